This design comes from an exercise in tuning for a short achievable clock period and few clock cycles on the open sky130 flow, not from production work.
Where RTL was checked, it was by simulation tests only, not by an equivalence proof against the original.
Order is by start time. A run may have started before the one above it ended, and the first run may already hold edits.
Not every run is shown, and edits may drop behaviour that the tests do not exercise.
Only the layout flow was run in runs 2, 6 to 11 and 15; the RTL was not checked for function there.

**run.sh**
```bash
#!/bin/bash
# synth_recipe.tcl (not shown) runs the flow's synth.tcl, then flattens the netlist and writes it again
# the make line also repeats each setting of config.mk as NAME=value (left out here)
make -C /OpenROAD-flow-scripts/flow DESIGN_CONFIG=/design/flow/config.mk WORK_HOME=/design/flow/orfs CLKGATE_MAP_FILE= SYNTH_SCRIPT=/design/flow/synth_recipe.tcl finish
```
**constraint.sdc**
```tcl
create_clock -name core_clock -period 5.0 [get_ports {clk}]
set_input_delay 1.0000 -clock core_clock [delete_from_list [all_inputs] [get_ports {clk}]]
set_output_delay 1.0000 -clock core_clock [all_outputs]
set_load 0.01 [all_outputs]
```
**config.mk**
```make
export PLATFORM = sky130hd
export DESIGN_NAME = processor
export DESIGN_NICKNAME = processor
export VERILOG_FILES = /design/flow/design.v
export SDC_FILE = /design/flow/constraint.sdc
export NUM_CORES = 4
export LEC_CHECK = 0
export CAP_MARGIN = 20
export CORE_MARGIN = 2
export CORE_UTILIZATION = 40
export PLACE_DENSITY = 0.6
export SLEW_MARGIN = 20
```
**design.v**
```verilog
module ALU (
  input wire [17:0] operand1,
  input wire [17:0] operand2,
  input wire [1:0] alu_select,
  input wire reset,
  input wire enable,
  input wire clk,
  output reg [17:0] result
);
  always @(posedge clk or posedge reset) begin
    if (reset) begin
      result <= 18'b0;
    end else if (enable) begin
      case (alu_select)
        2'b00: result <= operand1 + operand2;  
        2'b01: result <= operand1 & operand2;  
        2'b10: result <= ~(operand1 & operand2);  
        2'b11: result <= ~(operand1 | operand2);  
        default: result <= 18'b0;  
      endcase
    end
  end
endmodule
module RegisterFile(
  input [3:0] read_addr1,
  input [3:0] read_addr2,
  input [3:0] write_addr,
  input [17:0] write_data,
  input [17:0] write_data_in,
  input write_enable,
  input clk,
  output reg [17:0] data_out1,
  output reg [17:0] data_out2
);
  reg [17:0] registers [0:15];
  always @(posedge clk) begin
    if (write_enable) begin
      registers[write_addr] <= write_data;
    end
    data_out1 <= registers[read_addr1];
    data_out2 <= registers[read_addr2];
  end
endmodule
module Comparator_2sComplement (
  input signed [17:0] input1,
  input signed [17:0] input2,
  output reg zf,
  output reg cf
);
  always @* begin
    if (input1 == input2) begin
      cf = 0;
      zf = 1;
    end else if (input1 > input2) begin
      cf = 0;
      zf = 0;
    end else begin
      cf = 1;
      zf = 0;
    end
  end
endmodule
module PC_Counter (
  input signed [10:0] jumpAddress,
  input nextInstr,
  input jump,
  input cmpJump,
  input clk,
  input reset,
  input enable,
  output reg [10:0] pc
);
  always @(posedge clk or posedge reset) begin
    if (reset) begin
      pc <= 11'b0;
    end else if (enable) begin
      if (nextInstr) begin
        pc <= pc + 1;
      end else if (jump | cmpJump) begin
        pc <= pc + jumpAddress;
      end
    end
  end
endmodule
module processor (
  input  wire        clk,
  input  wire        reset,
  output wire [10:0] imem_addr,
  input  wire [17:0] imem_data,
  output wire [9:0]  dmem_addr,
  output wire        dmem_we,
  output wire [17:0] dmem_wdata,
  input  wire [17:0] dmem_rdata,
  output wire        halted
);
  localparam S_FETCH  = 3'd0;
  localparam S_DECODE = 3'd1;
  localparam S_EXEC   = 3'd2;
  localparam S_WB     = 3'd3;
  localparam S_HALT   = 3'd4;
  localparam OP_HALT = 4'b0000;
  localparam OP_ADD  = 4'b0001;
  localparam OP_AND  = 4'b0010;
  localparam OP_NAND = 4'b0011;
  localparam OP_NOR  = 4'b0100;
  localparam OP_ADDI = 4'b0101;
  localparam OP_ANDI = 4'b0110;
  localparam OP_JUMP = 4'b0111;
  localparam OP_LD   = 4'b1000;
  localparam OP_ST   = 4'b1001;
  localparam OP_CMP  = 4'b1010;
  localparam OP_JE   = 4'b1011;
  localparam OP_JA   = 4'b1100;
  localparam OP_JB   = 4'b1101;
  localparam OP_JAE  = 4'b1110;
  localparam OP_JBE  = 4'b1111;
  reg  [2:0]  state;
  reg  [17:0] ir;
  reg         zf_q, cf_q;
  wire [10:0] pc;
  wire [17:0] instr  = (state == S_DECODE) ? imem_data : ir;
  wire [3:0]  opcode = instr[17:14];
  wire [3:0]  op_ir  = ir[17:14];
  wire [17:0] rdata1, rdata2;
  wire        rd_from_hi = (opcode == OP_CMP) || (opcode == OP_ST);
  wire [3:0]  raddr1 = rd_from_hi ? instr[13:10] : instr[9:6];
  wire [3:0]  raddr2 = (opcode == OP_CMP) ? instr[9:6] : instr[5:2];
  wire        is_alu = (op_ir == OP_ADD) || (op_ir == OP_AND) || (op_ir == OP_NAND) ||
                       (op_ir == OP_NOR) || (op_ir == OP_ADDI) || (op_ir == OP_ANDI);
  wire        is_jcc = (op_ir == OP_JE) || (op_ir == OP_JA) || (op_ir == OP_JB) ||
                       (op_ir == OP_JAE) || (op_ir == OP_JBE);
  wire [17:0] alu_result;
  wire        rf_we    = (state == S_WB);
  wire [17:0] rf_wdata = (op_ir == OP_LD) ? dmem_rdata : alu_result;
  RegisterFile u_rf (
    .read_addr1   (raddr1),
    .read_addr2   (raddr2),
    .write_addr   (ir[13:10]),
    .write_data   (rf_wdata),
    .write_data_in(18'b0),
    .write_enable (rf_we),
    .clk          (clk),
    .data_out1    (rdata1),
    .data_out2    (rdata2)
  );
  reg  [1:0]  alu_sel;
  always @* begin
    case (op_ir)
      OP_ADD, OP_ADDI: alu_sel = 2'b00;
      OP_AND, OP_ANDI: alu_sel = 2'b01;
      OP_NAND:         alu_sel = 2'b10;
      default:         alu_sel = 2'b11;
    endcase
  end
  wire        use_imm = (op_ir == OP_ADDI) || (op_ir == OP_ANDI);
  wire [17:0] imm     = {{12{ir[5]}}, ir[5:0]};
  ALU u_alu (
    .operand1  (rdata1),
    .operand2  (use_imm ? imm : rdata2),
    .alu_select(alu_sel),
    .reset     (reset),
    .enable    ((state == S_EXEC) && is_alu),
    .clk       (clk),
    .result    (alu_result)
  );
  wire zf_c, cf_c;
  Comparator_2sComplement u_cmp (
    .input1(rdata1),
    .input2(rdata2),
    .zf    (zf_c),
    .cf    (cf_c)
  );
  reg taken;
  always @* begin
    case (op_ir)
      OP_JE:   taken = zf_q;
      OP_JA:   taken = !zf_q && !cf_q;
      OP_JB:   taken = cf_q;
      OP_JAE:  taken = !cf_q;
      OP_JBE:  taken = cf_q || zf_q;
      default: taken = 1'b0;
    endcase
  end
  wire in_exec   = (state == S_EXEC);
  wire pc_next   = (state == S_WB) ||
                   (in_exec && ((op_ir == OP_ST) || (op_ir == OP_CMP) || (is_jcc && !taken)));
  wire pc_jump   = in_exec && (op_ir == OP_JUMP);
  wire pc_cjump  = in_exec && is_jcc && taken;
  PC_Counter u_pc (
    .jumpAddress(ir[13:3]),
    .nextInstr  (pc_next),
    .jump       (pc_jump),
    .cmpJump    (pc_cjump),
    .clk        (clk),
    .reset      (reset),
    .enable     (pc_next || pc_jump || pc_cjump),
    .pc         (pc)
  );
  always @(posedge clk or posedge reset) begin
    if (reset) begin
      state <= S_FETCH;
      zf_q  <= 1'b0;
      cf_q  <= 1'b0;
    end else begin
      case (state)
        S_FETCH:  state <= S_DECODE;
        S_DECODE: state <= S_EXEC;
        S_EXEC: begin
          if (op_ir == OP_HALT)
            state <= S_HALT;
          else if (is_alu || (op_ir == OP_LD))
            state <= S_WB;
          else
            state <= S_FETCH;
          if (op_ir == OP_CMP) begin
            zf_q <= zf_c;
            cf_q <= cf_c;
          end
        end
        S_WB:     state <= S_FETCH;
        default:  state <= S_HALT;
      endcase
    end
  end
  always @(posedge clk or posedge reset) begin
    if (reset)
      ir <= 18'd0;
    else if (state == S_DECODE)
      ir <= imem_data;
  end
  assign imem_addr  = pc;
  assign dmem_addr  = ir[9:0];
  assign dmem_we    = in_exec && (op_ir == OP_ST);
  assign dmem_wdata = rdata1;
  assign halted     = (state == S_HALT);
endmodule
```
==> results of run 1 <==
==> sequential cells by signal, summed over array words and instances, names as in the netlist <==
| register | count |
|---|---|
| zf_q | 1 |
| ir | 18 |
| u_rf.data_out1 | 18 |
| u_alu.result | 18 |
| u_rf.data_out2 | 18 |
| u_pc.pc | 11 |
| cf_q | 1 |
| state | 3 |
| u_rf.registers | 288 |
==> cell usage in the layout, fill, tap and decap left out, types with 5 or more instances in the layout <==
master / netlist / layout
inv_1: 73 / 72
o21ai_0: 48 / 47
dfrtp_1: 52 / 52
nor2b_1: 16 / 16
clkinv_1: 1 / 6
dfxtp_1: 36 / 36
xnor2_1: 14 / 14
nor3_1: 13 / 8
nand2b_1: 9 / 9
nand3_1: 7 / 7
clkdlybuf4s50_1: 0 / 78
nand4_1: 7 / 7
ha_1: 64 / 64
a31oi_1: 6 / 6
nor3_2: 0 / 5
a211oi_1: 6 / 6
clkbuf_1: 16 / 14
clkinv_2: 0 / 8
edfxtp_1: 288 / 288
xor2_1: 7 / 7
buf_12: 0 / 5
nor2_1: 48 / 36
a21o_1: 10 / 10
mux2_2: 39 / 38
clkbuf_16: 0 / 43
mux2i_1: 356 / 356
buf_4: 22 / 43
a22o_1: 11 / 11
nor2_2: 0 / 12
a222oi_1: 7 / 7
mux4_2: 57 / 57
a21oi_1: 59 / 56
nand2_1: 45 / 45
mux4_1: 15 / 15
==> worst max-delay path, stage by stage (launching register included) <==
cell and delay (ns):
dfrtp_1 0.60, clkinv_1 0.16, nand3_1 0.11, buf_4 0.28
mux2i_1 0.15, inv_1 0.07, ha_1 0.18, inv_1 0.09
fa_1 0.44, nor2b_1 0.13, o21ai_0 0.11, a21boi_0 0.36
o31ai_1 0.20, a221oi_1 0.51, nand2_1 0.19, mux2i_1 0.18
nor2_1 0.06
==> layout make-up <==
cell class	count	area (µm²)
Sequential cell	376	10700
Fill cell	4380	27000
Tap cell	672	841
Multi-Input combinational cell	904	8840
Inverter	74	278
Clock inverter	20	190
Clock buffer	58	1140
Timing Repair Buffer	126	1200
==> through the flow <==
step,utilization,setup WS [ns]
finish,0.462,1.07
global route,0.462,0.728
CTS,0.462,1.08
detailed placement,0.435,0.926
global placement,0.435,0.997
floorplan,-,1.41
==> routing by layer <==
metal | wire (µm) | vias to the layer above | global-route usage
met3 | 2920 | 79 | 0.0279
li1 | - | 5693 | -
met1 | 24800 | 6524 | 0.295
met5 | 0 | - | 0
met2 | 26100 | 405 | 0.343
met4 | 1500 | 0 | 0.0676
==> final timing paths <==
kind | from | endpoint | slack [ns] | cells past startpoint
worst max-delay path | ir[17]$_DFF_PP0_ | u_alu.result[16]$_DFFE_PP0P_ | 1.07 | 16
max in group asynchronous | reset | u_alu.result[3]$_DFFE_PP0P_ | 3.40 | 3
worst min register to register | u_pc.pc[10]$_DFFE_PP0P_ | u_pc.pc[10]$_DFFE_PP0P_ | 0.47 | 1
worst max register to register | ir[17]$_DFF_PP0_ | u_alu.result[16]$_DFFE_PP0P_ | 1.07 | 16
min in group asynchronous | reset | u_alu.result[14]$_DFFE_PP0P_ | 0.75 | 2
worst min-delay path | u_pc.pc[10]$_DFFE_PP0P_ | u_pc.pc[10]$_DFFE_PP0P_ | 0.47 | 1
==> logic make-up after synthesis <==
| family | synth area share |
|---|---|
| mux | 0.281 |
| flops | 0.525 |
| compound gates | 0.0575 |
| buf+inv | 0.0454 |
| simple gates | 0.0400 |
| fa+ha+maj | 0.0414 |
| xor+xnor | 0.00906 |
==> flow_summary.json, run 1 <==
{
  "yosysMostFrequentCell": "mux2i_1",
  "maxSlewHeadroom": 0.280,
  "dr.first_iter.drc_count": 1048,
  "grt_max_degree": 73,
  "avgSynthCellArea_um2": 14.0,
  "antenna_found_initial": 1,
  "required_ns": 5.45,
  "setup_viol": 0,
  "diodes": 0,
  "wirelength_mm": 55.4,
  "crit_type": "reg -> reg",
  "synth_area_leader_cell": "edfxtp_1",
  "num_vias": 12700,
  "ys_ff_latch": 376,
  "synth_cell_types": 70,
  "layout_min_cycle_time_ns": 3.94,
  "post_cts_resize_count": 0,
  "placed_area_um2": 21800,
  "io_pins": 79,
  "drv_cap": 0,
  "first_pass_iters": 5,
  "clock_latency_ns": 0.59,
  "post_drt_wl_per_cell_um": 24.8,
  "grt_pass1_vias": 12800,
  "period_share": 0.787,
  "endpoint_kind": "flip-flop",
  "area_growth_pct": 14.1,
  "postCtsHoldBufs": 0,
  "synth_common_cells": "mux2i_1, edfxtp_1, inv_1, ha_1, a21oi_1",
  "synth.area.top_cells": "edfxtp_1, mux2i_1, dfrtp_1, mux4_2, ha_1",
  "worst_pin_slew_ns": 1.07,
  "hpwl_mm": 35.9,
  "die-area_um2": 52600,
  "max_clock_freq_mhz": 254,
  "cts.path.max_buffers": 3,
  "clkSinkCount": 376,
  "status": "finished clean",
  "core_um2": 50200,
  "synth_fp_nets": 1550,
  "final.setup.tns_ns": 0,
  "post_cts_buffers": 0,
  "cts_tree": "built",
  "slew_violations": 0,
  "htreeDepth": 2,
  "yosys_warnings": 5,
  "fin_hold_ws_ns": 0.474,
  "hold_class": "reg -> reg",
  "final.setup_skew_ns": 0.0276,
  "drive_gt1_frac": 0.151,
  "gp_congestion": 0.853,
  "rsz0062_at_grt": "false",
  "path_clk_slew_ns": 0.06,
  "synth_edf_count": 288,
  "grt-ovfl-total": 0,
  "fin_nets": 1629,
  "grt_pass1_wl_mm": 82.9,
  "synth_cells": 1446,
  "io_buffers": 78,
  "cts_root_buf": "clkbuf_16",
  "cts_buffers": 43,
  "grt_usage": 0.211,
  "critPathArrivalTime_ns": 4.38,
  "vias_per_cell": 5.70,
  "drc": 0,
  "timing_hold_violations_final": 0,
  "die_y_um": 229,
  "instances_no_fill": 2230,
  "fin_area_um2": 23200,
  "ant_nets": 0,
  "synthArstFlopShare": 0.138,
  "netlist_area_um2": 20300,
  "critPathLaunchType": "flip-flop",
  "yosysSeqAreaShare": 0.525,
  "initial_core_util": 0.405,
  "die_w_um": 229,
  "dp_cells": 2152,
  "yosys.area.top_type_share": 0.426,
  "ys.flop_type": "edfxtp_1",
  "crit_fanout": 19,
  "num_rows": 82
}
Testbench counts, summed over its fixed seeds: cycles 94,750.
Power of run 1 is not shown: the default activity estimate is doubtful for this run.
==> inputs of run 2 (changes only) <==
==> design.v (replaced) <==
module processor (
  input  wire        clk,
  input  wire        reset,
  output wire [10:0] imem_addr,
  input  wire [17:0] imem_data,
  output wire [9:0]  dmem_addr,
  output wire        dmem_we,
  output wire [17:0] dmem_wdata,
  input  wire [17:0] dmem_rdata,
  output wire        halted
);
  localparam OP_HALT = 4'b0000;
  localparam OP_ADD  = 4'b0001;
  localparam OP_AND  = 4'b0010;
  localparam OP_NAND = 4'b0011;
  localparam OP_NOR  = 4'b0100;
  localparam OP_ADDI = 4'b0101;
  localparam OP_ANDI = 4'b0110;
  localparam OP_JUMP = 4'b0111;
  localparam OP_LD   = 4'b1000;
  localparam OP_ST   = 4'b1001;
  localparam OP_CMP  = 4'b1010;
  localparam OP_JE   = 4'b1011;
  localparam OP_JA   = 4'b1100;
  localparam OP_JB   = 4'b1101;
  localparam OP_JAE  = 4'b1110;
  localparam OP_JBE  = 4'b1111;
  reg  [10:0] pc_f;           
  reg  [10:0] pc_d;           
  reg         v_d;            
  reg         halt_q;
  reg         e_alu;          
  reg         e_ld;           
  reg         e_cmp;          
  reg  [1:0]  e_sel;          
  reg  [3:0]  e_rd;
  reg  [17:0] x1, x2, x3;     
  reg         w_ld;           
  reg  [3:0]  w_rd;
  reg         zf_q, cf_q;
  reg  [9:0]  daddr_q;
  reg         dwe_q;
  reg  [17:0] dwdata_q;
  reg  [17:0] rf [0:15];
  reg  [17:0] alu;
  always @* begin
    case (e_sel)
      2'b00: alu = x2 + x3;
      2'b01: alu = x2 & x3;
      2'b10: alu = ~(x2 & x3);
      default: alu = ~(x2 | x3);
    endcase
  end
  wire        c_zf = (x1 == x2);
  wire        c_cf = ($signed(x1) < $signed(x2));
  wire        zf = e_cmp ? c_zf : zf_q;
  wire        cf = e_cmp ? c_cf : cf_q;
  wire [17:0] ir  = imem_data;
  wire [3:0]  op  = ir[17:14];
  wire [3:0]  f1  = ir[13:10];
  wire [3:0]  f2  = ir[9:6];
  wire [3:0]  f3  = ir[5:2];
  wire        vd  = v_d & ~halt_q;
  wire is_rr   = (op == OP_ADD) | (op == OP_AND) | (op == OP_NAND) | (op == OP_NOR);
  wire is_ri   = (op == OP_ADDI) | (op == OP_ANDI);
  wire is_alu  = is_rr | is_ri;
  wire is_ld   = (op == OP_LD);
  wire is_st   = (op == OP_ST);
  wire is_cmp  = (op == OP_CMP);
  wire is_jmp  = (op == OP_JUMP);
  wire is_halt = (op == OP_HALT);
  wire use1 = is_st | is_cmp;
  wire use2 = is_alu | is_cmp;
  wire use3 = is_rr;
  wire stall = e_ld & ((use1 & (f1 == e_rd)) | (use2 & (f2 == e_rd)) | (use3 & (f3 == e_rd)));
  wire go    = vd & ~stall;
  reg cond;
  always @* begin
    case (op)
      OP_JUMP: cond = 1'b1;
      OP_JE:   cond = zf;
      OP_JA:   cond = ~zf & ~cf;
      OP_JB:   cond = cf;
      OP_JAE:  cond = ~cf;
      OP_JBE:  cond = cf | zf;
      default: cond = 1'b0;
    endcase
  end
  wire [10:0] off    = ir[13:3];
  wire [10:0] target = pc_d + off;
  wire        taken  = go & cond & (off != 11'd1);
  function [17:0] rd_fwd(input [3:0] a);
    if (e_alu & (e_rd == a))      rd_fwd = alu;
    else if (w_ld & (w_rd == a))  rd_fwd = dmem_rdata;
    else                          rd_fwd = rf[a];
  endfunction
  wire [17:0] p1 = rd_fwd(f1);
  wire [17:0] p2 = rd_fwd(f2);
  wire [17:0] p3 = is_ri ? {{12{ir[5]}}, ir[5:0]} : rd_fwd(f3);
  reg [1:0] sel_d;
  always @* begin
    case (op)
      OP_ADD, OP_ADDI: sel_d = 2'b00;
      OP_AND, OP_ANDI: sel_d = 2'b01;
      OP_NAND:         sel_d = 2'b10;
      default:         sel_d = 2'b11;
    endcase
  end
  always @(posedge clk or posedge reset) begin
    if (reset) begin
      pc_f    <= 11'd0;
      pc_d    <= 11'd0;
      v_d     <= 1'b0;
      halt_q  <= 1'b0;
      e_alu   <= 1'b0;
      e_ld    <= 1'b0;
      e_cmp   <= 1'b0;
      w_ld    <= 1'b0;
      zf_q    <= 1'b0;
      cf_q    <= 1'b0;
      dwe_q   <= 1'b0;
    end else begin
      pc_d <= pc_f;
      if (vd & stall) begin
        pc_f <= pc_d;             
        v_d  <= 1'b0;
      end else if (taken) begin
        pc_f <= target;
        v_d  <= 1'b0;
      end else begin
        pc_f <= pc_f + 11'd1;
        v_d  <= 1'b1;
      end
      if (go & is_halt) halt_q <= 1'b1;
      e_alu <= go & is_alu;
      e_ld  <= go & is_ld;
      e_cmp <= go & is_cmp;
      w_ld  <= e_ld;
      if (e_cmp) begin
        zf_q <= c_zf;
        cf_q <= c_cf;
      end
      dwe_q <= go & is_st;
    end
  end
  always @(posedge clk) begin
    e_sel    <= sel_d;
    e_rd     <= f1;
    x1       <= p1;
    x2       <= p2;
    x3       <= p3;
    w_rd     <= e_rd;
    daddr_q  <= ir[9:0];
    dwdata_q <= p1;
  end
  integer k;
  always @(posedge clk) begin
    for (k = 0; k < 16; k = k + 1) begin
      if (e_alu & (e_rd == k))
        rf[k] <= alu;
      else if (w_ld & (w_rd == k))
        rf[k] <= dmem_rdata;
    end
  end
  assign imem_addr  = pc_f;
  assign dmem_addr  = daddr_q;
  assign dmem_we    = dwe_q;
  assign dmem_wdata = dwdata_q;
  assign halted     = halt_q;
endmodule
==> run 2 against run 1 <==
Die area up 20%. Final area increased by 23%. Non-clock buffer count up 107. Register-to-register slack got worse by 0.37 ns. Via count is 99% higher. Core utilization increased by 1.0 points. Fmax decreased by 8.5%. First-iteration DRC count rose to 5.1 times the previous value. Highest routed layer is now met5.
==> flow_summary.json, run 2 <==
{
  "met2_usage": 0.570,
  "largest_reg_flops": 288,
  "area_growth_pct": 16.2,
  "ys.flop_type": "edfxtp_1",
  "cp-startpoint": "x2[0]$_DFF_P_",
  "grt_use_met1": 0.524,
  "post-route-util": 0.472,
  "cts_root_buf": "clkbuf_16",
  "post-place-ws_ns": 0.692,
  "synth_common_cells": "nand2_1, o21ai_0, edfxtp_1, a22oi_1, clkbuf_1",
  "multi_input_comb_area_um2": 12800,
  "first_pass_iters": 14,
  "dr.first_iter.drc_count": 5317,
  "fillCellCount": 5644,
  "endpoint_kind": "flip-flop",
  "required_ns": 5.36,
  "clkSinkCount": 393,
  "hold_class": "reg -> reg",
  "synthArstFlopShare": 0.0789,
  "r2r-start": "x2[0]$_DFF_P_",
  "post_drt_wl_per_cell_um": 37.6,
  "post_cts_resize_count": 0,
  "vias_per_cell": 7.26,
  "die_y_um": 252,
  "ys_ff_latch": 393,
  "crit_fanout": 19,
  "drc": 0,
  "timing_hold_violations_final": 0,
  "critPathLaunchType": "flip-flop",
  "cts_tree": "built",
  "htreeDepth": 2,
  "fin_hold_ws_ns": 0.411,
  "synth_fp_nets": 2736,
  "io_buffers": 78,
  "cts_buffers": 47,
  "hpwl_mm": 84.2,
  "postCtsHoldBufs": 0,
  "ant_nets": 0,
  "io_pins": 79,
  "seq_area_um2": 10900,
  "grt_pass1_wl_mm": 181,
  "grt_pass1_vias": 23700,
  "grt_usage": 0.405,
  "path_clk_slew_ns": 0.06,
  "grt-ovfl-total": 0,
  "synth.area.top_cells": "edfxtp_1, a22oi_1, dfxtp_1, o21ai_0, nand2_1",
  "final.setup.tns_ns": 0,
  "min_from": "e_ld$_DFF_PP0_",
  "yosysMostFrequentCell": "nand2_1",
  "avgSynthCellArea_um2": 9.33,
  "core_um2": 60500,
  "max_clock_freq_mhz": 232,
  "initial_core_util": 0.406,
  "synth_edf_count": 288,
  "clock_latency_ns": 0.63,
  "yosys_warnings": 2,
  "antenna_found_initial": 5,
  "rsz0062_at_grt": "false",
  "die-area_um2": 63400,
  "yosys.area.top_type_share": 0.352,
  "slew_violations": 0,
  "drv_cap": 0,
  "num_rows": 90,
  "fin_nets": 2761,
  "synth_cell_types": 92,
  "setup_viol": 0,
  "synth_cells": 2631,
  "final.setup_skew_ns": 0.0299,
  "post_cts_buffers": 0,
  "gr-usage-met3": 0.152,
  "fin_ws_ns": 0.697,
  "status": "finished clean",
  "worst_pin_slew_ns": 1.20,
  "layout_min_cycle_time_ns": 4.30,
  "gp_congestion": 1.00,
  "crit_type": "reg -> reg",
  "final_common_cell": "nand2_1",
  "netlist_area_um2": 24500,
  "layout_common_cells": "nand2_1, edfxtp_1, o21ai_0",
  "maxSlewHeadroom": 0.200,
  "critPathArrivalTime_ns": 4.66,
  "regMostFlops": "rf",
  "die_w_um": 252,
  "wirelength_mm": 131,
  "num_vias": 25300,
  "drive_gt1_frac": 0.142,
  "synth_area_leader_cell": "edfxtp_1",
  "busiest_layer": "met2",
  "period_share": 0.861,
  "grt_max_degree": 55,
  "cts.path.max_buffers": 3,
  "yosysSeqAreaShare": 0.444
}
run 2: cell type report:
cell class / instances / share of cell area
Inverter: 67 / 0.00881
Multi-Input combinational cell: 1914 / 0.449
Sequential cell: 393 / 0.382
Clock inverter: 24 / 0.00816
Timing Repair Buffer: 233 / 0.0703
Clock buffer: 64 / 0.0471
Tap cell: 782 / 0.0343
Antenna cell: 2 / 0.000175
run 2: worst paths after layout:
kind                                   endpoint  slack [ns]  cells past startpoint
setup / recovery           rf[12][16]$_DFFE_PP_        0.70                     10
hold / removal                   w_ld$_DFF_PP0_        0.41                      0
setup reg to reg           rf[12][16]$_DFFE_PP_        0.70                     10
hold reg to reg                  w_ld$_DFF_PP0_        0.41                      0
max in group asynchronous     pc_f[8]$_DFF_PP0_        3.92                      3
min in group asynchronous     pc_f[6]$_DFF_PP0_        0.78                      3
run 2: logic make-up after synthesis:
group | synth area share
simple gates | 0.139
xor+xnor | 0.0175
fa+ha+maj | 0.0348
buf+inv | 0.0505
mux | 0.0479
compound gates | 0.266
flops | 0.444
run 2: metal layers:
layer | up-vias | routed length, µm
met5 | - | 103
met4 | 6 | 10200
met3 | 656 | 20100
met2 | 2409 | 52300
met1 | 12000 | 48100
li1 | 10200 | -
run 2: metrics by stage:
step | cell area, µm² | cells
2_1_floorplan | 24500 | 2631
3_3_place_gp | 26900 | 3388
3_5_place_dp | 26900 | 3388
4_1_cts | 28500 | 3476
5_1_grt | 28500 | 3477
6_report | 28500 | 3479
run 2: worst max-delay path, cell delays in order (launching register included):
cell	delay, ns
dfxtp_1	0.44
ha_1	0.32
fa_1	0.46
a211oi_1	0.42
o211ai_1	0.19
a41o_1	0.38
a211o_1	0.35
a211oi_1	0.44
o21ai_1	0.10
o21a_1	0.51
mux2_2	0.43
Power of run 2 is not shown: the default activity estimate is doubtful for this run.
==> inputs of run 3 (changes only) <==
==> design.v (replaced) <==
module processor (
  input  wire        clk,
  input  wire        reset,
  output wire [10:0] imem_addr,
  input  wire [17:0] imem_data,
  output wire [9:0]  dmem_addr,
  output wire        dmem_we,
  output wire [17:0] dmem_wdata,
  input  wire [17:0] dmem_rdata,
  output wire        halted
);
  localparam OP_HALT = 4'b0000;
  localparam OP_ADD  = 4'b0001;
  localparam OP_AND  = 4'b0010;
  localparam OP_NAND = 4'b0011;
  localparam OP_NOR  = 4'b0100;
  localparam OP_ADDI = 4'b0101;
  localparam OP_ANDI = 4'b0110;
  localparam OP_JUMP = 4'b0111;
  localparam OP_LD   = 4'b1000;
  localparam OP_ST   = 4'b1001;
  localparam OP_CMP  = 4'b1010;
  localparam OP_JE   = 4'b1011;
  localparam OP_JA   = 4'b1100;
  localparam OP_JB   = 4'b1101;
  localparam OP_JAE  = 4'b1110;
  localparam OP_JBE  = 4'b1111;
  reg  [10:0] pc_f;           
  reg  [10:0] pc_d;           
  reg         v_d;            
  reg         p_d;            
  reg         halt_q;
  reg         e_rep;          
  reg  [10:0] pc_e;
  reg         e_alu;          
  reg         e_add;          
  reg         e_ld;           
  reg         e_cmp;          
  reg  [1:0]  e_sel;          
  reg  [3:0]  e_rd;
  reg  [17:0] x1, x2, x3;     
  reg         w_we;           
  reg         w_ld;           
  reg  [3:0]  w_rd;
  reg  [17:0] r_q;            
  reg         lt_q, gt_q;
  reg  [9:0]  daddr_q;
  reg         dwe_q;
  reg  [17:0] dwdata_q;
  reg  [17:0] rf [0:15];
  wire [17:0] sum;
  pp_add #(18) u_add (.a(x2), .b(x3), .s(sum));
  reg  [17:0] lres;
  always @* begin
    case (e_sel)
      2'b01:   lres = x2 & x3;
      2'b10:   lres = ~(x2 & x3);
      default: lres = ~(x2 | x3);
    endcase
  end
  wire [17:0] alu;
  lmux #(18) u_alu (.s(e_add), .a(lres), .b(sum), .y(alu));
  wire        c_lt, c_eq, c_gt;
  cmp_s18 u_cmp (.a(x1), .b(x2), .lt(c_lt), .eq(c_eq), .gt(c_gt));
  wire [17:0] w_val = w_ld ? dmem_rdata : r_q;
  wire [17:0] ir  = imem_data;
  wire [3:0]  op  = ir[17:14];
  wire [3:0]  f1  = ir[13:10];
  wire [3:0]  f2  = ir[9:6];
  wire [3:0]  f3  = ir[5:2];
  wire        vd  = v_d & ~halt_q;
  wire is_rr   = (op == OP_ADD) | (op == OP_AND) | (op == OP_NAND) | (op == OP_NOR);
  wire is_ri   = (op == OP_ADDI) | (op == OP_ANDI);
  wire is_alu  = is_rr | is_ri;
  wire is_add  = (op == OP_ADD) | (op == OP_ADDI);
  wire is_ld   = (op == OP_LD);
  wire is_st   = (op == OP_ST);
  wire is_cmp  = (op == OP_CMP);
  wire is_halt = (op == OP_HALT);
  wire is_jmp  = (op == OP_JUMP);
  wire use1 = is_st | is_cmp;
  wire use2 = is_alu | is_cmp;
  wire use3 = is_rr;
  wire stall = e_ld & ((use1 & (f1 == e_rd)) | (use2 & (f2 == e_rd)) | (use3 & (f3 == e_rd)));
  wire go    = vd & ~stall & ~e_rep;
  wire [10:0] off    = ir[13:3];
  wire        far    = (off != 11'd1);
  wire        tk_lt  = far & (is_jmp | (op == OP_JB)  | (op == OP_JBE));
  wire        tk_eq  = far & (is_jmp | (op == OP_JE)  | (op == OP_JAE) | (op == OP_JBE));
  wire        tk_gt  = far & (is_jmp | (op == OP_JA)  | (op == OP_JAE));
  wire [10:0] target;
  pp_add #(11) u_tgt (.a(pc_d), .b(off), .s(target));
  wire [10:0] pc_f_inc, pc_d_inc;
  pp_inc #(11) u_incf (.a(pc_f), .s(pc_f_inc));
  pp_inc #(11) u_incd (.a(pc_d), .s(pc_d_inc));
  reg         bt_v [0:1];
  reg  [10:0] bt_pc [0:1];
  reg  [10:0] bt_tg [0:1];
  reg         bt_rep;
  reg         bt_wr;          
  reg  [10:0] bt_wpc, bt_wtg;
  wire        bt_h0  = bt_v[0] & (bt_pc[0] == pc_f);
  wire        bt_h1  = bt_v[1] & (bt_pc[1] == pc_f);
  wire        bt_hit = bt_h0 | bt_h1;
  wire [10:0] bt_nx  = bt_h0 ? bt_tg[0] : bt_tg[1];
  wire [10:0] pc_seq = bt_hit ? bt_nx : pc_f_inc;
  wire        rdy  = ~e_rep & vd;
  wire [3:0]  tk   = {tk_lt, tk_eq, tk_gt, (lt_q ? tk_lt : (gt_q ? tk_gt : tk_eq))};
  wire [3:0]  s_t  = {4{rdy & ~p_d}} & tk;      
  wire [3:0]  s_r  = {4{rdy & p_d}} & ~tk;      
  wire [3:0]  s_s  = {4{~e_rep}} & ~(s_t | s_r);
  wire        sel_t, sel_r, sel_s;
  br_sel u_bs (.use_c(e_cmp), .lt(c_lt), .eq(c_eq), .gt(c_gt),
               .s_t(s_t), .s_r(s_r), .s_s(s_s),
               .sel_t(sel_t), .sel_r(sel_r), .sel_s(sel_s));
  wire [10:0] pc_nx;
  pc_ao u_pc (.sel_t(sel_t), .sel_r(sel_r), .sel_s(sel_s), .sel_e(e_rep),
              .target(target), .pc_r(pc_d_inc), .pc_s(pc_seq), .pc_e(pc_e), .y(pc_nx));
  wire [17:0] imm = {{12{ir[5]}}, ir[5:0]};
  wire        e1 = e_alu & (e_rd == f1);
  wire        e2 = e_alu & (e_rd == f2);
  wire        e3 = e_alu & (e_rd == f3) & ~is_ri;
  wire [17:0] o1 = e1 ? lres : (w_we & (w_rd == f1)) ? w_val : rf[f1];
  wire [17:0] o2 = e2 ? lres : (w_we & (w_rd == f2)) ? w_val : rf[f2];
  wire [17:0] o3 = e3 ? lres : is_ri ? imm : (w_we & (w_rd == f3)) ? w_val : rf[f3];
  wire [17:0] p1, p2, p3;
  lmux #(18) u_p1 (.s(e1 & e_add), .a(o1), .b(sum), .y(p1));
  lmux #(18) u_p2 (.s(e2 & e_add), .a(o2), .b(sum), .y(p2));
  lmux #(18) u_p3 (.s(e3 & e_add), .a(o3), .b(sum), .y(p3));
  reg [1:0] sel_d;
  always @* begin
    case (op)
      OP_AND, OP_ANDI: sel_d = 2'b01;
      OP_NAND:         sel_d = 2'b10;
      default:         sel_d = 2'b11;
    endcase
  end
  always @(posedge clk or posedge reset) begin
    if (reset) begin
      pc_f    <= 11'd0;
      pc_d    <= 11'd0;
      v_d     <= 1'b0;
      p_d     <= 1'b0;
      bt_v[0] <= 1'b0;
      bt_v[1] <= 1'b0;
      bt_rep  <= 1'b0;
      bt_wr   <= 1'b0;
      halt_q  <= 1'b0;
      e_rep   <= 1'b0;
      e_alu   <= 1'b0;
      e_ld    <= 1'b0;
      e_cmp   <= 1'b0;
      w_we    <= 1'b0;
      w_ld    <= 1'b0;
      lt_q    <= 1'b0;
      gt_q    <= 1'b1;
      dwe_q   <= 1'b0;
    end else begin
      pc_f  <= pc_nx;
      v_d   <= sel_s;
      p_d   <= sel_s & bt_hit;
      bt_wr <= sel_t;
      pc_d  <= pc_f;
      if (bt_wr) begin
        bt_v[bt_rep] <= 1'b1;
        bt_rep       <= ~bt_rep;
      end
      if (go & is_halt) halt_q <= 1'b1;
      e_rep <= vd & stall & ~e_rep;
      e_alu <= go & is_alu;
      e_ld  <= go & is_ld;
      e_cmp <= go & is_cmp;
      w_we  <= e_alu | e_ld;
      w_ld  <= e_ld;
      if (e_cmp) begin
        lt_q <= c_lt;
        gt_q <= c_gt;
      end
      dwe_q <= go & is_st;
    end
  end
  always @(posedge clk) begin
    pc_e     <= pc_d;
    e_add    <= is_add;
    e_sel    <= sel_d;
    e_rd     <= f1;
    x1       <= p1;
    x2       <= p2;
    x3       <= p3;
    w_rd     <= e_rd;
    r_q      <= alu;
    daddr_q  <= ir[9:0];
    dwdata_q <= p1;
    bt_wpc   <= pc_d;
    bt_wtg   <= target;
  end
  always @(posedge clk) begin
    if (bt_wr) begin
      bt_pc[bt_rep] <= bt_wpc;
      bt_tg[bt_rep] <= bt_wtg;
    end
  end
  always @(posedge clk) begin
    if (w_we)
      rf[w_rd] <= w_val;
  end
  assign imem_addr  = pc_f;
  assign dmem_addr  = daddr_q;
  assign dmem_we    = dwe_q;
  assign dmem_wdata = dwdata_q;
  assign halted     = halt_q;
endmodule
module lmux #(parameter W = 18) (
  input  wire         s,
  input  wire [W-1:0] a,
  input  wire [W-1:0] b,
  output wire [W-1:0] y
);
  assign y = s ? b : a;
endmodule
module cmp_s18 (
  input  wire [17:0] a,
  input  wire [17:0] b,
  output wire        lt,
  output wire        eq,
  output wire        gt
);
  wire [17:0] ua = {~a[17], a[16:0]};
  wire [17:0] ub = {~b[17], b[16:0]};
  wire [17:0] e0 = ~(ua ^ ub);
  wire [17:0] l0 = ~ua & ub;
  wire [5:0]  e1, l1;
  wire [1:0]  e2, l2;
  genvar k;
  generate
    for (k = 0; k < 6; k = k + 1) begin : g1
      assign e1[k] = &e0[3*k +: 3];
      assign l1[k] = l0[3*k+2] | (e0[3*k+2] & l0[3*k+1]) | (e0[3*k+2] & e0[3*k+1] & l0[3*k]);
    end
    for (k = 0; k < 2; k = k + 1) begin : g2
      assign e2[k] = &e1[3*k +: 3];
      assign l2[k] = l1[3*k+2] | (e1[3*k+2] & l1[3*k+1]) | (e1[3*k+2] & e1[3*k+1] & l1[3*k]);
    end
  endgenerate
  assign eq = e2[1] & e2[0];
  assign lt = l2[1] | (e2[1] & l2[0]);
  assign gt = ~lt & ~eq;
endmodule
module br_sel (
  input  wire       use_c,
  input  wire       lt,
  input  wire       eq,
  input  wire       gt,
  input  wire [3:0] s_t,
  input  wire [3:0] s_r,
  input  wire [3:0] s_s,
  output wire       sel_t,
  output wire       sel_r,
  output wire       sel_s
);
  wire [3:0] m = use_c ? {lt, eq, gt, 1'b0} : 4'b0001;
  assign sel_t = |(m & s_t);
  assign sel_r = |(m & s_r);
  assign sel_s = |(m & s_s);
endmodule
module pc_ao (
  input  wire        sel_t,
  input  wire        sel_r,
  input  wire        sel_s,
  input  wire        sel_e,
  input  wire [10:0] target,
  input  wire [10:0] pc_r,
  input  wire [10:0] pc_s,
  input  wire [10:0] pc_e,
  output wire [10:0] y
);
  assign y = ({11{sel_t}} & target) | ({11{sel_r}} & pc_r) |
             ({11{sel_s}} & pc_s) | ({11{sel_e}} & pc_e);
endmodule
module pp_add #(parameter W = 18) (
  input  wire [W-1:0] a,
  input  wire [W-1:0] b,
  output wire [W-1:0] s
);
  assign s = a + b;
endmodule
module pp_inc #(parameter W = 11) (
  input  wire [W-1:0] a,
  output wire [W-1:0] s
);
  genvar j;
  generate
    for (j = 0; j < W; j = j + 1) begin : bt
      if (j == 0) begin : b0
        assign s[j] = ~a[j];
      end else begin : bn
        assign s[j] = a[j] ^ (&a[j-1:0]);
      end
    end
  endgenerate
endmodule
==> flow/run.sh (new file) <==
#!/bin/bash
set -euo pipefail
export BUFFER_PORTS_ARGS="-buffer_cell sky130_fd_sc_hd__buf_4"
bash standard.sh > standard.log 2>&1
==> standard.sh (new file) <==
#!/bin/bash
# synth_recipe.tcl (not shown) runs the flow's synth.tcl, then flattens the netlist and writes it again
# the make line also repeats each setting of config.mk as NAME=value (left out here)
make -C /OpenROAD-flow-scripts/flow DESIGN_CONFIG=/design/flow/config.mk WORK_HOME=/design/flow/orfs CLKGATE_MAP_FILE= SYNTH_SCRIPT=/design/flow/synth_recipe.tcl "${@:-finish}"
--- a/config.mk
+++ b/config.mk
@@ -10,3 +10,5 @@
 export CORE_UTILIZATION = 40
 export PLACE_DENSITY = 0.6
+export SETUP_SLACK_MARGIN = 3.0
 export SLEW_MARGIN = 20
+export SYNTH_HIERARCHICAL = 1
removed: run.sh
==> run 3 against run 2 <==
Synthesized area increased by 8.1%. Die area increased by 8.0%. Wire length decreased by 31%. Global-route usage decreased by 14 points. Final area increased by 22%. Worst hold slack improved by 0.013 ns. Critical path type unchanged.
==> flow_summary.json, run 3 <==
{
  "post_drt_wl_per_cell_um": 29.8,
  "synth_xor_xnor_area_share": 0.0287,
  "gp_congestion": 0.907,
  "grt_pass1_wl_mm": 131,
  "grt_usage": 0.263,
  "ant_nets": 0,
  "max_clock_freq_mhz": 346,
  "grt_max_degree": 42,
  "yosys.area.top_type_share": 0.376,
  "r2r-start": "dwdata_q[13]$_DFF_P_",
  "slowest_delay_ns": 0.60,
  "synth_top_family_by_area": "multiplexers",
  "layout_min_cycle_time_ns": 2.89,
  "yosysMostFrequentCell": "edfxtp_1",
  "rsz0062_at_grt": "true",
  "wirelength_mm": 90.9,
  "io_buffers": 78,
  "critical_path.cell_chain": "inv_4 > ha_4 > nand4_1 > or4_4 > nor3_4 > nor4_2 > buf_4 > a222oi_1 > buf_4 > a21oi_4 > a22oi_2 > nand2_1",
  "required_ns": 5.50,
  "largest_reg_flops": 288,
  "timing_hold_violations_final": 0,
  "synth_cells": 1911,
  "avgSynthCellArea_um2": 13.9,
  "synth_compound_area_frac": 0.0954,
  "fillCellCount": 5251,
  "clkSinkCount": 485,
  "diodes": 0,
  "crit_type": "reg -> reg",
  "die-area_um2": 68400,
  "cts_tree": "built",
  "ff2ff_setup_slack_ns": 2.11,
  "regMostFlops": "rf",
  "io_pins": 79,
  "synth_area_leader_cell": "edfxtp_1",
  "final.setup_skew_ns": 0.0327,
  "cp_common_cell": "buf_4",
  "yosysSeqAreaShare": 0.498,
  "worst_pin_slew_ns": 0.838,
  "endpoint_kind": "flip-flop",
  "cts.path.max_buffers": 3,
  "die_w_um": 262,
  "multi_input_comb_area_um2": 14300,
  "slew_violations": 0,
  "cp_slowest_cell": "or4_4",
  "synthMuxAreaShare": 0.250,
  "ys.flop_type": "edfxtp_1",
  "path_clk_slew_ns": 0.06,
  "synth.area.top_cells": "edfxtp_1, mux4_2, dfxtp_1, mux2i_1, dfrtp_1",
  "fin_nets": 2237,
  "hold_depth": 0,
  "setup_viol": 0,
  "final.setup.tns_ns": 0,
  "initial_core_util": 0.404,
  "critPathArrivalTime_ns": 3.39,
  "maxSlewHeadroom": 0.441,
  "core_um2": 65700,
  "num_vias": 19200,
  "critPathLaunchType": "flip-flop",
  "first_pass_iters": 7,
  "yosys.area_share.simple": 0.0575,
  "ys_ff_latch": 485,
  "grt_pass1_vias": 19300,
  "htreeDepth": 2,
  "cts_root_buf": "clkbuf_16",
  "status": "finished clean",
  "crit_buf_inv": 3,
  "hold_path_end": "bt_tg[1][3]$_DFFE_PP_",
  "synthAdderAreaFrac": 0.0278,
  "hpwl_mm": 54.0,
  "yosys_warnings": 8,
  "r2r_end": "pc_f[7]$_DFF_PP0_",
  "drive_gt1_frac": 0.480,
  "final_common_cell": "edfxtp_1",
  "crit_family": "simple AND/OR/NAND/NOR gates",
  "min_from": "bt_wtg[3]$_DFF_P_",
  "antenna_found_initial": 3,
  "synth_cell_types": 80,
  "die_y_um": 262,
  "grt-ovfl-total": 0,
  "clock_latency_ns": 0.63,
  "drc": 0,
  "seq_area_um2": 13300,
  "num_rows": 94,
  "drv_cap": 0,
  "dr.first_iter.drc_count": 2546,
  "synth_common_cells": "edfxtp_1, mux4_2, mux2i_1, dfxtp_1, nand2_1",
  "synthArstFlopShare": 0.0784,
  "crit_fanout": 6,
  "reg.largest.list": "rf x288, bt_pc x22, bt_tg x22",
  "layout_common_cells": "edfxtp_1, mux4_2, buf_4",
  "worst_r2r_path_depth": 12,
  "hold_class": "reg -> reg",
  "area_growth_pct": 30.9,
  "netlist_area_um2": 26500,
  "vias_per_cell": 6.31,
  "synth_fp_nets": 2006,
  "postCtsHoldBufs": 0,
  "cts_buffers": 52,
  "synth_edf_count": 332,
  "period_share": 0.577
}
## run 3: what timing repair did
item                                    CTS  global route
gates resized for setup                 455           111
pin swaps                               124            73
gates cloned                             32             2
setup buffers                           105            34
endpoints found under the setup margin  330           182
## run 3: how the worst max path moves through the flow
stage	from	end	slack, ns	cells past startpoint
CTS	dwdata_q[14]$_DFF_P_	pc_f[6]$_DFF_PP0_	2.11	12
finish	dwdata_q[13]$_DFF_P_	pc_f[7]$_DFF_PP0_	2.11	12
global route	dwdata_q[13]$_DFF_P_	pc_f[4]$_DFF_PP0_	2.06	12
floorplan	imem_data[8]	pc_f[0]$_DFF_PP0_	2.07	13
detailed placement	imem_data[10]	dwdata_q[10]$_DFF_P_	1.21	7
global placement	imem_data[10]	dwdata_q[10]$_DFF_P_	1.24	7
## run 3: layout make-up
cell class	count	area share
clock inverters	33	0.00980
clock buffers	65	0.0404
repair buffers	307	0.114
multi-input cells	1215	0.412
flip-flops and latches	485	0.384
inverters	81	0.00883
well taps	864	0.0311
## run 3: per-stage QoR
stage / setup WS, ns / hold WS [ns] / instance area [µm²] / utilization / instances
after floorplan: 2.07 / 0.396 / 27400 / - / 1911
after detailed placement: 1.21 / 0.413 / 28500 / 0.433 / 2779
after global placement: 1.24 / 0.406 / 28500 / 0.433 / 2779
after global routing: 2.06 / 0.438 / 34700 / 0.528 / 3050
after CTS: 2.11 / 0.427 / 33800 / 0.515 / 3014
final: 2.11 / 0.424 / 34700 / 0.528 / 3050
## run 3: logic make-up after synthesis
family                   Yosys count
AO/OA/AOI/OAI                    359
multiplexers                     410
flip-flops                       485
AND/OR/NAND/NOR                  300
adder cells (fa/ha/maj)           58
XOR/XNOR                          87
buffers and inverters            212
## run 3: modules after synthesis (local to each module, per instance), excerpt
module | cell area (µm²) | cells
processor | 23000 | 1489
br_sel | 56.3 | 9
pc_ao | 244 | 37
cmp_s18 | 475 | 65
## run 3: per-layer routing
metal | vias up | global-route usage | wire length (µm)
met5 | - | 0 | 33
met4 | 6 | 0.102 | 3510
met3 | 206 | 0.0577 | 8910
met2 | 1064 | 0.415 | 42500
met1 | 9887 | 0.356 | 35900
li1 | 8076 | - | -
Testbench counts for the RTL of run 3, summed over its fixed seeds: cycles 28,464.
Power of run 3 is not shown: the default activity estimate is doubtful for this run.
==> inputs of run 4 (changes only) <==
--- a/design.v
+++ b/design.v
@@ -50,5 +50,5 @@
   reg  [17:0] rf [0:15];
   wire [17:0] sum;
-  pp_add #(18) u_add (.a(x2), .b(x3), .s(sum));
+  add18 u_add (.a(x2), .b(x3), .s(sum));
   reg  [17:0] lres;
   always @* begin
@@ -61,6 +61,5 @@
   wire [17:0] alu;
   lmux #(18) u_alu (.s(e_add), .a(lres), .b(sum), .y(alu));
-  wire        c_lt, c_eq, c_gt;
-  cmp_s18 u_cmp (.a(x1), .b(x2), .lt(c_lt), .eq(c_eq), .gt(c_gt));
+  wire        c_lt, c_gt;
   wire [17:0] w_val = w_ld ? dmem_rdata : r_q;
   wire [17:0] ir  = imem_data;
@@ -90,5 +89,5 @@
   wire        tk_gt  = far & (is_jmp | (op == OP_JA)  | (op == OP_JAE));
   wire [10:0] target;
-  pp_add #(11) u_tgt (.a(pc_d), .b(off), .s(target));
+  add11 u_tgt (.a(pc_d), .b(off), .s(target));
   wire [10:0] pc_f_inc, pc_d_inc;
   pp_inc #(11) u_incf (.a(pc_f), .s(pc_f_inc));
@@ -107,11 +106,11 @@
   wire        rdy  = ~e_rep & vd;
   wire [3:0]  tk   = {tk_lt, tk_eq, tk_gt, (lt_q ? tk_lt : (gt_q ? tk_gt : tk_eq))};
-  wire [3:0]  s_t  = {4{rdy & ~p_d}} & tk;      
-  wire [3:0]  s_r  = {4{rdy & p_d}} & ~tk;      
-  wire [3:0]  s_s  = {4{~e_rep}} & ~(s_t | s_r);
+  wire [2:0]  tkx  = e_cmp ? tk[3:1] : {3{tk[0]}};
+  wire [2:0]  s_t  = {3{rdy & ~p_d}} & tkx;      
+  wire [2:0]  s_r  = {3{rdy & p_d}} & ~tkx;      
+  wire [2:0]  s_s  = {3{~e_rep}} & ~({3{rdy}} & (tkx ^ {3{p_d}}));
   wire        sel_t, sel_r, sel_s;
-  br_sel u_bs (.use_c(e_cmp), .lt(c_lt), .eq(c_eq), .gt(c_gt),
-               .s_t(s_t), .s_r(s_r), .s_s(s_s),
-               .sel_t(sel_t), .sel_r(sel_r), .sel_s(sel_s));
+  br_sel u_bs (.a(x1), .b(x2), .tn(~s_t), .rn(~s_r), .sn(~s_s),
+               .c_lt(c_lt), .c_gt(c_gt), .sel_t(sel_t), .sel_r(sel_r), .sel_s(sel_s));
   wire [10:0] pc_nx;
   pc_ao u_pc (.sel_t(sel_t), .sel_r(sel_r), .sel_s(sel_s), .sel_e(e_rep),
@@ -219,48 +218,165 @@
   assign y = s ? b : a;
 endmodule
-module cmp_s18 (
-  input  wire [17:0] a,
-  input  wire [17:0] b,
-  output wire        lt,
-  output wire        eq,
-  output wire        gt
-);
-  wire [17:0] ua = {~a[17], a[16:0]};
-  wire [17:0] ub = {~b[17], b[16:0]};
-  wire [17:0] e0 = ~(ua ^ ub);
-  wire [17:0] l0 = ~ua & ub;
-  wire [5:0]  e1, l1;
-  wire [1:0]  e2, l2;
-  genvar k;
+module pp_inc #(parameter W = 11) (
+  input  wire [W-1:0] a,
+  output wire [W-1:0] s
+);
+  genvar j;
   generate
-    for (k = 0; k < 6; k = k + 1) begin : g1
-      assign e1[k] = &e0[3*k +: 3];
-      assign l1[k] = l0[3*k+2] | (e0[3*k+2] & l0[3*k+1]) | (e0[3*k+2] & e0[3*k+1] & l0[3*k]);
-    end
-    for (k = 0; k < 2; k = k + 1) begin : g2
-      assign e2[k] = &e1[3*k +: 3];
-      assign l2[k] = l1[3*k+2] | (e1[3*k+2] & l1[3*k+1]) | (e1[3*k+2] & e1[3*k+1] & l1[3*k]);
+    for (j = 0; j < W; j = j + 1) begin : bt
+      if (j == 0) begin : b0
+        assign s[j] = ~a[j];
+      end else begin : bn
+        assign s[j] = a[j] ^ (&a[j-1:0]);
+      end
     end
   endgenerate
-  assign eq = e2[1] & e2[0];
-  assign lt = l2[1] | (e2[1] & l2[0]);
-  assign gt = ~lt & ~eq;
 endmodule
 module br_sel (
-  input  wire       use_c,
-  input  wire       lt,
-  input  wire       eq,
-  input  wire       gt,
-  input  wire [3:0] s_t,
-  input  wire [3:0] s_r,
-  input  wire [3:0] s_s,
-  output wire       sel_t,
-  output wire       sel_r,
-  output wire       sel_s
-);
-  wire [3:0] m = use_c ? {lt, eq, gt, 1'b0} : 4'b0001;
-  assign sel_t = |(m & s_t);
-  assign sel_r = |(m & s_r);
-  assign sel_s = |(m & s_s);
+  input  wire [17:0] a,
+  input  wire [17:0] b,
+  input  wire [2:0]  tn,
+  input  wire [2:0]  rn,
+  input  wire [2:0]  sn,
+  output wire        c_lt,
+  output wire        c_gt,
+  output wire        sel_t,
+  output wire        sel_r,
+  output wire        sel_s
+);
+  wire n1, n2, n3, n4, n5, n6, n7, n8, n9, n10, n11, n12;
+  wire n13, n14, n15, n16, n17, n18, n19, n20, n21, n22, n23, n24;
+  wire n25, n26, n27, n28, n29, n30, n31, n32, n33, n34, n35, n36;
+  wire n37, n38, n39, n40, n41, n42, n43, n44, n45, n46, n47, n48;
+  wire n49, n50, n51, n52, n53, n54, n55, n56, n57, n58, n59, n60;
+  wire n61, n62, n63, n64, n65, n66, n67, n68, n69, n70, n71, n72;
+  wire n73, n74, n75, n76, n77, n78, n79, n80, n81, n82, n83, n84;
+  wire n85, n86, n87, n88, n89, n90, n91, n92, n93, n94, n95, n96;
+  wire n97, n98, n99, n100, n101, n102, n103, n104, n105, n106, n107, n108;
+  wire n109, n110, n111, n112, n113, n114, n115, n116, n117, n118, n119;
+  g_nor2b u1 (.a(a[0]), .bn(b[0]), .y(n1));
+  g_nor2b u2 (.a(b[0]), .bn(a[0]), .y(n2));
+  g_xnor2 u3 (.a(a[0]), .b(b[0]), .y(n3));
+  g_nor2b u4 (.a(a[1]), .bn(b[1]), .y(n4));
+  g_nor2b u5 (.a(b[1]), .bn(a[1]), .y(n5));
+  g_xnor2 u6 (.a(a[1]), .b(b[1]), .y(n6));
+  g_nor2b u7 (.a(a[2]), .bn(b[2]), .y(n7));
+  g_nor2b u8 (.a(b[2]), .bn(a[2]), .y(n8));
+  g_xnor2 u9 (.a(a[2]), .b(b[2]), .y(n9));
+  g_nor2b u10 (.a(a[3]), .bn(b[3]), .y(n10));
+  g_nor2b u11 (.a(b[3]), .bn(a[3]), .y(n11));
+  g_xnor2 u12 (.a(a[3]), .b(b[3]), .y(n12));
+  g_nor2b u13 (.a(a[4]), .bn(b[4]), .y(n13));
+  g_nor2b u14 (.a(b[4]), .bn(a[4]), .y(n14));
+  g_xnor2 u15 (.a(a[4]), .b(b[4]), .y(n15));
+  g_nor2b u16 (.a(a[5]), .bn(b[5]), .y(n16));
+  g_nor2b u17 (.a(b[5]), .bn(a[5]), .y(n17));
+  g_xnor2 u18 (.a(a[5]), .b(b[5]), .y(n18));
+  g_nor2b u19 (.a(a[6]), .bn(b[6]), .y(n19));
+  g_nor2b u20 (.a(b[6]), .bn(a[6]), .y(n20));
+  g_xnor2 u21 (.a(a[6]), .b(b[6]), .y(n21));
+  g_nor2b u22 (.a(a[7]), .bn(b[7]), .y(n22));
+  g_nor2b u23 (.a(b[7]), .bn(a[7]), .y(n23));
+  g_xnor2 u24 (.a(a[7]), .b(b[7]), .y(n24));
+  g_nor2b u25 (.a(a[8]), .bn(b[8]), .y(n25));
+  g_nor2b u26 (.a(b[8]), .bn(a[8]), .y(n26));
+  g_xnor2 u27 (.a(a[8]), .b(b[8]), .y(n27));
+  g_nor2b u28 (.a(a[9]), .bn(b[9]), .y(n28));
+  g_nor2b u29 (.a(b[9]), .bn(a[9]), .y(n29));
+  g_xnor2 u30 (.a(a[9]), .b(b[9]), .y(n30));
+  g_nor2b u31 (.a(a[10]), .bn(b[10]), .y(n31));
+  g_nor2b u32 (.a(b[10]), .bn(a[10]), .y(n32));
+  g_xnor2 u33 (.a(a[10]), .b(b[10]), .y(n33));
+  g_nor2b u34 (.a(a[11]), .bn(b[11]), .y(n34));
+  g_nor2b u35 (.a(b[11]), .bn(a[11]), .y(n35));
+  g_xnor2 u36 (.a(a[11]), .b(b[11]), .y(n36));
+  g_nor2b u37 (.a(a[12]), .bn(b[12]), .y(n37));
+  g_nor2b u38 (.a(b[12]), .bn(a[12]), .y(n38));
+  g_xnor2 u39 (.a(a[12]), .b(b[12]), .y(n39));
+  g_nor2b u40 (.a(a[13]), .bn(b[13]), .y(n40));
+  g_nor2b u41 (.a(b[13]), .bn(a[13]), .y(n41));
+  g_xnor2 u42 (.a(a[13]), .b(b[13]), .y(n42));
+  g_nor2b u43 (.a(a[14]), .bn(b[14]), .y(n43));
+  g_nor2b u44 (.a(b[14]), .bn(a[14]), .y(n44));
+  g_xnor2 u45 (.a(a[14]), .b(b[14]), .y(n45));
+  g_nor2b u46 (.a(a[15]), .bn(b[15]), .y(n46));
+  g_nor2b u47 (.a(b[15]), .bn(a[15]), .y(n47));
+  g_xnor2 u48 (.a(a[15]), .b(b[15]), .y(n48));
+  g_nor2b u49 (.a(a[16]), .bn(b[16]), .y(n49));
+  g_nor2b u50 (.a(b[16]), .bn(a[16]), .y(n50));
+  g_xnor2 u51 (.a(a[16]), .b(b[16]), .y(n51));
+  g_nor2b u52 (.a(b[17]), .bn(a[17]), .y(n52));
+  g_nor2b u53 (.a(a[17]), .bn(b[17]), .y(n53));
+  g_xnor2 u54 (.a(a[17]), .b(b[17]), .y(n54));
+  g_a21oi u55 (.a1(n6), .a2(n1), .b1(n4), .y(n55));
+  g_a21oi u56 (.a1(n6), .a2(n2), .b1(n5), .y(n56));
+  g_nand2 u57 (.a(n6), .b(n3), .y(n57));
+  g_a21oi u58 (.a1(n12), .a2(n7), .b1(n10), .y(n58));
+  g_a21oi u59 (.a1(n12), .a2(n8), .b1(n11), .y(n59));
+  g_nand2 u60 (.a(n12), .b(n9), .y(n60));
+  g_a21oi u61 (.a1(n18), .a2(n13), .b1(n16), .y(n61));
+  g_a21oi u62 (.a1(n18), .a2(n14), .b1(n17), .y(n62));
+  g_nand2 u63 (.a(n18), .b(n15), .y(n63));
+  g_a21oi u64 (.a1(n24), .a2(n19), .b1(n22), .y(n64));
+  g_a21oi u65 (.a1(n24), .a2(n20), .b1(n23), .y(n65));
+  g_nand2 u66 (.a(n24), .b(n21), .y(n66));
+  g_a21oi u67 (.a1(n30), .a2(n25), .b1(n28), .y(n67));
+  g_a21oi u68 (.a1(n30), .a2(n26), .b1(n29), .y(n68));
+  g_nand2 u69 (.a(n30), .b(n27), .y(n69));
+  g_a21oi u70 (.a1(n36), .a2(n31), .b1(n34), .y(n70));
+  g_a21oi u71 (.a1(n36), .a2(n32), .b1(n35), .y(n71));
+  g_nand2 u72 (.a(n36), .b(n33), .y(n72));
+  g_a21oi u73 (.a1(n42), .a2(n37), .b1(n40), .y(n73));
+  g_a21oi u74 (.a1(n42), .a2(n38), .b1(n41), .y(n74));
+  g_nand2 u75 (.a(n42), .b(n39), .y(n75));
+  g_a21oi u76 (.a1(n48), .a2(n43), .b1(n46), .y(n76));
+  g_a21oi u77 (.a1(n48), .a2(n44), .b1(n47), .y(n77));
+  g_nand2 u78 (.a(n48), .b(n45), .y(n78));
+  g_a21oi u79 (.a1(n54), .a2(n49), .b1(n52), .y(n79));
+  g_a21oi u80 (.a1(n54), .a2(n50), .b1(n53), .y(n80));
+  g_nand2 u81 (.a(n54), .b(n51), .y(n81));
+  g_o21ai u82 (.a1(n60), .a2(n55), .b1(n58), .y(n82));
+  g_o21ai u83 (.a1(n60), .a2(n56), .b1(n59), .y(n83));
+  g_nor2 u84 (.a(n60), .b(n57), .y(n84));
+  g_o21ai u85 (.a1(n66), .a2(n61), .b1(n64), .y(n85));
+  g_o21ai u86 (.a1(n66), .a2(n62), .b1(n65), .y(n86));
+  g_nor2 u87 (.a(n66), .b(n63), .y(n87));
+  g_o21ai u88 (.a1(n72), .a2(n67), .b1(n70), .y(n88));
+  g_o21ai u89 (.a1(n72), .a2(n68), .b1(n71), .y(n89));
+  g_nor2 u90 (.a(n72), .b(n69), .y(n90));
+  g_o21ai u91 (.a1(n78), .a2(n73), .b1(n76), .y(n91));
+  g_o21ai u92 (.a1(n78), .a2(n74), .b1(n77), .y(n92));
+  g_nor2 u93 (.a(n78), .b(n75), .y(n93));
+  g_inv u94 (.a(n79), .y(n94));
+  g_inv u95 (.a(n81), .y(n95));
+  g_inv u96 (.a(n80), .y(n96));
+  g_a21oi u97 (.a1(n87), .a2(n82), .b1(n85), .y(n97));
+  g_a21oi u98 (.a1(n87), .a2(n83), .b1(n86), .y(n98));
+  g_nand2 u99 (.a(n87), .b(n84), .y(n99));
+  g_a21oi u100 (.a1(n93), .a2(n88), .b1(n91), .y(n100));
+  g_a21oi u101 (.a1(n93), .a2(n89), .b1(n92), .y(n101));
+  g_nand2 u102 (.a(n93), .b(n90), .y(n102));
+  g_inv u103 (.a(n94), .y(n103));
+  g_inv u104 (.a(n95), .y(n104));
+  g_inv u105 (.a(n96), .y(n105));
+  g_o21ai u106 (.a1(n102), .a2(n97), .b1(n100), .y(n106));
+  g_o21ai u107 (.a1(n102), .a2(n98), .b1(n101), .y(n107));
+  g_nor2 u108 (.a(n102), .b(n99), .y(n108));
+  g_inv u109 (.a(n103), .y(n109));
+  g_inv u110 (.a(n104), .y(n110));
+  g_inv u111 (.a(n105), .y(n111));
+  g_a21oi u112 (.a1(n110), .a2(n106), .b1(n109), .y(n112));
+  g_a21oi u113 (.a1(n110), .a2(n107), .b1(n111), .y(n113));
+  g_nand2 u114 (.a(n110), .b(n108), .y(n114));
+  g_o222ai u115 (.a1(n112), .a2(tn[2]), .b1(n114), .b2(tn[1]), .c1(n113), .c2(tn[0]), .y(n115));
+  g_o222ai u116 (.a1(n112), .a2(rn[2]), .b1(n114), .b2(rn[1]), .c1(n113), .c2(rn[0]), .y(n116));
+  g_o222ai u117 (.a1(n112), .a2(sn[2]), .b1(n114), .b2(sn[1]), .c1(n113), .c2(sn[0]), .y(n117));
+  g_inv u118 (.a(n112), .y(n118));
+  g_inv u119 (.a(n113), .y(n119));
+  assign c_lt  = n118;
+  assign c_gt  = n119;
+  assign sel_t = n115;
+  assign sel_r = n116;
+  assign sel_s = n117;
 endmodule
 module pc_ao (
@@ -275,27 +391,456 @@
   output wire [10:0] y
 );
-  assign y = ({11{sel_t}} & target) | ({11{sel_r}} & pc_r) |
-             ({11{sel_s}} & pc_s) | ({11{sel_e}} & pc_e);
+  wire n1, n2, n3, n4, n5, n6, n7, n8, n9, n10, n11, n12;
+  wire n13, n14, n15, n16, n17, n18, n19, n20, n21, n22, n23, n24;
+  wire n25, n26, n27, n28, n29, n30, n31, n32, n33;
+  g_a22oi u1 (.a1(target[0]), .a2(sel_t), .b1(pc_r[0]), .b2(sel_r), .y(n1));
+  g_a22oi u2 (.a1(pc_s[0]), .a2(sel_s), .b1(pc_e[0]), .b2(sel_e), .y(n2));
+  g_nand2 u3 (.a(n1), .b(n2), .y(n3));
+  g_a22oi u4 (.a1(target[1]), .a2(sel_t), .b1(pc_r[1]), .b2(sel_r), .y(n4));
+  g_a22oi u5 (.a1(pc_s[1]), .a2(sel_s), .b1(pc_e[1]), .b2(sel_e), .y(n5));
+  g_nand2 u6 (.a(n4), .b(n5), .y(n6));
+  g_a22oi u7 (.a1(target[2]), .a2(sel_t), .b1(pc_r[2]), .b2(sel_r), .y(n7));
+  g_a22oi u8 (.a1(pc_s[2]), .a2(sel_s), .b1(pc_e[2]), .b2(sel_e), .y(n8));
+  g_nand2 u9 (.a(n7), .b(n8), .y(n9));
+  g_a22oi u10 (.a1(target[3]), .a2(sel_t), .b1(pc_r[3]), .b2(sel_r), .y(n10));
+  g_a22oi u11 (.a1(pc_s[3]), .a2(sel_s), .b1(pc_e[3]), .b2(sel_e), .y(n11));
+  g_nand2 u12 (.a(n10), .b(n11), .y(n12));
+  g_a22oi u13 (.a1(target[4]), .a2(sel_t), .b1(pc_r[4]), .b2(sel_r), .y(n13));
+  g_a22oi u14 (.a1(pc_s[4]), .a2(sel_s), .b1(pc_e[4]), .b2(sel_e), .y(n14));
+  g_nand2 u15 (.a(n13), .b(n14), .y(n15));
+  g_a22oi u16 (.a1(target[5]), .a2(sel_t), .b1(pc_r[5]), .b2(sel_r), .y(n16));
+  g_a22oi u17 (.a1(pc_s[5]), .a2(sel_s), .b1(pc_e[5]), .b2(sel_e), .y(n17));
+  g_nand2 u18 (.a(n16), .b(n17), .y(n18));
+  g_a22oi u19 (.a1(target[6]), .a2(sel_t), .b1(pc_r[6]), .b2(sel_r), .y(n19));
+  g_a22oi u20 (.a1(pc_s[6]), .a2(sel_s), .b1(pc_e[6]), .b2(sel_e), .y(n20));
+  g_nand2 u21 (.a(n19), .b(n20), .y(n21));
+  g_a22oi u22 (.a1(target[7]), .a2(sel_t), .b1(pc_r[7]), .b2(sel_r), .y(n22));
+  g_a22oi u23 (.a1(pc_s[7]), .a2(sel_s), .b1(pc_e[7]), .b2(sel_e), .y(n23));
+  g_nand2 u24 (.a(n22), .b(n23), .y(n24));
+  g_a22oi u25 (.a1(target[8]), .a2(sel_t), .b1(pc_r[8]), .b2(sel_r), .y(n25));
+  g_a22oi u26 (.a1(pc_s[8]), .a2(sel_s), .b1(pc_e[8]), .b2(sel_e), .y(n26));
+  g_nand2 u27 (.a(n25), .b(n26), .y(n27));
+  g_a22oi u28 (.a1(target[9]), .a2(sel_t), .b1(pc_r[9]), .b2(sel_r), .y(n28));
+  g_a22oi u29 (.a1(pc_s[9]), .a2(sel_s), .b1(pc_e[9]), .b2(sel_e), .y(n29));
+  g_nand2 u30 (.a(n28), .b(n29), .y(n30));
+  g_a22oi u31 (.a1(target[10]), .a2(sel_t), .b1(pc_r[10]), .b2(sel_r), .y(n31));
+  g_a22oi u32 (.a1(pc_s[10]), .a2(sel_s), .b1(pc_e[10]), .b2(sel_e), .y(n32));
+  g_nand2 u33 (.a(n31), .b(n32), .y(n33));
+  assign y[0] = n3;
+  assign y[1] = n6;
+  assign y[2] = n9;
+  assign y[3] = n12;
+  assign y[4] = n15;
+  assign y[5] = n18;
+  assign y[6] = n21;
+  assign y[7] = n24;
+  assign y[8] = n27;
+  assign y[9] = n30;
+  assign y[10] = n33;
 endmodule
-module pp_add #(parameter W = 18) (
-  input  wire [W-1:0] a,
-  input  wire [W-1:0] b,
-  output wire [W-1:0] s
+module add18 (
+  input  wire [17:0] a,
+  input  wire [17:0] b,
+  output wire [17:0] s
 );
-  assign s = a + b;
+  wire n1, n2, n3, n4, n5, n6, n7, n8, n9, n10, n11, n12;
+  wire n13, n14, n15, n16, n17, n18, n19, n20, n21, n22, n23, n24;
+  wire n25, n26, n27, n28, n29, n30, n31, n32, n33, n34, n35, n36;
+  wire n37, n38, n39, n40, n41, n42, n43, n44, n45, n46, n47, n48;
+  wire n49, n50, n51, n52, n53, n54, n55, n56, n57, n58, n59, n60;
+  wire n61, n62, n63, n64, n65, n66, n67, n68, n69, n70, n71, n72;
+  wire n73, n74, n75, n76, n77, n78, n79, n80, n81, n82, n83, n84;
+  wire n85, n86, n87, n88, n89, n90, n91, n92, n93, n94, n95, n96;
+  wire n97, n98, n99, n100, n101, n102, n103, n104, n105, n106, n107, n108;
+  wire n109, n110, n111, n112, n113, n114, n115, n116, n117, n118, n119, n120;
+  wire n121, n122, n123, n124, n125, n126, n127, n128, n129, n130, n131, n132;
+  wire n133, n134, n135, n136, n137, n138, n139, n140, n141, n142, n143, n144;
+  wire n145, n146, n147, n148, n149, n150, n151, n152, n153, n154, n155, n156;
+  wire n157, n158, n159, n160, n161, n162, n163, n164, n165, n166, n167, n168;
+  wire n169, n170, n171, n172, n173, n174, n175, n176, n177, n178, n179, n180;
+  wire n181, n182, n183, n184, n185, n186, n187, n188, n189, n190, n191, n192;
+  wire n193, n194, n195, n196, n197, n198, n199, n200, n201, n202, n203;
+  g_xor2 u1 (.a(a[0]), .b(b[0]), .y(n1));
+  g_xor2 u2 (.a(a[1]), .b(b[1]), .y(n2));
+  g_xor2 u3 (.a(a[2]), .b(b[2]), .y(n3));
+  g_xor2 u4 (.a(a[3]), .b(b[3]), .y(n4));
+  g_xor2 u5 (.a(a[4]), .b(b[4]), .y(n5));
+  g_xor2 u6 (.a(a[5]), .b(b[5]), .y(n6));
+  g_xor2 u7 (.a(a[6]), .b(b[6]), .y(n7));
+  g_xor2 u8 (.a(a[7]), .b(b[7]), .y(n8));
+  g_xor2 u9 (.a(a[8]), .b(b[8]), .y(n9));
+  g_xor2 u10 (.a(a[9]), .b(b[9]), .y(n10));
+  g_xor2 u11 (.a(a[10]), .b(b[10]), .y(n11));
+  g_xor2 u12 (.a(a[11]), .b(b[11]), .y(n12));
+  g_xor2 u13 (.a(a[12]), .b(b[12]), .y(n13));
+  g_xor2 u14 (.a(a[13]), .b(b[13]), .y(n14));
+  g_xor2 u15 (.a(a[14]), .b(b[14]), .y(n15));
+  g_xor2 u16 (.a(a[15]), .b(b[15]), .y(n16));
+  g_xor2 u17 (.a(a[16]), .b(b[16]), .y(n17));
+  g_xor2 u18 (.a(a[17]), .b(b[17]), .y(n18));
+  g_nand2 u19 (.a(a[0]), .b(b[0]), .y(n19));
+  g_nand2 u20 (.a(a[1]), .b(b[1]), .y(n20));
+  g_nand2 u21 (.a(a[2]), .b(b[2]), .y(n21));
+  g_nand2 u22 (.a(a[3]), .b(b[3]), .y(n22));
+  g_nand2 u23 (.a(a[4]), .b(b[4]), .y(n23));
+  g_nand2 u24 (.a(a[5]), .b(b[5]), .y(n24));
+  g_nand2 u25 (.a(a[6]), .b(b[6]), .y(n25));
+  g_nand2 u26 (.a(a[7]), .b(b[7]), .y(n26));
+  g_nand2 u27 (.a(a[8]), .b(b[8]), .y(n27));
+  g_nand2 u28 (.a(a[9]), .b(b[9]), .y(n28));
+  g_nand2 u29 (.a(a[10]), .b(b[10]), .y(n29));
+  g_nand2 u30 (.a(a[11]), .b(b[11]), .y(n30));
+  g_nand2 u31 (.a(a[12]), .b(b[12]), .y(n31));
+  g_nand2 u32 (.a(a[13]), .b(b[13]), .y(n32));
+  g_nand2 u33 (.a(a[14]), .b(b[14]), .y(n33));
+  g_nand2 u34 (.a(a[15]), .b(b[15]), .y(n34));
+  g_nand2 u35 (.a(a[16]), .b(b[16]), .y(n35));
+  g_nand2 u36 (.a(a[17]), .b(b[17]), .y(n36));
+  g_nor2 u37 (.a(a[0]), .b(b[0]), .y(n37));
+  g_nor2 u38 (.a(a[1]), .b(b[1]), .y(n38));
+  g_nor2 u39 (.a(a[2]), .b(b[2]), .y(n39));
+  g_nor2 u40 (.a(a[3]), .b(b[3]), .y(n40));
+  g_nor2 u41 (.a(a[4]), .b(b[4]), .y(n41));
+  g_nor2 u42 (.a(a[5]), .b(b[5]), .y(n42));
+  g_nor2 u43 (.a(a[6]), .b(b[6]), .y(n43));
+  g_nor2 u44 (.a(a[7]), .b(b[7]), .y(n44));
+  g_nor2 u45 (.a(a[8]), .b(b[8]), .y(n45));
+  g_nor2 u46 (.a(a[9]), .b(b[9]), .y(n46));
+  g_nor2 u47 (.a(a[10]), .b(b[10]), .y(n47));
+  g_nor2 u48 (.a(a[11]), .b(b[11]), .y(n48));
+  g_nor2 u49 (.a(a[12]), .b(b[12]), .y(n49));
+  g_nor2 u50 (.a(a[13]), .b(b[13]), .y(n50));
+  g_nor2 u51 (.a(a[14]), .b(b[14]), .y(n51));
+  g_nor2 u52 (.a(a[15]), .b(b[15]), .y(n52));
+  g_nor2 u53 (.a(a[16]), .b(b[16]), .y(n53));
+  g_nor2 u54 (.a(a[17]), .b(b[17]), .y(n54));
+  g_inv u55 (.a(n19), .y(n55));
+  g_o21ai u56 (.a1(n38), .a2(n19), .b1(n20), .y(n56));
+  g_o21ai u57 (.a1(n39), .a2(n20), .b1(n21), .y(n57));
+  g_nor2 u58 (.a(n39), .b(n38), .y(n58));
+  g_o21ai u59 (.a1(n40), .a2(n21), .b1(n22), .y(n59));
+  g_nor2 u60 (.a(n40), .b(n39), .y(n60));
+  g_o21ai u61 (.a1(n41), .a2(n22), .b1(n23), .y(n61));
+  g_nor2 u62 (.a(n41), .b(n40), .y(n62));
+  g_o21ai u63 (.a1(n42), .a2(n23), .b1(n24), .y(n63));
+  g_nor2 u64 (.a(n42), .b(n41), .y(n64));
+  g_o21ai u65 (.a1(n43), .a2(n24), .b1(n25), .y(n65));
+  g_nor2 u66 (.a(n43), .b(n42), .y(n66));
+  g_o21ai u67 (.a1(n44), .a2(n25), .b1(n26), .y(n67));
+  g_nor2 u68 (.a(n44), .b(n43), .y(n68));
+  g_o21ai u69 (.a1(n45), .a2(n26), .b1(n27), .y(n69));
+  g_nor2 u70 (.a(n45), .b(n44), .y(n70));
+  g_o21ai u71 (.a1(n46), .a2(n27), .b1(n28), .y(n71));
+  g_nor2 u72 (.a(n46), .b(n45), .y(n72));
+  g_o21ai u73 (.a1(n47), .a2(n28), .b1(n29), .y(n73));
+  g_nor2 u74 (.a(n47), .b(n46), .y(n74));
+  g_o21ai u75 (.a1(n48), .a2(n29), .b1(n30), .y(n75));
+  g_nor2 u76 (.a(n48), .b(n47), .y(n76));
+  g_o21ai u77 (.a1(n49), .a2(n30), .b1(n31), .y(n77));
+  g_nor2 u78 (.a(n49), .b(n48), .y(n78));
+  g_o21ai u79 (.a1(n50), .a2(n31), .b1(n32), .y(n79));
+  g_nor2 u80 (.a(n50), .b(n49), .y(n80));
+  g_o21ai u81 (.a1(n51), .a2(n32), .b1(n33), .y(n81));
+  g_nor2 u82 (.a(n51), .b(n50), .y(n82));
+  g_o21ai u83 (.a1(n52), .a2(n33), .b1(n34), .y(n83));
+  g_nor2 u84 (.a(n52), .b(n51), .y(n84));
+  g_o21ai u85 (.a1(n53), .a2(n34), .b1(n35), .y(n85));
+  g_nor2 u86 (.a(n53), .b(n52), .y(n86));
+  g_o21ai u87 (.a1(n54), .a2(n35), .b1(n36), .y(n87));
+  g_nor2 u88 (.a(n54), .b(n53), .y(n88));
+  g_inv u89 (.a(n55), .y(n89));
+  g_inv u90 (.a(n56), .y(n90));
+  g_a21oi u91 (.a1(n58), .a2(n55), .b1(n57), .y(n91));
+  g_a21oi u92 (.a1(n60), .a2(n56), .b1(n59), .y(n92));
+  g_a21oi u93 (.a1(n62), .a2(n57), .b1(n61), .y(n93));
+  g_nand2 u94 (.a(n62), .b(n58), .y(n94));
+  g_a21oi u95 (.a1(n64), .a2(n59), .b1(n63), .y(n95));
+  g_nand2 u96 (.a(n64), .b(n60), .y(n96));
+  g_a21oi u97 (.a1(n66), .a2(n61), .b1(n65), .y(n97));
+  g_nand2 u98 (.a(n66), .b(n62), .y(n98));
+  g_a21oi u99 (.a1(n68), .a2(n63), .b1(n67), .y(n99));
+  g_nand2 u100 (.a(n68), .b(n64), .y(n100));
+  g_a21oi u101 (.a1(n70), .a2(n65), .b1(n69), .y(n101));
+  g_nand2 u102 (.a(n70), .b(n66), .y(n102));
+  g_a21oi u103 (.a1(n72), .a2(n67), .b1(n71), .y(n103));
+  g_nand2 u104 (.a(n72), .b(n68), .y(n104));
+  g_a21oi u105 (.a1(n74), .a2(n69), .b1(n73), .y(n105));
+  g_nand2 u106 (.a(n74), .b(n70), .y(n106));
+  g_a21oi u107 (.a1(n76), .a2(n71), .b1(n75), .y(n107));
+  g_nand2 u108 (.a(n76), .b(n72), .y(n108));
+  g_a21oi u109 (.a1(n78), .a2(n73), .b1(n77), .y(n109));
+  g_nand2 u110 (.a(n78), .b(n74), .y(n110));
+  g_a21oi u111 (.a1(n80), .a2(n75), .b1(n79), .y(n111));
+  g_nand2 u112 (.a(n80), .b(n76), .y(n112));
+  g_a21oi u113 (.a1(n82), .a2(n77), .b1(n81), .y(n113));
+  g_nand2 u114 (.a(n82), .b(n78), .y(n114));
+  g_a21oi u115 (.a1(n84), .a2(n79), .b1(n83), .y(n115));
+  g_nand2 u116 (.a(n84), .b(n80), .y(n116));
+  g_a21oi u117 (.a1(n86), .a2(n81), .b1(n85), .y(n117));
+  g_nand2 u118 (.a(n86), .b(n82), .y(n118));
+  g_a21oi u119 (.a1(n88), .a2(n83), .b1(n87), .y(n119));
+  g_nand2 u120 (.a(n88), .b(n84), .y(n120));
+  g_inv u121 (.a(n89), .y(n121));
+  g_inv u122 (.a(n90), .y(n122));
+  g_inv u123 (.a(n91), .y(n123));
+  g_inv u124 (.a(n92), .y(n124));
+  g_o21ai u125 (.a1(n94), .a2(n89), .b1(n93), .y(n125));
+  g_o21ai u126 (.a1(n96), .a2(n90), .b1(n95), .y(n126));
+  g_o21ai u127 (.a1(n98), .a2(n91), .b1(n97), .y(n127));
+  g_o21ai u128 (.a1(n100), .a2(n92), .b1(n99), .y(n128));
+  g_o21ai u129 (.a1(n102), .a2(n93), .b1(n101), .y(n129));
+  g_nor2 u130 (.a(n102), .b(n94), .y(n130));
+  g_o21ai u131 (.a1(n104), .a2(n95), .b1(n103), .y(n131));
+  g_nor2 u132 (.a(n104), .b(n96), .y(n132));
+  g_o21ai u133 (.a1(n106), .a2(n97), .b1(n105), .y(n133));
+  g_nor2 u134 (.a(n106), .b(n98), .y(n134));
+  g_o21ai u135 (.a1(n108), .a2(n99), .b1(n107), .y(n135));
+  g_nor2 u136 (.a(n108), .b(n100), .y(n136));
+  g_o21ai u137 (.a1(n110), .a2(n101), .b1(n109), .y(n137));
+  g_nor2 u138 (.a(n110), .b(n102), .y(n138));
+  g_o21ai u139 (.a1(n112), .a2(n103), .b1(n111), .y(n139));
+  g_nor2 u140 (.a(n112), .b(n104), .y(n140));
+  g_o21ai u141 (.a1(n114), .a2(n105), .b1(n113), .y(n141));
+  g_nor2 u142 (.a(n114), .b(n106), .y(n142));
+  g_o21ai u143 (.a1(n116), .a2(n107), .b1(n115), .y(n143));
+  g_nor2 u144 (.a(n116), .b(n108), .y(n144));
+  g_o21ai u145 (.a1(n118), .a2(n109), .b1(n117), .y(n145));
+  g_nor2 u146 (.a(n118), .b(n110), .y(n146));
+  g_o21ai u147 (.a1(n120), .a2(n111), .b1(n119), .y(n147));
+  g_nor2 u148 (.a(n120), .b(n112), .y(n148));
+  g_inv u149 (.a(n121), .y(n149));
+  g_inv u150 (.a(n122), .y(n150));
+  g_inv u151 (.a(n123), .y(n151));
+  g_inv u152 (.a(n124), .y(n152));
+  g_inv u153 (.a(n125), .y(n153));
+  g_inv u154 (.a(n126), .y(n154));
+  g_inv u155 (.a(n127), .y(n155));
+  g_inv u156 (.a(n128), .y(n156));
+  g_a21oi u157 (.a1(n130), .a2(n121), .b1(n129), .y(n157));
+  g_a21oi u158 (.a1(n132), .a2(n122), .b1(n131), .y(n158));
+  g_a21oi u159 (.a1(n134), .a2(n123), .b1(n133), .y(n159));
+  g_a21oi u160 (.a1(n136), .a2(n124), .b1(n135), .y(n160));
+  g_a21oi u161 (.a1(n138), .a2(n125), .b1(n137), .y(n161));
+  g_a21oi u162 (.a1(n140), .a2(n126), .b1(n139), .y(n162));
+  g_a21oi u163 (.a1(n142), .a2(n127), .b1(n141), .y(n163));
+  g_a21oi u164 (.a1(n144), .a2(n128), .b1(n143), .y(n164));
+  g_a21oi u165 (.a1(n146), .a2(n129), .b1(n145), .y(n165));
+  g_nand2 u166 (.a(n146), .b(n130), .y(n166));
+  g_a21oi u167 (.a1(n148), .a2(n131), .b1(n147), .y(n167));
+  g_nand2 u168 (.a(n148), .b(n132), .y(n168));
+  g_inv u169 (.a(n149), .y(n169));
+  g_inv u170 (.a(n150), .y(n170));
+  g_inv u171 (.a(n151), .y(n171));
+  g_inv u172 (.a(n152), .y(n172));
+  g_inv u173 (.a(n153), .y(n173));
+  g_inv u174 (.a(n154), .y(n174));
+  g_inv u175 (.a(n155), .y(n175));
+  g_inv u176 (.a(n156), .y(n176));
+  g_inv u177 (.a(n157), .y(n177));
+  g_inv u178 (.a(n158), .y(n178));
+  g_inv u179 (.a(n159), .y(n179));
+  g_inv u180 (.a(n160), .y(n180));
+  g_inv u181 (.a(n161), .y(n181));
+  g_inv u182 (.a(n162), .y(n182));
+  g_inv u183 (.a(n163), .y(n183));
+  g_inv u184 (.a(n164), .y(n184));
+  g_o21ai u185 (.a1(n166), .a2(n149), .b1(n165), .y(n185));
+  g_o21ai u186 (.a1(n168), .a2(n150), .b1(n167), .y(n186));
+  g_xor2 u187 (.a(n2), .b(n169), .y(n187));
+  g_xor2 u188 (.a(n3), .b(n170), .y(n188));
+  g_xor2 u189 (.a(n4), .b(n171), .y(n189));
+  g_xor2 u190 (.a(n5), .b(n172), .y(n190));
+  g_xor2 u191 (.a(n6), .b(n173), .y(n191));
+  g_xor2 u192 (.a(n7), .b(n174), .y(n192));
+  g_xor2 u193 (.a(n8), .b(n175), .y(n193));
+  g_xor2 u194 (.a(n9), .b(n176), .y(n194));
+  g_xor2 u195 (.a(n10), .b(n177), .y(n195));
+  g_xor2 u196 (.a(n11), .b(n178), .y(n196));
+  g_xor2 u197 (.a(n12), .b(n179), .y(n197));
+  g_xor2 u198 (.a(n13), .b(n180), .y(n198));
+  g_xor2 u199 (.a(n14), .b(n181), .y(n199));
+  g_xor2 u200 (.a(n15), .b(n182), .y(n200));
+  g_xor2 u201 (.a(n16), .b(n183), .y(n201));
+  g_xor2 u202 (.a(n17), .b(n184), .y(n202));
+  g_xor2 u203 (.a(n18), .b(n185), .y(n203));
+  assign s[0] = n1;
+  assign s[1] = n187;
+  assign s[2] = n188;
+  assign s[3] = n189;
+  assign s[4] = n190;
+  assign s[5] = n191;
+  assign s[6] = n192;
+  assign s[7] = n193;
+  assign s[8] = n194;
+  assign s[9] = n195;
+  assign s[10] = n196;
+  assign s[11] = n197;
+  assign s[12] = n198;
+  assign s[13] = n199;
+  assign s[14] = n200;
+  assign s[15] = n201;
+  assign s[16] = n202;
+  assign s[17] = n203;
 endmodule
-module pp_inc #(parameter W = 11) (
-  input  wire [W-1:0] a,
-  output wire [W-1:0] s
+module add11 (
+  input  wire [10:0] a,
+  input  wire [10:0] b,
+  output wire [10:0] s
 );
-  genvar j;
-  generate
-    for (j = 0; j < W; j = j + 1) begin : bt
-      if (j == 0) begin : b0
-        assign s[j] = ~a[j];
-      end else begin : bn
-        assign s[j] = a[j] ^ (&a[j-1:0]);
-      end
-    end
-  endgenerate
+  wire n1, n2, n3, n4, n5, n6, n7, n8, n9, n10, n11, n12;
+  wire n13, n14, n15, n16, n17, n18, n19, n20, n21, n22, n23, n24;
+  wire n25, n26, n27, n28, n29, n30, n31, n32, n33, n34, n35, n36;
+  wire n37, n38, n39, n40, n41, n42, n43, n44, n45, n46, n47, n48;
+  wire n49, n50, n51, n52, n53, n54, n55, n56, n57, n58, n59, n60;
+  wire n61, n62, n63, n64, n65, n66, n67, n68, n69, n70, n71, n72;
+  wire n73, n74, n75, n76, n77, n78, n79, n80, n81, n82, n83, n84;
+  wire n85, n86, n87, n88, n89, n90, n91, n92, n93, n94, n95, n96;
+  wire n97, n98, n99, n100, n101, n102, n103, n104, n105, n106;
+  g_xor2 u1 (.a(a[0]), .b(b[0]), .y(n1));
+  g_xor2 u2 (.a(a[1]), .b(b[1]), .y(n2));
+  g_xor2 u3 (.a(a[2]), .b(b[2]), .y(n3));
+  g_xor2 u4 (.a(a[3]), .b(b[3]), .y(n4));
+  g_xor2 u5 (.a(a[4]), .b(b[4]), .y(n5));
+  g_xor2 u6 (.a(a[5]), .b(b[5]), .y(n6));
+  g_xor2 u7 (.a(a[6]), .b(b[6]), .y(n7));
+  g_xor2 u8 (.a(a[7]), .b(b[7]), .y(n8));
+  g_xor2 u9 (.a(a[8]), .b(b[8]), .y(n9));
+  g_xor2 u10 (.a(a[9]), .b(b[9]), .y(n10));
+  g_xor2 u11 (.a(a[10]), .b(b[10]), .y(n11));
+  g_nand2 u12 (.a(a[0]), .b(b[0]), .y(n12));
+  g_nand2 u13 (.a(a[1]), .b(b[1]), .y(n13));
+  g_nand2 u14 (.a(a[2]), .b(b[2]), .y(n14));
+  g_nand2 u15 (.a(a[3]), .b(b[3]), .y(n15));
+  g_nand2 u16 (.a(a[4]), .b(b[4]), .y(n16));
+  g_nand2 u17 (.a(a[5]), .b(b[5]), .y(n17));
+  g_nand2 u18 (.a(a[6]), .b(b[6]), .y(n18));
+  g_nand2 u19 (.a(a[7]), .b(b[7]), .y(n19));
+  g_nand2 u20 (.a(a[8]), .b(b[8]), .y(n20));
+  g_nand2 u21 (.a(a[9]), .b(b[9]), .y(n21));
+  g_nand2 u22 (.a(a[10]), .b(b[10]), .y(n22));
+  g_nor2 u23 (.a(a[0]), .b(b[0]), .y(n23));
+  g_nor2 u24 (.a(a[1]), .b(b[1]), .y(n24));
+  g_nor2 u25 (.a(a[2]), .b(b[2]), .y(n25));
+  g_nor2 u26 (.a(a[3]), .b(b[3]), .y(n26));
+  g_nor2 u27 (.a(a[4]), .b(b[4]), .y(n27));
+  g_nor2 u28 (.a(a[5]), .b(b[5]), .y(n28));
+  g_nor2 u29 (.a(a[6]), .b(b[6]), .y(n29));
+  g_nor2 u30 (.a(a[7]), .b(b[7]), .y(n30));
+  g_nor2 u31 (.a(a[8]), .b(b[8]), .y(n31));
+  g_nor2 u32 (.a(a[9]), .b(b[9]), .y(n32));
+  g_nor2 u33 (.a(a[10]), .b(b[10]), .y(n33));
+  g_inv u34 (.a(n12), .y(n34));
+  g_o21ai u35 (.a1(n24), .a2(n12), .b1(n13), .y(n35));
+  g_o21ai u36 (.a1(n25), .a2(n13), .b1(n14), .y(n36));
+  g_nor2 u37 (.a(n25), .b(n24), .y(n37));
+  g_o21ai u38 (.a1(n26), .a2(n14), .b1(n15), .y(n38));
+  g_nor2 u39 (.a(n26), .b(n25), .y(n39));
+  g_o21ai u40 (.a1(n27), .a2(n15), .b1(n16), .y(n40));
+  g_nor2 u41 (.a(n27), .b(n26), .y(n41));
+  g_o21ai u42 (.a1(n28), .a2(n16), .b1(n17), .y(n42));
+  g_nor2 u43 (.a(n28), .b(n27), .y(n43));
+  g_o21ai u44 (.a1(n29), .a2(n17), .b1(n18), .y(n44));
+  g_nor2 u45 (.a(n29), .b(n28), .y(n45));
+  g_o21ai u46 (.a1(n30), .a2(n18), .b1(n19), .y(n46));
+  g_nor2 u47 (.a(n30), .b(n29), .y(n47));
+  g_o21ai u48 (.a1(n31), .a2(n19), .b1(n20), .y(n48));
+  g_nor2 u49 (.a(n31), .b(n30), .y(n49));
+  g_o21ai u50 (.a1(n32), .a2(n20), .b1(n21), .y(n50));
+  g_nor2 u51 (.a(n32), .b(n31), .y(n51));
+  g_o21ai u52 (.a1(n33), .a2(n21), .b1(n22), .y(n52));
+  g_nor2 u53 (.a(n33), .b(n32), .y(n53));
+  g_inv u54 (.a(n34), .y(n54));
+  g_inv u55 (.a(n35), .y(n55));
+  g_a21oi u56 (.a1(n37), .a2(n34), .b1(n36), .y(n56));
+  g_a21oi u57 (.a1(n39), .a2(n35), .b1(n38), .y(n57));
+  g_a21oi u58 (.a1(n41), .a2(n36), .b1(n40), .y(n58));
+  g_nand2 u59 (.a(n41), .b(n37), .y(n59));
+  g_a21oi u60 (.a1(n43), .a2(n38), .b1(n42), .y(n60));
+  g_nand2 u61 (.a(n43), .b(n39), .y(n61));
+  g_a21oi u62 (.a1(n45), .a2(n40), .b1(n44), .y(n62));
+  g_nand2 u63 (.a(n45), .b(n41), .y(n63));
+  g_a21oi u64 (.a1(n47), .a2(n42), .b1(n46), .y(n64));
+  g_nand2 u65 (.a(n47), .b(n43), .y(n65));
+  g_a21oi u66 (.a1(n49), .a2(n44), .b1(n48), .y(n66));
+  g_nand2 u67 (.a(n49), .b(n45), .y(n67));
+  g_a21oi u68 (.a1(n51), .a2(n46), .b1(n50), .y(n68));
+  g_nand2 u69 (.a(n51), .b(n47), .y(n69));
+  g_a21oi u70 (.a1(n53), .a2(n48), .b1(n52), .y(n70));
+  g_nand2 u71 (.a(n53), .b(n49), .y(n71));
+  g_inv u72 (.a(n54), .y(n72));
+  g_inv u73 (.a(n55), .y(n73));
+  g_inv u74 (.a(n56), .y(n74));
+  g_inv u75 (.a(n57), .y(n75));
+  g_o21ai u76 (.a1(n59), .a2(n54), .b1(n58), .y(n76));
+  g_o21ai u77 (.a1(n61), .a2(n55), .b1(n60), .y(n77));
+  g_o21ai u78 (.a1(n63), .a2(n56), .b1(n62), .y(n78));
+  g_o21ai u79 (.a1(n65), .a2(n57), .b1(n64), .y(n79));
+  g_o21ai u80 (.a1(n67), .a2(n58), .b1(n66), .y(n80));
+  g_nor2 u81 (.a(n67), .b(n59), .y(n81));
+  g_o21ai u82 (.a1(n69), .a2(n60), .b1(n68), .y(n82));
+  g_nor2 u83 (.a(n69), .b(n61), .y(n83));
+  g_o21ai u84 (.a1(n71), .a2(n62), .b1(n70), .y(n84));
+  g_nor2 u85 (.a(n71), .b(n63), .y(n85));
+  g_inv u86 (.a(n72), .y(n86));
+  g_inv u87 (.a(n73), .y(n87));
+  g_inv u88 (.a(n74), .y(n88));
+  g_inv u89 (.a(n75), .y(n89));
+  g_inv u90 (.a(n76), .y(n90));
+  g_inv u91 (.a(n77), .y(n91));
+  g_inv u92 (.a(n78), .y(n92));
+  g_inv u93 (.a(n79), .y(n93));
+  g_a21oi u94 (.a1(n81), .a2(n72), .b1(n80), .y(n94));
+  g_a21oi u95 (.a1(n83), .a2(n73), .b1(n82), .y(n95));
+  g_a21oi u96 (.a1(n85), .a2(n74), .b1(n84), .y(n96));
+  g_xnor2 u97 (.a(n2), .b(n86), .y(n97));
+  g_xnor2 u98 (.a(n3), .b(n87), .y(n98));
+  g_xnor2 u99 (.a(n4), .b(n88), .y(n99));
+  g_xnor2 u100 (.a(n5), .b(n89), .y(n100));
+  g_xnor2 u101 (.a(n6), .b(n90), .y(n101));
+  g_xnor2 u102 (.a(n7), .b(n91), .y(n102));
+  g_xnor2 u103 (.a(n8), .b(n92), .y(n103));
+  g_xnor2 u104 (.a(n9), .b(n93), .y(n104));
+  g_xnor2 u105 (.a(n10), .b(n94), .y(n105));
+  g_xnor2 u106 (.a(n11), .b(n95), .y(n106));
+  assign s[0] = n1;
+  assign s[1] = n97;
+  assign s[2] = n98;
+  assign s[3] = n99;
+  assign s[4] = n100;
+  assign s[5] = n101;
+  assign s[6] = n102;
+  assign s[7] = n103;
+  assign s[8] = n104;
+  assign s[9] = n105;
+  assign s[10] = n106;
+endmodule
+module g_inv (input wire a, output wire y);
+  assign y = ~a;
+endmodule
+module g_nand2 (input wire a, b, output wire y);
+  assign y = ~(a & b);
+endmodule
+module g_nor2 (input wire a, b, output wire y);
+  assign y = ~(a | b);
+endmodule
+module g_nor2b (input wire a, bn, output wire y);
+  assign y = ~a & bn;
+endmodule
+module g_xor2 (input wire a, b, output wire y);
+  assign y = a ^ b;
+endmodule
+module g_xnor2 (input wire a, b, output wire y);
+  assign y = ~(a ^ b);
+endmodule
+module g_a21oi (input wire a1, a2, b1, output wire y);
+  assign y = ~((a1 & a2) | b1);
+endmodule
+module g_o21ai (input wire a1, a2, b1, output wire y);
+  assign y = ~((a1 | a2) & b1);
+endmodule
+module g_a22oi (input wire a1, a2, b1, b2, output wire y);
+  assign y = ~((a1 & a2) | (b1 & b2));
+endmodule
+module g_o222ai (input wire a1, a2, b1, b2, c1, c2, output wire y);
+  assign y = ~((a1 | a2) & (b1 | b2) & (c1 | c2));
 endmodule
==> run 4 against run 3 <==
Still clean on timing, DRC and antenna. Synthesized area increased by 4.9%. Non-clock buffer count is 39 higher. Cell count grew 6.8%. Die area rose by 4.9%. Critical path type is now in -> reg. Largest cell class unchanged. Highest routed layer unchanged.
==> flow_summary.json, run 4 <==
{
  "post-place-ws_ns": 1.35,
  "synth_area_leader_cell": "edfxtp_1",
  "slew_violations": 0,
  "grt-ovfl-total": 0,
  "endpoint_kind": "flip-flop",
  "antenna_found_initial": 1,
  "reg.largest.list": "rf x288, bt_pc x22, bt_tg x22",
  "ys_ff_latch": 485,
  "min_from": "bt_wtg[0]$_DFF_P_",
  "drc": 0,
  "drv_cap": 0,
  "yosys.area.top_type_share": 0.358,
  "cts_root_buf": "clkbuf_16",
  "avgSynthCellArea_um2": 13.6,
  "regMostFlops": "rf",
  "layout_min_cycle_time_ns": 2.52,
  "vias_per_cell": 6.16,
  "die-area_um2": 71700,
  "first_pass_iters": 8,
  "dr.first_iter.drc_count": 2337,
  "synthArstFlopShare": 0.0784,
  "hpwl_mm": 52.5,
  "cp_slowest_cell": "mux4_2",
  "post-route-util": 0.534,
  "max_clock_freq_mhz": 398,
  "final_common_cell": "edfxtp_1",
  "hold_depth": 0,
  "period_share": 0.503,
  "grt_usage": 0.267,
  "crit_family": "multiplexers",
  "fin_ws_ns": 2.48,
  "cts.path.max_buffers": 3,
  "critical_path.cell_chain": "buf_16 > buf_12 > buf_16 > buf_6 > mux4_2 > mux2_4 > a21oi_4 > o221ai_2 > mux2_4",
  "cts_tree": "built",
  "clkSinkCount": 485,
  "final.setup.tns_ns": 0,
  "fin_nets": 2332,
  "clock_latency_ns": 0.62,
  "area_growth_pct": 31.8,
  "hold_class": "reg -> reg",
  "htreeDepth": 2,
  "synth_edf_count": 332,
  "yosys_warnings": 8,
  "status": "finished clean",
  "maxSlewHeadroom": 0.500,
  "crit_buf_inv": 4,
  "synth.area.top_cells": "edfxtp_1, mux4_2, dfxtp_1, dfrtp_1, mux2_2",
  "die_w_um": 268,
  "layout_common_cells": "edfxtp_1, mux4_2, buf_4",
  "critPathArrivalTime_ns": 3.01,
  "setup_viol": 0,
  "yosysMostFrequentCell": "edfxtp_1",
  "grt_pass1_wl_mm": 138,
  "gp_congestion": 0.855,
  "yosysSeqAreaShare": 0.475,
  "post_drt_wl_per_cell_um": 29.7,
  "diodes": 0,
  "worst_pin_slew_ns": 0.729,
  "crit_fanout": 7,
  "synth_cell_types": 70,
  "drive_gt1_frac": 0.508,
  "synth_common_cells": "edfxtp_1, mux4_2, nand2_1, dfxtp_1, inv_1",
  "synth_fp_nets": 2093,
  "initial_core_util": 0.405,
  "required_ns": 5.50,
  "rsz0062_at_grt": "true",
  "path_clk_slew_ns": 0.06,
  "netlist_area_um2": 27800,
  "num_rows": 96,
  "core_um2": 68700,
  "io_buffers": 78,
  "timing_hold_violations_final": 0,
  "num_vias": 20100,
  "critPathLaunchType": "input port",
  "worst_r2r_path_depth": 5,
  "synth_cells": 2045,
  "die_y_um": 268,
  "slowest_delay_ns": 0.48,
  "cp-startpoint": "imem_data[2]",
  "largest_reg_flops": 288,
  "grt_max_degree": 44,
  "cts_buffers": 52,
  "wirelength_mm": 96.8,
  "grt_pass1_vias": 19900,
  "ant_nets": 0,
  "ys.flop_type": "edfxtp_1",
  "final.setup_skew_ns": 0.0144,
  "crit_type": "in -> reg",
  "r2r-start": "w_ld$_DFF_PP0_",
  "worst-path-stages": 9,
  "io_pins": 79
}
## run 4: worst reg2reg max path, delay by kind of cell (launching register included)
kind / cells / cell delay (ns)
flops: 1 / 0.49
mux: 2 / 0.62
buf+inv: 2 / 0.70
compound gates: 1 / 0.45
## run 4: per-stage QoR
| stage | instances | instance area (µm²) | hold slack [ns] |
|---|---|---|---|
| after CTS | 3215 | 35600 | 0.428 |
| after detailed placement | 2923 | 29300 | 0.410 |
| after floorplan | 2045 | 28500 | 0.392 |
| after global placement | 2923 | 29300 | 0.406 |
| final | 3258 | 36700 | 0.427 |
| after global routing | 3258 | 36700 | 0.439 |
## run 4: Yosys stat by module (local to each module, per instance), a selection
| module | flip-flops and latches | cells inside | times used | area [µm²] |
|---|---|---|---|---|
| add11 | 0 | 11 | 1 | 82.6 |
| add18 | 0 | 18 | 1 | 135 |
| g_a21oi | 0 | 1 | 58 | 8.76 |
| g_a22oi | 0 | 1 | 22 | 12.5 |
| g_inv | 0 | 1 | 57 | 3.75 |
| g_nand2 | 0 | 1 | 70 | 3.75 |
| g_nor2 | 0 | 1 | 64 | 3.75 |
| g_nor2b | 0 | 1 | 36 | 13.8 |
| g_o21ai | 0 | 1 | 55 | 5.00 |
| g_o222ai | 0 | 2 | 3 | 17.5 |
| g_xnor2 | 0 | 1 | 28 | 8.76 |
| g_xor2 | 0 | 1 | 46 | 8.76 |
| pc_ao | 0 | 11 | 1 | 82.6 |
## run 4: worst paths after layout
| kind | end | slack (ns) |
|---|---|---|
| min in group asynchronous | dwe_q$_DFF_PP0_ | 0.52 |
| max in group asynchronous | e_rep$_DFF_PP0_ | 4.06 |
| hold reg to reg | bt_tg[1][0]$_DFFE_PP_ | 0.43 |
| setup reg to reg | x3[12]$_DFF_P_ | 2.63 |
| hold / removal | bt_tg[1][0]$_DFFE_PP_ | 0.43 |
| setup / recovery | x3[4]$_DFF_P_ | 2.48 |
## run 4: final cells by class
type | instances | area (µm²)
Multi-Input combinational cell | 1295 | 15100
Fill cell | 5438 | 32000
Inverter | 104 | 390
Sequential cell | 485 | 13400
Clock inverter | 30 | 314
Timing Repair Buffer | 346 | 4930
Tap cell | 931 | 1160
Clock buffer | 67 | 1430
## run 4: cells by family after synthesis
family	count (synthesis)	share of synthesized area
AND/OR/NAND/NOR	387	0.0780
flip-flops	485	0.475
multiplexers	391	0.248
adder cells (fa/ha/maj)	10	0.00449
buffers and inverters	267	0.0513
XOR/XNOR	134	0.0422
AO/OA/AOI/OAI	371	0.101
## run 4: per-layer routing
| metal | vias up | routed length, µm | share of wire | track usage |
|---|---|---|---|---|
| met1 | 10100 | 36100 | 0.37 | 0.341 |
| li1 | 8381 | - | - | - |
| met3 | 299 | 9310 | 0.096 | 0.0571 |
| met4 | 2 | 5930 | 0.061 | 0.136 |
| met5 | - | 15 | 0.00016 | 0 |
| met2 | 1232 | 45400 | 0.47 | 0.430 |
## run 4: repair_timing
action | CTS | global route
hold buffers | 0 | 0
setup buffers | 144 | 40
pin swaps | 91 | 68
resized for setup | 429 | 151
setup endpoints to repair | 540 | 207
cloned | 51 | 3
Testbench counts for the RTL of run 4, summed over its fixed seeds: cycles 28,464.
Power of run 4 is not shown: the default activity estimate is doubtful for this run.
--- run 5: outline of the changes from run 4 ---
design.v: 846 -> 2821 lines; modules unchanged: 15
  processor: edited, 211 -> 231 lines
  br_dec: new, 24 lines
  eff_ao: new, 1234 lines, shown in part
  opnd: new, 333 lines, not shown
  opnd_i: new, 354 lines, not shown
  pc_ao: edited, 59 -> 60 lines
  g_nand3: new, 3 lines
  g_nand4: new, 3 lines
  g_nor3: new, 3 lines
==> module processor as of run 5 <==
module processor (
  input  wire        clk,
  input  wire        reset,
  output wire [10:0] imem_addr,
  input  wire [17:0] imem_data,
  output wire [9:0]  dmem_addr,
  output wire        dmem_we,
  output wire [17:0] dmem_wdata,
  input  wire [17:0] dmem_rdata,
  output wire        halted
);
  localparam OP_HALT = 4'b0000;
  localparam OP_ADD  = 4'b0001;
  localparam OP_AND  = 4'b0010;
  localparam OP_NAND = 4'b0011;
  localparam OP_NOR  = 4'b0100;
  localparam OP_ADDI = 4'b0101;
  localparam OP_ANDI = 4'b0110;
  localparam OP_JUMP = 4'b0111;
  localparam OP_LD   = 4'b1000;
  localparam OP_ST   = 4'b1001;
  localparam OP_CMP  = 4'b1010;
  localparam OP_JE   = 4'b1011;
  localparam OP_JA   = 4'b1100;
  localparam OP_JB   = 4'b1101;
  localparam OP_JAE  = 4'b1110;
  localparam OP_JBE  = 4'b1111;
  reg  [10:0] pc_f;           
  reg  [10:0] pc_d;           
  reg         v_d;            
  reg         p_d;            
  reg         halt_q;
  reg         e_rep;          
  reg  [10:0] pc_e;
  reg         e_alu;          
  reg         e_add;          
  reg         e_ld;           
  reg         e_cmp;          
  reg         e_and, e_nand, e_nor;    
  reg  [3:0]  e_rd;
  reg  [17:0] x1, x2, x3;     
  reg  [15:0] e_wr;           
  reg  [15:0] e_es;           
  reg  [15:0] e_wl;           
  reg  [15:0] w_wr;           
  reg  [15:0] w_wl;           
  reg  [15:0] w_wa;           
  reg  [15:0] r_keep;         
  reg         w_ld;           
  reg  [17:0] r_q;            
  reg         lt_q, gt_q;
  reg  [9:0]  daddr_q;
  reg         dwe_q;
  reg  [17:0] dwdata_q;
  reg  [17:0] rf [0:15];
  wire [17:0] sum;
  add18 u_add (.a(x2), .b(x3), .s(sum));
  wire [17:0] lres = ({18{e_and}} & (x2 & x3)) | ({18{e_nand}} & ~(x2 & x3)) |
                     ({18{e_nor}} & ~(x2 | x3));
  wire [17:0] alu;
  lmux #(18) u_alu (.s(e_add), .a(lres), .b(sum), .y(alu));
  wire        c_lt, c_gt;
  wire [17:0] w_val = w_ld ? dmem_rdata : r_q;
  wire [17:0] ir  = imem_data;
  wire [3:0]  op  = ir[17:14];
  wire [3:0]  f1  = ir[13:10];
  wire [3:0]  f2  = ir[9:6];
  wire [3:0]  f3  = ir[5:2];
  wire        vd  = v_d & ~halt_q;
  wire is_rr   = (op == OP_ADD) | (op == OP_AND) | (op == OP_NAND) | (op == OP_NOR);
  wire is_ri   = (op == OP_ADDI) | (op == OP_ANDI);
  wire is_alu  = is_rr | is_ri;
  wire is_add  = (op == OP_ADD) | (op == OP_ADDI);
  wire is_ld   = (op == OP_LD);
  wire is_st   = (op == OP_ST);
  wire is_cmp  = (op == OP_CMP);
  wire is_halt = (op == OP_HALT);
  wire is_jmp  = (op == OP_JUMP);
  wire use1 = is_st | is_cmp;
  wire use2 = is_alu | is_cmp;
  wire use3 = is_rr;
  wire stall = e_ld & ((use1 & (f1 == e_rd)) | (use2 & (f2 == e_rd)) | (use3 & (f3 == e_rd)));
  wire go    = vd & ~stall & ~e_rep;
  wire [10:0] off    = ir[13:3];
  wire [10:0] target;
  add11 u_tgt (.a(pc_d), .b(off), .s(target));
  wire [10:0] pc_f_inc, pc_d_inc;
  pp_inc #(11) u_incf (.a(pc_f), .s(pc_f_inc));
  pp_inc #(11) u_incd (.a(pc_d), .s(pc_d_inc));
  reg         bt_v [0:1];
  reg  [10:0] bt_pc [0:1];
  reg  [10:0] bt_tg [0:1];
  reg         bt_rep;
  reg         bt_wr;          
  reg  [10:0] bt_wpc, bt_wtg;
  wire        bt_h0  = bt_v[0] & (bt_pc[0] == pc_f);
  wire        bt_h1  = bt_v[1] & (bt_pc[1] == pc_f);
  wire        bt_hit = bt_h0 | bt_h1;
  wire [10:0] bt_nx  = bt_h0 ? bt_tg[0] : bt_tg[1];
  wire [10:0] pc_seq = bt_hit ? bt_nx : pc_f_inc;
  wire        rdy  = ~e_rep & vd;
  wire [2:0]  s_tn, s_rn, s_sn;
  br_dec u_bd (.op(op), .off(off), .e_cmp(e_cmp), .lt_q(lt_q), .gt_q(gt_q),
               .rdy(rdy), .p_d(p_d), .e_rep(e_rep), .tn(s_tn), .rn(s_rn), .sn(s_sn));
  wire        sel_t, sel_r, sel_s;
  br_sel u_bs (.a(x1), .b(x2), .tn(s_tn), .rn(s_rn), .sn(s_sn),
               .c_lt(c_lt), .c_gt(c_gt), .sel_t(sel_t), .sel_r(sel_r), .sel_s(sel_s));
  wire [10:0] pc_nx;
  pc_ao u_pc (.clr(reset), .sel_t(sel_t), .sel_r(sel_r), .sel_s(sel_s), .sel_e(e_rep),
              .target(target), .pc_r(pc_d_inc), .pc_s(pc_seq), .pc_e(pc_e), .y(pc_nx));
  wire [17:0] imm = {{12{ir[5]}}, ir[5:0]};
  wire [287:0] eff, rf_flat;
  genvar gj;
  generate
    for (gj = 0; gj < 16; gj = gj + 1) begin : effr
      assign rf_flat[gj*18 +: 18] = rf[gj];
    end
  endgenerate
  eff_ao u_eff (.sel_wl(w_wl), .sel_wa(w_wa), .sel_rf(r_keep),
                .ld(dmem_rdata), .r(r_q), .rf(rf_flat), .y(eff));
  wire        es  = e_alu & e_add;
  wire        s1  = es & (e_rd == f1);
  wire        s2  = es & (e_rd == f2);
  wire        s3  = es & (e_rd == f3) & ~is_ri;
  wire        el  = e_alu & ~e_add;
  wire        l1  = el & (e_rd == f1);
  wire        l2  = el & (e_rd == f2);
  wire        l3  = el & (e_rd == f3) & ~is_ri;
  wire [17:0] p1, p2, p3;
  wire        k1n = ~(s1 | l1);
  wire        k2n = ~(s2 | l2);
  wire        k3n = ~(s3 | l3 | is_ri);
  opnd  u_p1 (.f(f1), .kn(k1n), .eff(eff), .sel_s(s1), .sum(sum), .sel_l(l1), .lres(lres), .p(p1));
  opnd  u_p2 (.f(f2), .kn(k2n), .eff(eff), .sel_s(s2), .sum(sum), .sel_l(l2), .lres(lres), .p(p2));
  opnd_i u_p3 (.f(f3), .kn(k3n), .en_n(is_ri), .imm(imm), .eff(eff), .sel_s(s3), .sum(sum), .sel_l(l3), .lres(lres), .p(p3));
  wire [15:0] d_alu = (go & is_alu) ? (16'd1 << f1) : 16'd0;
  wire [15:0] d_ld  = (go & is_ld)  ? (16'd1 << f1) : 16'd0;
  always @(posedge clk or posedge reset) begin
    if (reset) begin
      pc_d    <= 11'd0;
      v_d     <= 1'b0;
      p_d     <= 1'b0;
      bt_v[0] <= 1'b0;
      bt_v[1] <= 1'b0;
      bt_rep  <= 1'b0;
      bt_wr   <= 1'b0;
      e_rep   <= 1'b0;
      e_alu   <= 1'b0;
      e_ld    <= 1'b0;
      e_cmp   <= 1'b0;
      e_wr    <= 16'd0;
      e_es    <= 16'd0;
      e_wl    <= 16'd0;
      w_wr    <= 16'd0;
      w_wl    <= 16'd0;
      w_wa    <= 16'd0;
      r_keep  <= 16'hffff;
      w_ld    <= 1'b0;
      lt_q    <= 1'b0;
      gt_q    <= 1'b1;
    end else begin
      v_d   <= sel_s;
      p_d   <= sel_s & bt_hit;
      bt_wr <= sel_t;
      pc_d  <= pc_f;
      if (bt_wr) begin
        bt_v[bt_rep] <= 1'b1;
        bt_rep       <= ~bt_rep;
      end
      e_rep <= vd & stall & ~e_rep;
      e_alu <= go & is_alu;
      e_ld  <= go & is_ld;
      e_cmp <= go & is_cmp;
      e_wr  <= d_alu;
      e_es  <= (go & is_alu & is_add) ? (16'd1 << f1) : 16'd0;
      e_wl  <= d_ld;
      w_wr  <= e_wr | e_wl;
      w_wl  <= e_wl;
      w_wa  <= e_wr;
      r_keep <= ~(e_wr | e_wl);
      w_ld  <= e_ld;
      if (e_cmp) begin
        lt_q <= c_lt;
        gt_q <= c_gt;
      end
    end
  end
  always @(posedge clk) begin
    if (reset) begin
      halt_q <= 1'b0;
      dwe_q  <= 1'b0;
    end else begin
      if (go & is_halt) halt_q <= 1'b1;
      dwe_q  <= go & is_st;
    end
  end
  always @(posedge clk) begin
    pc_f     <= pc_nx;            
    pc_e     <= pc_d;
    e_add    <= is_add;
    e_and    <= (op == OP_AND) | (op == OP_ANDI);
    e_nand   <= (op == OP_NAND);
    e_nor    <= ~((op == OP_AND) | (op == OP_ANDI) | (op == OP_NAND));
    e_rd     <= f1;
    x1       <= p1;
    x2       <= p2;
    x3       <= p3;
    r_q      <= alu;
    daddr_q  <= ir[9:0];
    dwdata_q <= p1;
    bt_wpc   <= pc_d;
    bt_wtg   <= target;
  end
  always @(posedge clk) begin
    if (bt_wr) begin
      bt_pc[bt_rep] <= bt_wpc;
      bt_tg[bt_rep] <= bt_wtg;
    end
  end
  integer k;
  always @(posedge clk) begin
    for (k = 0; k < 16; k = k + 1)
      if (w_wr[k])
        rf[k] <= w_val;
  end
  assign imem_addr  = pc_f;
  assign dmem_addr  = daddr_q;
  assign dmem_we    = dwe_q;
  assign dmem_wdata = dwdata_q;
  assign halted     = halt_q;
endmodule
==> module br_dec as of run 5 <==
module br_dec (
  input  wire [3:0]  op,
  input  wire [10:0] off,
  input  wire        e_cmp,
  input  wire        lt_q,
  input  wire        gt_q,
  input  wire        rdy,
  input  wire        p_d,
  input  wire        e_rep,
  output wire [2:0]  tn,
  output wire [2:0]  rn,
  output wire [2:0]  sn
);
  wire       far   = (off != 11'd1);
  wire       jmp   = (op == 4'b0111);
  wire       tk_lt = far & (jmp | (op == 4'b1101) | (op == 4'b1111));
  wire       tk_eq = far & (jmp | (op == 4'b1011) | (op == 4'b1110) | (op == 4'b1111));
  wire       tk_gt = far & (jmp | (op == 4'b1100) | (op == 4'b1110));
  wire       tk_f  = lt_q ? tk_lt : (gt_q ? tk_gt : tk_eq);
  wire [2:0] tkx   = e_cmp ? {tk_lt, tk_eq, tk_gt} : {3{tk_f}};
  assign tn = ~({3{rdy & ~p_d}} & tkx);                         
  assign rn = ~({3{rdy & p_d}} & ~tkx);                         
  assign sn = ~({3{~e_rep}} & ~({3{rdy}} & (tkx ^ {3{p_d}})));  
endmodule
==> module eff_ao as of run 5, first 30 of 1234 lines <==
module eff_ao (
  input  wire [15:0]  sel_wl,
  input  wire [15:0]  sel_wa,
  input  wire [15:0]  sel_rf,
  input  wire [17:0]  ld,
  input  wire [17:0]  r,
  input  wire [287:0] rf,
  output wire [287:0] y
);
  wire n1, n2, n3, n4, n5, n6, n7, n8, n9, n10, n11, n12;
  wire n13, n14, n15, n16, n17, n18, n19, n20, n21, n22, n23, n24;
  wire n25, n26, n27, n28, n29, n30, n31, n32, n33, n34, n35, n36;
  wire n37, n38, n39, n40, n41, n42, n43, n44, n45, n46, n47, n48;
  wire n49, n50, n51, n52, n53, n54, n55, n56, n57, n58, n59, n60;
  wire n61, n62, n63, n64, n65, n66, n67, n68, n69, n70, n71, n72;
  wire n73, n74, n75, n76, n77, n78, n79, n80, n81, n82, n83, n84;
  wire n85, n86, n87, n88, n89, n90, n91, n92, n93, n94, n95, n96;
  wire n97, n98, n99, n100, n101, n102, n103, n104, n105, n106, n107, n108;
  wire n109, n110, n111, n112, n113, n114, n115, n116, n117, n118, n119, n120;
  wire n121, n122, n123, n124, n125, n126, n127, n128, n129, n130, n131, n132;
  wire n133, n134, n135, n136, n137, n138, n139, n140, n141, n142, n143, n144;
  wire n145, n146, n147, n148, n149, n150, n151, n152, n153, n154, n155, n156;
  wire n157, n158, n159, n160, n161, n162, n163, n164, n165, n166, n167, n168;
  wire n169, n170, n171, n172, n173, n174, n175, n176, n177, n178, n179, n180;
  wire n181, n182, n183, n184, n185, n186, n187, n188, n189, n190, n191, n192;
  wire n193, n194, n195, n196, n197, n198, n199, n200, n201, n202, n203, n204;
  wire n205, n206, n207, n208, n209, n210, n211, n212, n213, n214, n215, n216;
  wire n217, n218, n219, n220, n221, n222, n223, n224, n225, n226, n227, n228;
  wire n229, n230, n231, n232, n233, n234, n235, n236, n237, n238, n239, n240;
  wire n241, n242, n243, n244, n245, n246, n247, n248, n249, n250, n251, n252;
==> module pc_ao as of run 5 <==
module pc_ao (
  input  wire        clr,
  input  wire        sel_t,
  input  wire        sel_r,
  input  wire        sel_s,
  input  wire        sel_e,
  input  wire [10:0] target,
  input  wire [10:0] pc_r,
  input  wire [10:0] pc_s,
  input  wire [10:0] pc_e,
  output wire [10:0] y
);
  wire n1, n2, n3, n4, n5, n6, n7, n8, n9, n10, n11, n12;
  wire n13, n14, n15, n16, n17, n18, n19, n20, n21, n22, n23, n24;
  wire n25, n26, n27, n28, n29, n30, n31, n32, n33;
  g_a22oi u1 (.a1(target[0]), .a2(sel_t), .b1(pc_r[0]), .b2(sel_r), .y(n1));
  g_a22oi u2 (.a1(pc_s[0]), .a2(sel_s), .b1(pc_e[0]), .b2(sel_e), .y(n2));
  g_a21oi u3 (.a1(n1), .a2(n2), .b1(clr), .y(n3));
  g_a22oi u4 (.a1(target[1]), .a2(sel_t), .b1(pc_r[1]), .b2(sel_r), .y(n4));
  g_a22oi u5 (.a1(pc_s[1]), .a2(sel_s), .b1(pc_e[1]), .b2(sel_e), .y(n5));
  g_a21oi u6 (.a1(n4), .a2(n5), .b1(clr), .y(n6));
  g_a22oi u7 (.a1(target[2]), .a2(sel_t), .b1(pc_r[2]), .b2(sel_r), .y(n7));
  g_a22oi u8 (.a1(pc_s[2]), .a2(sel_s), .b1(pc_e[2]), .b2(sel_e), .y(n8));
  g_a21oi u9 (.a1(n7), .a2(n8), .b1(clr), .y(n9));
  g_a22oi u10 (.a1(target[3]), .a2(sel_t), .b1(pc_r[3]), .b2(sel_r), .y(n10));
  g_a22oi u11 (.a1(pc_s[3]), .a2(sel_s), .b1(pc_e[3]), .b2(sel_e), .y(n11));
  g_a21oi u12 (.a1(n10), .a2(n11), .b1(clr), .y(n12));
  g_a22oi u13 (.a1(target[4]), .a2(sel_t), .b1(pc_r[4]), .b2(sel_r), .y(n13));
  g_a22oi u14 (.a1(pc_s[4]), .a2(sel_s), .b1(pc_e[4]), .b2(sel_e), .y(n14));
  g_a21oi u15 (.a1(n13), .a2(n14), .b1(clr), .y(n15));
  g_a22oi u16 (.a1(target[5]), .a2(sel_t), .b1(pc_r[5]), .b2(sel_r), .y(n16));
  g_a22oi u17 (.a1(pc_s[5]), .a2(sel_s), .b1(pc_e[5]), .b2(sel_e), .y(n17));
  g_a21oi u18 (.a1(n16), .a2(n17), .b1(clr), .y(n18));
  g_a22oi u19 (.a1(target[6]), .a2(sel_t), .b1(pc_r[6]), .b2(sel_r), .y(n19));
  g_a22oi u20 (.a1(pc_s[6]), .a2(sel_s), .b1(pc_e[6]), .b2(sel_e), .y(n20));
  g_a21oi u21 (.a1(n19), .a2(n20), .b1(clr), .y(n21));
  g_a22oi u22 (.a1(target[7]), .a2(sel_t), .b1(pc_r[7]), .b2(sel_r), .y(n22));
  g_a22oi u23 (.a1(pc_s[7]), .a2(sel_s), .b1(pc_e[7]), .b2(sel_e), .y(n23));
  g_a21oi u24 (.a1(n22), .a2(n23), .b1(clr), .y(n24));
  g_a22oi u25 (.a1(target[8]), .a2(sel_t), .b1(pc_r[8]), .b2(sel_r), .y(n25));
  g_a22oi u26 (.a1(pc_s[8]), .a2(sel_s), .b1(pc_e[8]), .b2(sel_e), .y(n26));
  g_a21oi u27 (.a1(n25), .a2(n26), .b1(clr), .y(n27));
  g_a22oi u28 (.a1(target[9]), .a2(sel_t), .b1(pc_r[9]), .b2(sel_r), .y(n28));
  g_a22oi u29 (.a1(pc_s[9]), .a2(sel_s), .b1(pc_e[9]), .b2(sel_e), .y(n29));
  g_a21oi u30 (.a1(n28), .a2(n29), .b1(clr), .y(n30));
  g_a22oi u31 (.a1(target[10]), .a2(sel_t), .b1(pc_r[10]), .b2(sel_r), .y(n31));
  g_a22oi u32 (.a1(pc_s[10]), .a2(sel_s), .b1(pc_e[10]), .b2(sel_e), .y(n32));
  g_a21oi u33 (.a1(n31), .a2(n32), .b1(clr), .y(n33));
  assign y[0] = n3;
  assign y[1] = n6;
  assign y[2] = n9;
  assign y[3] = n12;
  assign y[4] = n15;
  assign y[5] = n18;
  assign y[6] = n21;
  assign y[7] = n24;
  assign y[8] = n27;
  assign y[9] = n30;
  assign y[10] = n33;
endmodule
==> module g_nand3 as of run 5 <==
module g_nand3 (input wire a, b, c, output wire y);
  assign y = ~(a & b & c);
endmodule
==> module g_nand4 as of run 5 <==
module g_nand4 (input wire a, b, c, d, output wire y);
  assign y = ~(a & b & c & d);
endmodule
==> module g_nor3 as of run 5 <==
module g_nor3 (input wire a, b, c, output wire y);
  assign y = ~(a | b | c);
endmodule
==> run 5 against run 4 <==
Setup slack improved by 0.060 ns. Wire length rose by 60%. Flip-flop and latch count rose by 92. Fmax rose by 2.5%. Via count rose by 59%. Critical path depth rose by 2. Highest routed layer is now met4. First-iteration DRC count rose by 120%. Synthesized area rose by 35%. Count of clock-buffer cells in the layout rose by 25. Clock skew rose by 0.022 ns. Core utilization fell by 4.2 points.
==> flow_summary.json, run 5 <==
{
  "reg.largest.list": "rf x288, bt_pc x22, bt_tg x22",
  "cts_buffers": 68,
  "drive_gt1_frac": 0.493,
  "num_vias": 31900,
  "multi_input_comb_area_um2": 20400,
  "required_ns": 5.52,
  "rsz0062_at_grt": "true",
  "cp_slowest_cell": "nand4_1",
  "final.setup.tns_ns": 0,
  "max_clock_freq_mhz": 407,
  "crit_type": "in -> reg",
  "cp_common_cell": "buf_12",
  "crit_fanout": 7,
  "fin_ws_ns": 2.54,
  "ys.flop_type": "edfxtp_1",
  "r2r_end": "pc_f[8]$_DFF_P_",
  "clkSinkCount": 577,
  "dr.first_iter.drc_count": 5111,
  "min_from": "e_wr[15]$_DFF_PP0_",
  "hold_depth": 0,
  "grt_pass1_vias": 30200,
  "worst_pin_slew_ns": 1.27,
  "ys_ff_latch": 577,
  "critPathLaunchType": "input port",
  "dp_cells": 4568,
  "path_clk_slew_ns": 0.06,
  "core_um2": 93200,
  "seq_area_um2": 15700,
  "grt_usage": 0.299,
  "wirelength_mm": 155,
  "drc": 0,
  "r2r-start": "x2[15]$_DFF_P_",
  "final.setup_skew_ns": 0.0365,
  "ff2ff_setup_slack_ns": 2.66,
  "avgSynthCellArea_um2": 10.5,
  "synth_common_cells": "nand2_1, a22oi_2, buf_4, edfxtp_1, nor2_1",
  "synthArstFlopShare": 0.208,
  "postCtsHoldBufs": 0,
  "timing_hold_violations_final": 0,
  "netlist_area_um2": 37600,
  "grt-ovfl-total": 0,
  "initial_core_util": 0.403,
  "die_y_um": 311,
  "post_drt_wl_per_cell_um": 31.0,
  "post-place-ws_ns": 1.68,
  "grt_max_degree": 113,
  "fin_hold_ws_ns": 0.358,
  "yosys.area.top_type_share": 0.265,
  "io_pins": 79,
  "num_rows": 112,
  "first_pass_iters": 8,
  "layout_min_cycle_time_ns": 2.46,
  "worst_r2r_path_depth": 11,
  "setup_viol": 0,
  "grt_pass1_wl_mm": 212,
  "synth_edf_count": 332,
  "ant_nets": 0,
  "cts_root_buf": "clkbuf_16",
  "hpwl_mm": 90.6,
  "instances_no_fill": 5008,
  "antenna_found_initial": 0,
  "largest_reg_flops": 288,
  "synth_fp_nets": 3627,
  "regMostFlops": "rf",
  "final_common_cell": "nand2_1",
  "clock_latency_ns": 0.66,
  "area_growth_pct": 22.1,
  "slew_violations": 0,
  "yosys_warnings": 9,
  "critical_path.cell_chain": "buf_12 > buf_12 > buf_8 > nand2_8 > nor2_4 > buf_12 > buf_12 > a22oi_2 > nand4_1 > o21ai_2 > nand3_1",
  "fillCellCount": 8246,
  "hold_path_end": "w_wa[15]$_DFF_PP0_",
  "yosysSeqAreaShare": 0.412,
  "drv_cap": 0,
  "status": "finished clean",
  "hold_class": "reg -> reg",
  "synth.area.top_cells": "edfxtp_1, a22oi_2, nand2_1, buf_4, dfrtp_1",
  "fin_nets": 3745,
  "synth_cell_types": 66,
  "layout_common_cells": "nand2_1, a22oi_2, edfxtp_1",
  "die-area_um2": 96500,
  "endpoint_kind": "flip-flop",
  "synth_cells": 3581,
  "period_share": 0.491,
  "slowest_delay_ns": 0.47,
  "diodes": 0,
  "io_buffers": 78,
  "cts_tree": "built",
  "yosysMostFrequentCell": "nand2_1",
  "vias_per_cell": 6.37,
  "htreeDepth": 3,
  "critPathArrivalTime_ns": 2.98,
  "die_w_um": 311,
  "cts.path.max_buffers": 3,
  "maxSlewHeadroom": 0.152,
  "gp_congestion": 0.947,
  "synth_area_leader_cell": "edfxtp_1"
}
## run 5: cell count changes after synthesis, moves of 66 or more
cell / previous run / this run
a22oi_2: 23 / 742
mux4_2: 216 / 0
buf_4: 49 / 383
nand4_1: 8 / 135
nor2_1: 102 / 195
dfrtp_1: 37 / 103
nand2_1: 136 / 835
## run 5: cells by family after synthesis
group,Yosys count,share of synthesized area
adder cells (fa/ha/maj),9,0.00293
multiplexers,49,0.0153
AO/OA/AOI/OAI,983,0.290
buffers and inverters,503,0.0901
AND/OR/NAND/NOR,1337,0.161
XOR/XNOR,123,0.0287
flip-flops,577,0.412
## run 5: modules after synthesis, one instance, submodules excluded, excerpt
module   copies in the design  cells inside
g_a22oi                   742             1
pc_ao                       1            11
g_xnor2                    28             1
g_inv                      69             1
br_dec                      1            56
g_nand2                   785             1
## run 5: metrics by stage
step	utilization	instance area (µm²)
global route	0.493	45900
finish	0.493	45900
detailed placement	0.404	37700
global placement	0.404	37700
floorplan	-	38100
CTS	0.467	43500
## run 5: layout make-up
class,instances,share of cell area
multi-input combinational,2502,0.443
sequential,577,0.342
timing repair buffer,453,0.122
clock buffer,92,0.0404
tap,1254,0.0342
inverter,97,0.00883
clock inverter,33,0.00834
## run 5: worst max-delay path, delay by kind of cell
kind | cells | cell delay [ns]
simple gates | 4 | 0.75
compound gates | 2 | 0.53
buf+inv | 5 | 0.67
## run 5: how the worst max path moves through the flow
stage / end / start
2_1_floorplan: pc_f[0]$_DFF_P_ / imem_data[17]
3_3_place_gp: pc_f[8]$_DFF_P_ / x2[15]$_DFF_P_
3_5_place_dp: pc_f[10]$_DFF_P_ / imem_data[5]
4_1_cts: pc_f[8]$_DFF_P_ / dwdata_q[15]$_DFF_P_
5_1_grt: x3[17]$_DFF_P_ / imem_data[4]
6_report: x2[0]$_DFF_P_ / imem_data[7]
## run 5: routing by layer
layer	wire (µm)	track usage	vias up
li1	-	-	13200
met1	59300	0.392	15600
met2	66300	0.446	2539
met3	19200	0.0764	605
met4	10300	0.173	0
met5	0	0.00247	-
## run 5: timing repair
| action | 4_1_cts | 5_1_grt |
|---|---|---|
| gates cloned | 3 | 12 |
| pin swaps | 109 | 162 |
| setup endpoints to repair | 208 | 127 |
| hold endpoints to repair | 0 | 0 |
| resized for setup | 333 | 256 |
| setup buffers | 181 | 119 |
Testbench counts for the RTL of run 5, summed over its fixed seeds: cycles 28,464.
Power of run 5 is not shown: the default activity estimate is doubtful for this run.
==> inputs of run 6 (changes only) <==
--- a/design.v
+++ b/design.v
@@ -101,6 +101,8 @@
   wire        rdy  = ~e_rep & vd;
   wire [2:0]  s_tn, s_rn, s_sn;
-  br_dec u_bd (.op(op), .off(off), .e_cmp(e_cmp), .lt_q(lt_q), .gt_q(gt_q),
-               .rdy(rdy), .p_d(p_d), .e_rep(e_rep), .tn(s_tn), .rn(s_rn), .sn(s_sn));
+  wire [2:0]  f_oh = {lt_q, ~lt_q & ~gt_q, gt_q};
+  wire [8:0]  w_oc = e_cmp ? 9'b100_010_001 : {3{f_oh}};
+  br_dec u_bd (.op(op), .off(off), .w(w_oc), .a(rdy & ~p_d), .b(rdy & p_d),
+               .e_rep(e_rep), .tn(s_tn), .rn(s_rn), .sn(s_sn));
   wire        sel_t, sel_r, sel_s;
   br_sel u_bs (.a(x1), .b(x2), .tn(s_tn), .rn(s_rn), .sn(s_sn),
@@ -253,12 +255,21 @@
   endgenerate
 endmodule
+module br_op (
+  input  wire [3:0] op,
+  output wire       m_lt,
+  output wire       m_eq,
+  output wire       m_gt
+);
+  wire jmp = (op == 4'b0111);
+  assign m_lt = jmp | (op == 4'b1101) | (op == 4'b1111);
+  assign m_eq = jmp | (op == 4'b1011) | (op == 4'b1110) | (op == 4'b1111);
+  assign m_gt = jmp | (op == 4'b1100) | (op == 4'b1110);
+endmodule
 module br_dec (
   input  wire [3:0]  op,
   input  wire [10:0] off,
-  input  wire        e_cmp,
-  input  wire        lt_q,
-  input  wire        gt_q,
-  input  wire        rdy,
-  input  wire        p_d,
+  input  wire [8:0]  w,
+  input  wire        a,
+  input  wire        b,
   input  wire        e_rep,
   output wire [2:0]  tn,
@@ -266,14 +277,37 @@
   output wire [2:0]  sn
 );
-  wire       far   = (off != 11'd1);
-  wire       jmp   = (op == 4'b0111);
-  wire       tk_lt = far & (jmp | (op == 4'b1101) | (op == 4'b1111));
-  wire       tk_eq = far & (jmp | (op == 4'b1011) | (op == 4'b1110) | (op == 4'b1111));
-  wire       tk_gt = far & (jmp | (op == 4'b1100) | (op == 4'b1110));
-  wire       tk_f  = lt_q ? tk_lt : (gt_q ? tk_gt : tk_eq);
-  wire [2:0] tkx   = e_cmp ? {tk_lt, tk_eq, tk_gt} : {3{tk_f}};
-  assign tn = ~({3{rdy & ~p_d}} & tkx);                         
-  assign rn = ~({3{rdy & p_d}} & ~tkx);                         
-  assign sn = ~({3{~e_rep}} & ~({3{rdy}} & (tkx ^ {3{p_d}})));  
+  wire m_lt, m_eq, m_gt;
+  br_op u_op (.op(op), .m_lt(m_lt), .m_eq(m_eq), .m_gt(m_gt));
+  wire n1, n2, n3, n4, n5, n6, n7, n8, n9, n10, n11, n12;
+  wire n13, n14, n15, n16, n17, n18, n19, n20;
+  g_inv u1 (.a(off[0]), .y(n1));
+  g_nor3 u2 (.a(off[10]), .b(off[9]), .c(off[8]), .y(n2));
+  g_nor3 u3 (.a(off[7]), .b(off[6]), .c(off[5]), .y(n3));
+  g_nor3 u4 (.a(off[4]), .b(off[3]), .c(off[2]), .y(n4));
+  g_nor2 u5 (.a(off[1]), .b(n1), .y(n5));
+  g_nand4 u6 (.a(n2), .b(n3), .c(n4), .d(n5), .y(n6));
+  g_and4 u7 (.a(n2), .b(n3), .c(n4), .d(n5), .y(n7));
+  g_inv u8 (.a(e_rep), .y(n8));
+  g_a222oi u9 (.a1(w[2]), .a2(m_lt), .b1(w[1]), .b2(m_eq), .c1(w[0]), .c2(m_gt), .y(n9));
+  g_nand3b u10 (.an(n9), .b(a), .c(n6), .y(n10));
+  g_o21ai u11 (.a1(n7), .a2(n9), .b1(b), .y(n11));
+  g_nand3 u12 (.a(n8), .b(n10), .c(n11), .y(n12));
+  g_a222oi u13 (.a1(w[5]), .a2(m_lt), .b1(w[4]), .b2(m_eq), .c1(w[3]), .c2(m_gt), .y(n13));
+  g_nand3b u14 (.an(n13), .b(a), .c(n6), .y(n14));
+  g_o21ai u15 (.a1(n7), .a2(n13), .b1(b), .y(n15));
+  g_nand3 u16 (.a(n8), .b(n14), .c(n15), .y(n16));
+  g_a222oi u17 (.a1(w[8]), .a2(m_lt), .b1(w[7]), .b2(m_eq), .c1(w[6]), .c2(m_gt), .y(n17));
+  g_nand3b u18 (.an(n17), .b(a), .c(n6), .y(n18));
+  g_o21ai u19 (.a1(n7), .a2(n17), .b1(b), .y(n19));
+  g_nand3 u20 (.a(n8), .b(n18), .c(n19), .y(n20));
+  assign tn[0] = n10;
+  assign rn[0] = n11;
+  assign sn[0] = n12;
+  assign tn[1] = n14;
+  assign rn[1] = n15;
+  assign sn[1] = n16;
+  assign tn[2] = n18;
+  assign rn[2] = n19;
+  assign sn[2] = n20;
 endmodule
 module eff_ao (
@@ -2811,4 +2845,13 @@
   assign y = ~(a & b & c);
 endmodule
+module g_nand3b (input wire an, b, c, output wire y);
+  assign y = ~(~an & b & c);
+endmodule
+module g_and4 (input wire a, b, c, d, output wire y);
+  assign y = a & b & c & d;
+endmodule
+module g_a222oi (input wire a1, a2, b1, b2, c1, c2, output wire y);
+  assign y = ~((a1 & a2) | (b1 & b2) | (c1 & c2));
+endmodule
 module g_nand4 (input wire a, b, c, d, output wire y);
   assign y = ~(a & b & c & d);
==> run 6 against run 5 <==
Still clean. Critical endpoint is now dwdata_q[2]$_DFF_P_. Die area is 0.19% lower. Final area fell by 1.6%. Global-route usage grew 1.8 points.
==> flow_summary.json, run 6 <==
{
  "max_clock_freq_mhz": 402,
  "synth_top_family_by_area": "compound AO/OA/AOI/OAI gates",
  "wirelength_mm": 158,
  "avgSynthCellArea_um2": 10.5,
  "critPathArrivalTime_ns": 3.02,
  "synth_area_leader_cell": "edfxtp_1",
  "min_from": "e_wr[8]$_DFF_PP0_",
  "required_ns": 5.53,
  "hold_path_end": "w_wa[8]$_DFF_PP0_",
  "ff2ff_setup_slack_ns": 2.51,
  "synth_edf_count": 332,
  "crit_fanout": 18,
  "cts_tree": "built",
  "synth_cells": 3568,
  "reg.largest.list": "rf x288, bt_pc x22, bt_tg x22",
  "grt_usage": 0.317,
  "critPathLaunchType": "flip-flop",
  "cp_common_cell": "a22oi_2",
  "grt-ovfl-total": 0,
  "worst_pin_slew_ns": 1.13,
  "yosysSeqAreaShare": 0.413,
  "die_w_um": 310,
  "largest_reg_flops": 288,
  "endpoint_kind": "flip-flop",
  "fin_nets": 3682,
  "die-area_um2": 96300,
  "dr.first_iter.drc_count": 4891,
  "final.setup_skew_ns": 0.0732,
  "synth_cell_types": 59,
  "layout_common_cells": "nand2_1, a22oi_2, edfxtp_1",
  "r2r_end": "dwdata_q[2]$_DFF_P_",
  "slew_violations": 0,
  "postCtsHoldBufs": 0,
  "synth_fp_nets": 3614,
  "timing_hold_violations_final": 0,
  "hold_depth": 0,
  "grt_max_degree": 121,
  "worst_r2r_path_depth": 7,
  "synth_compound_area_frac": 0.288,
  "initial_core_util": 0.403,
  "io_pins": 79,
  "clock_latency_ns": 0.68,
  "rsz0062_at_grt": "true",
  "maxSlewHeadroom": 0.244,
  "synth.area.top_cells": "edfxtp_1, a22oi_2, nand2_1, buf_4, dfrtp_1",
  "ys.flop_type": "edfxtp_1",
  "drive_gt1_frac": 0.492,
  "drc": 0,
  "cts_buffers": 69,
  "antenna_found_initial": 5,
  "fillCellCount": 8270,
  "vias_per_cell": 6.42,
  "die_y_um": 310,
  "num_rows": 112,
  "first_pass_iters": 10,
  "cts_root_buf": "clkbuf_16",
  "synthAdderAreaFrac": 0.00267,
  "slowest_delay_ns": 0.58,
  "core_um2": 93200,
  "hold_class": "reg -> reg",
  "path_clk_slew_ns": 0.06,
  "htreeDepth": 3,
  "yosys.area.top_type_share": 0.266,
  "crit_type": "reg -> reg",
  "synthArstFlopShare": 0.208,
  "synth_common_cells": "nand2_1, a22oi_2, buf_4, edfxtp_1, nor2_1",
  "io_buffers": 78,
  "r2r-start": "w_wl[9]$_DFF_PP0_",
  "layout_min_cycle_time_ns": 2.49,
  "grt_pass1_vias": 30200,
  "ant_nets": 0,
  "area_growth_pct": 20.4,
  "setup_viol": 0,
  "clkSinkCount": 577,
  "gp_congestion": 0.950,
  "critical_path.cell_chain": "buf_6 > a22oi_2 > nand2_1 > a22oi_2 > nand4_1 > o21ai_2 > nand3_1",
  "hpwl_mm": 94.0,
  "synth_xor_xnor_area_share": 0.0287,
  "synthMuxAreaShare": 0.0147,
  "period_share": 0.498,
  "post_drt_wl_per_cell_um": 31.9,
  "yosys.area_share.simple": 0.161,
  "regMostFlops": "rf",
  "final.setup.tns_ns": 0,
  "final_common_cell": "nand2_1",
  "status": "finished clean",
  "yosys_warnings": 9,
  "drv_cap": 0,
  "netlist_area_um2": 37500,
  "yosysMostFrequentCell": "nand2_1",
  "cp_slowest_cell": "nand4_1",
  "ys_ff_latch": 577,
  "cts.path.max_buffers": 3,
  "grt_pass1_wl_mm": 218,
  "num_vias": 31800
}
==> run 6: worst max-delay path by stage <==
stage	startpoint	depth (start not counted)	endpoint	slack, ns
CTS	imem_data[15]	10	pc_f[0]$_DFF_P_	2.76
finish	w_wl[9]$_DFF_PP0_	7	dwdata_q[2]$_DFF_P_	2.51
global placement	imem_data[8]	7	x2[2]$_DFF_P_	1.58
global route	w_wl[8]$_DFF_PP0_	7	dwdata_q[2]$_DFF_P_	2.52
detailed placement	imem_data[8]	7	x2[2]$_DFF_P_	1.55
floorplan	imem_data[15]	10	pc_f[0]$_DFF_P_	2.27
==> run 6: per-module statistics from Yosys, one instance, submodules excluded, excerpt <==
| module | times used | flip-flops and latches | cell area (µm²) | cells |
|---|---|---|---|---|
| g_nor3 | 3 | 0 | 10.0 | 1 |
| g_nand3b | 3 | 0 | 7.51 | 1 |
| g_nor2 | 113 | 0 | 3.75 | 1 |
| add11 | 1 | 0 | 82.6 | 11 |
| g_nor2b | 36 | 0 | 13.8 | 1 |
| g_a21oi | 69 | 0 | 8.76 | 1 |
| g_nand4 | 127 | 0 | 6.26 | 1 |
| g_o222ai | 3 | 0 | 17.5 | 2 |
| pc_ao | 1 | 0 | 82.6 | 11 |
| g_inv | 71 | 0 | 3.75 | 1 |
| opnd_i | 1 | 0 | 135 | 18 |
| br_dec | 1 | 0 | 67.6 | 9 |
| add18 | 1 | 0 | 135 | 18 |
| g_a222oi | 3 | 0 | 10.0 | 1 |
| g_xor2 | 46 | 0 | 8.76 | 1 |
| g_a22oi | 742 | 0 | 12.5 | 1 |
==> run 6: cells by family (layout without fill, tap and decap cells) <==
family / count (synthesis) / in the layout
AO/OA/AOI/OAI: 974 / 974
XOR/XNOR: 123 / 123
adder cells (fa/ha/maj): 8 / 8
buffers and inverters: 507 / 628
flip-flops: 577 / 577
multiplexers: 47 / 47
other: 0 / 3
AND/OR/NAND/NOR: 1332 / 1335
==> run 6: what timing repair did <==
item	CTS	global route
pin swaps	144	196
buffers inserted	183	83
gates resized for setup	293	245
setup endpoints to repair	147	147
cloned	3	4
==> run 6: per-stage QoR <==
step                      worst slack (ns)  cell area (µm²)  std cells   util  hold slack, ns
after floorplan                       2.27            38100       3568      -           0.346
after global placement                1.58            37600       4545  0.403           0.351
after detailed placement              1.55            37600       4546  0.403           0.352
after CTS                             2.76            43400       4859  0.466           0.336
after global routing                  2.52            45200       4946  0.485           0.368
final                                 2.51            45200       4949  0.485           0.339
==> run 6: layout make-up <==
type,instances,area (µm²),share of cell area
inverters,97,378,0.00836
diodes,3,7.51,0.000166
clock inverters,25,399,0.00883
clock buffers,102,2040,0.0451
flip-flops and latches,577,15800,0.349
repair buffers,404,4760,0.105
multi-input cells,2487,20300,0.449
well taps,1254,1570,0.0347
==> run 6: routing by layer <==
layer  GRT usage  vias up  part of all wire
met5           0        -           0.00022
met2       0.461     2559              0.42
li1            -    13000                 -
met1       0.407    15500              0.38
met4       0.217        6             0.080
met3      0.0910      719              0.12
==> run 6: worst max-delay path, delay by kind of cell, from the launching register on <==
family / cells / cell delay (ns)
AND/OR/NAND/NOR: 3 / 0.89
flip-flops: 1 / 0.37
AO/OA/AOI/OAI: 3 / 0.90
buffers and inverters: 1 / 0.22
Power of run 6 is not shown: the default activity estimate is doubtful for this run.
==> inputs of run 7 (changes only) <==
--- a/design.v
+++ b/design.v
@@ -39,5 +39,6 @@
   reg         e_and, e_nand, e_nor;    
   reg  [3:0]  e_rd;
-  reg  [17:0] x1, x2, x3;     
+  reg  [17:0] x2, x3;         
+  reg  [17:0] c1, c2;         
   reg  [15:0] e_wr;           
   reg  [15:0] e_es;           
@@ -106,5 +107,5 @@
                .e_rep(e_rep), .tn(s_tn), .rn(s_rn), .sn(s_sn));
   wire        sel_t, sel_r, sel_s;
-  br_sel u_bs (.a(x1), .b(x2), .tn(s_tn), .rn(s_rn), .sn(s_sn),
+  br_sel u_bs (.a(c1), .b(c2), .tn(s_tn), .rn(s_rn), .sn(s_sn),
                .c_lt(c_lt), .c_gt(c_gt), .sel_t(sel_t), .sel_r(sel_r), .sel_s(sel_s));
   wire [10:0] pc_nx;
@@ -129,5 +130,5 @@
   wire        l2  = el & (e_rd == f2);
   wire        l3  = el & (e_rd == f3) & ~is_ri;
-  wire [17:0] p1, p2, p3;
+  wire [17:0] p1, p2, p3, q1, q2;
   wire        k1n = ~(s1 | l1);
   wire        k2n = ~(s2 | l2);
@@ -135,4 +136,6 @@
   opnd  u_p1 (.f(f1), .kn(k1n), .eff(eff), .sel_s(s1), .sum(sum), .sel_l(l1), .lres(lres), .p(p1));
   opnd  u_p2 (.f(f2), .kn(k2n), .eff(eff), .sel_s(s2), .sum(sum), .sel_l(l2), .lres(lres), .p(p2));
+  opnd  u_q1 (.f(f1), .kn(k1n), .eff(eff), .sel_s(s1), .sum(sum), .sel_l(l1), .lres(lres), .p(q1));
+  opnd  u_q2 (.f(f2), .kn(k2n), .eff(eff), .sel_s(s2), .sum(sum), .sel_l(l2), .lres(lres), .p(q2));
   opnd_i u_p3 (.f(f3), .kn(k3n), .en_n(is_ri), .imm(imm), .eff(eff), .sel_s(s3), .sum(sum), .sel_l(l3), .lres(lres), .p(p3));
   wire [15:0] d_alu = (go & is_alu) ? (16'd1 << f1) : 16'd0;
@@ -205,5 +208,6 @@
     e_nor    <= ~((op == OP_AND) | (op == OP_ANDI) | (op == OP_NAND));
     e_rd     <= f1;
-    x1       <= p1;
+    c1       <= q1;
+    c2       <= q2;
     x2       <= p2;
     x3       <= p3;
==> run 7 against run 6 <==
Still clean on timing, DRC and antenna. Register-to-register slack worse by 0.23 ns. Worst hold slack better by 0.016 ns. Global-route usage up 4.8 points. Die area up 15%. Flip-flop and latch count up 36. Via count up 25%. Fmax down 8.6%. Cell count up 18%. Clock skew down 0.040 ns. Non-clock buffer count up 138. Count of clock-buffer cells in the layout down 16. Final area up 19%.
==> flow_summary.json, run 7 <==
{
  "htreeDepth": 3,
  "path_clk_slew_ns": 0.06,
  "endpoint_kind": "flip-flop",
  "grt_pass1_wl_mm": 288,
  "die_y_um": 333,
  "critPathLaunchType": "flip-flop",
  "final.setup_skew_ns": 0.0333,
  "yosysSeqAreaShare": 0.374,
  "die_w_um": 333,
  "post-place-ws_ns": 1.41,
  "cp-startpoint": "w_wl[15]$_DFF_PP0_",
  "synth_top_family_by_area": "compound AO/OA/AOI/OAI gates",
  "rsz0062_at_grt": "true",
  "grt_pass1_vias": 37400,
  "hpwl_mm": 126,
  "ys_ff_latch": 613,
  "core_um2": 107000,
  "drive_gt1_frac": 0.546,
  "diodes": 0,
  "initial_core_util": 0.404,
  "area_growth_pct": 23.7,
  "drv_cap": 0,
  "period_share": 0.545,
  "synth_fp_nets": 4246,
  "yosys.area_share.simple": 0.164,
  "reg.largest.list": "rf x288, bt_pc x22, bt_tg x22",
  "largest_reg_flops": 288,
  "status": "finished clean",
  "setup_viol": 0,
  "max_clock_freq_mhz": 367,
  "netlist_area_um2": 43400,
  "clkSinkCount": 613,
  "fin_ws_ns": 2.28,
  "yosys.area.top_type_share": 0.297,
  "cts.path.max_buffers": 3,
  "maxSlewHeadroom": 0.0722,
  "grt_usage": 0.365,
  "slew_violations": 0,
  "ant_nets": 0,
  "layout_common_cells": "a22oi_2, nand2_1, edfxtp_1",
  "dr.first_iter.drc_count": 6747,
  "synth_compound_area_frac": 0.337,
  "synthAdderAreaFrac": 0.00231,
  "vias_per_cell": 6.81,
  "required_ns": 5.53,
  "cts_tree": "built",
  "yosys_warnings": 9,
  "wirelength_mm": 211,
  "synth_area_leader_cell": "a22oi_2",
  "synthArstFlopShare": 0.196,
  "antenna_found_initial": 1,
  "crit_fanout": 5,
  "synthMuxAreaShare": 0.0127,
  "num_vias": 39800,
  "ys.flop_type": "edfxtp_1",
  "synth_edf_count": 332,
  "regMostFlops": "rf",
  "timing_hold_violations_final": 0,
  "avgSynthCellArea_um2": 10.3,
  "io_buffers": 78,
  "num_rows": 120,
  "synth_common_cells": "a22oi_2, nand2_1, buf_4, edfxtp_1, nor2_1",
  "fin_nets": 4425,
  "postCtsHoldBufs": 0,
  "fin_hold_ws_ns": 0.354,
  "yosysMostFrequentCell": "a22oi_2",
  "synth.area.top_cells": "a22oi_2, edfxtp_1, nand2_1, dfxtp_1, buf_4",
  "critPathArrivalTime_ns": 3.25,
  "cts_buffers": 74,
  "cts_root_buf": "clkbuf_16",
  "grt-ovfl-total": 0,
  "final_common_cell": "a22oi_2",
  "gp_congestion": 1.04,
  "io_pins": 79,
  "r2r-start": "w_wl[15]$_DFF_PP0_",
  "drc": 0,
  "synth_cells": 4200,
  "worst_pin_slew_ns": 1.39,
  "final.setup.tns_ns": 0,
  "grt_max_degree": 119,
  "synth_xor_xnor_area_share": 0.0248,
  "fin_area_um2": 53700,
  "crit_type": "reg -> reg",
  "post_drt_wl_per_cell_um": 36.2,
  "placed_area_um2": 43700,
  "first_pass_iters": 8,
  "fillCellCount": 9372,
  "clock_latency_ns": 0.68,
  "hold_class": "in -> async",
  "synth_cell_types": 59,
  "layout_min_cycle_time_ns": 2.72,
  "die-area_um2": 111000
}
-- run 7: kinds of logic after synthesis --
kind of cell,Yosys count
compound gates,1298
xor+xnor,123
fa+ha+maj,8
buf+inv,551
flops,613
mux,47
simple gates,1560
-- run 7: worst paths after layout --
check | to | slack [ns] | depth (start not counted)
worst max-delay path | x3[5]$_DFF_P_ | 2.28 | 9
worst min-delay path | bt_rep$_DFFE_PP0P_ | 0.35 | 2
worst max register to register | x3[5]$_DFF_P_ | 2.28 | 9
worst min register to register | w_wl[2]$_DFF_PP0_ | 0.36 | 0
max in group asynchronous | w_wa[10]$_DFF_PP0_ | 3.69 | 3
min in group core_clock | w_wl[2]$_DFF_PP0_ | 0.36 | 0
-- run 7: final cells by class --
cell class                 count  area [µm²]  share of cell area
clock inverter                51         459             0.00855
clock buffer                  86        2000              0.0372
inverter                     105         402             0.00748
timing repair buffer         542        6680               0.124
sequential                   613       16500               0.307
tap                         1403        1760              0.0327
multi-input combinational   3043       25900               0.483
-- run 7: through the flow --
| step | util | std cells |
|---|---|---|
| 3_3_place_gp | 0.407 | 5325 |
| 3_5_place_dp | 0.407 | 5325 |
| 6_report | 0.500 | 5843 |
| 2_1_floorplan | - | 4200 |
| 4_1_cts | 0.483 | 5739 |
| 5_1_grt | 0.500 | 5843 |
-- run 7: worst max-delay path: stages, from the launching register on --
cell	delay (ns)
dfrtp_4	0.50
buf_12	0.15
buf_12	0.13
buf_12	0.13
a22oi_2	0.16
nand2_2	0.11
a22oi_2	0.16
nand4_1	0.62
o21ai_2	0.49
nand4_1	0.12
-- run 7: repair_timing --
action                                  4_1_cts  5_1_grt
pin swaps                                   317      258
gates cloned                                  7        4
setup buffers                               270      100
resized for setup                           609      216
endpoints found under the setup margin      450      175
endpoints found under the hold margin         0        0
-- run 7: modules after synthesis (local to each module, per instance), excerpt --
module / cell area [µm²] / flip-flops and latches
g_a222oi: 10.0 / 0
g_nor3: 10.0 / 0
g_xor2: 8.76 / 0
g_nor2b: 13.8 / 0
g_inv: 3.75 / 0
add18: 135 / 0
-- run 7: layer usage --
metal | wire length, µm | GRT usage
met1 | 76200 | 0.447
met2 | 83300 | 0.503
met3 | 32100 | 0.163
met4 | 19800 | 0.266
met5 | 119 | 0.000434
Power of run 7 is not shown: the default activity estimate is doubtful for this run.
==> inputs of run 8 (changes only) <==
--- a/design.v
+++ b/design.v
@@ -42,5 +42,4 @@
   reg  [17:0] c1, c2;         
   reg  [15:0] e_wr;           
-  reg  [15:0] e_es;           
   reg  [15:0] e_wl;           
   reg  [15:0] w_wr;           
@@ -154,11 +153,4 @@
       e_ld    <= 1'b0;
       e_cmp   <= 1'b0;
-      e_wr    <= 16'd0;
-      e_es    <= 16'd0;
-      e_wl    <= 16'd0;
-      w_wr    <= 16'd0;
-      w_wl    <= 16'd0;
-      w_wa    <= 16'd0;
-      r_keep  <= 16'hffff;
       w_ld    <= 1'b0;
       lt_q    <= 1'b0;
@@ -177,11 +169,4 @@
       e_ld  <= go & is_ld;
       e_cmp <= go & is_cmp;
-      e_wr  <= d_alu;
-      e_es  <= (go & is_alu & is_add) ? (16'd1 << f1) : 16'd0;
-      e_wl  <= d_ld;
-      w_wr  <= e_wr | e_wl;
-      w_wl  <= e_wl;
-      w_wa  <= e_wr;
-      r_keep <= ~(e_wr | e_wl);
       w_ld  <= e_ld;
       if (e_cmp) begin
@@ -201,4 +186,12 @@
   end
   always @(posedge clk) begin
+    e_wr   <= d_alu;
+    e_wl   <= d_ld;
+    w_wr   <= e_wr | e_wl;
+    w_wl   <= e_wl;
+    w_wa   <= e_wr;
+    r_keep <= ~(e_wr | e_wl);
+  end
+  always @(posedge clk) begin
     pc_f     <= pc_nx;            
     pc_e     <= pc_d;
==> run 8 against run 7 <==
Register-to-register slack lost 0.13 ns. Fmax shrank 5.0%. Via count increased by 6.6%. Die area shrank 1.3%.
==> flow_summary.json, run 8 <==
{
  "drv_cap": 0,
  "status": "finished clean",
  "synth_cell_types": 55,
  "endpoint_kind": "flip-flop",
  "critical_path.cell_chain": "buf_16 > buf_16 > nand2_4 > nor2_4 > buf_12 > a22oi_2 > nand4_1 > o21ai_2 > nand3_1",
  "layout_common_cells": "a22oi_2, nand2_1, buf_4",
  "area_growth_pct": 31.8,
  "cp_common_cell": "buf_16",
  "cts_tree": "built",
  "path_clk_slew_ns": 0.06,
  "max_clock_freq_mhz": 349,
  "drc": 0,
  "synth_edf_count": 332,
  "hold_class": "reg -> reg",
  "grt_usage": 0.373,
  "synth_cells": 4203,
  "timing_hold_violations_final": 0,
  "gp_congestion": 1.06,
  "wirelength_mm": 226,
  "crit_fanout": 13,
  "cp_slowest_cell": "nand4_1",
  "io_pins": 79,
  "synth.area.top_cells": "a22oi_2, edfxtp_1, dfxtp_1, nand2_1, buf_4",
  "num_rows": 120,
  "regMostFlops": "rf",
  "fin_hold_ws_ns": 0.337,
  "grt_pass1_wl_mm": 293,
  "post-route-util": 0.530,
  "post_drt_wl_per_cell_um": 37.0,
  "io_buffers": 78,
  "critPathArrivalTime_ns": 3.40,
  "cts.path.max_buffers": 3,
  "final_common_cell": "a22oi_2",
  "first_pass_iters": 12,
  "grt_max_degree": 41,
  "die_w_um": 331,
  "final.setup.tns_ns": 0,
  "critPathLaunchType": "input port",
  "yosysMostFrequentCell": "a22oi_2",
  "ant_nets": 0,
  "htreeDepth": 3,
  "ys.flop_type": "edfxtp_1",
  "die-area_um2": 110000,
  "fillCellCount": 8937,
  "clkSinkCount": 613,
  "synthArstFlopShare": 0.0392,
  "avgSynthCellArea_um2": 10.2,
  "worst_pin_slew_ns": 1.26,
  "synth_common_cells": "a22oi_2, nand2_1, buf_4, edfxtp_1, dfxtp_1",
  "cts_buffers": 72,
  "grt_pass1_vias": 37400,
  "reg.largest.list": "rf x288, bt_pc x22, bt_tg x22",
  "hpwl_mm": 134,
  "yosys_warnings": 9,
  "setup_viol": 0,
  "drive_gt1_frac": 0.581,
  "largest_reg_flops": 288,
  "crit_family": "simple AND/OR/NAND/NOR gates",
  "antenna_found_initial": 16,
  "synth_area_leader_cell": "a22oi_2",
  "num_vias": 42400,
  "layout_min_cycle_time_ns": 2.87,
  "fin_nets": 4681,
  "required_ns": 5.54,
  "crit_buf_inv": 3,
  "maxSlewHeadroom": 0.158,
  "yosysSeqAreaShare": 0.367,
  "period_share": 0.574,
  "synth_fp_nets": 4249,
  "slowest_delay_ns": 0.86,
  "slew_violations": 0,
  "postCtsHoldBufs": 0,
  "crit_type": "in -> reg",
  "yosys.area.top_type_share": 0.301,
  "core_um2": 107000,
  "dr.first_iter.drc_count": 8159,
  "final.setup_skew_ns": 0.0381,
  "netlist_area_um2": 42900,
  "die_y_um": 331,
  "vias_per_cell": 6.94,
  "cts_root_buf": "clkbuf_16",
  "rsz0062_at_grt": "true",
  "grt-ovfl-total": 0,
  "ys_ff_latch": 613,
  "seq_area_um2": 16000,
  "initial_core_util": 0.402,
  "multi_input_comb_area_um2": 26600,
  "clock_latency_ns": 0.67
}
-- run 8: changes by cell type after synthesis, moves of 4 or more --
cell,change
xor2_1,-8
dfstp_2,-16
or3_1,+4
clkbuf_1,+4
buf_2,-4
xnor2_1,+7
dfrtp_1,-80
dfxtp_1,+96
-- run 8: cells by family (layout without fill, tap and decap cells) --
| logic type | Yosys count | in the layout | share of synthesized area |
|---|---|---|---|
| AOI/OAI and AO/OA | 1297 | 1297 | 0.340 |
| xor gates and xnor gates | 122 | 122 | 0.0249 |
| adders and majority gates | 8 | 8 | 0.00234 |
| buffers and inverters | 550 | 1033 | 0.0862 |
| DFF | 613 | 613 | 0.367 |
| muxes | 47 | 47 | 0.0129 |
| other | 0 | 14 | 0 |
| and+or+nand+nor | 1566 | 1575 | 0.166 |
-- run 8: through the flow --
stage	worst slack (ns)	cells	instance area, µm²
final	2.13	6112	56500
after global routing	2.24	6101	56400
after CTS	2.66	5713	50700
after detailed placement	1.48	5326	43200
after global placement	1.60	5326	43200
after floorplan	2.28	4203	43400
-- run 8: metal layers --
layer | up-vias | GRT usage | wire length (µm)
li1 | 16400 | - | -
met1 | 20500 | 0.451 | 78500
met2 | 4102 | 0.518 | 87600
met3 | 1375 | 0.171 | 36400
met4 | 16 | 0.265 | 22800
met5 | - | 0.0404 | 667
-- run 8: Yosys stat by module (local to each module, per instance), a selection --
module     flip-flops and latches  cell area [µm²]  cells
g_inv                           0             3.75      1
br_op                           0             46.3      7
opnd                            0              135     18
g_nor2b                         0             13.8      1
g_nand3                         0             5.00      1
g_a22oi                         0             12.5      1
add11                           0             82.6     11
g_nand4                         0             6.26      1
g_nor2                          0             3.75      1
g_xor2                          0             8.76      1
g_o222ai                        0             17.5      2
br_dec                          0             67.6      9
add18                           0              135     18
eff_ao                          0             2160    288
processor                     613            17700    965
-- run 8: final cells by class --
class                           instances  area share
Inverter                              105     0.00769
Tap cell                             1403      0.0311
Clock inverter                         29     0.00507
Timing Repair Buffer                  794       0.165
Antenna cell                           14    0.000620
Clock buffer                          105      0.0371
Sequential cell                       613       0.283
Multi-Input combinational cell       3049       0.471
-- run 8: worst paths after layout --
kind	from	end	slack, ns	depth (start not counted)
max	imem_data[9]	x2[2]$_DFF_P_	2.13	9
min	e_wl[0]$_SDFF_PN0_	w_wl[0]$_DFF_P_	0.34	0
max reg2reg	r_q[17]$_DFF_P_	c2[17]$_DFF_P_	2.15	8
min reg2reg	e_wl[0]$_SDFF_PN0_	w_wl[0]$_DFF_P_	0.34	0
max in group asynchronous	reset	e_rep$_DFF_PP0_	4.11	3
min in group asynchronous	reset	lt_q$_DFFE_PP0P_	0.56	3
-- run 8: what timing repair did --
action | 4_1_cts | 5_1_grt
gates cloned | 16 | 15
buffers inserted | 237 | 368
gates resized for setup | 557 | 585
endpoints found under the setup margin | 279 | 182
pin swaps | 224 | 455
-- run 8: worst register-to-register path, delay by kind of cell, from the launching register on --
| kind | cells | cell delay (ns) |
|---|---|---|
| AOI/OAI and AO/OA | 3 | 0.86 |
| buffers and inverters | 2 | 0.35 |
| DFF | 1 | 0.34 |
| and+or+nand+nor | 3 | 1.17 |
Power of run 8 is not shown: the default activity estimate is doubtful for this run.
==> inputs of run 9 (changes only) <==
--- a/design.v
+++ b/design.v
@@ -39,6 +39,5 @@
   reg         e_and, e_nand, e_nor;    
   reg  [3:0]  e_rd;
-  reg  [17:0] x2, x3;         
-  reg  [17:0] c1, c2;         
+  reg  [17:0] x1, x2, x3;     
   reg  [15:0] e_wr;           
   reg  [15:0] e_wl;           
@@ -106,5 +105,5 @@
                .e_rep(e_rep), .tn(s_tn), .rn(s_rn), .sn(s_sn));
   wire        sel_t, sel_r, sel_s;
-  br_sel u_bs (.a(c1), .b(c2), .tn(s_tn), .rn(s_rn), .sn(s_sn),
+  br_sel u_bs (.a(x1), .b(x2), .tn(s_tn), .rn(s_rn), .sn(s_sn),
                .c_lt(c_lt), .c_gt(c_gt), .sel_t(sel_t), .sel_r(sel_r), .sel_s(sel_s));
   wire [10:0] pc_nx;
@@ -129,5 +128,5 @@
   wire        l2  = el & (e_rd == f2);
   wire        l3  = el & (e_rd == f3) & ~is_ri;
-  wire [17:0] p1, p2, p3, q1, q2;
+  wire [17:0] p1, p2, p3;
   wire        k1n = ~(s1 | l1);
   wire        k2n = ~(s2 | l2);
@@ -135,6 +134,4 @@
   opnd  u_p1 (.f(f1), .kn(k1n), .eff(eff), .sel_s(s1), .sum(sum), .sel_l(l1), .lres(lres), .p(p1));
   opnd  u_p2 (.f(f2), .kn(k2n), .eff(eff), .sel_s(s2), .sum(sum), .sel_l(l2), .lres(lres), .p(p2));
-  opnd  u_q1 (.f(f1), .kn(k1n), .eff(eff), .sel_s(s1), .sum(sum), .sel_l(l1), .lres(lres), .p(q1));
-  opnd  u_q2 (.f(f2), .kn(k2n), .eff(eff), .sel_s(s2), .sum(sum), .sel_l(l2), .lres(lres), .p(q2));
   opnd_i u_p3 (.f(f3), .kn(k3n), .en_n(is_ri), .imm(imm), .eff(eff), .sel_s(s3), .sum(sum), .sel_l(l3), .lres(lres), .p(p3));
   wire [15:0] d_alu = (go & is_alu) ? (16'd1 << f1) : 16'd0;
@@ -201,6 +198,5 @@
     e_nor    <= ~((op == OP_AND) | (op == OP_ANDI) | (op == OP_NAND));
     e_rd     <= f1;
-    c1       <= q1;
-    c2       <= q2;
+    x1       <= p1;
     x2       <= p2;
     x3       <= p3;
==> run 9 against run 8 <==
Still clean on timing, DRC and antenna. Wire length fell by 29%. Sequential share of layout area grew 5.0 points. Fmax increased by 15%. Synthesized area shrank 14%. Worst hold slack better by 0.0020 ns. Via count is 24% lower. Global-route usage is 6.5 points lower. Largest cell class unchanged. Highest routed layer unchanged.
==> flow_summary.json, run 9 <==
{
  "status": "finished clean",
  "ant_nets": 0,
  "htreeDepth": 2,
  "io_pins": 79,
  "clkSinkCount": 577,
  "clock_latency_ns": 0.68,
  "path_clk_slew_ns": 0.06,
  "hpwl_mm": 93.8,
  "endpoint_kind": "flip-flop",
  "die_y_um": 308,
  "die_w_um": 308,
  "cts_root_buf": "clkbuf_16",
  "hold_class": "reg -> reg",
  "worst_r2r_path_depth": 6,
  "synth_edf_count": 332,
  "cts_tree": "built",
  "layout_min_cycle_time_ns": 2.50,
  "synth_cells": 3565,
  "cts_buffers": 60,
  "crit_fanout": 8,
  "rsz0062_at_grt": "true",
  "fin_hold_ws_ns": 0.339,
  "slew_violations": 0,
  "netlist_area_um2": 37000,
  "synth_area_leader_cell": "edfxtp_1",
  "gp_congestion": 0.962,
  "antenna_found_initial": 3,
  "required_ns": 5.52,
  "crit_family": "simple AND/OR/NAND/NOR gates",
  "reg.largest.list": "rf x288, bt_pc x22, bt_tg x22",
  "grt_pass1_vias": 29700,
  "cp_common_cell": "buf_12",
  "r2r-start": "r_q[17]$_DFF_P_",
  "num_rows": 111,
  "initial_core_util": 0.404,
  "final.setup_skew_ns": 0.0415,
  "crit_type": "in -> reg",
  "grt_pass1_wl_mm": 212,
  "fin_nets": 3750,
  "r2r_end": "x2[17]$_DFF_P_",
  "ys_ff_latch": 577,
  "critPathLaunchType": "input port",
  "hold_depth": 0,
  "ys.flop_type": "edfxtp_1",
  "num_vias": 32300,
  "cp_slowest_cell": "nand4_1",
  "die-area_um2": 95000,
  "grt-ovfl-total": 0,
  "synthArstFlopShare": 0.0416,
  "maxSlewHeadroom": 0.228,
  "post_drt_wl_per_cell_um": 32.4,
  "drv_cap": 0,
  "drive_gt1_frac": 0.506,
  "final.setup.tns_ns": 0,
  "io_buffers": 78,
  "worst_pin_slew_ns": 1.16,
  "setup_viol": 0,
  "area_growth_pct": 24.1,
  "avgSynthCellArea_um2": 10.4,
  "largest_reg_flops": 288,
  "instances_no_fill": 4943,
  "slowest_delay_ns": 0.58,
  "dr.first_iter.drc_count": 5116,
  "hold_path_end": "w_wl[11]$_DFF_P_",
  "postCtsHoldBufs": 0,
  "synth_fp_nets": 3611,
  "dp_cells": 4465,
  "critical_path.cell_chain": "buf_12 > clkinvlp_4 > nand2_4 > nor2_4 > buf_12 > a22oi_2 > nand4_1 > o21ai_4 > nand3_2",
  "cp-startpoint": "imem_data[7]",
  "vias_per_cell": 6.53,
  "final_common_cell": "nand2_1",
  "layout_common_cells": "nand2_1, a22oi_2, edfxtp_1",
  "first_pass_iters": 8,
  "yosys_warnings": 9,
  "grt_max_degree": 25,
  "synth_cell_types": 55,
  "critPathArrivalTime_ns": 3.02,
  "synth.area.top_cells": "edfxtp_1, a22oi_2, dfxtp_1, nand2_1, buf_4",
  "cts.path.max_buffers": 3,
  "yosysSeqAreaShare": 0.405,
  "max_clock_freq_mhz": 399,
  "crit_buf_inv": 3,
  "grt_usage": 0.308,
  "period_share": 0.501,
  "yosysMostFrequentCell": "nand2_1",
  "synth_common_cells": "nand2_1, a22oi_2, buf_4, edfxtp_1, dfxtp_1",
  "timing_hold_violations_final": 0,
  "ff2ff_setup_slack_ns": 2.56,
  "min_from": "e_wl[11]$_SDFF_PN0_",
  "core_um2": 91700,
  "wirelength_mm": 160,
  "regMostFlops": "rf",
  "drc": 0,
  "yosys.area.top_type_share": 0.269
}
-- run 9: cells by family after synthesis --
family / after synthesis / share of synthesized area
XOR/XNOR: 122 / 0.0288
flip-flops: 577 / 0.405
multiplexers: 47 / 0.0149
AND/OR/NAND/NOR: 1328 / 0.164
adder cells (fa/ha/maj): 8 / 0.00270
AO/OA/AOI/OAI: 972 / 0.292
buffers and inverters: 511 / 0.0929
-- run 9: Yosys stat by module (local to each module, per instance), a selection --
module	flip-flops and latches	times used	cells inside
add11	0	1	11
add18	0	1	18
br_dec	0	1	9
br_op	0	1	7
g_a222oi	0	3	1
g_nand3	0	39	1
g_nand3b	0	3	1
g_nand4	0	127	1
g_nor2	0	113	1
g_o222ai	0	3	2
g_xor2	0	46	1
opnd	0	2	18
opnd_i	0	1	18
processor	577	1	923
-- run 9: layer usage --
metal / global-route usage / wire length, µm / vias to the layer above
li1: - / - / 13200
met1: 0.403 / 59300 / 15600
met2: 0.452 / 66300 / 2747
met3: 0.0921 / 21600 / 776
met4: 0.173 / 12600 / 13
met5: 0 / 334 / -
-- run 9: how the worst max path moves through the flow --
stage                                 endpoint  slack, ns  cells past startpoint
after floorplan                pc_f[0]$_DFF_P_       2.27                     10
after global placement    dwdata_q[15]$_DFF_P_       1.44                      7
after detailed placement  dwdata_q[15]$_DFF_P_       1.44                      7
after CTS                      pc_f[1]$_DFF_P_       2.73                     12
after global routing            x2[17]$_DFF_P_       2.48                      9
final                           x2[17]$_DFF_P_       2.50                      9
-- run 9: repair_timing --
action / in CTS / in global routing
setup buffers: 203 / 141
gates resized for setup: 338 / 310
endpoints found under the setup margin: 200 / 148
hold endpoints to repair: 0 / 0
pin swaps: 110 / 286
cloned: 2 / 17
-- run 9: per-stage QoR --
step / worst slack (ns) / instance area (µm²) / util
floorplan: 2.27 / 37500 / -
global placement: 1.44 / 36900 / 0.403
detailed placement: 1.44 / 36900 / 0.403
CTS: 2.73 / 42900 / 0.468
global route: 2.48 / 46000 / 0.502
finish: 2.50 / 46000 / 0.502
-- run 9: area by class of cell --
class / count / area [µm²]
antenna: 1 / 2.50
clock buffer: 88 / 1790
clock inverter: 26 / 294
fill: 7877 / 45700
inverter: 96 / 392
multi-input combinational: 2481 / 20500
sequential: 577 / 15300
tap: 1186 / 1480
timing repair buffer: 488 / 6190
Power of run 9 is not shown: the default activity estimate is doubtful for this run.
--- run 10: outline of the changes from run 9 ---
design.v: 2857 -> 2842 lines; modules unchanged: 26
  opnd: edited, 333 -> 314 lines
  opnd_i: edited, 354 -> 355 lines, shown in part
  g_and2: new, 3 lines
==> module opnd as of run 10 <==
module opnd (
  input  wire [3:0]   f,
  input  wire         kn,
  input  wire [287:0] eff,
  input  wire         sel_s,
  input  wire [17:0]  sum,
  input  wire         sel_l,
  input  wire [17:0]  lres,
  output wire [17:0]  p
);
  wire n1, n2, n3, n4, n5, n6, n7, n8, n9, n10, n11, n12;
  wire n13, n14, n15, n16, n17, n18, n19, n20, n21, n22, n23, n24;
  wire n25, n26, n27, n28, n29, n30, n31, n32, n33, n34, n35, n36;
  wire n37, n38, n39, n40, n41, n42, n43, n44, n45, n46, n47, n48;
  wire n49, n50, n51, n52, n53, n54, n55, n56, n57, n58, n59, n60;
  wire n61, n62, n63, n64, n65, n66, n67, n68, n69, n70, n71, n72;
  wire n73, n74, n75, n76, n77, n78, n79, n80, n81, n82, n83, n84;
  wire n85, n86, n87, n88, n89, n90, n91, n92, n93, n94, n95, n96;
  wire n97, n98, n99, n100, n101, n102, n103, n104, n105, n106, n107, n108;
  wire n109, n110, n111, n112, n113, n114, n115, n116, n117, n118, n119, n120;
  wire n121, n122, n123, n124, n125, n126, n127, n128, n129, n130, n131, n132;
  wire n133, n134, n135, n136, n137, n138, n139, n140, n141, n142, n143, n144;
  wire n145, n146, n147, n148, n149, n150, n151, n152, n153, n154, n155, n156;
  wire n157, n158, n159, n160, n161, n162, n163, n164, n165, n166, n167, n168;
  wire n169, n170, n171, n172, n173, n174, n175, n176, n177, n178, n179, n180;
  wire n181, n182, n183, n184, n185, n186, n187, n188, n189, n190, n191, n192;
  wire n193, n194, n195, n196, n197, n198, n199, n200, n201, n202, n203, n204;
  wire n205, n206, n207, n208, n209, n210, n211, n212, n213, n214, n215, n216;
  wire n217, n218, n219, n220, n221, n222, n223, n224, n225, n226, n227, n228;
  wire n229, n230, n231, n232, n233, n234, n235, n236, n237, n238, n239, n240;
  wire n241, n242, n243, n244, n245, n246, n247, n248, n249, n250, n251, n252;
  wire n253, n254, n255, n256, n257, n258, n259, n260, n261, n262, n263;
  g_inv u1 (.a(f[0]), .y(n1));
  g_inv u2 (.a(f[1]), .y(n2));
  g_inv u3 (.a(f[2]), .y(n3));
  g_inv u4 (.a(f[3]), .y(n4));
  g_nand2 u5 (.a(n1), .b(n2), .y(n5));
  g_nand2 u6 (.a(f[0]), .b(n2), .y(n6));
  g_nand2 u7 (.a(n1), .b(f[1]), .y(n7));
  g_nand2 u8 (.a(f[0]), .b(f[1]), .y(n8));
  g_nand2 u9 (.a(n3), .b(n4), .y(n9));
  g_nand2 u10 (.a(f[2]), .b(n4), .y(n10));
  g_nand2 u11 (.a(n3), .b(f[3]), .y(n11));
  g_nand2 u12 (.a(f[2]), .b(f[3]), .y(n12));
  g_inv u13 (.a(kn), .y(n13));
  g_nor3 u14 (.a(n5), .b(n9), .c(n13), .y(n14));
  g_nor3 u15 (.a(n6), .b(n9), .c(n13), .y(n15));
  g_nor3 u16 (.a(n7), .b(n9), .c(n13), .y(n16));
  g_nor3 u17 (.a(n8), .b(n9), .c(n13), .y(n17));
  g_nor3 u18 (.a(n5), .b(n10), .c(n13), .y(n18));
  g_nor3 u19 (.a(n6), .b(n10), .c(n13), .y(n19));
  g_nor3 u20 (.a(n7), .b(n10), .c(n13), .y(n20));
  g_nor3 u21 (.a(n8), .b(n10), .c(n13), .y(n21));
  g_nor3 u22 (.a(n5), .b(n11), .c(n13), .y(n22));
  g_nor3 u23 (.a(n6), .b(n11), .c(n13), .y(n23));
  g_nor3 u24 (.a(n7), .b(n11), .c(n13), .y(n24));
  g_nor3 u25 (.a(n8), .b(n11), .c(n13), .y(n25));
  g_nor3 u26 (.a(n5), .b(n12), .c(n13), .y(n26));
  g_nor3 u27 (.a(n6), .b(n12), .c(n13), .y(n27));
  g_nor3 u28 (.a(n7), .b(n12), .c(n13), .y(n28));
  g_nor3 u29 (.a(n8), .b(n12), .c(n13), .y(n29));
  g_a22oi u30 (.a1(n14), .a2(eff[0]), .b1(n15), .b2(eff[18]), .y(n30));
  g_a22oi u31 (.a1(n16), .a2(eff[36]), .b1(n17), .b2(eff[54]), .y(n31));
  g_a22oi u32 (.a1(n18), .a2(eff[72]), .b1(n19), .b2(eff[90]), .y(n32));
  g_a22oi u33 (.a1(n20), .a2(eff[108]), .b1(n21), .b2(eff[126]), .y(n33));
  g_a22oi u34 (.a1(n22), .a2(eff[144]), .b1(n23), .b2(eff[162]), .y(n34));
  g_a22oi u35 (.a1(n24), .a2(eff[180]), .b1(n25), .b2(eff[198]), .y(n35));
  g_a22oi u36 (.a1(n26), .a2(eff[216]), .b1(n27), .b2(eff[234]), .y(n36));
  g_a22oi u37 (.a1(n28), .a2(eff[252]), .b1(n29), .b2(eff[270]), .y(n37));
  g_and4 u38 (.a(n30), .b(n31), .c(n32), .d(n33), .y(n38));
  g_and4 u39 (.a(n34), .b(n35), .c(n36), .d(n37), .y(n39));
  g_nand2 u40 (.a(sel_s), .b(sum[0]), .y(n40));
  g_nand2 u41 (.a(sel_l), .b(lres[0]), .y(n41));
  g_nand4 u42 (.a(n38), .b(n39), .c(n40), .d(n41), .y(n42));
  g_a22oi u43 (.a1(n14), .a2(eff[1]), .b1(n15), .b2(eff[19]), .y(n43));
  g_a22oi u44 (.a1(n16), .a2(eff[37]), .b1(n17), .b2(eff[55]), .y(n44));
  g_a22oi u45 (.a1(n18), .a2(eff[73]), .b1(n19), .b2(eff[91]), .y(n45));
  g_a22oi u46 (.a1(n20), .a2(eff[109]), .b1(n21), .b2(eff[127]), .y(n46));
  g_a22oi u47 (.a1(n22), .a2(eff[145]), .b1(n23), .b2(eff[163]), .y(n47));
  g_a22oi u48 (.a1(n24), .a2(eff[181]), .b1(n25), .b2(eff[199]), .y(n48));
  g_a22oi u49 (.a1(n26), .a2(eff[217]), .b1(n27), .b2(eff[235]), .y(n49));
  g_a22oi u50 (.a1(n28), .a2(eff[253]), .b1(n29), .b2(eff[271]), .y(n50));
  g_and4 u51 (.a(n43), .b(n44), .c(n45), .d(n46), .y(n51));
  g_and4 u52 (.a(n47), .b(n48), .c(n49), .d(n50), .y(n52));
  g_nand2 u53 (.a(sel_s), .b(sum[1]), .y(n53));
  g_nand2 u54 (.a(sel_l), .b(lres[1]), .y(n54));
  g_nand4 u55 (.a(n51), .b(n52), .c(n53), .d(n54), .y(n55));
  g_a22oi u56 (.a1(n14), .a2(eff[2]), .b1(n15), .b2(eff[20]), .y(n56));
  g_a22oi u57 (.a1(n16), .a2(eff[38]), .b1(n17), .b2(eff[56]), .y(n57));
  g_a22oi u58 (.a1(n18), .a2(eff[74]), .b1(n19), .b2(eff[92]), .y(n58));
  g_a22oi u59 (.a1(n20), .a2(eff[110]), .b1(n21), .b2(eff[128]), .y(n59));
  g_a22oi u60 (.a1(n22), .a2(eff[146]), .b1(n23), .b2(eff[164]), .y(n60));
  g_a22oi u61 (.a1(n24), .a2(eff[182]), .b1(n25), .b2(eff[200]), .y(n61));
  g_a22oi u62 (.a1(n26), .a2(eff[218]), .b1(n27), .b2(eff[236]), .y(n62));
  g_a22oi u63 (.a1(n28), .a2(eff[254]), .b1(n29), .b2(eff[272]), .y(n63));
  g_and4 u64 (.a(n56), .b(n57), .c(n58), .d(n59), .y(n64));
  g_and4 u65 (.a(n60), .b(n61), .c(n62), .d(n63), .y(n65));
  g_nand2 u66 (.a(sel_s), .b(sum[2]), .y(n66));
  g_nand2 u67 (.a(sel_l), .b(lres[2]), .y(n67));
  g_nand4 u68 (.a(n64), .b(n65), .c(n66), .d(n67), .y(n68));
  g_a22oi u69 (.a1(n14), .a2(eff[3]), .b1(n15), .b2(eff[21]), .y(n69));
  g_a22oi u70 (.a1(n16), .a2(eff[39]), .b1(n17), .b2(eff[57]), .y(n70));
  g_a22oi u71 (.a1(n18), .a2(eff[75]), .b1(n19), .b2(eff[93]), .y(n71));
  g_a22oi u72 (.a1(n20), .a2(eff[111]), .b1(n21), .b2(eff[129]), .y(n72));
  g_a22oi u73 (.a1(n22), .a2(eff[147]), .b1(n23), .b2(eff[165]), .y(n73));
  g_a22oi u74 (.a1(n24), .a2(eff[183]), .b1(n25), .b2(eff[201]), .y(n74));
  g_a22oi u75 (.a1(n26), .a2(eff[219]), .b1(n27), .b2(eff[237]), .y(n75));
  g_a22oi u76 (.a1(n28), .a2(eff[255]), .b1(n29), .b2(eff[273]), .y(n76));
  g_and4 u77 (.a(n69), .b(n70), .c(n71), .d(n72), .y(n77));
  g_and4 u78 (.a(n73), .b(n74), .c(n75), .d(n76), .y(n78));
  g_nand2 u79 (.a(sel_s), .b(sum[3]), .y(n79));
  g_nand2 u80 (.a(sel_l), .b(lres[3]), .y(n80));
  g_nand4 u81 (.a(n77), .b(n78), .c(n79), .d(n80), .y(n81));
  g_a22oi u82 (.a1(n14), .a2(eff[4]), .b1(n15), .b2(eff[22]), .y(n82));
  g_a22oi u83 (.a1(n16), .a2(eff[40]), .b1(n17), .b2(eff[58]), .y(n83));
  g_a22oi u84 (.a1(n18), .a2(eff[76]), .b1(n19), .b2(eff[94]), .y(n84));
  g_a22oi u85 (.a1(n20), .a2(eff[112]), .b1(n21), .b2(eff[130]), .y(n85));
  g_a22oi u86 (.a1(n22), .a2(eff[148]), .b1(n23), .b2(eff[166]), .y(n86));
  g_a22oi u87 (.a1(n24), .a2(eff[184]), .b1(n25), .b2(eff[202]), .y(n87));
  g_a22oi u88 (.a1(n26), .a2(eff[220]), .b1(n27), .b2(eff[238]), .y(n88));
  g_a22oi u89 (.a1(n28), .a2(eff[256]), .b1(n29), .b2(eff[274]), .y(n89));
  g_and4 u90 (.a(n82), .b(n83), .c(n84), .d(n85), .y(n90));
  g_and4 u91 (.a(n86), .b(n87), .c(n88), .d(n89), .y(n91));
  g_nand2 u92 (.a(sel_s), .b(sum[4]), .y(n92));
  g_nand2 u93 (.a(sel_l), .b(lres[4]), .y(n93));
  g_nand4 u94 (.a(n90), .b(n91), .c(n92), .d(n93), .y(n94));
  g_a22oi u95 (.a1(n14), .a2(eff[5]), .b1(n15), .b2(eff[23]), .y(n95));
  g_a22oi u96 (.a1(n16), .a2(eff[41]), .b1(n17), .b2(eff[59]), .y(n96));
  g_a22oi u97 (.a1(n18), .a2(eff[77]), .b1(n19), .b2(eff[95]), .y(n97));
  g_a22oi u98 (.a1(n20), .a2(eff[113]), .b1(n21), .b2(eff[131]), .y(n98));
  g_a22oi u99 (.a1(n22), .a2(eff[149]), .b1(n23), .b2(eff[167]), .y(n99));
  g_a22oi u100 (.a1(n24), .a2(eff[185]), .b1(n25), .b2(eff[203]), .y(n100));
  g_a22oi u101 (.a1(n26), .a2(eff[221]), .b1(n27), .b2(eff[239]), .y(n101));
  g_a22oi u102 (.a1(n28), .a2(eff[257]), .b1(n29), .b2(eff[275]), .y(n102));
  g_and4 u103 (.a(n95), .b(n96), .c(n97), .d(n98), .y(n103));
  g_and4 u104 (.a(n99), .b(n100), .c(n101), .d(n102), .y(n104));
  g_nand2 u105 (.a(sel_s), .b(sum[5]), .y(n105));
  g_nand2 u106 (.a(sel_l), .b(lres[5]), .y(n106));
  g_nand4 u107 (.a(n103), .b(n104), .c(n105), .d(n106), .y(n107));
  g_a22oi u108 (.a1(n14), .a2(eff[6]), .b1(n15), .b2(eff[24]), .y(n108));
  g_a22oi u109 (.a1(n16), .a2(eff[42]), .b1(n17), .b2(eff[60]), .y(n109));
  g_a22oi u110 (.a1(n18), .a2(eff[78]), .b1(n19), .b2(eff[96]), .y(n110));
  g_a22oi u111 (.a1(n20), .a2(eff[114]), .b1(n21), .b2(eff[132]), .y(n111));
  g_a22oi u112 (.a1(n22), .a2(eff[150]), .b1(n23), .b2(eff[168]), .y(n112));
  g_a22oi u113 (.a1(n24), .a2(eff[186]), .b1(n25), .b2(eff[204]), .y(n113));
  g_a22oi u114 (.a1(n26), .a2(eff[222]), .b1(n27), .b2(eff[240]), .y(n114));
  g_a22oi u115 (.a1(n28), .a2(eff[258]), .b1(n29), .b2(eff[276]), .y(n115));
  g_and4 u116 (.a(n108), .b(n109), .c(n110), .d(n111), .y(n116));
  g_and4 u117 (.a(n112), .b(n113), .c(n114), .d(n115), .y(n117));
  g_nand2 u118 (.a(sel_s), .b(sum[6]), .y(n118));
  g_nand2 u119 (.a(sel_l), .b(lres[6]), .y(n119));
  g_nand4 u120 (.a(n116), .b(n117), .c(n118), .d(n119), .y(n120));
  g_a22oi u121 (.a1(n14), .a2(eff[7]), .b1(n15), .b2(eff[25]), .y(n121));
  g_a22oi u122 (.a1(n16), .a2(eff[43]), .b1(n17), .b2(eff[61]), .y(n122));
  g_a22oi u123 (.a1(n18), .a2(eff[79]), .b1(n19), .b2(eff[97]), .y(n123));
  g_a22oi u124 (.a1(n20), .a2(eff[115]), .b1(n21), .b2(eff[133]), .y(n124));
  g_a22oi u125 (.a1(n22), .a2(eff[151]), .b1(n23), .b2(eff[169]), .y(n125));
  g_a22oi u126 (.a1(n24), .a2(eff[187]), .b1(n25), .b2(eff[205]), .y(n126));
  g_a22oi u127 (.a1(n26), .a2(eff[223]), .b1(n27), .b2(eff[241]), .y(n127));
  g_a22oi u128 (.a1(n28), .a2(eff[259]), .b1(n29), .b2(eff[277]), .y(n128));
  g_and4 u129 (.a(n121), .b(n122), .c(n123), .d(n124), .y(n129));
  g_and4 u130 (.a(n125), .b(n126), .c(n127), .d(n128), .y(n130));
  g_nand2 u131 (.a(sel_s), .b(sum[7]), .y(n131));
  g_nand2 u132 (.a(sel_l), .b(lres[7]), .y(n132));
  g_nand4 u133 (.a(n129), .b(n130), .c(n131), .d(n132), .y(n133));
  g_a22oi u134 (.a1(n14), .a2(eff[8]), .b1(n15), .b2(eff[26]), .y(n134));
  g_a22oi u135 (.a1(n16), .a2(eff[44]), .b1(n17), .b2(eff[62]), .y(n135));
  g_a22oi u136 (.a1(n18), .a2(eff[80]), .b1(n19), .b2(eff[98]), .y(n136));
  g_a22oi u137 (.a1(n20), .a2(eff[116]), .b1(n21), .b2(eff[134]), .y(n137));
  g_a22oi u138 (.a1(n22), .a2(eff[152]), .b1(n23), .b2(eff[170]), .y(n138));
  g_a22oi u139 (.a1(n24), .a2(eff[188]), .b1(n25), .b2(eff[206]), .y(n139));
  g_a22oi u140 (.a1(n26), .a2(eff[224]), .b1(n27), .b2(eff[242]), .y(n140));
  g_a22oi u141 (.a1(n28), .a2(eff[260]), .b1(n29), .b2(eff[278]), .y(n141));
  g_and4 u142 (.a(n134), .b(n135), .c(n136), .d(n137), .y(n142));
  g_and4 u143 (.a(n138), .b(n139), .c(n140), .d(n141), .y(n143));
  g_nand2 u144 (.a(sel_s), .b(sum[8]), .y(n144));
  g_nand2 u145 (.a(sel_l), .b(lres[8]), .y(n145));
  g_nand4 u146 (.a(n142), .b(n143), .c(n144), .d(n145), .y(n146));
  g_a22oi u147 (.a1(n14), .a2(eff[9]), .b1(n15), .b2(eff[27]), .y(n147));
  g_a22oi u148 (.a1(n16), .a2(eff[45]), .b1(n17), .b2(eff[63]), .y(n148));
  g_a22oi u149 (.a1(n18), .a2(eff[81]), .b1(n19), .b2(eff[99]), .y(n149));
  g_a22oi u150 (.a1(n20), .a2(eff[117]), .b1(n21), .b2(eff[135]), .y(n150));
  g_a22oi u151 (.a1(n22), .a2(eff[153]), .b1(n23), .b2(eff[171]), .y(n151));
  g_a22oi u152 (.a1(n24), .a2(eff[189]), .b1(n25), .b2(eff[207]), .y(n152));
  g_a22oi u153 (.a1(n26), .a2(eff[225]), .b1(n27), .b2(eff[243]), .y(n153));
  g_a22oi u154 (.a1(n28), .a2(eff[261]), .b1(n29), .b2(eff[279]), .y(n154));
  g_and4 u155 (.a(n147), .b(n148), .c(n149), .d(n150), .y(n155));
  g_and4 u156 (.a(n151), .b(n152), .c(n153), .d(n154), .y(n156));
  g_nand2 u157 (.a(sel_s), .b(sum[9]), .y(n157));
  g_nand2 u158 (.a(sel_l), .b(lres[9]), .y(n158));
  g_nand4 u159 (.a(n155), .b(n156), .c(n157), .d(n158), .y(n159));
  g_a22oi u160 (.a1(n14), .a2(eff[10]), .b1(n15), .b2(eff[28]), .y(n160));
  g_a22oi u161 (.a1(n16), .a2(eff[46]), .b1(n17), .b2(eff[64]), .y(n161));
  g_a22oi u162 (.a1(n18), .a2(eff[82]), .b1(n19), .b2(eff[100]), .y(n162));
  g_a22oi u163 (.a1(n20), .a2(eff[118]), .b1(n21), .b2(eff[136]), .y(n163));
  g_a22oi u164 (.a1(n22), .a2(eff[154]), .b1(n23), .b2(eff[172]), .y(n164));
  g_a22oi u165 (.a1(n24), .a2(eff[190]), .b1(n25), .b2(eff[208]), .y(n165));
  g_a22oi u166 (.a1(n26), .a2(eff[226]), .b1(n27), .b2(eff[244]), .y(n166));
  g_a22oi u167 (.a1(n28), .a2(eff[262]), .b1(n29), .b2(eff[280]), .y(n167));
  g_and4 u168 (.a(n160), .b(n161), .c(n162), .d(n163), .y(n168));
  g_and4 u169 (.a(n164), .b(n165), .c(n166), .d(n167), .y(n169));
  g_nand2 u170 (.a(sel_s), .b(sum[10]), .y(n170));
  g_nand2 u171 (.a(sel_l), .b(lres[10]), .y(n171));
  g_nand4 u172 (.a(n168), .b(n169), .c(n170), .d(n171), .y(n172));
  g_a22oi u173 (.a1(n14), .a2(eff[11]), .b1(n15), .b2(eff[29]), .y(n173));
  g_a22oi u174 (.a1(n16), .a2(eff[47]), .b1(n17), .b2(eff[65]), .y(n174));
  g_a22oi u175 (.a1(n18), .a2(eff[83]), .b1(n19), .b2(eff[101]), .y(n175));
  g_a22oi u176 (.a1(n20), .a2(eff[119]), .b1(n21), .b2(eff[137]), .y(n176));
  g_a22oi u177 (.a1(n22), .a2(eff[155]), .b1(n23), .b2(eff[173]), .y(n177));
  g_a22oi u178 (.a1(n24), .a2(eff[191]), .b1(n25), .b2(eff[209]), .y(n178));
  g_a22oi u179 (.a1(n26), .a2(eff[227]), .b1(n27), .b2(eff[245]), .y(n179));
  g_a22oi u180 (.a1(n28), .a2(eff[263]), .b1(n29), .b2(eff[281]), .y(n180));
  g_and4 u181 (.a(n173), .b(n174), .c(n175), .d(n176), .y(n181));
  g_and4 u182 (.a(n177), .b(n178), .c(n179), .d(n180), .y(n182));
  g_nand2 u183 (.a(sel_s), .b(sum[11]), .y(n183));
  g_nand2 u184 (.a(sel_l), .b(lres[11]), .y(n184));
  g_nand4 u185 (.a(n181), .b(n182), .c(n183), .d(n184), .y(n185));
  g_a22oi u186 (.a1(n14), .a2(eff[12]), .b1(n15), .b2(eff[30]), .y(n186));
  g_a22oi u187 (.a1(n16), .a2(eff[48]), .b1(n17), .b2(eff[66]), .y(n187));
  g_a22oi u188 (.a1(n18), .a2(eff[84]), .b1(n19), .b2(eff[102]), .y(n188));
  g_a22oi u189 (.a1(n20), .a2(eff[120]), .b1(n21), .b2(eff[138]), .y(n189));
  g_a22oi u190 (.a1(n22), .a2(eff[156]), .b1(n23), .b2(eff[174]), .y(n190));
  g_a22oi u191 (.a1(n24), .a2(eff[192]), .b1(n25), .b2(eff[210]), .y(n191));
  g_a22oi u192 (.a1(n26), .a2(eff[228]), .b1(n27), .b2(eff[246]), .y(n192));
  g_a22oi u193 (.a1(n28), .a2(eff[264]), .b1(n29), .b2(eff[282]), .y(n193));
  g_and4 u194 (.a(n186), .b(n187), .c(n188), .d(n189), .y(n194));
  g_and4 u195 (.a(n190), .b(n191), .c(n192), .d(n193), .y(n195));
  g_nand2 u196 (.a(sel_s), .b(sum[12]), .y(n196));
  g_nand2 u197 (.a(sel_l), .b(lres[12]), .y(n197));
  g_nand4 u198 (.a(n194), .b(n195), .c(n196), .d(n197), .y(n198));
  g_a22oi u199 (.a1(n14), .a2(eff[13]), .b1(n15), .b2(eff[31]), .y(n199));
  g_a22oi u200 (.a1(n16), .a2(eff[49]), .b1(n17), .b2(eff[67]), .y(n200));
  g_a22oi u201 (.a1(n18), .a2(eff[85]), .b1(n19), .b2(eff[103]), .y(n201));
  g_a22oi u202 (.a1(n20), .a2(eff[121]), .b1(n21), .b2(eff[139]), .y(n202));
  g_a22oi u203 (.a1(n22), .a2(eff[157]), .b1(n23), .b2(eff[175]), .y(n203));
  g_a22oi u204 (.a1(n24), .a2(eff[193]), .b1(n25), .b2(eff[211]), .y(n204));
  g_a22oi u205 (.a1(n26), .a2(eff[229]), .b1(n27), .b2(eff[247]), .y(n205));
  g_a22oi u206 (.a1(n28), .a2(eff[265]), .b1(n29), .b2(eff[283]), .y(n206));
  g_and4 u207 (.a(n199), .b(n200), .c(n201), .d(n202), .y(n207));
  g_and4 u208 (.a(n203), .b(n204), .c(n205), .d(n206), .y(n208));
  g_nand2 u209 (.a(sel_s), .b(sum[13]), .y(n209));
  g_nand2 u210 (.a(sel_l), .b(lres[13]), .y(n210));
  g_nand4 u211 (.a(n207), .b(n208), .c(n209), .d(n210), .y(n211));
  g_a22oi u212 (.a1(n14), .a2(eff[14]), .b1(n15), .b2(eff[32]), .y(n212));
  g_a22oi u213 (.a1(n16), .a2(eff[50]), .b1(n17), .b2(eff[68]), .y(n213));
  g_a22oi u214 (.a1(n18), .a2(eff[86]), .b1(n19), .b2(eff[104]), .y(n214));
  g_a22oi u215 (.a1(n20), .a2(eff[122]), .b1(n21), .b2(eff[140]), .y(n215));
  g_a22oi u216 (.a1(n22), .a2(eff[158]), .b1(n23), .b2(eff[176]), .y(n216));
  g_a22oi u217 (.a1(n24), .a2(eff[194]), .b1(n25), .b2(eff[212]), .y(n217));
  g_a22oi u218 (.a1(n26), .a2(eff[230]), .b1(n27), .b2(eff[248]), .y(n218));
  g_a22oi u219 (.a1(n28), .a2(eff[266]), .b1(n29), .b2(eff[284]), .y(n219));
  g_and4 u220 (.a(n212), .b(n213), .c(n214), .d(n215), .y(n220));
  g_and4 u221 (.a(n216), .b(n217), .c(n218), .d(n219), .y(n221));
  g_nand2 u222 (.a(sel_s), .b(sum[14]), .y(n222));
  g_nand2 u223 (.a(sel_l), .b(lres[14]), .y(n223));
  g_nand4 u224 (.a(n220), .b(n221), .c(n222), .d(n223), .y(n224));
  g_a22oi u225 (.a1(n14), .a2(eff[15]), .b1(n15), .b2(eff[33]), .y(n225));
  g_a22oi u226 (.a1(n16), .a2(eff[51]), .b1(n17), .b2(eff[69]), .y(n226));
  g_a22oi u227 (.a1(n18), .a2(eff[87]), .b1(n19), .b2(eff[105]), .y(n227));
  g_a22oi u228 (.a1(n20), .a2(eff[123]), .b1(n21), .b2(eff[141]), .y(n228));
  g_a22oi u229 (.a1(n22), .a2(eff[159]), .b1(n23), .b2(eff[177]), .y(n229));
  g_a22oi u230 (.a1(n24), .a2(eff[195]), .b1(n25), .b2(eff[213]), .y(n230));
  g_a22oi u231 (.a1(n26), .a2(eff[231]), .b1(n27), .b2(eff[249]), .y(n231));
  g_a22oi u232 (.a1(n28), .a2(eff[267]), .b1(n29), .b2(eff[285]), .y(n232));
  g_and4 u233 (.a(n225), .b(n226), .c(n227), .d(n228), .y(n233));
  g_and4 u234 (.a(n229), .b(n230), .c(n231), .d(n232), .y(n234));
  g_nand2 u235 (.a(sel_s), .b(sum[15]), .y(n235));
  g_nand2 u236 (.a(sel_l), .b(lres[15]), .y(n236));
  g_nand4 u237 (.a(n233), .b(n234), .c(n235), .d(n236), .y(n237));
  g_a22oi u238 (.a1(n14), .a2(eff[16]), .b1(n15), .b2(eff[34]), .y(n238));
  g_a22oi u239 (.a1(n16), .a2(eff[52]), .b1(n17), .b2(eff[70]), .y(n239));
  g_a22oi u240 (.a1(n18), .a2(eff[88]), .b1(n19), .b2(eff[106]), .y(n240));
  g_a22oi u241 (.a1(n20), .a2(eff[124]), .b1(n21), .b2(eff[142]), .y(n241));
  g_a22oi u242 (.a1(n22), .a2(eff[160]), .b1(n23), .b2(eff[178]), .y(n242));
  g_a22oi u243 (.a1(n24), .a2(eff[196]), .b1(n25), .b2(eff[214]), .y(n243));
  g_a22oi u244 (.a1(n26), .a2(eff[232]), .b1(n27), .b2(eff[250]), .y(n244));
  g_a22oi u245 (.a1(n28), .a2(eff[268]), .b1(n29), .b2(eff[286]), .y(n245));
  g_and4 u246 (.a(n238), .b(n239), .c(n240), .d(n241), .y(n246));
  g_and4 u247 (.a(n242), .b(n243), .c(n244), .d(n245), .y(n247));
  g_nand2 u248 (.a(sel_s), .b(sum[16]), .y(n248));
  g_nand2 u249 (.a(sel_l), .b(lres[16]), .y(n249));
  g_nand4 u250 (.a(n246), .b(n247), .c(n248), .d(n249), .y(n250));
  g_a22oi u251 (.a1(n14), .a2(eff[17]), .b1(n15), .b2(eff[35]), .y(n251));
  g_a22oi u252 (.a1(n16), .a2(eff[53]), .b1(n17), .b2(eff[71]), .y(n252));
  g_a22oi u253 (.a1(n18), .a2(eff[89]), .b1(n19), .b2(eff[107]), .y(n253));
  g_a22oi u254 (.a1(n20), .a2(eff[125]), .b1(n21), .b2(eff[143]), .y(n254));
  g_a22oi u255 (.a1(n22), .a2(eff[161]), .b1(n23), .b2(eff[179]), .y(n255));
  g_a22oi u256 (.a1(n24), .a2(eff[197]), .b1(n25), .b2(eff[215]), .y(n256));
  g_a22oi u257 (.a1(n26), .a2(eff[233]), .b1(n27), .b2(eff[251]), .y(n257));
  g_a22oi u258 (.a1(n28), .a2(eff[269]), .b1(n29), .b2(eff[287]), .y(n258));
  g_and4 u259 (.a(n251), .b(n252), .c(n253), .d(n254), .y(n259));
  g_and4 u260 (.a(n255), .b(n256), .c(n257), .d(n258), .y(n260));
  g_nand2 u261 (.a(sel_s), .b(sum[17]), .y(n261));
  g_nand2 u262 (.a(sel_l), .b(lres[17]), .y(n262));
  g_nand4 u263 (.a(n259), .b(n260), .c(n261), .d(n262), .y(n263));
  assign p[0] = n42;
  assign p[1] = n55;
  assign p[2] = n68;
  assign p[3] = n81;
  assign p[4] = n94;
  assign p[5] = n107;
  assign p[6] = n120;
  assign p[7] = n133;
  assign p[8] = n146;
  assign p[9] = n159;
  assign p[10] = n172;
  assign p[11] = n185;
  assign p[12] = n198;
  assign p[13] = n211;
  assign p[14] = n224;
  assign p[15] = n237;
  assign p[16] = n250;
  assign p[17] = n263;
endmodule
==> module opnd_i as of run 10, first 32 of 355 lines <==
module opnd_i (
  input  wire [3:0]   f,
  input  wire         kn,
  input  wire         en_n,
  input  wire [17:0]  imm,
  input  wire [287:0] eff,
  input  wire         sel_s,
  input  wire [17:0]  sum,
  input  wire         sel_l,
  input  wire [17:0]  lres,
  output wire [17:0]  p
);
  wire n1, n2, n3, n4, n5, n6, n7, n8, n9, n10, n11, n12;
  wire n13, n14, n15, n16, n17, n18, n19, n20, n21, n22, n23, n24;
  wire n25, n26, n27, n28, n29, n30, n31, n32, n33, n34, n35, n36;
  wire n37, n38, n39, n40, n41, n42, n43, n44, n45, n46, n47, n48;
  wire n49, n50, n51, n52, n53, n54, n55, n56, n57, n58, n59, n60;
  wire n61, n62, n63, n64, n65, n66, n67, n68, n69, n70, n71, n72;
  wire n73, n74, n75, n76, n77, n78, n79, n80, n81, n82, n83, n84;
  wire n85, n86, n87, n88, n89, n90, n91, n92, n93, n94, n95, n96;
  wire n97, n98, n99, n100, n101, n102, n103, n104, n105, n106, n107, n108;
  wire n109, n110, n111, n112, n113, n114, n115, n116, n117, n118, n119, n120;
  wire n121, n122, n123, n124, n125, n126, n127, n128, n129, n130, n131, n132;
  wire n133, n134, n135, n136, n137, n138, n139, n140, n141, n142, n143, n144;
  wire n145, n146, n147, n148, n149, n150, n151, n152, n153, n154, n155, n156;
  wire n157, n158, n159, n160, n161, n162, n163, n164, n165, n166, n167, n168;
  wire n169, n170, n171, n172, n173, n174, n175, n176, n177, n178, n179, n180;
  wire n181, n182, n183, n184, n185, n186, n187, n188, n189, n190, n191, n192;
  wire n193, n194, n195, n196, n197, n198, n199, n200, n201, n202, n203, n204;
  wire n205, n206, n207, n208, n209, n210, n211, n212, n213, n214, n215, n216;
  wire n217, n218, n219, n220, n221, n222, n223, n224, n225, n226, n227, n228;
  wire n229, n230, n231, n232, n233, n234, n235, n236, n237, n238, n239, n240;
==> module g_and2 as of run 10 <==
module g_and2 (input wire a, b, output wire y);
  assign y = a & b;
endmodule
==> run 10 against run 9 <==
Still clean on timing, DRC and antenna. Cell count is 0.49% lower. Global-route usage is 3.1 points higher. Final area is 1.2% lower. Critical path depth is 5 higher. Synthesized cell count is 0.93% lower. Fmax is 5.7% lower. Clock skew is 0.0016 ns lower. Non-clock buffer count is 72 lower. Setup slack worse by 0.15 ns. Via count is 0.36% lower. Worst hold slack worse by 0.012 ns.
==> flow_summary.json, run 10 <==
{
  "status": "finished clean",
  "dr.first_iter.drc_count": 4606,
  "clkSinkCount": 577,
  "synthAdderAreaFrac": 0.00267,
  "grt-ovfl-total": 0,
  "yosysSeqAreaShare": 0.400,
  "final.setup.tns_ns": 0,
  "cts_buffers": 67,
  "first_pass_iters": 8,
  "rsz0062_at_grt": "true",
  "hold_class": "reg -> reg",
  "post_drt_wl_per_cell_um": 34.4,
  "fin_ws_ns": 2.34,
  "drc": 0,
  "ant_nets": 0,
  "synth_edf_count": 332,
  "cts_root_buf": "clkbuf_16",
  "num_vias": 32200,
  "final_common_cell": "nand2_1",
  "yosys.area.top_type_share": 0.266,
  "vias_per_cell": 6.54,
  "grt_max_degree": 25,
  "initial_core_util": 0.402,
  "netlist_area_um2": 37500,
  "io_buffers": 78,
  "cts_tree": "built",
  "worst_pin_slew_ns": 1.22,
  "crit_type": "in -> reg",
  "yosysMostFrequentCell": "nand2_1",
  "path_clk_slew_ns": 0.06,
  "timing_hold_violations_final": 0,
  "cts.path.max_buffers": 3,
  "drive_gt1_frac": 0.483,
  "die-area_um2": 96200,
  "gp_congestion": 1.04,
  "yosys_warnings": 9,
  "core_um2": 93200,
  "critPathLaunchType": "input port",
  "slew_violations": 0,
  "setup_viol": 0,
  "yosys.area_share.simple": 0.181,
  "fin_nets": 3650,
  "drv_cap": 0,
  "synth.area.top_cells": "edfxtp_1, a22oi_2, dfxtp_1, nand2_1, buf_4",
  "reg.largest.list": "rf x288, bt_pc x22, bt_tg x22",
  "fillCellCount": 8190,
  "clock_latency_ns": 0.66,
  "layout_min_cycle_time_ns": 2.66,
  "synth_fp_nets": 3578,
  "layout_common_cells": "nand2_1, a22oi_2, edfxtp_1",
  "synth_area_leader_cell": "edfxtp_1",
  "io_pins": 79,
  "synthMuxAreaShare": 0.0147,
  "area_growth_pct": 21.1,
  "hpwl_mm": 105,
  "period_share": 0.531,
  "ys_ff_latch": 577,
  "required_ns": 5.49,
  "avgSynthCellArea_um2": 10.6,
  "synth_compound_area_frac": 0.281,
  "crit_fanout": 8,
  "wirelength_mm": 169,
  "synth_cells": 3532,
  "largest_reg_flops": 288,
  "final.setup_skew_ns": 0.0399,
  "endpoint_kind": "flip-flop",
  "antenna_found_initial": 8,
  "maxSlewHeadroom": 0.190,
  "post-place-ws_ns": 1.08,
  "synthArstFlopShare": 0.0416,
  "num_rows": 112,
  "synth_cell_types": 55,
  "critPathArrivalTime_ns": 3.15,
  "synth_xor_xnor_area_share": 0.0285,
  "die_y_um": 310,
  "synth_common_cells": "nand2_1, a22oi_2, buf_4, edfxtp_1, dfxtp_1",
  "regMostFlops": "rf",
  "die_w_um": 310,
  "ys.flop_type": "edfxtp_1",
  "grt_pass1_wl_mm": 230,
  "max_clock_freq_mhz": 377,
  "htreeDepth": 3,
  "grt_usage": 0.339,
  "fin_hold_ws_ns": 0.326,
  "grt_pass1_vias": 30100,
  "synth_top_family_by_area": "compound AO/OA/AOI/OAI gates"
}
[run 10: changes by cell type in the layout (fill, tap and decap cells not counted), moves of 30 or more]
cell	previous run	this run
nand4_1	135	63
and4_4	0	69
buf_12	129	67
nor2_4	59	5
nand2_1	769	820
nor3_4	2	53
and4_1	0	40
nand3_1	52	21
o21ai_2	37	7
[run 10: per-stage QoR]
stage               utilization  area, µm²  std cells
finish                    0.487      45400       4919
global placement          0.406      37800       4559
floorplan                     -      37700       3532
CTS                       0.470      43800       4839
global route              0.487      45400       4915
detailed placement        0.406      37800       4559
[run 10: final cells by class]
cell class | count | area, µm² | area share
clock inverters | 28 | 259 | 0.00570
flip-flops and latches | 577 | 15200 | 0.335
repair buffers | 416 | 5370 | 0.118
multi-input cells | 2443 | 20600 | 0.453
clock buffers | 96 | 2010 | 0.0444
diodes | 6 | 15.0 | 0.000331
well taps | 1254 | 1570 | 0.0346
inverters | 99 | 382 | 0.00840
[run 10: layer usage]
| layer | vias up | GRT usage | part of all wire |
|---|---|---|---|
| li1 | 12900 | - | - |
| met1 | 15800 | 0.403 | 0.36 |
| met2 | 2638 | 0.485 | 0.41 |
| met3 | 754 | 0.145 | 0.14 |
| met4 | 16 | 0.245 | 0.085 |
| met5 | - | 0.0263 | 0.0029 |
[run 10: critical path, stage by stage]
cell	delay (ns)
buf_12	0.11
xor2_4	0.15
nor4_4	0.31
and2_4	0.20
nor2_4	0.04
clkinvlp_4	0.11
buf_6	0.11
buf_12	0.14
nor3_4	0.06
buf_12	0.16
buf_12	0.14
a22oi_2	0.17
and4_4	0.28
nand4_1	0.13
[run 10: final timing paths]
check                      depth (start not counted)                end  slack, ns               start
max reg2reg                                       13      x3[8]$_DFF_P_       2.38     e_rd[1]$_DFF_P_
min                                                0    w_wl[5]$_DFF_P_       0.33  e_wl[5]$_SDFF_PN0_
max                                               14      x3[8]$_DFF_P_       2.34        imem_data[3]
min in group asynchronous                          3  pc_d[8]$_DFF_PP0_       0.63               reset
max in group asynchronous                          3    e_rep$_DFF_PP0_       4.02               reset
min reg2reg                                        0    w_wl[5]$_DFF_P_       0.33  e_wl[5]$_SDFF_PN0_
[run 10: logic make-up after synthesis]
group	Yosys count
and+or+nand+nor	1346
AOI/OAI and AO/OA	918
DFF	577
buffers and inverters	514
xor gates and xnor gates	122
muxes	47
adders and majority gates	8
[run 10: repair_timing]
| item | CTS | global route |
|---|---|---|
| cloned | 42 | 9 |
| pin swaps | 152 | 209 |
| resized for setup | 511 | 185 |
| setup endpoints to repair | 247 | 187 |
| setup buffers | 114 | 65 |
| hold buffers | 0 | 0 |
[run 10: Yosys stat by module, one instance, submodules excluded, excerpt]
module / cell area, µm² / times used / cells inside
g_o222ai: 17.5 / 3 / 2
g_nor2b: 13.8 / 36 / 1
add11: 82.6 / 1 / 11
g_nand2: 3.75 / 785 / 1
g_nand3b: 7.51 / 3 / 1
g_o21ai: 5.00 / 58 / 1
opnd: 135 / 2 / 18
Power of run 10 is not shown: the default activity estimate is doubtful for this run.
==> run 11: too many edits to list; what changed since run 10 <==
design.v: 2842 -> 1680 lines; modules unchanged: 25
  processor: edited, 226 -> 232 lines
  opnd: edited, 314 -> 355 lines, not shown
  opnd_i: edited, 355 -> 377 lines, shown in part
  g_and3: new, 3 lines
  removed: eff_ao
==> module processor, changes in run 11 <==
@@ -43,7 +43,6 @@
   reg  [15:0] e_wl;           
   reg  [15:0] w_wr;           
-  reg  [15:0] w_wl;           
-  reg  [15:0] w_wa;           
-  reg  [15:0] r_keep;         
+  reg         w_we;           
+  reg  [3:0]  w_rd;
   reg         w_ld;           
   reg  [17:0] r_q;            
@@ -111,28 +110,35 @@
               .target(target), .pc_r(pc_d_inc), .pc_s(pc_seq), .pc_e(pc_e), .y(pc_nx));
   wire [17:0] imm = {{12{ir[5]}}, ir[5:0]};
-  wire [287:0] eff, rf_flat;
+  wire [287:0] rf_flat;
   genvar gj;
   generate
-    for (gj = 0; gj < 16; gj = gj + 1) begin : effr
+    for (gj = 0; gj < 16; gj = gj + 1) begin : rff
       assign rf_flat[gj*18 +: 18] = rf[gj];
     end
   endgenerate
-  eff_ao u_eff (.sel_wl(w_wl), .sel_wa(w_wa), .sel_rf(r_keep),
-                .ld(dmem_rdata), .r(r_q), .rf(rf_flat), .y(eff));
   wire        es  = e_alu & e_add;
+  wire        el  = e_alu & ~e_add;
   wire        s1  = es & (e_rd == f1);
   wire        s2  = es & (e_rd == f2);
   wire        s3  = es & (e_rd == f3) & ~is_ri;
-  wire        el  = e_alu & ~e_add;
   wire        l1  = el & (e_rd == f1);
   wire        l2  = el & (e_rd == f2);
   wire        l3  = el & (e_rd == f3) & ~is_ri;
+  wire        h1  = w_we & (w_rd == f1);
+  wire        h2  = w_we & (w_rd == f2);
+  wire        h3  = w_we & (w_rd == f3) & ~is_ri;
+  wire        v1  = h1 & ~(s1 | l1);
+  wire        v2  = h2 & ~(s2 | l2);
+  wire        v3  = h3 & ~(s3 | l3);
+  wire        k1n = ~(s1 | l1 | h1);
+  wire        k2n = ~(s2 | l2 | h2);
+  wire        k3n = ~(s3 | l3 | h3 | is_ri);
   wire [17:0] p1, p2, p3;
-  wire        k1n = ~(s1 | l1);
-  wire        k2n = ~(s2 | l2);
-  wire        k3n = ~(s3 | l3 | is_ri);
-  opnd  u_p1 (.f(f1), .kn(k1n), .eff(eff), .sel_s(s1), .sum(sum), .sel_l(l1), .lres(lres), .p(p1));
-  opnd  u_p2 (.f(f2), .kn(k2n), .eff(eff), .sel_s(s2), .sum(sum), .sel_l(l2), .lres(lres), .p(p2));
-  opnd_i u_p3 (.f(f3), .kn(k3n), .en_n(is_ri), .imm(imm), .eff(eff), .sel_s(s3), .sum(sum), .sel_l(l3), .lres(lres), .p(p3));
+  opnd  u_p1 (.f(f1), .kn(k1n), .rf(rf_flat), .sel_s(s1), .sum(sum), .sel_l(l1), .lres(lres),
+              .sel_w(v1), .wv(w_val), .p(p1));
+  opnd  u_p2 (.f(f2), .kn(k2n), .rf(rf_flat), .sel_s(s2), .sum(sum), .sel_l(l2), .lres(lres),
+              .sel_w(v2), .wv(w_val), .p(p2));
+  opnd_i u_p3 (.f(f3), .kn(k3n), .en_n(is_ri), .imm(imm), .rf(rf_flat), .sel_s(s3), .sum(sum),
+               .sel_l(l3), .lres(lres), .sel_w(v3), .wv(w_val), .p(p3));
   wire [15:0] d_alu = (go & is_alu) ? (16'd1 << f1) : 16'd0;
   wire [15:0] d_ld  = (go & is_ld)  ? (16'd1 << f1) : 16'd0;
@@ -151,4 +157,5 @@
       e_cmp   <= 1'b0;
       w_ld    <= 1'b0;
+      w_we    <= 1'b0;
       lt_q    <= 1'b0;
       gt_q    <= 1'b1;
@@ -167,4 +174,5 @@
       e_cmp <= go & is_cmp;
       w_ld  <= e_ld;
+      w_we  <= e_alu | e_ld;
       if (e_cmp) begin
         lt_q <= c_lt;
@@ -186,7 +194,5 @@
     e_wl   <= d_ld;
     w_wr   <= e_wr | e_wl;
-    w_wl   <= e_wl;
-    w_wa   <= e_wr;
-    r_keep <= ~(e_wr | e_wl);
+    w_rd   <= e_rd;
   end
   always @(posedge clk) begin
==> module opnd_i, changes in run 11, first 36 of 614 lines <==
@@ -4,9 +4,11 @@
   input  wire         en_n,
   input  wire [17:0]  imm,
-  input  wire [287:0] eff,
+  input  wire [287:0] rf,
   input  wire         sel_s,
   input  wire [17:0]  sum,
   input  wire         sel_l,
   input  wire [17:0]  lres,
+  input  wire         sel_w,
+  input  wire [17:0]  wv,
   output wire [17:0]  p
 );
@@ -35,5 +37,7 @@
   wire n265, n266, n267, n268, n269, n270, n271, n272, n273, n274, n275, n276;
   wire n277, n278, n279, n280, n281, n282, n283, n284, n285, n286, n287, n288;
-  wire n289, n290, n291, n292, n293, n294, n295, n296, n297, n298, n299;
+  wire n289, n290, n291, n292, n293, n294, n295, n296, n297, n298, n299, n300;
+  wire n301, n302, n303, n304, n305, n306, n307, n308, n309, n310, n311, n312;
+  wire n313, n314, n315, n316, n317;
   g_inv u1 (.a(f[0]), .y(n1));
   g_inv u2 (.a(f[1]), .y(n2));
@@ -65,291 +69,309 @@
   g_nor3 u28 (.a(n7), .b(n12), .c(n13), .y(n28));
   g_nor3 u29 (.a(n8), .b(n12), .c(n13), .y(n29));
-  g_a22oi u30 (.a1(n14), .a2(eff[0]), .b1(n15), .b2(eff[18]), .y(n30));
-  g_a22oi u31 (.a1(n16), .a2(eff[36]), .b1(n17), .b2(eff[54]), .y(n31));
-  g_a22oi u32 (.a1(n18), .a2(eff[72]), .b1(n19), .b2(eff[90]), .y(n32));
-  g_a22oi u33 (.a1(n20), .a2(eff[108]), .b1(n21), .b2(eff[126]), .y(n33));
-  g_a22oi u34 (.a1(n22), .a2(eff[144]), .b1(n23), .b2(eff[162]), .y(n34));
-  g_a22oi u35 (.a1(n24), .a2(eff[180]), .b1(n25), .b2(eff[198]), .y(n35));
-  g_a22oi u36 (.a1(n26), .a2(eff[216]), .b1(n27), .b2(eff[234]), .y(n36));
-  g_a22oi u37 (.a1(n28), .a2(eff[252]), .b1(n29), .b2(eff[270]), .y(n37));
+  g_a22oi u30 (.a1(n14), .a2(rf[0]), .b1(n15), .b2(rf[18]), .y(n30));
+  g_a22oi u31 (.a1(n16), .a2(rf[36]), .b1(n17), .b2(rf[54]), .y(n31));
+  g_a22oi u32 (.a1(n18), .a2(rf[72]), .b1(n19), .b2(rf[90]), .y(n32));
==> module g_and3 as of run 11 <==
module g_and3 (input wire a, b, c, output wire y);
  assign y = a & b & c;
endmodule
==> run 11 against run 10 <==
Via count decreased by 28%. Register-to-register slack worse by 0.08 ns. Cell count shrank 24%. Critical path depth increased by 1. Die area is 22% lower. Fmax fell by 4.2%. Clock skew fell by 0.018 ns.
==> flow_summary.json, run 11 <==
{
  "crit_type": "in -> reg",
  "drc": 0,
  "timing_hold_violations_final": 0,
  "largest_reg_flops": 288,
  "fin_ws_ns": 2.23,
  "hold_class": "reg -> reg",
  "yosysMostFrequentCell": "a22oi_2",
  "synth_common_cells": "a22oi_2, edfxtp_1, nand2_1, dfxtp_1, nor2_1",
  "post-place-ws_ns": 1.03,
  "htreeDepth": 2,
  "synth_cells": 2437,
  "placed_area_um2": 31200,
  "ant_nets": 0,
  "fin_area_um2": 37800,
  "drive_gt1_frac": 0.508,
  "cts_root_buf": "clkbuf_16",
  "required_ns": 5.51,
  "layout_min_cycle_time_ns": 2.77,
  "cts_tree": "built",
  "yosys.area.top_type_share": 0.340,
  "drv_cap": 0,
  "die_w_um": 275,
  "netlist_area_um2": 29300,
  "io_buffers": 78,
  "endpoint_kind": "flip-flop",
  "clock_latency_ns": 0.65,
  "first_pass_iters": 5,
  "num_rows": 99,
  "ys_ff_latch": 534,
  "worst_pin_slew_ns": 1.18,
  "post_drt_wl_per_cell_um": 29.7,
  "synthArstFlopShare": 0.0468,
  "setup_viol": 0,
  "yosysSeqAreaShare": 0.483,
  "synth_edf_count": 332,
  "r2r-start": "e_rd[3]$_DFF_P_",
  "core_um2": 72700,
  "grt_usage": 0.280,
  "min_from": "pc_f[7]$_DFF_P_",
  "grt_max_degree": 24,
  "grt_pass1_vias": 22500,
  "initial_core_util": 0.403,
  "synth.area.top_cells": "edfxtp_1, a22oi_2, dfxtp_1, nand2_1, and4_1",
  "reg.largest.list": "rf x288, bt_pc x22, bt_tg x22",
  "final.setup.tns_ns": 0,
  "yosys_warnings": 9,
  "layout_common_cells": "a22oi_2, edfxtp_1, nand2_1",
  "hold_depth": 0,
  "wirelength_mm": 111,
  "grt-ovfl-total": 0,
  "synth_cell_types": 58,
  "dr.first_iter.drc_count": 2717,
  "status": "finished clean",
  "vias_per_cell": 6.20,
  "slew_violations": 0,
  "final_common_cell": "a22oi_2",
  "critPathArrivalTime_ns": 3.28,
  "final.setup_skew_ns": 0.0221,
  "post-route-util": 0.519,
  "maxSlewHeadroom": 0.213,
  "max_clock_freq_mhz": 361,
  "die_y_um": 275,
  "regMostFlops": "rf",
  "gp_congestion": 0.893,
  "area_growth_pct": 28.8,
  "cts_buffers": 59,
  "ff2ff_setup_slack_ns": 2.30,
  "rsz0062_at_grt": "true",
  "hpwl_mm": 67.4,
  "avgSynthCellArea_um2": 12.0,
  "clkSinkCount": 534,
  "diodes": 0,
  "path_clk_slew_ns": 0.06,
  "period_share": 0.554,
  "ys.flop_type": "edfxtp_1",
  "die-area_um2": 75400,
  "synth_area_leader_cell": "edfxtp_1",
  "num_vias": 23200,
  "crit_fanout": 6,
  "grt_pass1_wl_mm": 154,
  "hold_path_end": "pc_d[7]$_DFF_PP0_",
  "worst_r2r_path_depth": 14,
  "critPathLaunchType": "input port",
  "r2r_end": "x3[0]$_DFF_P_",
  "cts.path.max_buffers": 3,
  "synth_fp_nets": 2483,
  "antenna_found_initial": 0,
  "io_pins": 79,
  "fin_nets": 2771
}
[run 11: kinds of logic (layout without fill, tap and decap cells)]
| kind of cell | Yosys count | in the layout | synth area share |
|---|---|---|---|
| AO/OA/AOI/OAI | 632 | 634 | 0.237 |
| flip-flops | 534 | 534 | 0.483 |
| buffers and inverters | 212 | 548 | 0.0426 |
| multiplexers | 47 | 47 | 0.0189 |
| AND/OR/NAND/NOR | 870 | 871 | 0.176 |
| adder cells (fa/ha/maj) | 8 | 8 | 0.00342 |
| XOR/XNOR | 134 | 134 | 0.0400 |
[run 11: worst max path at each step]
stage                        from                   end  slack (ns)  cells past startpoint
finish               imem_data[5]         x3[0]$_DFF_P_        2.23                     15
global route         imem_data[5]        x3[10]$_DFF_P_        2.12                     15
CTS                 imem_data[12]  dwdata_q[13]$_DFF_P_        2.42                     13
detailed placement   imem_data[5]         x3[0]$_DFF_P_        1.03                     11
global placement     imem_data[5]         x3[5]$_DFF_P_        1.10                     11
floorplan           imem_data[14]         x3[0]$_DFF_P_        1.25                     11
[run 11: final cells by class]
type,count,area [µm²]
Timing Repair Buffer,353,4330
Tap cell,959,1200
Multi-Input combinational cell,1694,15400
Clock buffer,75,1650
Clock inverter,37,467
Fill cell,6115,35000
Sequential cell,534,14400
Inverter,83,319
[run 11: repair_timing]
action                     4_1_cts  5_1_grt
pin swaps                       99      164
setup endpoints to repair      162      160
gates cloned                    14       13
buffers inserted                86       79
hold buffers                     0        0
resized for setup              485      152
[run 11: metal layers]
metal	GRT usage	part of all wire	up-vias
met4	0.161	0.063	0
met2	0.443	0.45	1503
met1	0.358	0.39	11500
met3	0.0556	0.096	326
li1	-	-	9838
met5	0	0	-
[run 11: per-module statistics from Yosys, one instance, submodules excluded, excerpt]
module | copies in the design | flops+latches | cells inside
processor | 1 | 534 | 890
pc_ao | 1 | 0 | 11
br_op | 1 | 0 | 7
g_nor3 | 51 | 0 | 1
g_and4 | 109 | 0 | 1
g_o21ai | 58 | 0 | 1
[run 11: critical path, cell delays in order]
cell and delay (ns):
buf_16 0.13, xor2_2 0.15, nor4_2 0.39, and2_4 0.23, nor3_4 0.05, clkinvlp_4 0.09
buf_6 0.09, buf_12 0.11, buf_12 0.12, nor3_4 0.04, buf_6 0.16, clkbuf_16 0.17
a22oi_2 0.15, and4_4 0.29, nand4_1 0.09
[run 11: metrics by stage]
step	hold WS, ns	cells
3_5_place_dp	0.397	3431
3_3_place_gp	0.393	3431
4_1_cts	0.407	3643
5_1_grt	0.414	3735
2_1_floorplan	0.389	2437
6_report	0.409	3735
Power of run 11 is not shown: the default activity estimate is doubtful for this run.
--- run 12: outline of the changes from run 11 ---
design.v: 1680 -> 1717 lines; modules unchanged: 27
  opnd: edited, 355 -> 374 lines, not shown
  opnd_i: edited, 377 -> 395 lines, shown in part
==> module opnd_i as of run 12, first 33 of 395 lines <==
module opnd_i (
  input  wire [3:0]   f,
  input  wire         kn,
  input  wire         en_n,
  input  wire [17:0]  imm,
  input  wire [287:0] rf,
  input  wire         sel_s,
  input  wire [17:0]  sum,
  input  wire         sel_l,
  input  wire [17:0]  lres,
  input  wire         sel_w,
  input  wire [17:0]  wv,
  output wire [17:0]  p
);
  wire n1, n2, n3, n4, n5, n6, n7, n8, n9, n10, n11, n12;
  wire n13, n14, n15, n16, n17, n18, n19, n20, n21, n22, n23, n24;
  wire n25, n26, n27, n28, n29, n30, n31, n32, n33, n34, n35, n36;
  wire n37, n38, n39, n40, n41, n42, n43, n44, n45, n46, n47, n48;
  wire n49, n50, n51, n52, n53, n54, n55, n56, n57, n58, n59, n60;
  wire n61, n62, n63, n64, n65, n66, n67, n68, n69, n70, n71, n72;
  wire n73, n74, n75, n76, n77, n78, n79, n80, n81, n82, n83, n84;
  wire n85, n86, n87, n88, n89, n90, n91, n92, n93, n94, n95, n96;
  wire n97, n98, n99, n100, n101, n102, n103, n104, n105, n106, n107, n108;
  wire n109, n110, n111, n112, n113, n114, n115, n116, n117, n118, n119, n120;
  wire n121, n122, n123, n124, n125, n126, n127, n128, n129, n130, n131, n132;
  wire n133, n134, n135, n136, n137, n138, n139, n140, n141, n142, n143, n144;
  wire n145, n146, n147, n148, n149, n150, n151, n152, n153, n154, n155, n156;
  wire n157, n158, n159, n160, n161, n162, n163, n164, n165, n166, n167, n168;
  wire n169, n170, n171, n172, n173, n174, n175, n176, n177, n178, n179, n180;
  wire n181, n182, n183, n184, n185, n186, n187, n188, n189, n190, n191, n192;
  wire n193, n194, n195, n196, n197, n198, n199, n200, n201, n202, n203, n204;
  wire n205, n206, n207, n208, n209, n210, n211, n212, n213, n214, n215, n216;
  wire n217, n218, n219, n220, n221, n222, n223, n224, n225, n226, n227, n228;
==> run 12 against run 11 <==
Critical path depth decreased by 4. Still clean on timing, DRC and antenna. Setup slack improved by 0.45 ns. Synthesized area decreased by 1.3%. Fmax increased by 19%. Final area decreased by 0.22%. Worst hold slack got worse by 0.0058 ns. Non-clock buffer count increased by 18. Critical endpoint is now x3[2]$_DFF_P_. Highest routed layer unchanged. Wire length decreased by 0.93%. Cell count increased by 1.5%. Clock skew increased by 0.016 ns. Critical path type unchanged. Count of clock-buffer cells in the layout increased by 3.
==> flow_summary.json, run 12 <==
{
  "status": "finished clean",
  "period_share": 0.464,
  "ant_nets": 0,
  "post_drt_wl_per_cell_um": 29.0,
  "setup_viol": 0,
  "synth_common_cells": "a22oi_2, edfxtp_1, nand2_1, dfxtp_1, nor2_1",
  "synthArstFlopShare": 0.0468,
  "reg.largest.list": "rf x288, bt_pc x22, bt_tg x22",
  "slew_violations": 0,
  "core_um2": 71500,
  "die-area_um2": 74500,
  "drive_gt1_frac": 0.510,
  "io_buffers": 78,
  "drv_cap": 0,
  "postCtsHoldBufs": 0,
  "synth_cell_types": 58,
  "rsz0062_at_grt": "true",
  "critPathArrivalTime_ns": 2.84,
  "synth_edf_count": 332,
  "area_growth_pct": 30.2,
  "initial_core_util": 0.405,
  "fin_nets": 2840,
  "yosys.area.top_type_share": 0.345,
  "crit_fanout": 8,
  "worst_pin_slew_ns": 0.973,
  "busiest_layer": "met2",
  "first_pass_iters": 6,
  "synth.area.top_cells": "edfxtp_1, a22oi_2, dfxtp_1, nand2_1, buf_4",
  "final.setup.tns_ns": 0,
  "grt-ovfl-total": 0,
  "gr-usage-met3": 0.0500,
  "clock_latency_ns": 0.65,
  "die_y_um": 273,
  "met2_usage": 0.435,
  "grt_usage": 0.268,
  "regMostFlops": "rf",
  "ys.flop_type": "edfxtp_1",
  "vias_per_cell": 6.26,
  "layout_min_cycle_time_ns": 2.32,
  "num_rows": 98,
  "largest_reg_flops": 288,
  "io_pins": 79,
  "ys_ff_latch": 534,
  "yosysMostFrequentCell": "a22oi_2",
  "num_vias": 23700,
  "final_common_cell": "a22oi_2",
  "yosys_warnings": 9,
  "hpwl_mm": 62.7,
  "crit_type": "in -> reg",
  "grt_use_met1": 0.333,
  "grt_pass1_wl_mm": 148,
  "netlist_area_um2": 28900,
  "synth_fp_nets": 2534,
  "critPathLaunchType": "input port",
  "hold_class": "reg -> reg",
  "cts_buffers": 58,
  "drc": 0,
  "endpoint_kind": "flip-flop",
  "clkSinkCount": 534,
  "post-route-util": 0.527,
  "avgSynthCellArea_um2": 11.6,
  "path_clk_slew_ns": 0.06,
  "htreeDepth": 2,
  "grt_max_degree": 24,
  "grt_pass1_vias": 22700,
  "layout_common_cells": "a22oi_2, edfxtp_1, nand2_1",
  "cts_root_buf": "clkbuf_16",
  "synth_area_leader_cell": "edfxtp_1",
  "final.setup_skew_ns": 0.0381,
  "dr.first_iter.drc_count": 3024,
  "synth_cells": 2488,
  "die_w_um": 273,
  "wirelength_mm": 110,
  "maxSlewHeadroom": 0.350,
  "antenna_found_initial": 1,
  "max_clock_freq_mhz": 431,
  "yosysSeqAreaShare": 0.489,
  "required_ns": 5.52,
  "gp_congestion": 0.905,
  "cts.path.max_buffers": 3,
  "cts_tree": "built",
  "timing_hold_violations_final": 0
}
## run 12: cell count changes after synthesis, moves of 48 or more
cell	change
o21ai_1	+54
nand4_1	+54
nor2_1	+48
and4_1	-108
nor3_2	-48
nand3_1	+54
## run 12: cells by family (layout without fill, tap and decap cells)
group,Yosys count,count (layout),synth area share
xor gates and xnor gates,134,134,0.0406
and+or+nand+nor,870,873,0.156
AOI/OAI and AO/OA,686,687,0.249
buffers and inverters,209,557,0.0427
other,0,1,0
DFF,534,534,0.489
adders and majority gates,8,8,0.00346
muxes,47,47,0.0191
## run 12: what timing repair did
action | in CTS | in global routing
cloned | 2 | 24
hold endpoints to repair | 0 | 0
buffers inserted | 157 | 86
setup endpoints to repair | 203 | 149
resized for setup | 286 | 250
pin swaps | 99 | 163
## run 12: worst paths after layout
check | from | to | slack (ns) | cells past startpoint
worst max register to register | e_cmp$_DFF_PP0_ | pc_f[4]$_DFF_P_ | 2.72 | 9
worst min register to register | e_wr[0]$_SDFF_PN0_ | w_wr[0]$_DFF_P_ | 0.40 | 1
min in group asynchronous | reset | w_we$_DFF_PP0_ | 0.54 | 2
worst min-delay path | e_wr[0]$_SDFF_PN0_ | w_wr[0]$_DFF_P_ | 0.40 | 1
worst max-delay path | imem_data[4] | x3[2]$_DFF_P_ | 2.68 | 11
max in group asynchronous | reset | e_ld$_DFF_PP0_ | 3.78 | 3
## run 12: area by class of cell
type,count,area (µm²)
Fill cell,5908,33800
Multi-Input combinational cell,1749,15300
Sequential cell,534,14400
Timing Repair Buffer,371,4600
Clock buffer,78,1580
Tap cell,950,1190
Inverter,80,324
Clock inverter,28,314
Antenna cell,1,2.50
## run 12: modules after synthesis (local to each module, per instance), excerpt
module	cells inside	area, µm²
add11	11	82.6
pc_ao	11	82.6
g_o222ai	2	17.5
br_dec	9	67.6
g_nand3b	1	7.51
g_nand4	1	6.26
processor	890	16400
g_nand3	1	5.00
g_a21oi	1	8.76
g_and4	1	8.76
g_and2	1	6.26
g_nor2b	1	13.8
opnd_i	18	135
## run 12: stage by stage
stage	worst slack, ns	std cells	area, µm²	hold slack (ns)
finish	2.68	3791	37700	0.403
global route	2.67	3790	37700	0.412
CTS	2.75	3680	35400	0.403
detailed placement	1.61	3415	30500	0.397
global placement	1.58	3415	30500	0.393
floorplan	2.27	2488	29400	0.389
## run 12: critical path, cell delays in order
cell,delay [ns]
buf_16,0.12
buf_12,0.12
inv_6,0.05
nand2_8,0.08
buf_12,0.10
nor2_4,0.06
clkbuf_16,0.19
a22oi_2,0.19
nand4_1,0.40
o21ai_4,0.38
nand3_1,0.13
## run 12: routing by layer
metal,up-vias,wire (µm)
li1,9979,-
met1,11900,41500
met2,1498,51100
met3,365,10700
met4,0,6610
met5,-,0
Testbench counts for the RTL of run 12, summed over its fixed seeds: cycles 28,464.
Power of run 12 is not shown: the default activity estimate is doubtful for this run.
==> inputs of run 13 (changes only) <==
--- a/config.mk
+++ b/config.mk
@@ -10,5 +10,5 @@
 export CORE_UTILIZATION = 40
 export PLACE_DENSITY = 0.6
-export SETUP_SLACK_MARGIN = 3.0
+export SETUP_SLACK_MARGIN = 2.8
 export SLEW_MARGIN = 20
 export SYNTH_HIERARCHICAL = 1
==> run 13 against run 12 <==
Non-clock buffer count fell by 130. First-iteration DRC count fell by 19%. Wire length fell by 6.9%. Fmax fell by 1.2%. Via count fell by 5.3%. Core utilization fell by 4.0 points. Synthesized area did not move. Critical endpoint is now x3[10]$_DFF_P_. Largest cell class unchanged.
==> flow_summary.json, run 13 <==
{
  "r2r-start": "e_cmp$_DFF_PP0_",
  "final.setup.tns_ns": 0,
  "die_y_um": 273,
  "post_drt_wl_per_cell_um": 28.0,
  "yosys_warnings": 9,
  "grt_usage": 0.269,
  "top_layer": "met4",
  "largest_reg_flops": 288,
  "slew_violations": 0,
  "antenna_found_initial": 0,
  "synthArstFlopShare": 0.0468,
  "synth_fp_nets": 2534,
  "synth_edf_count": 332,
  "cp-startpoint": "imem_data[4]",
  "synth_cells": 2488,
  "regMostFlops": "rf",
  "post-place-ws_ns": 1.55,
  "num_vias": 22500,
  "cts_root_buf": "clkbuf_16",
  "io_pins": 79,
  "cp_common_cell": "buf_4",
  "status": "finished clean",
  "clkSinkCount": 534,
  "period_share": 0.470,
  "setup_viol": 0,
  "timing_hold_violations_final": 0,
  "crit_fanout": 18,
  "netlist_area_um2": 28900,
  "cts_tree": "built",
  "worst_pin_slew_ns": 0.956,
  "vias_per_cell": 6.15,
  "rsz0062_at_grt": "true",
  "synth_cell_types": 58,
  "path_clk_slew_ns": 0.07,
  "num_rows": 98,
  "met1_length_mm": 39.4,
  "crit_family": "simple AND/OR/NAND/NOR gates",
  "drc": 0,
  "final.setup_skew_ns": 0.0384,
  "endpoint_kind": "flip-flop",
  "yosysMostFrequentCell": "a22oi_2",
  "fin_hold_ws_ns": 0.398,
  "maxSlewHeadroom": 0.362,
  "cts.path.max_buffers": 3,
  "initial_core_util": 0.405,
  "crit_type": "in -> reg",
  "cp_slowest_cell": "o21ai_2",
  "met3WireLength_mm": 8.37,
  "dr.first_iter.drc_count": 2450,
  "synth_common_cells": "a22oi_2, edfxtp_1, nand2_1, dfxtp_1, nor2_1",
  "final_common_cell": "a22oi_2",
  "critical_path.cell_chain": "buf_4 > inv_1 > nand2_2 > nor2_2 > buf_4 > a22oi_2 > nand4_1 > o21ai_2 > nand3_1",
  "io_buffers": 78,
  "fin_nets": 2706,
  "synth.area.top_cells": "edfxtp_1, a22oi_2, dfxtp_1, nand2_1, buf_4",
  "synth_area_leader_cell": "edfxtp_1",
  "grt_pass1_wl_mm": 149,
  "min_from": "e_wr[9]$_SDFF_PN0_",
  "die_w_um": 273,
  "die-area_um2": 74500,
  "ys.flop_type": "edfxtp_1",
  "grt-ovfl-total": 0,
  "instances_no_fill": 3656,
  "reg.largest.list": "rf x288, bt_pc x22, bt_tg x22",
  "critPathLaunchType": "input port",
  "critPathArrivalTime_ns": 2.84,
  "routed-wl-met2_mm": 47.6,
  "avgSynthCellArea_um2": 11.6,
  "dp_cells": 3418,
  "wirelength_mm": 102,
  "drive_gt1_frac": 0.435,
  "required_ns": 5.49,
  "crit_buf_inv": 3,
  "grt_max_degree": 24,
  "fillCellCount": 6229,
  "hold_class": "reg -> reg",
  "core_um2": 71500,
  "hpwl_mm": 62.9,
  "clock_latency_ns": 0.65,
  "htreeDepth": 2,
  "cts_buffers": 57,
  "diodes": 0,
  "area_growth_pct": 20.4,
  "fin_ws_ns": 2.65,
  "slowest_delay_ns": 0.34,
  "postCtsHoldBufs": 0,
  "drv_cap": 0,
  "layout_common_cells": "a22oi_2, edfxtp_1, nand2_1",
  "grt_pass1_vias": 22700,
  "layout_min_cycle_time_ns": 2.35,
  "first_pass_iters": 5,
  "gp_congestion": 0.895,
  "ant_nets": 0,
  "yosysSeqAreaShare": 0.489,
  "ys_ff_latch": 534,
  "max_clock_freq_mhz": 425,
  "yosys.area.top_type_share": 0.345
}
[run 13: cell types whose count changed in the layout (fill, tap and decap cells not counted), moves of 21 or more]
cell     previous run  this run
dfxtp_1           105       128
o21ai_1            57        81
buf_4             193       169
o21ai_2            50        29
buf_12             87        62
buf_6              60         8
[run 13: metrics by stage]
stage	area, µm²	util
after floorplan	29400	-
after global placement	30500	0.426
after detailed placement	30500	0.426
after CTS	34300	0.480
after global routing	34800	0.487
final	34800	0.487
[run 13: area by class of cell]
type	instances	area [µm²]	share of cell area
timing repair buffer	241	2640	0.0759
multi-input combinational	1746	14600	0.418
tap	950	1190	0.0341
clock buffer	77	1590	0.0455
inverter	80	308	0.00884
sequential	534	14300	0.410
clock inverter	28	253	0.00725
[run 13: metal layers]
metal / track usage / vias to the layer above
met1: 0.336 / 11100
met3: 0.0430 / 363
met4: 0.168 / 0
li1: - / 9691
met2: 0.436 / 1295
met5: 0 / -
[run 13: final timing paths]
| path | end | slack [ns] | cells past startpoint |
|---|---|---|---|
| max | x3[10]$_DFF_P_ | 2.65 | 9 |
| min | w_wr[9]$_DFF_P_ | 0.40 | 1 |
| min in group asynchronous | lt_q$_DFFE_PP0P_ | 0.54 | 2 |
| max in group asynchronous | e_rep$_DFF_PP0_ | 3.79 | 3 |
| max reg2reg | pc_f[1]$_DFF_P_ | 2.68 | 9 |
| min reg2reg | w_wr[9]$_DFF_P_ | 0.40 | 1 |
[run 13: per-module statistics from Yosys (local to each module, per instance), excerpt]
module | cell area (µm²) | cells | flip-flops and latches
add18 | 135 | 18 | 0
g_o222ai | 17.5 | 2 | 0
g_nor2b | 13.8 | 1 | 0
g_nor3 | 10.0 | 1 | 0
g_a222oi | 10.0 | 1 | 0
g_a21oi | 8.76 | 1 | 0
g_xor2 | 8.76 | 1 | 0
g_and2 | 6.26 | 1 | 0
g_inv | 3.75 | 1 | 0
[run 13: kinds of logic after synthesis]
logic type | Yosys count | synth area share
XOR/XNOR | 134 | 0.0406
AO/OA/AOI/OAI | 686 | 0.249
AND/OR/NAND/NOR | 870 | 0.156
buffers and inverters | 209 | 0.0427
adder cells (fa/ha/maj) | 8 | 0.00346
flip-flops | 534 | 0.489
multiplexers | 47 | 0.0191
[run 13: what timing repair did]
action | 4_1_cts | 5_1_grt
pin swaps | 69 | 42
setup endpoints to repair | 140 | 84
hold endpoints to repair | 0 | 0
buffers inserted | 110 | 21
cloned | 2 | 0
resized for setup | 147 | 73
Power of run 13 is not shown: the default activity estimate is doubtful for this run.
==> inputs of run 14 (changes only) <==
--- a/config.mk
+++ b/config.mk
@@ -10,5 +10,5 @@
 export CORE_UTILIZATION = 40
 export PLACE_DENSITY = 0.6
-export SETUP_SLACK_MARGIN = 2.8
+export SETUP_SLACK_MARGIN = 3.3
 export SLEW_MARGIN = 20
 export SYNTH_HIERARCHICAL = 1
==> run 14 against run 13 <==
Wire length increased by 13%. Flip-flop and latch count unchanged. Count of clock-buffer cells in the layout decreased by 2. Final area increased by 13%. Cell count increased by 5.1%. Setup slack improved by 0.0057 ns. Die area unchanged. Clock skew decreased by 0.0061 ns. Global-route usage increased by 2.3 points. Synthesized area unchanged. Non-clock buffer count increased by 175. Critical path depth increased by 2. Critical path type is now reg -> reg.
==> flow_summary.json, run 14 <==
{
  "yosysMostFrequentCell": "a22oi_2",
  "critPathArrivalTime_ns": 2.92,
  "crit_type": "reg -> reg",
  "cp-startpoint": "e_cmp$_DFF_PP0_",
  "final_common_cell": "a22oi_2",
  "yosys_warnings": 9,
  "slew_violations": 0,
  "cts_root_buf": "clkbuf_16",
  "path_clk_slew_ns": 0.06,
  "final.setup.tns_ns": 0,
  "synth_edf_count": 332,
  "gp_congestion": 0.879,
  "num_rows": 98,
  "vias_per_cell": 6.35,
  "antenna_found_initial": 3,
  "required_ns": 5.57,
  "largest_reg_flops": 288,
  "synth_area_leader_cell": "edfxtp_1",
  "hold_class": "in -> async",
  "crit_fanout": 7,
  "htreeDepth": 2,
  "die_y_um": 273,
  "layout_common_cells": "a22oi_2, edfxtp_1, nand2_1",
  "num_vias": 24400,
  "grt_max_degree": 24,
  "rsz0062_at_grt": "true",
  "post_drt_wl_per_cell_um": 30.1,
  "synth.area.top_cells": "edfxtp_1, a22oi_2, dfxtp_1, nand2_1, buf_4",
  "drc": 0,
  "worst_pin_slew_ns": 0.982,
  "synth_common_cells": "a22oi_2, edfxtp_1, nand2_1, dfxtp_1, nor2_1",
  "cts_buffers": 57,
  "grt_pass1_wl_mm": 160,
  "io_pins": 79,
  "cts.path.max_buffers": 3,
  "period_share": 0.469,
  "first_pass_iters": 6,
  "critPathLaunchType": "flip-flop",
  "die_w_um": 273,
  "synth_cell_types": 58,
  "die-area_um2": 74500,
  "grt-ovfl-total": 0,
  "area_growth_pct": 35.8,
  "io_buffers": 78,
  "initial_core_util": 0.405,
  "synthArstFlopShare": 0.0468,
  "clkSinkCount": 534,
  "grt_usage": 0.292,
  "core_um2": 71500,
  "endpoint_kind": "flip-flop",
  "status": "finished clean",
  "yosys.area.top_type_share": 0.345,
  "cts_tree": "built",
  "dr.first_iter.drc_count": 3116,
  "r2r-start": "e_cmp$_DFF_PP0_",
  "ant_nets": 0,
  "slowest_delay_ns": 0.45,
  "hpwl_mm": 62.6,
  "reg.largest.list": "rf x288, bt_pc x22, bt_tg x22",
  "fin_nets": 2889,
  "drv_cap": 0,
  "ys_ff_latch": 534,
  "cp_slowest_cell": "dfrtp_2",
  "setup_viol": 0,
  "synth_cells": 2488,
  "postCtsHoldBufs": 0,
  "synth_fp_nets": 2534,
  "critical_path.cell_chain": "nor2b_1 > nor2_1 > a222oi_1 > buf_4 > nand3b_1 > nand3_1 > o22a_1 > o21ai_4 > buf_12 > a22oi_2 > a21oi_2",
  "timing_hold_violations_final": 0,
  "max_clock_freq_mhz": 426,
  "layout_min_cycle_time_ns": 2.34,
  "fillCellCount": 5714,
  "ys.flop_type": "edfxtp_1",
  "avgSynthCellArea_um2": 11.6,
  "maxSlewHeadroom": 0.345,
  "drive_gt1_frac": 0.556,
  "yosysSeqAreaShare": 0.489,
  "netlist_area_um2": 28900,
  "clock_latency_ns": 0.66,
  "final.setup_skew_ns": 0.0323,
  "wirelength_mm": 116,
  "grt_pass1_vias": 23700,
  "regMostFlops": "rf"
}
## run 14: cell counts after synthesis
Identical to the previous run, type by type.
## run 14: worst paths after layout
| check | cells past startpoint | slack, ns | to |
|---|---|---|---|
| setup / recovery | 11 | 2.66 | pc_f[3]$_DFF_P_ |
| hold / removal | 2 | 0.40 | pc_d[8]$_DFF_PP0_ |
| setup reg to reg | 11 | 2.66 | pc_f[3]$_DFF_P_ |
| hold reg to reg | 0 | 0.40 | pc_d[5]$_DFF_PP0_ |
| max in group asynchronous | 3 | 3.96 | e_rep$_DFF_PP0_ |
| min in group core_clock | 0 | 0.40 | pc_d[5]$_DFF_PP0_ |
## run 14: per-module statistics from Yosys (local to each module, per instance), a selection
module / copies in the design / flops+latches / cell area [µm²] / cells inside
g_nor2: 113 / 0 / 3.75 / 1
g_o21ai: 112 / 0 / 5.00 / 1
add11: 1 / 0 / 82.6 / 11
g_and3: 18 / 0 / 6.26 / 1
g_and4: 1 / 0 / 8.76 / 1
g_xor2: 46 / 0 / 8.76 / 1
br_dec: 1 / 0 / 67.6 / 9
processor: 1 / 534 / 16400 / 890
g_nand3b: 3 / 0 / 7.51 / 1
g_a22oi: 454 / 0 / 12.5 / 1
add18: 1 / 0 / 135 / 18
g_inv: 71 / 0 / 3.75 / 1
g_nand2: 263 / 0 / 3.75 / 1
g_and2: 36 / 0 / 6.26 / 1
opnd_i: 1 / 0 / 135 / 18
g_a21oi: 69 / 0 / 8.76 / 1
## run 14: cells by family after synthesis
| kind of cell | share of synthesized area |
|---|---|
| simple gates | 0.156 |
| fa+ha+maj | 0.00346 |
| flops | 0.489 |
| xor+xnor | 0.0406 |
| compound gates | 0.249 |
| mux | 0.0191 |
| buf+inv | 0.0427 |
## run 14: what timing repair did
item	CTS	global route
pin swaps	237	173
resized for setup	539	170
setup endpoints to repair	455	158
hold endpoints to repair	0	0
cloned	32	10
buffers inserted	206	68
## run 14: through the flow
stage,utilization,worst slack [ns],hold slack (ns),area (µm²),std cells
after floorplan,-,2.27,0.389,29600,2488
after global placement,0.429,1.67,0.393,30700,3418
after detailed placement,0.429,1.68,0.392,30700,3418
after CTS,0.527,2.74,0.371,37700,3761
after global routing,0.549,2.58,0.407,39300,3840
final,0.549,2.66,0.403,39300,3841
## run 14: critical path, delay by kind of cell (launching register included)
family / cells / cell delay (ns)
flops: 1 / 0.45
simple gates: 4 / 0.61
compound gates: 5 / 0.82
buf+inv: 2 / 0.36
## run 14: cell type report
| type | count | area (µm²) | share of cell area |
|---|---|---|---|
| Multi-Input combinational cell | 1754 | 16100 | 0.409 |
| Sequential cell | 534 | 14400 | 0.366 |
| Tap cell | 950 | 1190 | 0.0303 |
| Inverter | 80 | 327 | 0.00832 |
| Clock inverter | 30 | 298 | 0.00758 |
| Clock buffer | 75 | 1590 | 0.0404 |
| Timing Repair Buffer | 416 | 5430 | 0.138 |
| Antenna cell | 2 | 5.00 | 0.000127 |
## run 14: routing by layer
layer | share of wire | vias up | global-route usage
met5 | 0.00010 | - | 0
met4 | 0.068 | 2 | 0.174
met3 | 0.10 | 448 | 0.0597
met2 | 0.45 | 1639 | 0.459
met1 | 0.38 | 12200 | 0.373
li1 | - | 10100 | -
Power of run 14 is not shown: the default activity estimate is doubtful for this run.
==> inputs of run 15 (changes only) <==
--- a/design.v
+++ b/design.v
@@ -254,14 +254,14 @@
   endgenerate
 endmodule
-module br_op (
+module br_mx (
   input  wire [3:0] op,
-  output wire       m_lt,
-  output wire       m_eq,
-  output wire       m_gt
+  input  wire [2:0] w,
+  output wire       mxn
 );
-  wire jmp = (op == 4'b0111);
-  assign m_lt = jmp | (op == 4'b1101) | (op == 4'b1111);
-  assign m_eq = jmp | (op == 4'b1011) | (op == 4'b1110) | (op == 4'b1111);
-  assign m_gt = jmp | (op == 4'b1100) | (op == 4'b1110);
+  wire jmp  = (op == 4'b0111);
+  wire m_lt = jmp | (op == 4'b1101) | (op == 4'b1111);
+  wire m_eq = jmp | (op == 4'b1011) | (op == 4'b1110) | (op == 4'b1111);
+  wire m_gt = jmp | (op == 4'b1100) | (op == 4'b1110);
+  assign mxn = ~((w[2] & m_lt) | (w[1] & m_eq) | (w[0] & m_gt));
 endmodule
 module br_dec (
@@ -276,8 +276,10 @@
   output wire [2:0]  sn
 );
-  wire m_lt, m_eq, m_gt;
-  br_op u_op (.op(op), .m_lt(m_lt), .m_eq(m_eq), .m_gt(m_gt));
+  wire [2:0] mxn;
+  br_mx u_m0 (.op(op), .w(w[2:0]), .mxn(mxn[0]));
+  br_mx u_m1 (.op(op), .w(w[5:3]), .mxn(mxn[1]));
+  br_mx u_m2 (.op(op), .w(w[8:6]), .mxn(mxn[2]));
   wire n1, n2, n3, n4, n5, n6, n7, n8, n9, n10, n11, n12;
-  wire n13, n14, n15, n16, n17, n18, n19, n20;
+  wire n13, n14, n15, n16, n17;
   g_inv u1 (.a(off[0]), .y(n1));
   g_nor3 u2 (.a(off[10]), .b(off[9]), .c(off[8]), .y(n2));
@@ -288,25 +290,22 @@
   g_and4 u7 (.a(n2), .b(n3), .c(n4), .d(n5), .y(n7));
   g_inv u8 (.a(e_rep), .y(n8));
-  g_a222oi u9 (.a1(w[2]), .a2(m_lt), .b1(w[1]), .b2(m_eq), .c1(w[0]), .c2(m_gt), .y(n9));
-  g_nand3b u10 (.an(n9), .b(a), .c(n6), .y(n10));
-  g_o21ai u11 (.a1(n7), .a2(n9), .b1(b), .y(n11));
-  g_nand3 u12 (.a(n8), .b(n10), .c(n11), .y(n12));
-  g_a222oi u13 (.a1(w[5]), .a2(m_lt), .b1(w[4]), .b2(m_eq), .c1(w[3]), .c2(m_gt), .y(n13));
-  g_nand3b u14 (.an(n13), .b(a), .c(n6), .y(n14));
-  g_o21ai u15 (.a1(n7), .a2(n13), .b1(b), .y(n15));
-  g_nand3 u16 (.a(n8), .b(n14), .c(n15), .y(n16));
-  g_a222oi u17 (.a1(w[8]), .a2(m_lt), .b1(w[7]), .b2(m_eq), .c1(w[6]), .c2(m_gt), .y(n17));
-  g_nand3b u18 (.an(n17), .b(a), .c(n6), .y(n18));
-  g_o21ai u19 (.a1(n7), .a2(n17), .b1(b), .y(n19));
-  g_nand3 u20 (.a(n8), .b(n18), .c(n19), .y(n20));
-  assign tn[0] = n10;
-  assign rn[0] = n11;
-  assign sn[0] = n12;
-  assign tn[1] = n14;
-  assign rn[1] = n15;
-  assign sn[1] = n16;
-  assign tn[2] = n18;
-  assign rn[2] = n19;
-  assign sn[2] = n20;
+  g_nand3b u9 (.an(mxn[0]), .b(a), .c(n6), .y(n9));
+  g_o21ai u10 (.a1(n7), .a2(mxn[0]), .b1(b), .y(n10));
+  g_nand3 u11 (.a(n8), .b(n9), .c(n10), .y(n11));
+  g_nand3b u12 (.an(mxn[1]), .b(a), .c(n6), .y(n12));
+  g_o21ai u13 (.a1(n7), .a2(mxn[1]), .b1(b), .y(n13));
+  g_nand3 u14 (.a(n8), .b(n12), .c(n13), .y(n14));
+  g_nand3b u15 (.an(mxn[2]), .b(a), .c(n6), .y(n15));
+  g_o21ai u16 (.a1(n7), .a2(mxn[2]), .b1(b), .y(n16));
+  g_nand3 u17 (.a(n8), .b(n15), .c(n16), .y(n17));
+  assign tn[0] = n9;
+  assign rn[0] = n10;
+  assign sn[0] = n11;
+  assign tn[1] = n12;
+  assign rn[1] = n13;
+  assign sn[1] = n14;
+  assign tn[2] = n15;
+  assign rn[2] = n16;
+  assign sn[2] = n17;
 endmodule
 module opnd (
--- a/config.mk
+++ b/config.mk
@@ -10,5 +10,5 @@
 export CORE_UTILIZATION = 40
 export PLACE_DENSITY = 0.6
-export SETUP_SLACK_MARGIN = 3.3
+export SETUP_SLACK_MARGIN = 3.0
 export SLEW_MARGIN = 20
 export SYNTH_HIERARCHICAL = 1
==> run 15 against run 14 <==
Synthesized cell count increased by 0.56%. Non-clock buffer count down 84. Core utilization down 2.7 points. Still clean on timing, DRC and antenna. Critical path depth increased by 1. Final area down 4.7%. Global-route usage decreased by 2.1 points.
==> flow_summary.json, run 15 <==
{
  "status": "finished clean",
  "final_common_cell": "a22oi_2",
  "crit_type": "reg -> reg",
  "met2_usage": 0.431,
  "synth_common_cells": "a22oi_2, edfxtp_1, nand2_1, dfxtp_1, nor2_1",
  "critPathLaunchType": "flip-flop",
  "yosys.area_share.simple": 0.156,
  "worst_pin_slew_ns": 0.924,
  "grt_pass1_vias": 23200,
  "setup_viol": 0,
  "dr.first_iter.drc_count": 3257,
  "ys.flop_type": "edfxtp_1",
  "synth_top_family_by_area": "compound AO/OA/AOI/OAI gates",
  "io_pins": 79,
  "vias_per_cell": 6.27,
  "first_pass_iters": 6,
  "largest_reg_flops": 288,
  "crit_buf_inv": 2,
  "cts.path.max_buffers": 3,
  "multi_input_comb_area_um2": 15700,
  "clock_latency_ns": 0.64,
  "synth_xor_xnor_area_share": 0.0404,
  "num_rows": 98,
  "endpoint_kind": "flip-flop",
  "core_um2": 71600,
  "synth.area.top_cells": "edfxtp_1, a22oi_2, dfxtp_1, nand2_1, buf_4",
  "grt_pass1_wl_mm": 151,
  "yosys.area.top_type_share": 0.344,
  "layout_common_cells": "a22oi_2, edfxtp_1, nand2_1",
  "cts_root_buf": "clkbuf_16",
  "maxSlewHeadroom": 0.383,
  "num_vias": 23700,
  "synth_fp_nets": 2548,
  "postCtsHoldBufs": 0,
  "cts_tree": "built",
  "die-area_um2": 74700,
  "cp_slowest_cell": "dfrtp_2",
  "gp_congestion": 0.929,
  "ant_nets": 0,
  "path_clk_slew_ns": 0.06,
  "synth_compound_area_frac": 0.250,
  "hpwl_mm": 64.9,
  "reg.largest.list": "rf x288, bt_pc x22, bt_tg x22",
  "cp_common_cell": "nand3b_1",
  "grt-ovfl-total": 0,
  "clkSinkCount": 534,
  "seq_area_um2": 14400,
  "synthArstFlopShare": 0.0468,
  "required_ns": 5.56,
  "io_buffers": 78,
  "busiest_layer": "met2",
  "synthMuxAreaShare": 0.0191,
  "placed_area_um2": 30600,
  "fillCellCount": 5995,
  "hold_depth": 0,
  "slowest_delay_ns": 0.43,
  "worst_r2r_path_depth": 12,
  "die_y_um": 273,
  "worst-path-stages": 12,
  "htreeDepth": 2,
  "slew_violations": 0,
  "fin_nets": 2818,
  "initial_core_util": 0.405,
  "wirelength_mm": 109,
  "antenna_found_initial": 1,
  "synth_cells": 2502,
  "synth_cell_types": 59,
  "avgSynthCellArea_um2": 11.6,
  "hold_class": "reg -> reg",
  "crit_family": "compound AO/OA/AOI/OAI gates",
  "yosys_warnings": 9,
  "final.setup.tns_ns": 0,
  "period_share": 0.495,
  "synthAdderAreaFrac": 0.00345,
  "drc": 0,
  "post_drt_wl_per_cell_um": 28.9,
  "drive_gt1_frac": 0.522,
  "grt_max_degree": 26,
  "cts_buffers": 57,
  "rsz0062_at_grt": "true",
  "synth_edf_count": 332,
  "max_clock_freq_mhz": 404,
  "drv_cap": 0,
  "yosysSeqAreaShare": 0.487,
  "grt_usage": 0.271,
  "critPathArrivalTime_ns": 3.03,
  "netlist_area_um2": 29000,
  "synth_area_leader_cell": "edfxtp_1",
  "die_w_um": 273,
  "critical_path.cell_chain": "or2_4 > nor2_4 > nand3b_1 > o221a_1 > o21ai_2 > nand3b_1 > buf_4 > o22a_1 > o21ai_4 > buf_12 > a22oi_2 > a21oi_2",
  "grt_use_met1": 0.350,
  "ys_ff_latch": 534,
  "layout_min_cycle_time_ns": 2.47,
  "yosysMostFrequentCell": "a22oi_2",
  "crit_fanout": 12,
  "fin_area_um2": 37400,
  "final.setup_skew_ns": 0.0201,
  "area_growth_pct": 29.0,
  "timing_hold_violations_final": 0,
  "regMostFlops": "rf",
  "gr-usage-met3": 0.0477
}
[run 15: worst reg2reg max path, stage by stage (launching register included)]
cell and delay, ns:
dfrtp_2 0.43, or2_4 0.25, nor2_4 0.15, nand3b_1 0.13, o221a_1 0.19, o21ai_2 0.08, nand3b_1 0.22, buf_4 0.17
o22a_1 0.23, o21ai_4 0.09, buf_12 0.18, a22oi_2 0.13, a21oi_2 0.16
[run 15: final timing paths]
| check | to | slack, ns | startpoint |
|---|---|---|---|
| min reg2reg | pc_d[9]$_DFF_PP0_ | 0.40 | pc_f[9]$_DFF_P_ |
| min | pc_d[9]$_DFF_PP0_ | 0.40 | pc_f[9]$_DFF_P_ |
| max | pc_f[5]$_DFF_P_ | 2.53 | e_cmp$_DFF_PP0_ |
| max in group asynchronous | pc_d[3]$_DFF_PP0_ | 3.75 | reset |
| min in group asynchronous | w_we$_DFF_PP0_ | 0.59 | reset |
| max reg2reg | pc_f[5]$_DFF_P_ | 2.53 | e_cmp$_DFF_PP0_ |
[run 15: stage by stage]
stage	hold WS (ns)	instances	worst slack [ns]	utilization
CTS	0.407	3687	2.64	0.493
global route	0.401	3770	2.46	0.523
detailed placement	0.401	3429	1.58	0.427
global placement	0.396	3429	1.62	0.427
finish	0.402	3771	2.53	0.523
floorplan	0.389	2502	2.51	-
[run 15: layout make-up]
type / instances / area share
inverters: 83 / 0.00879
repair buffers: 332 / 0.107
clock inverters: 31 / 0.00669
well taps: 950 / 0.0318
flip-flops and latches: 534 / 0.384
clock buffers: 76 / 0.0422
diodes: 1 / 0.0000669
multi-input cells: 1764 / 0.419
[run 15: cell families (layout without fill, tap and decap cells)]
logic type                 Yosys count  in the layout
xor gates and xnor gates           134            134
buffers and inverters              212            522
adders and majority gates            8              8
DFF                                534            534
muxes                               47             47
and+or+nand+nor                    875            882
other                                0              1
AOI/OAI and AO/OA                  692            693
[run 15: per-layer routing]
metal | up-vias | part of all wire
met5 | - | 0.000092
li1 | 9952 | -
met4 | 2 | 0.059
met3 | 350 | 0.094
met2 | 1515 | 0.45
met1 | 11800 | 0.39
[run 15: timing repair]
item / 4_1_cts / 5_1_grt
buffers inserted: 145 / 64
setup endpoints to repair: 160 / 152
cloned: 6 / 19
pin swaps: 87 / 94
gates resized for setup: 300 / 297
[run 15: Yosys stat by module, one instance, submodules excluded, excerpt]
module | cell area [µm²] | cells | flops+latches | times used
g_nand4 | 6.26 | 1 | 0 | 109
br_dec | 67.6 | 9 | 0 | 1
add18 | 135 | 18 | 0 | 1
g_a22oi | 12.5 | 1 | 0 | 454
opnd_i | 135 | 18 | 0 | 1
g_nor2b | 13.8 | 1 | 0 | 36
opnd | 135 | 18 | 0 | 2
g_nand3 | 5.00 | 1 | 0 | 57
processor | 16400 | 890 | 534 | 1
g_nor3 | 10.0 | 1 | 0 | 3
g_nor2 | 3.75 | 1 | 0 | 113
Power of run 15 is not shown: the default activity estimate is doubtful for this run.
==> inputs of run 16 (changes only) <==
==> design.v: back to that of run 12 <==
--- a/config.mk
+++ b/config.mk
@@ -8,6 +8,6 @@
 export CAP_MARGIN = 20
 export CORE_MARGIN = 2
-export CORE_UTILIZATION = 40
-export PLACE_DENSITY = 0.6
+export CORE_UTILIZATION = 50
+export PLACE_DENSITY = 0.65
 export SETUP_SLACK_MARGIN = 3.0
 export SLEW_MARGIN = 20
==> run 16 against run 15 <==
Cell count is 4.4% lower. Synthesized area down 0.33%. Flip-flop and latch count did not move. Worst hold slack got worse by 0.024 ns. Synthesized cell count decreased by 0.56%. Wire length rose by 2.2%. Fmax down 0.99%. Critical path type is now in -> reg. Highest routed layer is now met4.
==> flow_summary.json, run 16 <==
{
  "worst_r2r_path_depth": 10,
  "largest_reg_flops": 288,
  "final.setup_skew_ns": 0.0303,
  "avgSynthCellArea_um2": 11.6,
  "met3WireLength_mm": 12.4,
  "crit_fanout": 7,
  "first_pass_iters": 5,
  "ys.flop_type": "edfxtp_1",
  "initial_core_util": 0.503,
  "drc": 0,
  "reg.largest.list": "rf x288, bt_pc x22, bt_tg x22",
  "met1_length_mm": 40.8,
  "layout_min_cycle_time_ns": 2.50,
  "die_w_um": 245,
  "postCtsHoldBufs": 0,
  "synthArstFlopShare": 0.0468,
  "crit_path_end": "pc_f[10]$_DFF_P_",
  "final.setup.tns_ns": 0,
  "num_vias": 24500,
  "critPathArrivalTime_ns": 3.05,
  "wirelength_mm": 112,
  "rsz0062_at_grt": "true",
  "area_growth_pct": 30.9,
  "cts_tree": "built",
  "r2r-start": "gt_q$_DFFE_PP1P_",
  "grt_usage": 0.333,
  "synth_cells": 2488,
  "ff2ff_setup_slack_ns": 2.55,
  "grt-ovfl-total": 0,
  "path_clk_slew_ns": 0.07,
  "die_y_um": 245,
  "synth_common_cells": "a22oi_2, edfxtp_1, nand2_1, dfxtp_1, nor2_1",
  "status": "finished clean",
  "top_layer": "met4",
  "critPathLaunchType": "input port",
  "cp-startpoint": "imem_data[15]",
  "ant_nets": 0,
  "core_um2": 57500,
  "slew_violations": 0,
  "fin_nets": 2837,
  "max_clock_freq_mhz": 400,
  "yosysMostFrequentCell": "a22oi_2",
  "io_buffers": 78,
  "maxSlewHeadroom": 0.231,
  "hold_class": "in -> async",
  "cts_root_buf": "clkbuf_16",
  "num_rows": 88,
  "post_drt_wl_per_cell_um": 30.9,
  "yosysSeqAreaShare": 0.489,
  "period_share": 0.499,
  "netlist_area_um2": 28900,
  "routed-wl-met2_mm": 50.1,
  "grt_pass1_wl_mm": 148,
  "vias_per_cell": 6.79,
  "synth_fp_nets": 2534,
  "synth_edf_count": 332,
  "grt_max_degree": 24,
  "synth_cell_types": 58,
  "clkSinkCount": 534,
  "fin_area_um2": 37900,
  "synth.area.top_cells": "edfxtp_1, a22oi_2, dfxtp_1, nand2_1, buf_4",
  "dr.first_iter.drc_count": 3345,
  "regMostFlops": "rf",
  "io_pins": 79,
  "placed_area_um2": 30200,
  "hpwl_mm": 61.4,
  "die-area_um2": 59800,
  "yosys_warnings": 9,
  "worst_pin_slew_ns": 1.15,
  "grt_pass1_vias": 22900,
  "ys_ff_latch": 534,
  "layout_common_cells": "a22oi_2, edfxtp_1, nand2_1",
  "drv_cap": 0,
  "setup_viol": 0,
  "final_common_cell": "a22oi_2",
  "htreeDepth": 2,
  "antenna_found_initial": 2,
  "fillCellCount": 4105,
  "drive_gt1_frac": 0.537,
  "r2r_end": "pc_f[10]$_DFF_P_",
  "post-route-util": 0.659,
  "gp_congestion": 0.918,
  "cts_buffers": 56,
  "required_ns": 5.55,
  "timing_hold_violations_final": 0,
  "yosys.area.top_type_share": 0.345,
  "clock_latency_ns": 0.64,
  "endpoint_kind": "flip-flop",
  "synth_area_leader_cell": "edfxtp_1",
  "cts.path.max_buffers": 3,
  "crit_type": "in -> reg"
}
-- run 16: changes by cell type in the layout (fill, tap and decap cells not counted), sizes merged, moves of 3 or more --
cell | before | now
buf | 317 | 347
clkbuf | 91 | 102
clkinv | 19 | 15
o211ai | 5 | 2
o221a | 3 | 0
o2111ai | 3 | 0
inv | 86 | 79
a222oi | 0 | 3
nand3 | 89 | 83
-- run 16: cells by family after synthesis --
| logic type | Yosys count | share of synthesized area |
|---|---|---|
| AOI/OAI and AO/OA | 686 | 0.249 |
| xor gates and xnor gates | 134 | 0.0406 |
| adders and majority gates | 8 | 0.00346 |
| buffers and inverters | 209 | 0.0427 |
| DFF | 534 | 0.489 |
| muxes | 47 | 0.0191 |
| and+or+nand+nor | 870 | 0.156 |
-- run 16: critical path: stages --
cell	delay, ns
buf_12	0.10
o211a_1	0.25
a222oi_1	0.50
nand3b_1	0.26
nand3_2	0.11
o22a_1	0.23
o21ai_4	0.14
buf_12	0.20
a22oi_2	0.09
a21oi_2	0.14
-- run 16: area by class of cell --
| cell class | instances | area (µm²) | share of cell area |
|---|---|---|---|
| Antenna cell | 2 | 5.00 | 0.000132 |
| Multi-Input combinational cell | 1752 | 15800 | 0.417 |
| Tap cell | 765 | 957 | 0.0253 |
| Inverter | 80 | 325 | 0.00859 |
| Sequential cell | 534 | 14300 | 0.379 |
| Clock buffer | 82 | 1660 | 0.0439 |
| Timing Repair Buffer | 367 | 4550 | 0.120 |
| Clock inverter | 23 | 243 | 0.00641 |
-- run 16: modules after synthesis, one instance, submodules excluded, excerpt --
module	area [µm²]	cells inside	copies in the design	flip-flops and latches
processor	16400	890	1	534
opnd_i	135	18	1	0
br_dec	67.6	9	1	0
br_op	46.3	7	1	0
g_o222ai	17.5	2	3	0
g_nor2b	13.8	1	36	0
g_a222oi	10.0	1	3	0
g_nor3	10.0	1	3	0
g_xor2	8.76	1	46	0
g_nand3	5.00	1	57	0
-- run 16: timing repair --
action                     4_1_cts  5_1_grt
setup endpoints to repair      440      147
pin swaps                       88      141
buffers inserted               165       73
cloned                           6       22
gates resized for setup        284      356
-- run 16: worst min-delay path by stage --
stage,start,endpoint,slack (ns),cells after the start
after CTS,reset,e_cmp$_DFF_PP0_,0.36,2
after floorplan,e_wr[0]$_SDFF_PN0_,w_wr[0]$_DFF_P_,0.39,1
final,reset,lt_q$_DFFE_PP0P_,0.38,2
after global routing,reset,lt_q$_DFFE_PP0P_,0.41,2
after global placement,e_wr[6]$_SDFF_PN0_,w_wr[6]$_DFF_P_,0.39,1
after detailed placement,e_wr[6]$_SDFF_PN0_,w_wr[6]$_DFF_P_,0.40,1
-- run 16: layer usage --
| metal | GRT usage | up-vias |
|---|---|---|
| met3 | 0.0525 | 510 |
| met2 | 0.530 | 1944 |
| met4 | 0.187 | 0 |
| met1 | 0.433 | 12100 |
| met5 | 0 | - |
| li1 | - | 9979 |
-- run 16: per-stage QoR --
| stage | instances | setup slack [ns] | hold WS (ns) |
|---|---|---|---|
| finish | 3605 | 2.50 | 0.378 |
| global route | 3603 | 2.51 | 0.405 |
| CTS | 3508 | 2.70 | 0.364 |
| detailed placement | 3232 | 1.66 | 0.397 |
| global placement | 3232 | 1.68 | 0.394 |
| floorplan | 2488 | 2.27 | 0.389 |
Testbench counts for the RTL of run 16, summed over its fixed seeds: cycles 28,464.
Power of run 16 is not shown: the default activity estimate is doubtful for this run.
==> inputs of run 17 (changes only) <==
--- a/config.mk
+++ b/config.mk
@@ -8,6 +8,6 @@
 export CAP_MARGIN = 20
 export CORE_MARGIN = 2
-export CORE_UTILIZATION = 50
-export PLACE_DENSITY = 0.65
+export CORE_UTILIZATION = 40
+export PLACE_DENSITY = 0.7
 export SETUP_SLACK_MARGIN = 3.0
 export SLEW_MARGIN = 20
==> run 17 against run 16 <==
Still clean on timing, DRC and antenna. Fmax is 3.6% higher. Core utilization is 14 points lower. First-iteration DRC count is 15% higher. Sequential share of layout area is 0.76 points higher.
==> flow_summary.json, run 17 <==
{
  "status": "finished clean",
  "io_buffers": 78,
  "reg.largest.list": "rf x288, bt_pc x22, bt_tg x22",
  "diodes": 0,
  "r2r-start": "x2[9]$_DFF_P_",
  "num_rows": 98,
  "slew_violations": 0,
  "cts_buffers": 54,
  "antenna_found_initial": 4,
  "period_share": 0.482,
  "final.setup_skew_ns": 0.0172,
  "synth_cell_types": 58,
  "yosys.area.top_type_share": 0.345,
  "worst_r2r_path_depth": 11,
  "yosysSeqAreaShare": 0.489,
  "top_layer": "met5",
  "drc": 0,
  "hold_class": "in -> async",
  "ant_nets": 0,
  "worst_pin_slew_ns": 0.859,
  "synth_edf_count": 332,
  "grt-ovfl-total": 0,
  "cts_root_buf": "clkbuf_16",
  "synth_common_cells": "a22oi_2, edfxtp_1, nand2_1, dfxtp_1, nor2_1",
  "synth_fp_nets": 2534,
  "layout_min_cycle_time_ns": 2.41,
  "r2r_end": "pc_f[9]$_DFF_P_",
  "dr.first_iter.drc_count": 3836,
  "met1_length_mm": 39.8,
  "critPathLaunchType": "input port",
  "endpoint_kind": "flip-flop",
  "drive_gt1_frac": 0.521,
  "grt_pass1_wl_mm": 152,
  "ff2ff_setup_slack_ns": 2.65,
  "core_um2": 71500,
  "clkSinkCount": 534,
  "ys.flop_type": "edfxtp_1",
  "crit_type": "in -> reg",
  "met3WireLength_mm": 12.4,
  "postCtsHoldBufs": 0,
  "wirelength_mm": 107,
  "synth_cells": 2488,
  "gp_congestion": 0.968,
  "timing_hold_violations_final": 0,
  "avgSynthCellArea_um2": 11.6,
  "rsz0062_at_grt": "true",
  "synth_area_leader_cell": "edfxtp_1",
  "die_w_um": 273,
  "cts_tree": "built",
  "yosys_warnings": 9,
  "die_y_um": 273,
  "synth.area.top_cells": "edfxtp_1, a22oi_2, dfxtp_1, nand2_1, buf_4",
  "hpwl_mm": 62.3,
  "post_drt_wl_per_cell_um": 28.8,
  "regMostFlops": "rf",
  "fin_nets": 2780,
  "htreeDepth": 2,
  "maxSlewHeadroom": 0.427,
  "grt_usage": 0.272,
  "io_pins": 79,
  "grt_pass1_vias": 23600,
  "critPathArrivalTime_ns": 2.90,
  "largest_reg_flops": 288,
  "crit_fanout": 18,
  "layout_common_cells": "a22oi_2, edfxtp_1, nand2_1",
  "required_ns": 5.49,
  "final.setup.tns_ns": 0,
  "cts.path.max_buffers": 3,
  "routed-wl-met2_mm": 47.9,
  "final_common_cell": "a22oi_2",
  "ys_ff_latch": 534,
  "first_pass_iters": 9,
  "clock_latency_ns": 0.62,
  "area_growth_pct": 28.3,
  "grt_max_degree": 25,
  "drv_cap": 0,
  "netlist_area_um2": 28900,
  "initial_core_util": 0.405,
  "path_clk_slew_ns": 0.07,
  "die-area_um2": 74500,
  "max_clock_freq_mhz": 415,
  "vias_per_cell": 6.49,
  "synthArstFlopShare": 0.0468,
  "num_vias": 24200,
  "setup_viol": 0,
  "yosysMostFrequentCell": "a22oi_2"
}
run 17: final cells by class:
class                   count  area (µm²)
inverters                  80         304
clock buffers              76        1590
clock inverters            23         203
flip-flops and latches    534       14300
well taps                 950        1190
repair buffers            311        3880
multi-input cells        1753       15600
fillers                  5749       34400
run 17: modules after synthesis, one instance, submodules excluded, excerpt:
module | cells inside | times used
g_a21oi | 1 | 69
g_and2 | 1 | 36
g_and3 | 1 | 18
g_and4 | 1 | 1
g_inv | 1 | 71
g_nand3b | 1 | 3
g_nand4 | 1 | 109
g_nor2b | 1 | 36
g_o21ai | 1 | 112
g_o222ai | 2 | 3
opnd_i | 18 | 1
pc_ao | 11 | 1
run 17: logic make-up after synthesis:
family,count (synthesis),synth area share
adder cells (fa/ha/maj),8,0.00346
multiplexers,47,0.0191
buffers and inverters,209,0.0427
AND/OR/NAND/NOR,870,0.156
AO/OA/AOI/OAI,686,0.249
flip-flops,534,0.489
XOR/XNOR,134,0.0406
run 17: how the worst max path moves through the flow:
stage	start	to	slack [ns]	cells after the start
finish	imem_data[4]	x3[4]$_DFF_P_	2.59	9
floorplan	imem_data[15]	pc_f[0]$_DFF_P_	2.27	10
detailed placement	imem_data[5]	x3[15]$_DFF_P_	1.66	7
CTS	x2[9]$_DFF_P_	pc_f[1]$_DFF_P_	2.68	12
global route	gt_q$_DFFE_PP1P_	pc_f[9]$_DFF_P_	2.55	10
global placement	imem_data[5]	x3[15]$_DFF_P_	1.67	7
run 17: routing by layer:
metal,track usage,up-vias
li1,-,9852
met1,0.348,11900
met2,0.424,1893
met3,0.0639,511
met4,0.154,4
met5,0,-
run 17: critical path, cell delays in order:
cell and delay [ns]:
buf_6 0.17, inv_1 0.13, nand2_2 0.19, nor2_2 0.08, buf_4 0.27, a22oi_2 0.24
nand4_1 0.38, o21ai_2 0.33, nand3_1 0.10
run 17: repair_timing:
action,in CTS,in global routing
gates resized for setup,333,249
pin swaps,108,93
setup endpoints to repair,246,149
setup buffers,152,37
cloned,12,11
run 17: metrics by stage:
stage	cells	instance area, µm²	setup WS (ns)	hold slack (ns)	util
2_1_floorplan	2488	29400	2.27	0.389	-
3_5_place_dp	3416	30500	1.66	0.394	0.426
4_1_cts	3679	35600	2.68	0.351	0.498
3_3_place_gp	3416	30500	1.67	0.397	0.426
5_1_grt	3727	37100	2.55	0.366	0.519
6_report	3727	37100	2.59	0.376	0.519
Power of run 17 is not shown: the default activity estimate is doubtful for this run.

-- what the ideal ports hide --
The results above use ideal ports. As a check the final layouts listed here were re-extracted and re-timed, cells and wires unchanged. Step 1: set_driving_cell puts a clkbuf_16 on clk and a buf_2 on each other input, an assumption about the parent block. Step 2 adds t to the input delays and takes it off the output delays; t is the mean of the earliest and latest rising clock arrival at the registers after step 1. Input paths then give back, and output paths get back, about the clock's delay inside the block. Slacks: ideal ports / drivers / drivers and shift; pairs: ideal ports / drivers.
| run | t, ns | slack for setup (ns) | worst setup path after step 2 | latest minus earliest clock arrival (ns) |
|---|---|---|---|---|
| run 1 | 0.633 | 1.065 / 1.065 / 0.955 | input to register | 0.029 / 0.028 |
| run 2 | 0.673 | 0.697 / 0.697 / 0.597 | input to register | 0.031 / 0.031 |
| run 3 | 0.682 | 2.114 / 2.114 / 1.667 | input to register | 0.033 / 0.033 |
| run 4 | 0.671 | 2.484 / 2.355 / 1.684 | input to register | 0.018 / 0.017 |
| run 5 | 0.705 | 2.545 / 2.564 / 1.859 | input to register | 0.036 / 0.037 |
| run 6 | 0.712 | 2.510 / 2.508 / 1.796 | input to register | 0.074 / 0.073 |
| run 7 | 0.732 | 2.276 / 2.245 / 1.513 | input to register | 0.034 / 0.034 |
| run 8 | 0.735 | 2.132 / 2.036 / 1.301 | input to register | 0.039 / 0.040 |
| run 9 | 0.728 | 2.497 / 2.481 / 1.753 | input to register | 0.042 / 0.042 |
| run 10 | 0.712 | 2.345 / 2.369 / 1.657 | input to register | 0.040 / 0.041 |
| run 11 | 0.703 | 2.228 / 2.148 / 1.445 | input to register | 0.022 / 0.022 |
| run 12 | 0.697 | 2.678 / 2.537 / 1.840 | input to register | 0.041 / 0.041 |
| run 13 | 0.692 | 2.649 / 2.681 / 1.998 | input to register | 0.042 / 0.042 |
| run 14 | 0.706 | 2.655 / 2.590 / 1.884 | input to register | 0.032 / 0.033 |
| run 15 | 0.692 | 2.527 / 2.527 / 1.955 | input to register | 0.020 / 0.021 |
| run 16 | 0.694 | 2.503 / 2.519 / 1.826 | input to register | 0.034 / 0.035 |
| run 17 | 0.676 | 2.590 / 2.601 / 1.925 | input to register | 0.025 / 0.024 |
After both steps setup and hold are still met in every run listed. For run 12, which loses most, drivers alone change the setup slack by -0.141 ns; drivers and shift together by -0.838 ns.
